From an optimization exercise on the open Yosys and OpenROAD flow, aimed at small area; shortcuts taken in it are not production practice. Where RTL was checked, it was by simulation tests only, not by an equivalence proof against the original. The runs stand in the order in which they began. Some may have run side by side, so a run need not build on the results above it, and the first need not be the original design. The series may have gaps, and a smaller design here may also do less where the tests do not look. For runs 5 and 6, only the layout was checked, not whether the RTL still works. Power is estimated from default activity; no workload was simulated.

File: design/flow/config.mk
export PLATFORM = sky130hd
export DESIGN_NAME = PCC_4op
export DESIGN_NICKNAME = PCC_4op
export VERILOG_FILES = /design/flow/design.v
export SDC_FILE = /design/flow/constraint.sdc
export NUM_CORES = 4
export LEC_CHECK = 0
export CAP_MARGIN = 20
export CORE_MARGIN = 2
export CORE_UTILIZATION = 40
export SLEW_MARGIN = 20
File: design/flow/constraint.sdc
create_clock -name core_clock -period 4.0 [get_ports {clk}]
set_input_delay 0.8000 -clock core_clock [delete_from_list [all_inputs] [get_ports {clk}]]
set_output_delay 0.8000 -clock core_clock [all_outputs]
set_load 0.01 [all_outputs]
File: design/flow/design.v
`timescale 1ns / 10ps
module InputFSM
#(
parameter	LOCAL_Y		=	4'b0010,
parameter	LOCAL_X		=	4'b0010,
parameter	DATAW		=	66,
parameter	ADDRYX		=	8,
parameter	BWCTRLW		=	3
)
(
input		clk,
input		reset,
input					input_stb_i,
input					input_fwd_i,
input					input_grant_i, 
input	[BWCTRLW-1:0]	input_bwctrl_i, 
input					input_deny_i, 
input	[DATAW-1:0]		input_data_i,
output					input_fwd_o,
output					input_stb_o,
output	[DATAW-1:0]		input_data_o,
output					input_request_o,
output					input_cancel_o,
output					input_suspend_o,
output					input_pack_o,
output					input_fail_o,
output	[ADDRYX-1:0]	input_address_o
);
parameter	PACKPOS		=	0;
parameter	SUSPENDPOS	=	1;
parameter	CANCELPOS	=	2;
parameter	F_IDLE		=	3'b000;
parameter	F_REQ1		=	3'b001;
parameter	F_REQ2		=	3'b010;
parameter	F_PRELOCK	=	3'b011;
parameter	F_LOCK		=	3'b100;
parameter	F_FALL		=	3'b101;
wire	  	 check_pot;
wire[1:0]    multicast;
wire[1:0]	 channel;
reg		     skip_pack_r;
reg	[ADDRYX-1:0]	address_r;
reg					fail_r;
reg					request_r;
reg					pack_r;
reg					suspend_r;
reg					cancel_r;
reg	[2:0]		input_cs;
reg	[2:0]		input_ns;
assign  multicast=(reset)?2'd0:((input_data_i[DATAW-3]==1'b0)?2'd1:(input_data_i[DATAW-3]==1'b1)?2'd2:2'd0);
always@(posedge clk)	begin
	if(reset)
		input_cs<=F_IDLE;
	else
		input_cs<=input_ns;
end	
always@(input_stb_i,input_data_i,input_grant_i,input_bwctrl_i,input_deny_i,input_cs)	begin
	input_ns=input_cs;
	case(input_cs)
		F_IDLE	:	begin
						if(input_stb_i && input_data_i[DATAW-1])
							input_ns=F_REQ1;
						else
							input_ns=F_IDLE;		
					end
		F_REQ1	:	begin
						if(!input_stb_i)
							input_ns=F_IDLE;
						else if(input_deny_i)
							input_ns=F_FALL;
						else if(input_grant_i)
							input_ns=F_PRELOCK;
						else
							input_ns=F_REQ1;
					end
		F_REQ2	:	begin
						if(!input_stb_i)
							input_ns=F_IDLE;
						else if(input_deny_i)
							input_ns=F_FALL;
						else if(input_grant_i)
							input_ns=F_PRELOCK;
						else
							input_ns=F_REQ2;
					end
		F_PRELOCK:	begin
						if(!input_stb_i)
							input_ns=F_IDLE;
						else if(input_deny_i)
							input_ns=F_FALL;
						else if(input_bwctrl_i[PACKPOS] && (!check_pot || skip_pack_r))
							input_ns=F_LOCK;
						else if(input_bwctrl_i[PACKPOS] && check_pot)
							input_ns=F_REQ2;
						else
							input_ns=F_PRELOCK;
					end
		F_LOCK	:	begin
						if(!input_stb_i)
							input_ns=F_IDLE;
 						else if(input_deny_i)
							input_ns=F_FALL;
						else if(input_bwctrl_i[CANCELPOS])
							input_ns=F_IDLE;
						else
							input_ns=F_LOCK;
					end
		F_FALL	:	begin
						if(!input_stb_i)
							input_ns=F_IDLE;
						else
							input_ns=F_FALL;
					end
		default	:	input_ns=F_IDLE;			
	endcase
end
always@(posedge clk)	begin
	if(reset)
		address_r<=8'd0;
	else if(multicast==2'd1)
	  begin
		if(input_ns==F_REQ1 && input_stb_i)
			address_r<=input_data_i[2*ADDRYX-1:ADDRYX];
		else if(input_ns==F_REQ2 && input_stb_i)
			address_r<=input_data_i[3*ADDRYX-1:ADDRYX*2];
		else
			address_r<=8'd0;
	  end
	else if(multicast==2'd2)
	  begin
		if(input_ns==F_REQ1 && input_stb_i)
			address_r[7:4]<=input_data_i[ADDRYX+3:ADDRYX];
		else if(input_ns==F_REQ2 && input_stb_i)
			address_r[7:4]<=input_data_i[2*ADDRYX-1:ADDRYX+4];
		else
			address_r<=8'd0;
	  end  
end
always@(posedge clk)	begin
	if(reset)
		skip_pack_r<=1'd0;
	else if(!input_stb_i)
		skip_pack_r<=1'd0;
	else if(input_ns==F_REQ2 && input_stb_i)
		skip_pack_r<=1'd1;
	else
		skip_pack_r<=skip_pack_r;
end
assign	check_pot	=	input_data_i[DATAW-1:DATAW-2]==2'b10 && ( (multicast==2'd2 && input_data_i[ADDRYX+3:ADDRYX]==LOCAL_Y && |input_data_i[2*ADDRYX-1:ADDRYX+4]) || (multicast==2'd1 && input_data_i[ADDRYX+3:ADDRYX]==LOCAL_X && input_data_i[2*ADDRYX-1:ADDRYX+4]==LOCAL_Y && |input_data_i[3*ADDRYX-1:ADDRYX*2]));
always@(posedge clk)	begin
	if(reset)
		fail_r<=1'b0;
	else if(input_cs!=F_FALL &&	input_ns==F_FALL && input_stb_i)
		fail_r<=1'b1;
	else
		fail_r<=1'b0;
end
always@(posedge clk)	begin
	if(reset)
		request_r<=1'b0;
	else if((input_ns==F_REQ1 || input_ns==F_REQ2)&& input_stb_i)
		request_r<=1'b1;
	else
		request_r<=1'b0;
end
always@(posedge clk)	begin
	if(reset)
		pack_r<=1'b0;
	else
		pack_r<=input_bwctrl_i[PACKPOS];
end
always@(posedge clk)	begin
	if(reset)
		suspend_r<=1'b0;
	else
		suspend_r<=input_bwctrl_i[SUSPENDPOS];
end
always@(posedge clk)	begin
	if(reset)
		cancel_r<=1'b0;
	else
		cancel_r<=input_bwctrl_i[CANCELPOS];
end
assign	input_data_o	=	input_data_i;
assign	input_stb_o		=	input_stb_i;
assign	input_fwd_o		=	input_fwd_i;
assign	input_request_o	=	request_r;
assign	input_address_o	=	address_r;
assign	input_fail_o    = 	fail_r;                              
assign	input_pack_o    = 	pack_r;                              
assign	input_suspend_o = 	suspend_r;                           
assign	input_cancel_o  = 	cancel_r;
endmodule
`timescale 1ns / 10ps
module Priority
#(parameter	PORTS=4)
(
input	[PORTS-1:0]	priority_request_i, 
output	[PORTS-1:0]	priority_request_o
);
wire	[PORTS-1:0]	priority_select;
assign	priority_select	=	priority_request_i[0]?	4'b0001:				 
							priority_request_i[3]?	4'b1000:				 
							priority_request_i[1]?	4'b0010:				 
							priority_request_i[2]?	4'b0100:4'b0000;		 
assign	priority_request_o=priority_select;
endmodule
`timescale 1ns / 10ps
module Decoder
#(
parameter	LOCAL_Y		=	4'b0010,
parameter	LOCAL_X		=	4'b0010,
parameter	PORTS		=	4,
parameter	ADDRYX		=	8,
parameter	ADDRX		=	4,
parameter	ADDRY		=	4,
parameter	IPCOREPOS	=	0,
parameter	BRIDGEPOS	=	3,
parameter	CLKWPOS		=	2,
parameter	ATCLKWPOS	=	1
)
(
input						clk,
input						reset,
input	[PORTS-1:0]			decoder_select_i,   
input	[PORTS*ADDRYX-1:0]	decoder_address_i,	
output	[PORTS-1:0]			decoder_src_o, 
output	[PORTS-1:0]			decoder_dest_o 
);
reg		[PORTS-1:0]		src_r;
reg		[PORTS-1:0]		dest_r;
wire	[ADDRX-1:0]		addr_x_num;
wire	[ADDRY-1:0]		addr_y_num;
wire	[PORTS-1:0]		dest_num;
wire	[ADDRYX-1:0]    address_num;
assign	address_num	=	decoder_select_i[0]?	decoder_address_i[ADDRYX-1:0]: 
						decoder_select_i[1]?	decoder_address_i[2*ADDRYX-1:ADDRYX]:
						decoder_select_i[2]?	decoder_address_i[3*ADDRYX-1:2*ADDRYX]:
						decoder_select_i[3]?	decoder_address_i[4*ADDRYX-1:3*ADDRYX]:{ADDRYX{1'b0}};
assign	addr_y_num	=	address_num[ADDRX+ADDRY-1:ADDRX];				
assign	addr_x_num	=	address_num[ADDRX-1:0];	
reg  CLKW;
reg  ATCLKW;
reg  BRIDGE;
reg [3:0] addr_y_bridge;
wire [3:0] abs;
reg [3:0] abs2;
assign abs=addr_y_num - LOCAL_Y ; 
always@(posedge clk )begin
	if(reset)begin
		CLKW <= 1'b0;
		ATCLKW <= 1'b0;
		BRIDGE <= 1'b0;
		addr_y_bridge <= 4'd0;
	end
	else if(addr_x_num==LOCAL_X && (decoder_select_i[0]==1'b1||decoder_select_i[3]==1'b1))begin	
		if((addr_x_num == 4'd1 && abs <= 8 && abs!=0) || (addr_x_num == 4'd2 && abs <= 4 && abs!=0))begin
				CLKW <= 1'b1;
				ATCLKW <= 1'b0;
				BRIDGE <= 1'b0;
				end
		else begin
				ATCLKW <= 1'b1;
				CLKW <= 1'b0;
				BRIDGE <= 1'b0;
				end
	end
	else if(addr_x_num==LOCAL_X && decoder_select_i[1]==1'b1)begin
			CLKW <= 1'b1;
			ATCLKW <= 1'b0;
			BRIDGE <= 1'b0;
			end
	else if(addr_x_num==LOCAL_X && decoder_select_i[2]==1'b1)begin
			CLKW   <= 1'b0;
			ATCLKW <= 1'b1;
			BRIDGE <= 1'b0;
			end	
	else if(addr_x_num!=LOCAL_X && addr_x_num != 4'd0)begin
		if(LOCAL_X == 4'd2)begin
			case(addr_y_num)
			4'd0: addr_y_bridge <= 4'd1;
			4'd1: addr_y_bridge <= 4'd1;
			4'd2: addr_y_bridge <= 4'd1;
			4'd3: addr_y_bridge <= 4'd1;
			4'd4: addr_y_bridge <= 4'd3;
			4'd5: addr_y_bridge <= 4'd3;
			4'd6: addr_y_bridge <= 4'd3;
			4'd7: addr_y_bridge <= 4'd3;
			4'd8: addr_y_bridge <= 4'd5;
			4'd9: addr_y_bridge <= 4'd5;
			4'd10: addr_y_bridge <= 4'd5;
			4'd11: addr_y_bridge <= 4'd5;
			4'd12: addr_y_bridge <= 4'd7;
			4'd13: addr_y_bridge <= 4'd7;
			4'd14: addr_y_bridge <= 4'd7;
			4'd15: addr_y_bridge <= 4'd7;
			default:;
			endcase
			abs2=addr_y_bridge - LOCAL_Y ;
			if(addr_y_bridge == LOCAL_Y)begin
				BRIDGE <= 1'b1;
				ATCLKW <= 1'b0;
				CLKW <= 1'b0;
			end
			else if(abs2 <= 4 && abs2!=0)begin
				CLKW   <= 1'b1;
				BRIDGE <= 1'b0;
				ATCLKW <= 1'b0;
			end
			else
				begin
				ATCLKW <=1'b1;
				CLKW   <= 1'b0;
				BRIDGE <= 1'b0;
			end
		end
		else if(LOCAL_X == 4'd1)begin
			case(LOCAL_Y)
			4'd0: addr_y_bridge <= 4'd2;
			4'd1: addr_y_bridge <= 4'd2;
			4'd2: addr_y_bridge <= 4'd2;
			4'd3: addr_y_bridge <= 4'd2;
			4'd4: addr_y_bridge <= 4'd6;
			4'd5: addr_y_bridge <= 4'd6;
			4'd6: addr_y_bridge <= 4'd6;
			4'd7: addr_y_bridge <= 4'd6;
			4'd8: addr_y_bridge <= 4'd10;
			4'd9: addr_y_bridge <= 4'd10;
			4'd10: addr_y_bridge <= 4'd10;
			4'd11: addr_y_bridge <= 4'd10;
			4'd12: addr_y_bridge <= 4'd14;
			4'd13: addr_y_bridge <= 4'd14;
			4'd14: addr_y_bridge <= 4'd14;
			4'd15: addr_y_bridge <= 4'd14;
			default:;
			endcase		
			if(addr_y_bridge == LOCAL_Y)begin
				BRIDGE <= 1'b1;
				ATCLKW <= 1'b0;
				CLKW <= 1'b0;
			end
			else if(addr_y_bridge > LOCAL_Y)begin
				CLKW   <= 1'b1;
				BRIDGE <= 1'b0;
				ATCLKW <= 1'b0;
			end
			else if(addr_y_bridge < LOCAL_Y)begin
				ATCLKW <=1'b1;
				CLKW   <= 1'b0;
				BRIDGE <= 1'b0;
			end
		end
	end
end
assign	dest_num[IPCOREPOS]		=	(|decoder_select_i && addr_x_num==LOCAL_X  &&  addr_y_num==LOCAL_Y)?	1'b1:1'b0;
assign	dest_num[BRIDGEPOS]		=	(|decoder_select_i && BRIDGE == 1'b1)?	1'b1:1'b0;
assign	dest_num[CLKWPOS]		=	(|decoder_select_i && CLKW	 == 1'b1)?	1'b1:1'b0;
assign	dest_num[ATCLKWPOS]		=	(|decoder_select_i && ATCLKW == 1'b1)?	1'b1:1'b0;
always@(posedge clk)
	if(reset)
		dest_r<={PORTS{1'b0}};
	else
		dest_r<=dest_num;
reg		[PORTS-1:0]		src_r_delay;
always@(posedge clk)
	if(reset)
		src_r_delay<={PORTS{1'b0}};
	else
		src_r_delay<=decoder_select_i;
always@(posedge clk)
	if(reset)
		src_r<={PORTS{1'b0}};
	else
		src_r<=src_r_delay;	          	
assign	decoder_src_o	=	src_r;
assign	decoder_dest_o	=	dest_r;
endmodule
`timescale 1ns / 10ps
module Arbiter
#(parameter	CONNECTIONW=16,PORTS=4)
(
input						clk,
input						reset,
input	[PORTS-1:0]			arbiter_stb_i,
input	[PORTS-1:0]			arbiter_src_i,
input	[PORTS-1:0]			arbiter_dest_i,
input	[PORTS-1:0]			arbiter_fail_i,
input	[PORTS-1:0]			arbiter_cancel_i,
output	[PORTS-1:0]			arbiter_grant_o, 
output	[PORTS-1:0]			arbiter_deny_o, 
output	[CONNECTIONW-1:0]	arbiter_connections_o,  
output	[PORTS-1:0]			arbiter_occupied_o 
);
reg		[PORTS-1:0]			src_r;
reg		[CONNECTIONW-1:0]	connections_r;
wire	[PORTS-1:0]			grant_int;
wire	[PORTS-1:0]			deny_src_int;
wire	[PORTS-1:0]			deny_int;
wire	[PORTS-1:0]			occupied_int;
wire						src_change_int;
always@(posedge clk)
	if(reset)
		src_r<={PORTS{1'b0}};
	else
		src_r<=arbiter_src_i;
always@(posedge clk)
	if(reset)
		connections_r<={CONNECTIONW{1'b0}};
	else
		begin
			if((|arbiter_cancel_i)||(|arbiter_fail_i))
				begin
					if(arbiter_cancel_i[0]||arbiter_fail_i[0]) 
						connections_r[3:0]<=4'b0;
					if(arbiter_cancel_i[1]||arbiter_fail_i[1])
						connections_r[7:4]<=4'b0;
					if(arbiter_cancel_i[2]||arbiter_fail_i[2])
						connections_r[11:8]<=4'b0;
					if(arbiter_cancel_i[3]||arbiter_fail_i[3])
						connections_r[15:12]<=4'b0;
				end 
			if(src_change_int)
				begin
					if(arbiter_src_i[0]) 
						begin
							if(arbiter_dest_i[0]&&!occupied_int[0]) 
								connections_r[0]<=1'b1;
							else if(arbiter_dest_i[1]&&!occupied_int[1]) 
								connections_r[4]<=1'b1;
							else if(arbiter_dest_i[2]&&!occupied_int[2])
								connections_r[8]<=1'b1;
							else if(arbiter_dest_i[3]&&!occupied_int[3])
								connections_r[12]<=1'b1;						
						end
					if(arbiter_src_i[1])
						begin
							if(arbiter_dest_i[0]&&!occupied_int[0])
								connections_r[1]<=1'b1;
							else if(arbiter_dest_i[1]&&!occupied_int[1])
								connections_r[5]<=1'b1;
							else if(arbiter_dest_i[2]&&!occupied_int[2])
								connections_r[9]<=1'b1;
							else if(arbiter_dest_i[3]&&!occupied_int[3])
								connections_r[13]<=1'b1;							
						end
					if(arbiter_src_i[2])
						begin
							if(arbiter_dest_i[0]&&!occupied_int[0])
								connections_r[2]<=1'b1;
							else if(arbiter_dest_i[1]&&!occupied_int[1])
								connections_r[6]<=1'b1;
							else if(arbiter_dest_i[2]&&!occupied_int[2])
								connections_r[10]<=1'b1;
							else if(arbiter_dest_i[3]&&!occupied_int[3])
								connections_r[14]<=1'b1;
						end
					if(arbiter_src_i[3])
						begin
							if(arbiter_dest_i[0]&&!occupied_int[0])
								connections_r[3]<=1'b1;
							else if(arbiter_dest_i[1]&&!occupied_int[1])
								connections_r[7]<=1'b1;
							else if(arbiter_dest_i[2]&&!occupied_int[2])
								connections_r[11]<=1'b1;
							else if(arbiter_dest_i[3]&&!occupied_int[3])
								connections_r[15]<=1'b1;						
						end
				end
			if(!arbiter_stb_i[0])
				begin
					connections_r[0]<=1'b0;
					connections_r[4]<=1'b0;
					connections_r[8]<=1'b0;
					connections_r[12]<=1'b0;				
				end
			if(!arbiter_stb_i[1])
				begin
					connections_r[1]<=1'b0;
					connections_r[5]<=1'b0;
					connections_r[9]<=1'b0;
					connections_r[13]<=1'b0;
				end
			if(!arbiter_stb_i[2])
				begin
					connections_r[2]<=1'b0;
					connections_r[6]<=1'b0;
					connections_r[10]<=1'b0;
					connections_r[14]<=1'b0;
				end
			if(!arbiter_stb_i[3])
				begin
					connections_r[3]<=1'b0;
					connections_r[7]<=1'b0;
					connections_r[11]<=1'b0;
					connections_r[15]<=1'b0;
				end							
		end
assign	src_change_int	=	(src_r != arbiter_src_i)?	1'b1:1'b0;
assign	occupied_int	=	{	|{connections_r[15:12]},
								|{connections_r[11:8]},
								|{connections_r[7:4]},
								|{connections_r[3:0]} 
							};
assign	grant_int	=	(src_change_int && |((~occupied_int) & arbiter_dest_i))?	arbiter_src_i:{PORTS{1'b0}};
assign	deny_src_int	=	(src_change_int && !(|((~occupied_int) & arbiter_dest_i)))?	arbiter_src_i:{PORTS{1'b0}};
assign	deny_int	=	deny_src_int	|(arbiter_fail_i[0]?	connections_r[3:0]		:4'd0)
										|(arbiter_fail_i[1]?	connections_r[7:4]		:4'd0)
										|(arbiter_fail_i[2]?	connections_r[11:8]		:4'd0)
										|(arbiter_fail_i[3]?	connections_r[15:12]	:4'd0);
assign	arbiter_grant_o			=	grant_int;
assign	arbiter_deny_o			=	deny_int;
assign	arbiter_connections_o	=	connections_r;
assign	arbiter_occupied_o		=	occupied_int;
endmodule
`timescale 1ns / 10ps
module Crossbar
#(
parameter	DATAW			=	66,
parameter	PORTS			=	4,
parameter	CONNECTIONW		=	16,
parameter	FWCTRLW			=	1,
parameter	BWCTRLW			=	3
)
(
input	[CONNECTIONW-1:0]		crossbar_connections_i, 
input	[PORTS*FWCTRLW-1:0]		crossbar_fw_ctrl_i, 
input	[PORTS*BWCTRLW-1:0]		crossbar_bw_ctrl_i, 
input	[PORTS*DATAW-1:0]		crossbar_data_i,
output	[PORTS*FWCTRLW-1:0]		crossbar_fw_ctrl_o, 
output	[PORTS*BWCTRLW-1:0]		crossbar_bw_ctrl_o, 
output	[PORTS*DATAW-1:0]		crossbar_data_o 
);
assign	crossbar_data_o[DATAW-1:0]			=	crossbar_connections_i[0]?crossbar_data_i[DATAW-1:0]			: 
												crossbar_connections_i[1]?crossbar_data_i[DATAW*2-1:DATAW]	    : 
												crossbar_connections_i[2]?crossbar_data_i[DATAW*3-1:DATAW*2]	:
												crossbar_connections_i[3]?crossbar_data_i[DATAW*4-1:DATAW*3]	:	{DATAW{1'b0}};													
assign	crossbar_data_o[DATAW*2-1:DATAW]	=	crossbar_connections_i[4]?crossbar_data_i[DATAW-1:0]			:
												crossbar_connections_i[5]?crossbar_data_i[DATAW*2-1:DATAW]	    :
												crossbar_connections_i[6]?crossbar_data_i[DATAW*3-1:DATAW*2]	:
												crossbar_connections_i[7]?crossbar_data_i[DATAW*4-1:DATAW*3]	:	{DATAW{1'b0}};													
assign	crossbar_data_o[DATAW*3-1:DATAW*2]	=	crossbar_connections_i[8]?crossbar_data_i[DATAW-1:0]			:
												crossbar_connections_i[9]?crossbar_data_i[DATAW*2-1:DATAW]		:
												crossbar_connections_i[10]?crossbar_data_i[DATAW*3-1:DATAW*2]	:
												crossbar_connections_i[11]?crossbar_data_i[DATAW*4-1:DATAW*3]	:	{DATAW{1'b0}};	
assign	crossbar_data_o[DATAW*4-1:DATAW*3]	=	crossbar_connections_i[12]?crossbar_data_i[DATAW-1:0]			:
												crossbar_connections_i[13]?crossbar_data_i[DATAW*2-1:DATAW]		:
												crossbar_connections_i[14]?crossbar_data_i[DATAW*3-1:DATAW*2]	:
												crossbar_connections_i[15]?crossbar_data_i[DATAW*4-1:DATAW*3]	:	{DATAW{1'b0}};												
assign	crossbar_fw_ctrl_o[0]	=	crossbar_connections_i[0]	?	crossbar_fw_ctrl_i[0]	: 
									crossbar_connections_i[1]	?	crossbar_fw_ctrl_i[1]	:
									crossbar_connections_i[2]	?	crossbar_fw_ctrl_i[2]	:	
									crossbar_connections_i[3]	?	crossbar_fw_ctrl_i[3]	:	1'b0;									
assign	crossbar_fw_ctrl_o[1]	=	crossbar_connections_i[4]	?	crossbar_fw_ctrl_i[0]	:
									crossbar_connections_i[5]	?	crossbar_fw_ctrl_i[1]	:
									crossbar_connections_i[6]	?	crossbar_fw_ctrl_i[2]	:	
									crossbar_connections_i[7]	?	crossbar_fw_ctrl_i[3]	:	1'b0;										
assign	crossbar_fw_ctrl_o[2]	=	crossbar_connections_i[8]	?	crossbar_fw_ctrl_i[0]	:
									crossbar_connections_i[9]	?	crossbar_fw_ctrl_i[1]	:
									crossbar_connections_i[10]	?	crossbar_fw_ctrl_i[2]	:	
									crossbar_connections_i[11]	?	crossbar_fw_ctrl_i[3]	:	1'b0;									
assign	crossbar_fw_ctrl_o[3]	=	crossbar_connections_i[12]	?	crossbar_fw_ctrl_i[0]	:
									crossbar_connections_i[13]	?	crossbar_fw_ctrl_i[1]	:
									crossbar_connections_i[14]	?	crossbar_fw_ctrl_i[2]	:
									crossbar_connections_i[15]	?	crossbar_fw_ctrl_i[3]	:	1'b0;
assign	crossbar_bw_ctrl_o[BWCTRLW-1:0]				=	 (crossbar_connections_i[0]		?   crossbar_bw_ctrl_i[BWCTRLW-1:0]				:{BWCTRLW{1'b0}})
														|(crossbar_connections_i[4]		?   crossbar_bw_ctrl_i[BWCTRLW*2-1:BWCTRLW]		:{BWCTRLW{1'b0}})
														|(crossbar_connections_i[8]		?   crossbar_bw_ctrl_i[BWCTRLW*3-1:BWCTRLW*2]	:{BWCTRLW{1'b0}})
														|(crossbar_connections_i[12]	?   crossbar_bw_ctrl_i[BWCTRLW*4-1:BWCTRLW*3]	:{BWCTRLW{1'b0}});
assign	crossbar_bw_ctrl_o[BWCTRLW*2-1:BWCTRLW]		=	 (crossbar_connections_i[1]	 	?	crossbar_bw_ctrl_i[BWCTRLW-1:0]				:{BWCTRLW{1'b0}})
														|(crossbar_connections_i[5]		?	crossbar_bw_ctrl_i[BWCTRLW*2-1:BWCTRLW]		:{BWCTRLW{1'b0}})
														|(crossbar_connections_i[9]		?	crossbar_bw_ctrl_i[BWCTRLW*3-1:BWCTRLW*2]	:{BWCTRLW{1'b0}})
														|(crossbar_connections_i[13]	?   crossbar_bw_ctrl_i[BWCTRLW*4-1:BWCTRLW*3]	:{BWCTRLW{1'b0}});
assign	crossbar_bw_ctrl_o[BWCTRLW*3-1:BWCTRLW*2]	=	 (crossbar_connections_i[2]		?	crossbar_bw_ctrl_i[BWCTRLW-1:0]				:{BWCTRLW{1'b0}})
														|(crossbar_connections_i[6]		?	crossbar_bw_ctrl_i[BWCTRLW*2-1:BWCTRLW]		:{BWCTRLW{1'b0}})
														|(crossbar_connections_i[10]	?	crossbar_bw_ctrl_i[BWCTRLW*3-1:BWCTRLW*2]	:{BWCTRLW{1'b0}})
														|(crossbar_connections_i[14]	?   crossbar_bw_ctrl_i[BWCTRLW*4-1:BWCTRLW*3]	:{BWCTRLW{1'b0}});
assign	crossbar_bw_ctrl_o[BWCTRLW*4-1:BWCTRLW*3]	=	 (crossbar_connections_i[3]		?	crossbar_bw_ctrl_i[BWCTRLW-1:0]				:{BWCTRLW{1'b0}})
														|(crossbar_connections_i[7]		?	crossbar_bw_ctrl_i[BWCTRLW*2-1:BWCTRLW]		:{BWCTRLW{1'b0}})
														|(crossbar_connections_i[11]	?	crossbar_bw_ctrl_i[BWCTRLW*3-1:BWCTRLW*2]	:{BWCTRLW{1'b0}})
														|(crossbar_connections_i[15]	?	crossbar_bw_ctrl_i[BWCTRLW*4-1:BWCTRLW*3]	:{BWCTRLW{1'b0}});
endmodule
`timescale 1ns / 10ps
module OutputFSM
#(
parameter	LOCAL_Y		=	4'b0010,
parameter	LOCAL_X		=	4'b0100,
parameter	DATAW		=	66,
parameter	OFSMNUM		=	0,
parameter	ADDRYX		=	8,
parameter	BWCTRLW		=	3
)
(
input		clk,
input		reset,
input					output_fwd_i, 
input					output_occupied_i, 
input					output_cancel_i,
input					output_suspend_i,
input					output_pack_i,
input					output_fail_i, 
input	[DATAW-1:0]		output_data_i,
output	[BWCTRLW-1:0]	output_bwctrl_o,
output					output_fail_o,
output					output_cancel_o,
output					output_fwd_o,       
output					output_stb_o,       
output	[DATAW-1:0]		output_data_o
);
parameter	F_IDLE		=	2'b01;
parameter	F_LOCK		=	2'b10;
reg	[1:0]	output_cs;
reg	[1:0]	output_ns;
always@(posedge clk)	begin
	if(reset)
		output_cs<=F_IDLE;
	else
		output_cs<=output_ns;
end
always@(output_cs,output_occupied_i) begin
	case(output_cs)
	F_IDLE	:	begin
					if(output_occupied_i)
						output_ns=F_LOCK;
					else
						output_ns=F_IDLE;
				end
	F_LOCK	:	begin
					if(!output_occupied_i)
						output_ns=F_IDLE;
					else
						output_ns=F_LOCK;
				end
	default	:	output_ns=F_IDLE;
	endcase
end
reg				stb_r;
reg				fwd_r;
reg	[DATAW-1:0]	data_r;
reg				fail_r;
reg				cancel_r;
reg				suspend_r;
reg				pack_r;
always@(posedge clk)	begin
	if(reset)
		stb_r<=1'b0;
	else if(output_ns==F_LOCK)
		stb_r<=1'b1;
	else
		stb_r<=1'b0;
end
always@(posedge clk)	begin
	if(reset)
		fwd_r<=1'b0;
	else
		fwd_r<=output_fwd_i;
end
always@(posedge clk)	begin
	if(reset)
		data_r<={DATAW{1'b0}};
	else
		data_r<=output_data_i;
end
always@(posedge clk)	begin
	if(reset)
		fail_r<=1'b0;
	else
		fail_r<=output_fail_i;
end
always@(posedge clk)	begin
	if(reset)
		cancel_r<=1'b0;
	else if(output_data_i[DATAW-1:DATAW-2]==2'b01)
		cancel_r<=output_cancel_i;
	else
		cancel_r<=1'b0;
end
always@(posedge clk)	begin
	if(reset)
		suspend_r<=1'b0;
	else
		suspend_r<=output_suspend_i;
end
always@(posedge clk)	begin
	if(reset)
		pack_r<=1'b0;
	else
		pack_r<=output_pack_i;
end
assign	output_data_o		=	data_r;
assign	output_fwd_o		=	fwd_r;
assign	output_stb_o		=	stb_r;
assign	output_bwctrl_o		=	{cancel_r,suspend_r,pack_r};
assign	output_cancel_o		=	cancel_r;
assign	output_fail_o		=	fail_r;
endmodule
`timescale 1ns / 10ps
module PCC_4op
#(
parameter	LOCAL_Y	=	4'b0010,
parameter	LOCAL_X	=	4'b0001,
parameter	DATAW		=	66,
parameter	PORTS		=	4,
parameter   OUT_PORTS	=	4,
parameter	CONNECTIONW	=	16,
parameter	ADDRYX		=	8,
parameter	FWCTRLW		=	1,
parameter	BWCTRLW		=	3
)
(
input				clk,
input				reset,
input	[DATAW-1:0]	PCC_ip_data_i0,		PCC_ip_data_i1,		PCC_ip_data_i2,		PCC_ip_data_i3,	 
input				PCC_ip_stb_i0,		PCC_ip_stb_i1,		PCC_ip_stb_i2,		PCC_ip_stb_i3,	
input				PCC_ip_fwd_i0,		PCC_ip_fwd_i1,		PCC_ip_fwd_i2,		PCC_ip_fwd_i3,	    	
input				PCC_op_fail_i0,		PCC_op_fail_i1,		PCC_op_fail_i2,		PCC_op_fail_i3,	
input				PCC_op_pack_i0,		PCC_op_pack_i1,		PCC_op_pack_i2,		PCC_op_pack_i3,	
input				PCC_op_suspend_i0,	PCC_op_suspend_i1,	PCC_op_suspend_i2,	PCC_op_suspend_i3,	
input				PCC_op_cancel_i0,	PCC_op_cancel_i1,	PCC_op_cancel_i2,	PCC_op_cancel_i3,	
output	[DATAW-1:0]	PCC_op_data_o0,		PCC_op_data_o1,		PCC_op_data_o2,		PCC_op_data_o3,	
output				PCC_op_stb_o0,		PCC_op_stb_o1,		PCC_op_stb_o2,		PCC_op_stb_o3,	
output				PCC_op_fwd_o0,		PCC_op_fwd_o1,		PCC_op_fwd_o2,		PCC_op_fwd_o3,	
output				PCC_ip_fail_o0,		PCC_ip_fail_o1,		PCC_ip_fail_o2,		PCC_ip_fail_o3,	 
output				PCC_ip_pack_o0,		PCC_ip_pack_o1,		PCC_ip_pack_o2,		PCC_ip_pack_o3,	
output				PCC_ip_suspend_o0,	PCC_ip_suspend_o1,	PCC_ip_suspend_o2,	PCC_ip_suspend_o3,	
output				PCC_ip_cancel_o0,	PCC_ip_cancel_o1,	PCC_ip_cancel_o2,	PCC_ip_cancel_o3
);
wire	[PORTS-1:0]			if_pe_request;
wire	[DATAW*PORTS-1:0]	if_cb_data;
wire	[PORTS-1:0]			if_arb_stb;
wire	[PORTS-1:0]			if_cb_fwd;
wire	[ADDRYX*PORTS-1:0]	if_de_address;
wire	[PORTS-1:0]			pe_de_sel;
wire	[PORTS-1:0]			de_arb_src;
wire	[OUT_PORTS-1:0]		de_arb_dest;
wire	[PORTS-1:0]			arb_if_grant;
wire	[PORTS-1:0]			arb_if_deny;
wire	[CONNECTIONW-1:0]	arb_cb_connections;
wire	[OUT_PORTS-1:0]		arb_of_occupied;
wire	[BWCTRLW*PORTS-1:0]		cb_if_bw;
wire	[DATAW*OUT_PORTS-1:0]	cb_of_data;
wire	[FWCTRLW*OUT_PORTS-1:0]	cb_of_fwd;
wire	[OUT_PORTS-1:0]			of_arb_fail;
wire	[OUT_PORTS-1:0]			of_arb_cancel;
wire	[BWCTRLW*OUT_PORTS-1:0]	of_cb_bw;
InputFSM #(LOCAL_Y,LOCAL_X,DATAW)	InputFSM_IPCORE (
    .clk(clk), 
    .reset(reset), 
    .input_stb_i(PCC_ip_stb_i0), 
    .input_fwd_i(PCC_ip_fwd_i0), 
    .input_grant_i(arb_if_grant[0]), 
    .input_bwctrl_i(cb_if_bw[BWCTRLW-1:0]), 
    .input_deny_i(arb_if_deny[0]), 
    .input_data_i(PCC_ip_data_i0), 
    .input_fwd_o(if_cb_fwd[0]), 
    .input_stb_o(if_arb_stb[0]), 
    .input_data_o(if_cb_data[DATAW-1:0]), 
    .input_request_o(if_pe_request[0]), 
    .input_cancel_o(PCC_ip_cancel_o0), 
    .input_suspend_o(PCC_ip_suspend_o0), 
    .input_pack_o(PCC_ip_pack_o0), 
    .input_fail_o(PCC_ip_fail_o0), 
    .input_address_o(if_de_address[ADDRYX-1:0])
    );
InputFSM #(LOCAL_Y,LOCAL_X,DATAW)	InputFSM_1 (
    .clk(clk), 
    .reset(reset), 
    .input_stb_i(PCC_ip_stb_i1), 
    .input_fwd_i(PCC_ip_fwd_i1), 
    .input_grant_i(arb_if_grant[1]), 
    .input_bwctrl_i(cb_if_bw[BWCTRLW*2-1:BWCTRLW]), 
    .input_deny_i(arb_if_deny[1]), 
    .input_data_i(PCC_ip_data_i1), 
    .input_fwd_o(if_cb_fwd[1]), 
    .input_stb_o(if_arb_stb[1]), 
    .input_data_o(if_cb_data[DATAW*2-1:DATAW]), 
    .input_request_o(if_pe_request[1]), 
    .input_cancel_o(PCC_ip_cancel_o1), 
    .input_suspend_o(PCC_ip_suspend_o1), 
    .input_pack_o(PCC_ip_pack_o1), 
    .input_fail_o(PCC_ip_fail_o1), 
    .input_address_o(if_de_address[ADDRYX*2-1:ADDRYX])
    );
InputFSM #(LOCAL_Y,LOCAL_X,DATAW)	InputFSM_2 (
    .clk(clk), 
    .reset(reset), 
    .input_stb_i(PCC_ip_stb_i2), 
    .input_fwd_i(PCC_ip_fwd_i2), 
    .input_grant_i(arb_if_grant[2]), 
    .input_bwctrl_i(cb_if_bw[BWCTRLW*3-1:BWCTRLW*2]), 
    .input_deny_i(arb_if_deny[2]), 
    .input_data_i(PCC_ip_data_i2), 
    .input_fwd_o(if_cb_fwd[2]), 
    .input_stb_o(if_arb_stb[2]), 
    .input_data_o(if_cb_data[DATAW*3-1:DATAW*2]), 
    .input_request_o(if_pe_request[2]), 
    .input_cancel_o(PCC_ip_cancel_o2), 
    .input_suspend_o(PCC_ip_suspend_o2), 
    .input_pack_o(PCC_ip_pack_o2), 
    .input_fail_o(PCC_ip_fail_o2), 
    .input_address_o(if_de_address[ADDRYX*3-1:ADDRYX*2])
    );
InputFSM #(LOCAL_Y,LOCAL_X,DATAW)	InputFSM_BRIDGE (
    .clk(clk), 
    .reset(reset), 
    .input_stb_i(PCC_ip_stb_i3), 
    .input_fwd_i(PCC_ip_fwd_i3), 
    .input_grant_i(arb_if_grant[3]), 
    .input_bwctrl_i(cb_if_bw[BWCTRLW*4-1:BWCTRLW*3]), 
    .input_deny_i(arb_if_deny[3]), 
    .input_data_i(PCC_ip_data_i3), 
    .input_fwd_o(if_cb_fwd[3]), 
    .input_stb_o(if_arb_stb[3]), 
    .input_data_o(if_cb_data[DATAW*4-1:DATAW*3]), 
    .input_request_o(if_pe_request[3]), 
    .input_cancel_o(PCC_ip_cancel_o3), 
    .input_suspend_o(PCC_ip_suspend_o3), 
    .input_pack_o(PCC_ip_pack_o3), 
    .input_fail_o(PCC_ip_fail_o3), 
    .input_address_o(if_de_address[ADDRYX*4-1:ADDRYX*3])
    );
Priority Priority (
    .priority_request_i(if_pe_request), 
    .priority_request_o(pe_de_sel)
    );
Decoder #(LOCAL_Y,LOCAL_X,PORTS)	Decoder (
    .clk(clk), 
    .reset(reset), 
    .decoder_select_i(pe_de_sel), 
    .decoder_address_i(if_de_address),
    .decoder_src_o(de_arb_src), 
    .decoder_dest_o(de_arb_dest)
    );	
Arbiter Arbiter (
    .clk(clk), 
    .reset(reset), 
    .arbiter_stb_i(if_arb_stb), 
    .arbiter_src_i(de_arb_src), 
    .arbiter_dest_i(de_arb_dest), 
    .arbiter_fail_i(of_arb_fail), 
    .arbiter_cancel_i(of_arb_cancel),
    .arbiter_grant_o(arb_if_grant), 
    .arbiter_deny_o(arb_if_deny), 
    .arbiter_connections_o(arb_cb_connections), 
    .arbiter_occupied_o(arb_of_occupied)
    );
Crossbar #(DATAW)	Crossbar (
    .crossbar_connections_i(arb_cb_connections), 
    .crossbar_fw_ctrl_i(if_cb_fwd), 
    .crossbar_bw_ctrl_i(of_cb_bw), 
    .crossbar_data_i(if_cb_data), 
    .crossbar_fw_ctrl_o(cb_of_fwd), 
    .crossbar_bw_ctrl_o(cb_if_bw), 
    .crossbar_data_o(cb_of_data)
    );
OutputFSM #(LOCAL_Y,LOCAL_X,DATAW,3'd0)	OutputFSM_IPCORE (
    .clk(clk), 
    .reset(reset), 
    .output_fwd_i(cb_of_fwd[0]), 
    .output_occupied_i(arb_of_occupied[0]), 
    .output_cancel_i(PCC_op_cancel_i0), 
    .output_suspend_i(PCC_op_suspend_i0), 
    .output_pack_i(PCC_op_pack_i0), 
    .output_fail_i(PCC_op_fail_i0), 
    .output_data_i(cb_of_data[DATAW-1:0]), 
    .output_bwctrl_o(of_cb_bw[BWCTRLW-1:0]), 
    .output_fail_o(of_arb_fail[0]), 
    .output_cancel_o(of_arb_cancel[0]), 
    .output_fwd_o(PCC_op_fwd_o0), 
    .output_stb_o(PCC_op_stb_o0), 
    .output_data_o(PCC_op_data_o0)
    );
OutputFSM #(LOCAL_Y,LOCAL_X,DATAW,3'd1)	OutputFSM_1 (
    .clk(clk), 
    .reset(reset), 
    .output_fwd_i(cb_of_fwd[1]), 
    .output_occupied_i(arb_of_occupied[1]), 
    .output_cancel_i(PCC_op_cancel_i1), 
    .output_suspend_i(PCC_op_suspend_i1), 
    .output_pack_i(PCC_op_pack_i1), 
    .output_fail_i(PCC_op_fail_i1), 
    .output_data_i(cb_of_data[DATAW*2-1:DATAW]), 
    .output_bwctrl_o(of_cb_bw[BWCTRLW*2-1:BWCTRLW]), 
    .output_fail_o(of_arb_fail[1]), 
    .output_cancel_o(of_arb_cancel[1]), 
    .output_fwd_o(PCC_op_fwd_o1), 
    .output_stb_o(PCC_op_stb_o1), 
    .output_data_o(PCC_op_data_o1)
    );
OutputFSM #(LOCAL_Y,LOCAL_X,DATAW,3'd2)	OutputFSM_2 (
    .clk(clk), 
    .reset(reset), 
    .output_fwd_i(cb_of_fwd[2]), 
    .output_occupied_i(arb_of_occupied[2]), 
    .output_cancel_i(PCC_op_cancel_i2), 
    .output_suspend_i(PCC_op_suspend_i2), 
    .output_pack_i(PCC_op_pack_i2), 
    .output_fail_i(PCC_op_fail_i2), 
    .output_data_i(cb_of_data[DATAW*3-1:DATAW*2]), 
    .output_bwctrl_o(of_cb_bw[BWCTRLW*3-1:BWCTRLW*2]), 
    .output_fail_o(of_arb_fail[2]), 
    .output_cancel_o(of_arb_cancel[2]), 
    .output_fwd_o(PCC_op_fwd_o2), 
    .output_stb_o(PCC_op_stb_o2), 
    .output_data_o(PCC_op_data_o2)
    );
OutputFSM #(LOCAL_Y,LOCAL_X,DATAW,3'd3)	OutputFSM_BRIDGE (
    .clk(clk), 
    .reset(reset), 
    .output_fwd_i(cb_of_fwd[3]), 
    .output_occupied_i(arb_of_occupied[3]), 
    .output_cancel_i(PCC_op_cancel_i3), 
    .output_suspend_i(PCC_op_suspend_i3), 
    .output_pack_i(PCC_op_pack_i3), 
    .output_fail_i(PCC_op_fail_i3), 
    .output_data_i(cb_of_data[DATAW*4-1:DATAW*3]),
    .output_bwctrl_o(of_cb_bw[BWCTRLW*4-1:BWCTRLW*3]), 
    .output_fail_o(of_arb_fail[3]), 
    .output_cancel_o(of_arb_cancel[3]), 
    .output_fwd_o(PCC_op_fwd_o3), 
    .output_stb_o(PCC_op_stb_o3), 
    .output_data_o(PCC_op_data_o3)
    );
endmodule
File: design/flow/run.sh
#!/bin/bash
# synth_recipe.tcl (not shown) runs the flow's synth.tcl, then flattens the netlist and writes it again
# the make line also repeats each setting of config.mk as NAME=value (left out here)
make -C /OpenROAD-flow-scripts/flow DESIGN_CONFIG=/design/flow/config.mk WORK_HOME=/design/flow/orfs CLKGATE_MAP_FILE= SYNTH_SCRIPT=/design/flow/synth_recipe.tcl finish
==> flow_summary_export.csv, run 1 <==
group,metric,value,unit
status,outcome,"complete, no violations",
clock_network,max-clock-path-buffers,3,
synthesis,synth_most_common_cell,"sky130_fd_sc_hd__nor2_1",
power_and_ir_drop,power-per-cell-area,320,nW/um^2
synthesis,synth_area_leaders,"sky130_fd_sc_hd__dfxtp_1 (38%), sky130_fd_sc_hd__nor2_1 (18%), sky130_fd_sc_hd__a21oi_1 (17%)",
synthesis,instance_count_of_the_mapped_netlist,3141,
timing,final.period_utilization,0.874,
timing,max_freq,286,MHz
worst_setup_path,crit_path_max_fanout,6,
worst_setup_path,cp_endpoint_kind,"flop",
global_route,antenna_found_initial,21,
floorplanning,die_width,233,um
timing,tns_setup,0,ns
global_route,grt_pass1_vias,23060,
global_route,grt_overflow,0,
routing,via_per_inst,5.78,
timing,timing.final.crit_period,3.49,ns
place,routabilityCongestion,1.02,
worst_setup_path,critical_r2r_launch,"Arbiter.connections_r[4]",
routing,drt-wirelength-per-cell,23.7,um
power_and_ir_drop,p_leak,11.8,nW
routing,drt_pass1_iterations,8,
floorplanning,die_height,233,um
cells_and_area,final_area,29200,um^2
min_path,worst_hold_path.num_cells,1,
timing,finalClockSkew,0.0303,ns
timing,slew_violations,0,
clock_network,clk_latency,0.61,ns
timing,finalSetupViolCount,0,
routing,postRouteAntennaNets,0,
global_route,grt_first_pass_wirelength,149000,um
place,placement.io_buffers,577,
cells_and_area,nNetsFinal,3901,
min_path,worst_hold_path_type,"reg -> reg",
clock_network,tritoncts.num_buffers,46,
clock_network,hold_buffers,0,
routing,remaining_drc_errors,0,
place,hpwl,72300,um
timing,slew_at_the_pin_closest_to_its_max_slew_limit,1.12,ns
synthesis,synth_top_area_cell,"sky130_fd_sc_hd__dfxtp_1",
routing,route.vias.total,25140,
routing,drtIter0Drc,2808,
global_route,maximum_number_of_pins_on_one_net_before_global_route_repair,92,
cells_and_area,post_route_cells_drive_above_1_share,0.0645,
synthesis,synth_enable_flop_cells,0,
power_and_ir_drop,power.share.switching,0.236,
clock_network,cts.repair.resized,0,
run,cap_violations,0,
cells_and_area,synthesis_to_layout_area_growth,38.8,%
worst_setup_path,r2r.worst_path.cells,9,
place,place_area,27500,um^2
synthesis,ys.warnings.count,7,
synthesis,synth_area,21100,um^2
synthesis,synth_cell_type_count,92,
floorplanning,num_io_pins,578,
worst_setup_path,setup.worst_path.start_class,"input pin",
power_and_ir_drop,net-switching-power,2.21,mW
synthesis,synth_commonest_cells,"sky130_fd_sc_hd__nor2_1 (1,025), sky130_fd_sc_hd__a21oi_1 (723), sky130_fd_sc_hd__dfxtp_1 (396)",
synthesis,avgSynthCellArea,6.70,um^2
worst_setup_path,worstSetupPathType,"in -> reg",
worst_setup_path,endpoint,"InputFSM_1.address_r[1]",
timing,timing.final.hold_violations,0,
floorplanning,core_area,52300,um^2
clock_network,path_clk_slew,0.06,ns
floorplanning,dieArea,54500,um^2
floorplanning,row_count,84,
cells_and_area,multi_input_area,12000,um^2
power_and_ir_drop,worst_ir_drop_vdd,292,uV
clock_network,cts_tree,"built",
cells_and_area,final-seq-area,7980,um^2
synthesis,synth_top_flop_cell,"sky130_fd_sc_hd__dfxtp_1",
worst_setup_path,worst-endpoint-required,4.49,ns
synthesis,synth_top_cell_area_share,0.376,
worst_setup_path,startpoint,"PCC_ip_data_i1[21]",
worst_setup_path,reg2reg_slack,0.62,ns
synthesis,postSynthRegisterBits,396,
global_route,grt_use_total,0.363,
power_and_ir_drop,clkPwrFrac,0.496,
power_and_ir_drop,seq_power_share,0.425,
floorplanning,floorplan.initialDensity,0.402,
synthesis,synthArstFlopShare,0,
worst_setup_path,worstPathArrival,3.99,ns
clock_network,h-tree-depth,2,
clock_network,cts.sinks,396,
synthesis,syn-num-nets,3433,
clock_network,post-cts-setup-buffers,0,
power_and_ir_drop,power_report.internal_total,7.15,mW
worst_setup_path,r2r-end,"InputFSM_IPCORE.address_r[5]",
timing,max_slew_margin,0.256,
routing,finalWirelength,103000,um
cells_and_area,layout.filler_cells,5086,
power_and_ir_drop,p_comb_frac,0.078,
clock_network,cts_root_buf,"sky130_fd_sc_hd__clkbuf_16",
synthesis,seq_area_frac_synth,0.376,
timing,setup_repair_after_global_routing_missed_its_margin,"no",
flip-flops by register name, summed over array words and instances, names as in the netlist, 8 cells and up:
register and count:
Arbiter.connections_r 16, InputFSM_1.address_r 8, InputFSM_2.address_r 8, InputFSM_BRIDGE.address_r 8, InputFSM_IPCORE.address_r 8, OutputFSM_1.data_r 66, OutputFSM_2.data_r 66, OutputFSM_BRIDGE.data_r 66
OutputFSM_IPCORE.data_r 66
cell usage in the layout (no fill, tap or decap), drive strengths merged, types with 30 or more instances in the layout:
cell type / instances
nand2: 230
a22oi: 105
dfxtp: 396
clkbuf: 59
buf: 103
o21ai: 30
clkdlybuf4s50: 576
nor2: 1025
nor2b: 50
inv: 30
nor3: 32
a21oi: 725
layout make-up:
| cell class | instances | area share |
|---|---|---|
| inverter | 29 | 0.00372 |
| antenna | 19 | 0.00163 |
| sequential | 396 | 0.273 |
| clock buffer | 59 | 0.0442 |
| multi-input combinational | 2457 | 0.412 |
| timing repair buffer | 679 | 0.224 |
| clock inverter | 23 | 0.0119 |
| tap | 688 | 0.0295 |
how the worst min path moves through the flow:
stage                                      start               end  slack, ns
after floorplan           Decoder.src_r_delay[0]  Decoder.src_r[0]       0.41
after global placement    Decoder.src_r_delay[2]  Decoder.src_r[2]       0.42
after detailed placement  Decoder.src_r_delay[2]  Decoder.src_r[2]       0.43
after CTS                 Decoder.src_r_delay[2]  Decoder.src_r[2]       0.43
after global routing      Decoder.src_r_delay[2]  Decoder.src_r[2]       0.45
final                     Decoder.src_r_delay[2]  Decoder.src_r[2]       0.42
stage by stage:
stage	setup slack (ns)	std cells	power [mW]	util	hold WS (ns)
6_report	0.505	4350	9.36	0.558	0.425
5_1_grt	0.376	4344	9.59	0.558	0.449
4_1_cts	0.646	4330	9.39	0.557	0.434
3_5_place_dp	0.0194	4248	4.78	0.526	0.428
3_3_place_gp	0.0823	4248	4.77	0.526	0.416
2_1_floorplan	1.07	3141	4.22	-	0.414
logic make-up after synthesis:
| logic type | Yosys count | synth area share |
|---|---|---|
| AOI/OAI and AO/OA | 1000 | 0.278 |
| xor gates and xnor gates | 10 | 0.00416 |
| adders and majority gates | 2 | 0.00119 |
| buffers and inverters | 288 | 0.0526 |
| DFF | 396 | 0.376 |
| muxes | 4 | 0.00190 |
| and+or+nand+nor | 1441 | 0.286 |
layer usage:
metal | global-route usage | up-vias | part of all wire
met5 | 0 | - | 0.00089
li1 | - | 11655 | -
met2 | 0.567 | 1467 | 0.44
met1 | 0.469 | 11749 | 0.40
met3 | 0.0938 | 255 | 0.11
met4 | 0.163 | 14 | 0.045
worst max-delay path, cell delays in order:
cell and delay [ns]:
sky130_fd_sc_hd__clkdlybuf4s50_1 0.50, sky130_fd_sc_hd__nor4_1 0.84, sky130_fd_sc_hd__a211oi_1 0.21, sky130_fd_sc_hd__a311o_1 0.41, sky130_fd_sc_hd__o21a_1 0.18, sky130_fd_sc_hd__o2111ai_1 0.19, sky130_fd_sc_hd__buf_4 0.17, sky130_fd_sc_hd__or2_1 0.20
sky130_fd_sc_hd__a21oi_2 0.11, sky130_fd_sc_hd__a221o_1 0.36
power by group through the flow:
stage | clock [mW] | combinational, mW | sequential (mW)
detailed placement | 0 | 0.711 | 4.07
CTS | 4.69 | 0.715 | 3.98
global placement | 0 | 0.703 | 4.07
global route | 4.85 | 0.763 | 3.98
floorplan | 0 | 0.158 | 4.07
finish | 4.64 | 0.733 | 3.98
==> inputs of run 2 (changes only) <==
==> design/flow/design.v (replaced) <==
`timescale 1ns / 10ps
module PCC_4op
#(
parameter	LOCAL_Y	=	4'b0010,
parameter	LOCAL_X	=	4'b0001,
parameter	DATAW		=	66,
parameter	PORTS		=	4,
parameter   OUT_PORTS	=	4,
parameter	CONNECTIONW	=	16,
parameter	ADDRYX		=	8,
parameter	FWCTRLW		=	1,
parameter	BWCTRLW		=	3
)
(
input				clk,
input				reset,
input	[DATAW-1:0]	PCC_ip_data_i0,		PCC_ip_data_i1,		PCC_ip_data_i2,		PCC_ip_data_i3,	 
input				PCC_ip_stb_i0,		PCC_ip_stb_i1,		PCC_ip_stb_i2,		PCC_ip_stb_i3,	
input				PCC_ip_fwd_i0,		PCC_ip_fwd_i1,		PCC_ip_fwd_i2,		PCC_ip_fwd_i3,	    	
input				PCC_op_fail_i0,		PCC_op_fail_i1,		PCC_op_fail_i2,		PCC_op_fail_i3,	
input				PCC_op_pack_i0,		PCC_op_pack_i1,		PCC_op_pack_i2,		PCC_op_pack_i3,	
input				PCC_op_suspend_i0,	PCC_op_suspend_i1,	PCC_op_suspend_i2,	PCC_op_suspend_i3,	
input				PCC_op_cancel_i0,	PCC_op_cancel_i1,	PCC_op_cancel_i2,	PCC_op_cancel_i3,	
output	[DATAW-1:0]	PCC_op_data_o0,		PCC_op_data_o1,		PCC_op_data_o2,		PCC_op_data_o3,	
output				PCC_op_stb_o0,		PCC_op_stb_o1,		PCC_op_stb_o2,		PCC_op_stb_o3,	
output				PCC_op_fwd_o0,		PCC_op_fwd_o1,		PCC_op_fwd_o2,		PCC_op_fwd_o3,	
output				PCC_ip_fail_o0,		PCC_ip_fail_o1,		PCC_ip_fail_o2,		PCC_ip_fail_o3,	 
output				PCC_ip_pack_o0,		PCC_ip_pack_o1,		PCC_ip_pack_o2,		PCC_ip_pack_o3,	
output				PCC_ip_suspend_o0,	PCC_ip_suspend_o1,	PCC_ip_suspend_o2,	PCC_ip_suspend_o3,	
output				PCC_ip_cancel_o0,	PCC_ip_cancel_o1,	PCC_ip_cancel_o2,	PCC_ip_cancel_o3
);
localparam [2:0] S_IDLE = 3'd0, S_REQ1 = 3'd1, S_REQ2 = 3'd2,
                 S_PRE  = 3'd3, S_LOCK = 3'd4, S_FALL = 3'd5;
wire nr = ~reset;
wire [DATAW-1:0] din [0:3];
assign din[0] = PCC_ip_data_i0;
assign din[1] = PCC_ip_data_i1;
assign din[2] = PCC_ip_data_i2;
assign din[3] = PCC_ip_data_i3;
wire [3:0] stb_i   = {PCC_ip_stb_i3, PCC_ip_stb_i2, PCC_ip_stb_i1, PCC_ip_stb_i0};
wire [3:0] fwd_i   = {PCC_ip_fwd_i3, PCC_ip_fwd_i2, PCC_ip_fwd_i1, PCC_ip_fwd_i0};
wire [3:0] ofail_i = {PCC_op_fail_i3, PCC_op_fail_i2, PCC_op_fail_i1, PCC_op_fail_i0};
wire [3:0] opack_i = {PCC_op_pack_i3, PCC_op_pack_i2, PCC_op_pack_i1, PCC_op_pack_i0};
wire [3:0] osusp_i = {PCC_op_suspend_i3, PCC_op_suspend_i2, PCC_op_suspend_i1, PCC_op_suspend_i0};
wire [3:0] ocanc_i = {PCC_op_cancel_i3, PCC_op_cancel_i2, PCC_op_cancel_i1, PCC_op_cancel_i0};
reg  [15:0] conn;
reg  [4*DATAW-1:0] odata;
reg  [3:0]  ostb, ofwd, ofail, ocanc, osusp, opack;
reg  [3:0]  ipack, isusp, icanc, ifail, ireq, iskip;
reg  [11:0] ics;
reg  [3:0]  ax_eq, ax_off;           
reg  [3:0]  ay_loc, ay_cw;           
reg  [3:0]  sel_d1, sel_d2;          
reg         chg;                     
reg  [3:0]  dest_r;
reg         dir_a, dir_b, dir_c, ybr;
wire [3:0] occ = {|conn[15:12], |conn[11:8], |conn[7:4], |conn[3:0]};
wire [15:0] csel = conn & {16{nr}};
wire [DATAW-1:0] xd [0:3];
wire [3:0] xfwd;
wire [3:0] bw_pack, bw_susp, bw_canc;
genvar j, k;
generate
for (j = 0; j < 4; j = j + 1) begin : g_out
    assign xd[j] = ({DATAW{conn[4*j  ]}} & din[0]) | ({DATAW{conn[4*j+1]}} & din[1])
                 | ({DATAW{conn[4*j+2]}} & din[2]) | ({DATAW{conn[4*j+3]}} & din[3]);
    assign xfwd[j] = |(conn[4*j+:4] & fwd_i);
    always @(posedge clk) begin
        odata[DATAW*j+:DATAW] <= ({DATAW{csel[4*j  ]}} & din[0]) | ({DATAW{csel[4*j+1]}} & din[1])
                  | ({DATAW{csel[4*j+2]}} & din[2]) | ({DATAW{csel[4*j+3]}} & din[3]);
        ofwd[j]  <= nr & xfwd[j];
        ostb[j]  <= nr & occ[j];
        ofail[j] <= nr & ofail_i[j];
        opack[j] <= nr & opack_i[j];
        osusp[j] <= nr & osusp_i[j];
        ocanc[j] <= nr & ocanc_i[j] & ~xd[j][DATAW-1] & xd[j][DATAW-2];
    end
end
for (k = 0; k < 4; k = k + 1) begin : g_bw
    wire [3:0] col = {conn[12+k], conn[8+k], conn[4+k], conn[k]};
    assign bw_pack[k] = |(col & opack);
    assign bw_susp[k] = |(col & osusp);
    assign bw_canc[k] = |(col & ocanc);
end
endgenerate
wire [3:0] sel = ireq[0] ? 4'b0001 : ireq[3] ? 4'b1000 :
                 ireq[1] ? 4'b0010 : ireq[2] ? 4'b0100 : 4'b0000;
wire any_sel = |ireq;
wire s_xeq  = |(sel & ax_eq);
wire s_xoff = |(sel & ax_off);
wire s_yloc = |(sel & ay_loc);
wire s_ycw  = |(sel & ay_cw);
always @(posedge clk) begin
    sel_d1 <= sel & {4{nr}};
    sel_d2 <= sel_d1 & {4{nr}};
    chg    <= nr & (sel_d1 != sel_d2);
    dest_r <= {4{nr}} & {any_sel & dir_b, any_sel & dir_c, any_sel & dir_a, s_xeq & s_yloc};
    if (reset) begin
        dir_a <= 1'b0; dir_b <= 1'b0; dir_c <= 1'b0; ybr <= 1'b0;
    end else if (s_xeq) begin
        if (sel[1] || ((sel[0] || sel[3]) && s_ycw)) begin
            dir_c <= 1'b1; dir_a <= 1'b0; dir_b <= 1'b0;
        end else begin
            dir_c <= 1'b0; dir_a <= 1'b1; dir_b <= 1'b0;
        end
    end else if (s_xoff) begin
        dir_b <= ybr; dir_a <= ~ybr; dir_c <= 1'b0; ybr <= 1'b1;
    end
end
wire [3:0] src = sel_d2;
wire [3:0] freed = dest_r & ~occ;
wire anyfree = |freed;
wire [3:0] first = {freed[3] & ~|freed[2:0], freed[2] & ~|freed[1:0], freed[1] & ~freed[0], freed[0]};
wire [3:0] grant = (chg & anyfree) ? src : 4'b0;
wire [3:0] deny  = ((chg & ~anyfree) ? src : 4'b0)
                 | (ofail[0] ? conn[3:0]   : 4'b0) | (ofail[1] ? conn[7:4]   : 4'b0)
                 | (ofail[2] ? conn[11:8]  : 4'b0) | (ofail[3] ? conn[15:12] : 4'b0);
generate
for (j = 0; j < 4; j = j + 1) begin : g_conn_j
    for (k = 0; k < 4; k = k + 1) begin : g_conn_k
        always @(posedge clk)
            conn[4*j+k] <= nr & stb_i[k] &
                ((conn[4*j+k] & ~(ocanc[j] | ofail[j])) | (chg & src[k] & first[j]));
    end
end
endgenerate
function [1:0] xcls;    
    input [3:0] x;
    xcls = {x != LOCAL_X && x != 4'd0, x == LOCAL_X};
endfunction
function [1:0] ycls;    
    input [3:0] y;
    reg [3:0] d;
    begin
        d = y - LOCAL_Y;
        ycls = {(LOCAL_X == 4'd1 && d <= 4'd8 && d != 4'd0) || (LOCAL_X == 4'd2 && d <= 4'd4 && d != 4'd0),
                y == LOCAL_Y};
    end
endfunction
generate
for (k = 0; k < 4; k = k + 1) begin : g_in
    wire [DATAW-1:0] d = din[k];
    wire stb = stb_i[k];
    wire [2:0] cs = ics[3*k+:3];
    wire mc2 = d[DATAW-3];
    wire check_pot = d[DATAW-1:DATAW-2] == 2'b10 &&
        ((mc2 && d[11:8] == LOCAL_Y && |d[15:12]) ||
         (!mc2 && d[11:8] == LOCAL_X && d[15:12] == LOCAL_Y && |d[23:16]));
    reg [2:0] ns;
    always @(*) begin
        case (cs)
        S_IDLE: ns = (stb && d[DATAW-1]) ? S_REQ1 : S_IDLE;
        S_REQ1: ns = !stb ? S_IDLE : deny[k] ? S_FALL : grant[k] ? S_PRE : S_REQ1;
        S_REQ2: ns = !stb ? S_IDLE : deny[k] ? S_FALL : grant[k] ? S_PRE : S_REQ2;
        S_PRE:  ns = !stb ? S_IDLE : deny[k] ? S_FALL :
                     !bw_pack[k] ? S_PRE : (!check_pot || iskip[k]) ? S_LOCK : S_REQ2;
        S_LOCK: ns = !stb ? S_IDLE : deny[k] ? S_FALL : bw_canc[k] ? S_IDLE : S_LOCK;
        S_FALL: ns = !stb ? S_IDLE : S_FALL;
        default: ns = S_IDLE;
        endcase
    end
    wire ld1 = ns == S_REQ1;
    wire ld2 = ns == S_REQ2;
    wire [1:0] xc = ld1 ? xcls(d[11:8]) : xcls(d[19:16]);
    wire [1:0] yc = !mc2 ? (ld2 ? ycls(d[23:20]) : ycls(d[15:12]))
                         : (ld2 ? ycls(d[15:12]) : ycls(d[11:8]));
    always @(posedge clk) begin
        ics[3*k+:3] <= reset ? S_IDLE : ns;
        ifail[k] <= nr & (cs != S_FALL) & (ns == S_FALL);
        ireq[k]  <= nr & (ld1 | ld2);
        iskip[k] <= nr & stb & (ld2 | iskip[k]);
        ipack[k] <= nr & bw_pack[k];
        isusp[k] <= nr & bw_susp[k];
        icanc[k] <= nr & bw_canc[k];
        if (!nr || !(ld1 || ld2)) begin
            ax_eq[k] <= 1'b0; ax_off[k] <= 1'b0;
        end else if (!mc2) begin
            ax_eq[k] <= xc[0]; ax_off[k] <= xc[1];
        end
        ay_loc[k] <= yc[0];
        ay_cw[k]  <= yc[1];
    end
end
endgenerate
assign PCC_op_data_o0 = odata[DATAW*0+:DATAW];
assign PCC_op_data_o1 = odata[DATAW*1+:DATAW];
assign PCC_op_data_o2 = odata[DATAW*2+:DATAW];
assign PCC_op_data_o3 = odata[DATAW*3+:DATAW];
assign {PCC_op_stb_o3, PCC_op_stb_o2, PCC_op_stb_o1, PCC_op_stb_o0} = ostb;
assign {PCC_op_fwd_o3, PCC_op_fwd_o2, PCC_op_fwd_o1, PCC_op_fwd_o0} = ofwd;
assign {PCC_ip_fail_o3, PCC_ip_fail_o2, PCC_ip_fail_o1, PCC_ip_fail_o0} = ifail;
assign {PCC_ip_pack_o3, PCC_ip_pack_o2, PCC_ip_pack_o1, PCC_ip_pack_o0} = ipack;
assign {PCC_ip_suspend_o3, PCC_ip_suspend_o2, PCC_ip_suspend_o1, PCC_ip_suspend_o0} = isusp;
assign {PCC_ip_cancel_o3, PCC_ip_cancel_o2, PCC_ip_cancel_o1, PCC_ip_cancel_o0} = icanc;
endmodule
==> flow_summary_export.csv, run 2 <==
group,metric,value,unit
status,outcome,"complete, no violations",
floorplanning,row_count,74,
routing,finalWirelength,84300,um
cells_and_area,post_route_cells_drive_above_1_share,0.0719,
power_and_ir_drop,p_leak,9.52,nW
worst_setup_path,critical_r2r_launch,"conn[14]",
worst_setup_path,worst-endpoint-required,4.47,ns
clock_network,clk_latency,0.57,ns
cells_and_area,layout.filler_cells,3598,
timing,setup_repair_after_global_routing_missed_its_margin,"no",
timing,max_freq,288,MHz
worst_setup_path,reg2reg_slack,0.52,ns
clock_network,cts.repair.resized,0,
clock_network,cts_root_buf,"sky130_fd_sc_hd__clkbuf_16",
global_route,grt_pass1_vias,17802,
routing,drtIter0Drc,2465,
clock_network,cts_tree,"built",
worst_setup_path,cp_endpoint_kind,"flop",
floorplanning,die_height,208,um
power_and_ir_drop,power-per-cell-area,334,nW/um^2
place,placed_cells,2867,
floorplanning,die_width,208,um
clock_network,tritoncts.num_buffers,42,
global_route,grt_use_total,0.374,
synthesis,synth_top_flop_cell,"sky130_fd_sc_hd__dfxtp_1",
timing,timing.final.crit_period,3.48,ns
synthesis,instance_count_of_the_mapped_netlist,1867,
synthesis,ys.warnings.count,1,
place,hpwl,58100,um
synthesis,synth_commonest_cells,"sky130_fd_sc_hd__a22oi_1 (564), sky130_fd_sc_hd__dfxtp_1 (371), sky130_fd_sc_hd__nand2_1 (293)",
worst_setup_path,endpoint,"ax_eq[2]",
worst_setup_path,worstSetupPathType,"reg -> reg",
synthesis,seq_area_frac_synth,0.447,
min_path,worst_hold_path_type,"reg -> reg",
timing,tns_setup,0,ns
floorplanning,floorplan.initialDensity,0.406,
worst_setup_path,r2r-end,"ax_eq[2]",
global_route,grt_first_pass_wirelength,123000,um
cells_and_area,final_common_cell,"sky130_fd_sc_hd__clkdlybuf4s50_1",
place,placement.io_buffers,577,
global_route,antenna_found_initial,7,
cells_and_area,largest_register_ffs,264,
synthesis,synth_top_cell_area_share,0.447,
place,worst_slack_after_detailed_placement,0.148,ns
routing,drt-wirelength-per-cell,28.6,um
timing,finalClockSkew,0.0156,ns
cells_and_area,final_cell_count_no_fill,2943,
routing,route.vias.total,18576,
global_route,grt_overflow,0,
timing,slew_violations,0,
synthesis,avgSynthCellArea,8.90,um^2
clock_network,hold_buffers,0,
cells_and_area,multi_input_area,8480,um^2
worst_setup_path,crit_path_max_fanout,11,
timing,final.period_utilization,0.869,
routing,remaining_drc_errors,0,
floorplanning,dieArea,43200,um^2
worst_setup_path,setup.worst_path.start_class,"flop",
clock_network,post-cts-setup-buffers,0,
cells_and_area,largest_register,"odata",
cells_and_area,final-seq-area,7430,um^2
cells_and_area,nNetsFinal,2687,
cells_and_area,synthesis_to_layout_area_growth,46.8,%
clock_network,path_clk_slew,0.06,ns
routing,via_per_inst,6.31,
timing,max_slew_margin,0.414,
synthesis,synth_most_common_cell,"sky130_fd_sc_hd__a22oi_1",
cells_and_area,final_area,24400,um^2
synthesis,synthArstFlopShare,0,
floorplanning,core_area,40900,um^2
synthesis,synth_cell_type_count,84,
synthesis,synth_enable_flop_cells,0,
clock_network,max-clock-path-buffers,3,
worst_setup_path,r2r.worst_path.cells,8,
clock_network,h-tree-depth,2,
synthesis,synth_area,16600,um^2
global_route,maximum_number_of_pins_on_one_net_before_global_route_repair,65,
worst_setup_path,worstPathArrival,3.94,ns
timing,slew_at_the_pin_closest_to_its_max_slew_limit,0.867,ns
routing,drt_pass1_iterations,8,
synthesis,synth_top_area_cell,"sky130_fd_sc_hd__dfxtp_1",
timing,finalSetupViolCount,0,
floorplanning,num_io_pins,578,
synthesis,synth_area_leaders,"sky130_fd_sc_hd__dfxtp_1 (45%), sky130_fd_sc_hd__a22oi_1 (25%), sky130_fd_sc_hd__nand2_1 (6.6%)",
cells_and_area,mostFrequentLayoutCells,"sky130_fd_sc_hd__clkdlybuf4s50_1 (576), sky130_fd_sc_hd__a22oi_1 (564), sky130_fd_sc_hd__dfxtp_1 (371), sky130_fd_sc_hd__nand2_1 (293), sky130_fd_sc_hd__nor2_1 (94)",
place,place_area,23100,um^2
synthesis,postSynthRegisterBits,371,
cells_and_area,layout_top_registers,"odata (264), conn (16), ics (12)",
power_and_ir_drop,finalPower,8.14,mW
clock_network,cts.sinks,371,
worst_setup_path,startpoint,"conn[14]",
timing,timing.final.hold_violations,0,
run,cap_violations,0,
routing,postRouteAntennaNets,0,
power_and_ir_drop,worst_ir_drop_vdd,247,uV
synthesis,syn-num-nets,2175,
timing,fin_ws,0.524,ns
place,routabilityCongestion,0.992,
## run 2: worst max-delay path: stages (launching register included)
cell and delay, ns:
sky130_fd_sc_hd__dfxtp_1 0.67, sky130_fd_sc_hd__nor4_4 0.15, sky130_fd_sc_hd__a22oi_2 0.63, sky130_fd_sc_hd__nand2_1 0.34, sky130_fd_sc_hd__and3_1 0.28, sky130_fd_sc_hd__o2111ai_1 0.34
sky130_fd_sc_hd__and4_4 0.33, sky130_fd_sc_hd__mux2_4 0.32, sky130_fd_sc_hd__a2111oi_4 0.33
## run 2: worst min-delay path by stage
stage               cells past startpoint         to      start
finish                                  2   ax_eq[3]   ax_eq[3]
global route                            1  sel_d2[2]  sel_d1[2]
CTS                                     2   ax_eq[3]   ax_eq[3]
detailed placement                      1  dest_r[2]      dir_c
global placement                        1  dest_r[2]      dir_c
floorplan                               1  dest_r[3]      dir_b
## run 2: layer usage
layer / up-vias / share of wire / global-route usage
met3: 232 / 0.12 / 0.112
li1: 8016 / - / -
met4: 6 / 0.045 / 0.161
met5: - / 0.00052 / 0
met2: 1435 / 0.45 / 0.592
met1: 8887 / 0.38 / 0.471
## run 2: final cells by class
| type | count | area share |
|---|---|---|
| Multi-Input combinational cell | 1291 | 0.348 |
| Inverter | 35 | 0.00538 |
| Antenna cell | 6 | 0.000615 |
| Sequential cell | 371 | 0.304 |
| Clock buffer | 55 | 0.0484 |
| Clock inverter | 15 | 0.00436 |
| Timing Repair Buffer | 638 | 0.262 |
| Tap cell | 532 | 0.0273 |
## run 2: power breakdown
part / switching, mW / total [mW] / leakage (nW) / internal, mW
Combinational: 0.326 / 0.657 / 5.88 / 0.331
Clock: 1.61 / 3.74 / 0.646 / 2.13
Sequential: 0.0275 / 3.75 / 2.99 / 3.72
Total: 1.96 / 8.14 / 9.52 / 6.18
## run 2: kinds of logic after synthesis
kind of cell             after synthesis  synth area share
buffers and inverters                205            0.0501
AO/OA/AOI/OAI                        710             0.321
multiplexers                          13           0.00851
adder cells (fa/ha/maj)               18            0.0136
AND/OR/NAND/NOR                      534             0.152
XOR/XNOR                              16           0.00843
flip-flops                           371             0.447
## run 2: per-stage QoR
stage / utilization / hold slack, ns
after global placement: 0.564 / 0.453
after global routing: 0.596 / 0.497
after detailed placement: 0.564 / 0.466
after CTS: 0.596 / 0.478
final: 0.596 / 0.475
after floorplan: - / 0.429
==> inputs of run 3 (changes only) <==
--- a/design/flow/config.mk
+++ b/design/flow/config.mk
@@ -5,6 +5,7 @@
 export SDC_FILE = /design/flow/constraint.sdc
 export NUM_CORES = 4
 export LEC_CHECK = 0
+export ABC_AREA = 1
 export CAP_MARGIN = 20
 export CORE_MARGIN = 2
 export CORE_UTILIZATION = 40
==> flow_summary_export.csv, run 3 <==
group,metric,value,unit
synthesis,seq_area_frac_synth,0.440,
timing,timing.final.hold_violations,0,
cells_and_area,largest_register_ffs,264,
cells_and_area,synthesis_to_layout_area_growth,47.2,%
routing,drtIter0Drc,3046,
floorplanning,core_area,41900,um^2
worst_setup_path,crit_path_max_fanout,6,
floorplanning,row_count,75,
timing,max_freq,369,MHz
routing,drt_pass1_iterations,8,
cells_and_area,final_common_cell,"sky130_fd_sc_hd__clkdlybuf4s50_1",
global_route,grt_use_total,0.404,
synthesis,synth_top_area_cell,"sky130_fd_sc_hd__dfxtp_1",
synthesis,synth_enable_flop_cells,0,
synthesis,ys.warnings.count,1,
timing,slew_at_the_pin_closest_to_its_max_slew_limit,0.928,ns
timing,final.period_utilization,0.677,
clock_network,tritoncts.num_buffers,43,
cells_and_area,post_route_cells_drive_above_1_share,0.0605,
cells_and_area,mostFrequentLayoutCells,"sky130_fd_sc_hd__clkdlybuf4s50_1 (576), sky130_fd_sc_hd__nand2_1 (391), sky130_fd_sc_hd__dfxtp_1 (371), sky130_fd_sc_hd__inv_1 (305), sky130_fd_sc_hd__o21ai_0 (260)",
worst_setup_path,setup.worst_path.start_class,"input pin",
synthesis,synth_most_common_cell,"sky130_fd_sc_hd__nand2_1",
worst_setup_path,worst-endpoint-required,4.52,ns
place,hpwl,68100,um
timing,setup_repair_after_global_routing_missed_its_margin,"no",
synthesis,synth_top_cell_area_share,0.440,
worst_setup_path,worstPathArrival,3.23,ns
run,cap_violations,0,
clock_network,hold_buffers,0,
timing,slew_violations,0,
cells_and_area,nNetsFinal,3185,
clock_network,max-clock-path-buffers,3,
synthesis,synthArstFlopShare,0,
synthesis,synth_commonest_cells,"sky130_fd_sc_hd__nand2_1 (391), sky130_fd_sc_hd__dfxtp_1 (371), sky130_fd_sc_hd__inv_1 (308)",
routing,route.vias.total,20365,
clock_network,path_clk_slew,0.06,ns
cells_and_area,layout_top_registers,"odata (264), conn (16), ics (12)",
floorplanning,num_io_pins,578,
synthesis,synth_area,16900,um^2
synthesis,syn-num-nets,2626,
global_route,grt_first_pass_wirelength,131000,um
synthesis,synth_top_flop_cell,"sky130_fd_sc_hd__dfxtp_1",
clock_network,post-cts-setup-buffers,0,
synthesis,synth_area_leaders,"sky130_fd_sc_hd__dfxtp_1 (44%), sky130_fd_sc_hd__nand2_1 (8.7%), sky130_fd_sc_hd__o21ai_0 (7.7%)",
routing,via_per_inst,5.89,
global_route,maximum_number_of_pins_on_one_net_before_global_route_repair,51,
power_and_ir_drop,power-per-cell-area,343,nW/um^2
routing,drt-wirelength-per-cell,26.8,um
timing,tns_setup,0,ns
place,worst_slack_after_detailed_placement,0.773,ns
floorplanning,die_width,209,um
power_and_ir_drop,worst_ir_drop_vdd,274,uV
clock_network,cts_root_buf,"sky130_fd_sc_hd__clkbuf_16",
synthesis,postSynthRegisterBits,371,
clock_network,cts_tree,"built",
place,placement.io_buffers,577,
clock_network,cts.repair.resized,0,
timing,finalSetupViolCount,0,
floorplanning,dieArea,43900,um^2
floorplanning,die_height,209,um
worst_setup_path,cp_endpoint_kind,"flop",
timing,max_slew_margin,0.381,
timing,finalClockSkew,0.0275,ns
cells_and_area,largest_register,"odata",
clock_network,clk_latency,0.59,ns
routing,postRouteAntennaNets,0,
synthesis,instance_count_of_the_mapped_netlist,2318,
power_and_ir_drop,p_leak,9.94,nW
worst_setup_path,worstSetupPathType,"in -> reg",
timing,timing.final.crit_period,2.71,ns
power_and_ir_drop,finalPower,8.52,mW
synthesis,avgSynthCellArea,7.28,um^2
place,routabilityCongestion,0.993,
timing,fin_ws,1.29,ns
clock_network,h-tree-depth,2,
global_route,grt_overflow,0,
clock_network,cts.sinks,371,
min_path,worst_hold_path_type,"reg -> reg",
global_route,antenna_found_initial,9,
global_route,grt_pass1_vias,19379,
routing,remaining_drc_errors,0,
synthesis,synth_cell_type_count,46,
floorplanning,floorplan.initialDensity,0.403,
status,outcome,"complete, no violations",
routing,finalWirelength,92600,um
[run 3: changes by cell type after synthesis, sizes merged, moves of 32 or more]
cell / change
inv: +282
nand3: +50
buf: -34
a21oi: +205
o21ai: +246
a22oi: -567
nand4: +32
o22ai: +198
nor2: +66
nand2: +109
nor2b: -42
[run 3: final cells by class]
cell class,instances,area (um^2)
antenna,6,15.0
sequential,371,7430
tap,539,674
inverter,321,1200
timing repair buffer,626,6230
clock inverter,17,198
multi-input combinational,1514,7880
fill,3830,17000
clock buffer,61,1220
[run 3: where the power goes]
part / switching (mW) / leakage [nW] / total [mW] / internal [mW]
logic: 0.384 / 6.25 / 0.717 / 0.333
clock network: 1.67 / 0.700 / 4.06 / 2.39
registers: 0.0201 / 2.99 / 3.74 / 3.72
[run 3: final timing paths]
kind,from,to,slack [ns],cells past startpoint
min reg2reg,sel_d1[2],sel_d2[2],0.44,2
min,sel_d1[2],sel_d2[2],0.44,2
max reg2reg,conn[12],ax_eq[0],1.48,13
max,PCC_ip_data_i2[14],ax_off[2],1.29,18
[run 3: layer usage]
layer | global-route usage | part of all wire | wire length [um] | vias up
li1 | - | - | - | 9011
met1 | 0.510 | 0.38 | 35100 | 9558
met2 | 0.638 | 0.45 | 41600 | 1486
met3 | 0.0977 | 0.11 | 10400 | 302
met4 | 0.220 | 0.058 | 5410 | 8
met5 | 0 | 0.00057 | 53 | -
[run 3: critical path, cell delays in order]
cell	delay, ns
sky130_fd_sc_hd__clkdlybuf4s50_1	0.40
sky130_fd_sc_hd__inv_1	0.21
sky130_fd_sc_hd__ha_1	0.20
sky130_fd_sc_hd__nor3b_1	0.33
sky130_fd_sc_hd__nand2_1	0.12
sky130_fd_sc_hd__nor2_1	0.11
sky130_fd_sc_hd__nand2_1	0.06
sky130_fd_sc_hd__nand2_1	0.07
sky130_fd_sc_hd__nand2_1	0.05
sky130_fd_sc_hd__nand2_1	0.09
sky130_fd_sc_hd__nand2_1	0.06
sky130_fd_sc_hd__nand2_1	0.12
sky130_fd_sc_hd__nand2_1	0.10
sky130_fd_sc_hd__nor2_2	0.14
sky130_fd_sc_hd__inv_2	0.06
sky130_fd_sc_hd__nand2_1	0.09
sky130_fd_sc_hd__nand3_1	0.07
sky130_fd_sc_hd__nor2_1	0.14
[run 3: metrics by stage]
stage,std cells,util,instance area (um^2),hold WS (ns)
6_report,3455,0.594,24900,0.436
2_1_floorplan,2318,-,16900,0.416
4_1_cts,3449,0.593,24800,0.441
3_5_place_dp,3371,0.559,23400,0.426
5_1_grt,3452,0.594,24800,0.464
3_3_place_gp,3371,0.559,23400,0.424
[run 3: logic make-up after synthesis]
logic type	share of synthesized area
adder cells (fa/ha/maj)	0.0133
AND/OR/NAND/NOR	0.174
flip-flops	0.440
XOR/XNOR	0.00830
buffers and inverters	0.0977
AO/OA/AOI/OAI	0.266
==> inputs of run 4 (changes only) <==
==> design/flow/flow/run.sh (new file) <==
#!/bin/bash
# Standard ORFS layout, with the smallest buffer for the port buffers and
# smaller clock-tree buffers without dummy loads.
set -euo pipefail
bash standard.sh \
  "BUFFER_PORTS_ARGS=-buffer_cell sky130_fd_sc_hd__buf_1" \
  "CTS_ARGS=-sink_clustering_enable -repair_clock_nets -dont_use_dummy_load -buf_list {sky130_fd_sc_hd__clkbuf_4 sky130_fd_sc_hd__clkbuf_8}" \
  finish > flow_make.log 2>&1
==> design/flow/standard.sh (new file) <==
#!/bin/bash
# synth_recipe.tcl (not shown) runs the flow's synth.tcl, then flattens the netlist and writes it again
# the make line also repeats each setting of config.mk as NAME=value (left out here)
make -C /OpenROAD-flow-scripts/flow DESIGN_CONFIG=/design/flow/config.mk WORK_HOME=/design/flow/orfs CLKGATE_MAP_FILE= SYNTH_SCRIPT=/design/flow/synth_recipe.tcl "${@:-finish}"
--- a/design/flow/config.mk
+++ b/design/flow/config.mk
@@ -5,7 +5,6 @@
 export SDC_FILE = /design/flow/constraint.sdc
 export NUM_CORES = 4
 export LEC_CHECK = 0
-export ABC_AREA = 1
 export CAP_MARGIN = 20
 export CORE_MARGIN = 2
 export CORE_UTILIZATION = 40
removed: design/flow/run.sh
==> flow_summary_export.csv, run 4 <==
group,metric,value,unit
status,outcome,"complete, no violations",
global_route,grt_overflow,0,
cells_and_area,largest_register_ffs,264,
synthesis,synth_top_flop_cell,"sky130_fd_sc_hd__dfxtp_1",
synthesis,post_synth_xor_area_fraction,0.00843,
worst_setup_path,r2r.worst_path.cells,8,
clock_network,post-cts-setup-buffers,0,
clock_network,tritoncts.num_buffers,69,
timing,tns_setup,0,ns
run,cap_violations,0,
worst_setup_path,r2r-end,"ax_eq[2]",
timing,max_slew_margin,0.390,
synthesis,synth_enable_flop_cells,0,
cells_and_area,largest_register,"odata",
worst_setup_path,setup.worst_path.start_class,"flop",
routing,via_per_inst,6.31,
synthesis,postSynthRegisterBits,371,
timing,slew_at_the_pin_closest_to_its_max_slew_limit,0.914,ns
routing,postRouteAntennaNets,0,
worst_setup_path,worstSetupPathType,"reg -> reg",
worst_setup_path,crit_path_max_fanout,10,
global_route,antenna_found_initial,7,
cells_and_area,final_common_cell,"sky130_fd_sc_hd__buf_1",
clock_network,max-clock-path-buffers,3,
synthesis,synth_area,16600,um^2
clock_network,path_clk_slew,0.06,ns
synthesis,synth_commonest_cells,"sky130_fd_sc_hd__a22oi_1 (564), sky130_fd_sc_hd__dfxtp_1 (371), sky130_fd_sc_hd__nand2_1 (293)",
floorplanning,core_area,40900,um^2
cells_and_area,synthesis_to_layout_area_growth,21.9,%
synthesis,instance_count_of_the_mapped_netlist,1867,
routing,drt-wirelength-per-cell,27.0,um
synthesis,synth_most_common_cell,"sky130_fd_sc_hd__a22oi_1",
worst_setup_path,startpoint,"conn[2]",
clock_network,cts_root_buf,"sky130_fd_sc_hd__clkbuf_8",
power_and_ir_drop,worst_ir_drop_vdd,258,uV
place,placement.io_buffers,577,
synthesis,synth_simple_gate_area_frac,0.152,
synthesis,synth_compound_area_frac,0.321,
routing,drt_pass1_iterations,8,
synthesis,synth_area_leaders,"sky130_fd_sc_hd__dfxtp_1 (45%), sky130_fd_sc_hd__a22oi_1 (25%), sky130_fd_sc_hd__nand2_1 (6.6%)",
timing,finalClockSkew,0.0584,ns
timing,worst_hold_slack,0.402,ns
clock_network,h-tree-depth,3,
floorplanning,floorplan.initialDensity,0.406,
floorplanning,num_io_pins,578,
timing,slew_violations,0,
clock_network,hold_buffers,0,
routing,finalWirelength,78800,um
synthesis,synth_cell_type_count,84,
synthesis,synthArstFlopShare,0,
clock_network,cts.repair.resized,0,
cells_and_area,layout_top_registers,"odata (264), conn (16), ics (12)",
timing,setup_repair_after_global_routing_missed_its_margin,"no",
cells_and_area,nNetsFinal,2692,
timing,timing.final.hold_violations,0,
clock_network,cts.sinks,371,
worst_setup_path,reg2reg_slack,0.95,ns
synthesis,synth_top_area_cell,"sky130_fd_sc_hd__dfxtp_1",
worst_setup_path,worst-endpoint-required,4.50,ns
synthesis,largest_family_of_logic_cells_by_synthesized_area,"compound AO/OA/AOI/OAI gates",
worst_setup_path,endpoint,"ax_eq[2]",
global_route,grt_use_total,0.348,
synthesis,syn-num-nets,2175,
floorplanning,die_width,208,um
global_route,grt_first_pass_wirelength,116000,um
min_path,worst_hold_path_type,"in -> reg",
floorplanning,dieArea,43200,um^2
power_and_ir_drop,p_leak,7.82,nW
clock_network,clk_latency,0.62,ns
synthesis,ys.warnings.count,1,
worst_setup_path,critical_r2r_launch,"conn[2]",
synthesis,avgSynthCellArea,8.90,um^2
power_and_ir_drop,power-per-cell-area,356,nW/um^2
worst_setup_path,worstPathArrival,3.55,ns
timing,max_freq,328,MHz
synthesis,synth_fa_ha_area_frac,0.0136,
cells_and_area,layout.filler_cells,4056,
cells_and_area,post_route_cells_drive_above_1_share,0.0655,
timing,timing.final.crit_period,3.05,ns
floorplanning,row_count,74,
floorplanning,die_height,208,um
cells_and_area,mostFrequentLayoutCells,"sky130_fd_sc_hd__buf_1 (576), sky130_fd_sc_hd__a22oi_1 (564), sky130_fd_sc_hd__dfxtp_1 (371), sky130_fd_sc_hd__nand2_1 (293), sky130_fd_sc_hd__nor2_1 (94)",
worst_setup_path,cp_endpoint_kind,"flop",
clock_network,cts_tree,"built",
global_route,maximum_number_of_pins_on_one_net_before_global_route_repair,65,
synthesis,synthMuxAreaShare,0.00851,
routing,remaining_drc_errors,0,
place,routabilityCongestion,0.970,
routing,route.vias.total,18408,
timing,finalSetupViolCount,0,
synthesis,seq_area_frac_synth,0.447,
timing,final.period_utilization,0.763,
synthesis,synth_top_cell_area_share,0.447,
place,hpwl,53400,um
routing,drtIter0Drc,2511,
global_route,grt_pass1_vias,17826,
-- run 4: kinds of logic after synthesis --
family          after synthesis
compound gates              710
buf+inv                     205
xor+xnor                     16
simple gates                534
flops                       371
fa+ha+maj                    18
mux                          13
-- run 4: layout make-up --
cell class / instances / area (um^2) / area share
diodes: 5 / 12.5 / 0.000617
clock buffers: 69 / 950 / 0.0469
inverters: 35 / 131 / 0.00648
multi-input cells: 1291 / 8480 / 0.418
flip-flops and latches: 371 / 7430 / 0.366
well taps: 532 / 666 / 0.0328
repair buffers: 616 / 2600 / 0.128
-- run 4: worst min path at each step --
stage / depth (start not counted) / startpoint / end / slack [ns]
finish: 2 / PCC_op_fail_i0 / ofail[0] / 0.40
global route: 2 / PCC_op_fail_i1 / ofail[1] / 0.40
CTS: 2 / PCC_op_fail_i0 / ofail[0] / 0.36
detailed placement: 1 / dir_c / dest_r[2] / 0.46
global placement: 1 / dir_c / dest_r[2] / 0.45
floorplan: 1 / dir_b / dest_r[3] / 0.43
-- run 4: worst max-delay path, stage by stage (launching register included) --
cell and delay, ns:
sky130_fd_sc_hd__dfxtp_1 0.66, sky130_fd_sc_hd__a22o_1 0.27, sky130_fd_sc_hd__o21ai_0 0.23, sky130_fd_sc_hd__a211oi_1 0.39, sky130_fd_sc_hd__nor2_1 0.09, sky130_fd_sc_hd__o2111ai_1 0.35
sky130_fd_sc_hd__and4_4 0.33, sky130_fd_sc_hd__mux2_4 0.32, sky130_fd_sc_hd__a2111oi_4 0.32
-- run 4: layer usage --
metal / GRT usage / vias up / wire [um]
met5: 0 / - / 25
met4: 0.166 / 4 / 3380
met3: 0.0882 / 218 / 9190
met2: 0.542 / 1436 / 35500
met1: 0.450 / 8762 / 30700
li1: - / 7988 / -
-- run 4: metrics by stage --
step                      area [um^2]  setup slack (ns)   util  power [mW]  cells
after global placement          19300             0.601  0.472        4.25   2845
after CTS                       20300              1.00  0.495        7.24   2914
after detailed placement        19300             0.522  0.472        4.26   2845
after global routing            20300             0.764  0.495        7.45   2917
final                           20300             0.947  0.495        7.21   2919
after floorplan                 16600              1.07      -        3.96   1867
-- run 4: power breakdown --
part	internal [mW]	switching, mW
combinational	0.135	0.321
sequential	3.72	0.0268
clock	1.52	1.48
total	5.38	1.83
==> inputs of run 5 (changes only) <==
--- a/design/flow/design.v
+++ b/design/flow/design.v
@@ -29,8 +29,8 @@
 output				PCC_ip_suspend_o0,	PCC_ip_suspend_o1,	PCC_ip_suspend_o2,	PCC_ip_suspend_o3,	
 output				PCC_ip_cancel_o0,	PCC_ip_cancel_o1,	PCC_ip_cancel_o2,	PCC_ip_cancel_o3
 );
-localparam [2:0] S_IDLE = 3'd0, S_REQ1 = 3'd1, S_REQ2 = 3'd2,
-                 S_PRE  = 3'd3, S_LOCK = 3'd4, S_FALL = 3'd5;
+localparam [2:0] S_IDLE = 3'b000, S_PRE  = 3'b001, S_LOCK = 3'b010,
+                 S_FALL = 3'b011, S_REQ1 = 3'b100, S_REQ2 = 3'b101;
 wire nr = ~reset;
 wire [DATAW-1:0] din [0:3];
 assign din[0] = PCC_ip_data_i0;
@@ -46,7 +46,7 @@
 reg  [15:0] conn;
 reg  [4*DATAW-1:0] odata;
 reg  [3:0]  ostb, ofwd, ofail, ocanc, osusp, opack;
-reg  [3:0]  ipack, isusp, icanc, ifail, ireq, iskip;
+reg  [3:0]  ipack, isusp, icanc, ifail, iskip;
 reg  [11:0] ics;
 reg  [3:0]  ax_eq, ax_off;           
 reg  [3:0]  ay_loc, ay_cw;           
@@ -54,35 +54,32 @@
 reg         chg;                     
 reg  [3:0]  dest_r;
 reg         dir_a, dir_b, dir_c, ybr;
-wire [3:0] occ = {|conn[15:12], |conn[11:8], |conn[7:4], |conn[3:0]};
-wire [15:0] csel = conn & {16{nr}};
-wire [DATAW-1:0] xd [0:3];
-wire [3:0] xfwd;
+wire [15:0] cs_ = conn & {16{nr}};
+wire [3:0] occ = {|cs_[15:12], |cs_[11:8], |cs_[7:4], |cs_[3:0]};
 wire [3:0] bw_pack, bw_susp, bw_canc;
 genvar j, k;
 generate
 for (j = 0; j < 4; j = j + 1) begin : g_out
-    assign xd[j] = ({DATAW{conn[4*j  ]}} & din[0]) | ({DATAW{conn[4*j+1]}} & din[1])
-                 | ({DATAW{conn[4*j+2]}} & din[2]) | ({DATAW{conn[4*j+3]}} & din[3]);
-    assign xfwd[j] = |(conn[4*j+:4] & fwd_i);
+    wire [DATAW-1:0] xd = ({DATAW{cs_[4*j  ]}} & din[0]) | ({DATAW{cs_[4*j+1]}} & din[1])
+                        | ({DATAW{cs_[4*j+2]}} & din[2]) | ({DATAW{cs_[4*j+3]}} & din[3]);
     always @(posedge clk) begin
-        odata[DATAW*j+:DATAW] <= ({DATAW{csel[4*j  ]}} & din[0]) | ({DATAW{csel[4*j+1]}} & din[1])
-                  | ({DATAW{csel[4*j+2]}} & din[2]) | ({DATAW{csel[4*j+3]}} & din[3]);
-        ofwd[j]  <= nr & xfwd[j];
-        ostb[j]  <= nr & occ[j];
-        ofail[j] <= nr & ofail_i[j];
-        opack[j] <= nr & opack_i[j];
-        osusp[j] <= nr & osusp_i[j];
-        ocanc[j] <= nr & ocanc_i[j] & ~xd[j][DATAW-1] & xd[j][DATAW-2];
+        odata[DATAW*j+:DATAW] <= xd;
+        ofwd[j]  <= |(cs_[4*j+:4] & fwd_i);
+        ostb[j]  <= occ[j];
+        ofail[j] <= ofail_i[j];
+        opack[j] <= opack_i[j];
+        osusp[j] <= osusp_i[j];
+        ocanc[j] <= ocanc_i[j] & ~xd[DATAW-1] & xd[DATAW-2];
     end
 end
 for (k = 0; k < 4; k = k + 1) begin : g_bw
-    wire [3:0] col = {conn[12+k], conn[8+k], conn[4+k], conn[k]};
+    wire [3:0] col = {cs_[12+k], cs_[8+k], cs_[4+k], cs_[k]};
     assign bw_pack[k] = |(col & opack);
     assign bw_susp[k] = |(col & osusp);
     assign bw_canc[k] = |(col & ocanc);
 end
 endgenerate
+wire [3:0] ireq = {ics[11], ics[8], ics[5], ics[2]};
 wire [3:0] sel = ireq[0] ? 4'b0001 : ireq[3] ? 4'b1000 :
                  ireq[1] ? 4'b0010 : ireq[2] ? 4'b0100 : 4'b0000;
 wire any_sel = |ireq;
@@ -94,7 +91,7 @@
     sel_d1 <= sel & {4{nr}};
     sel_d2 <= sel_d1 & {4{nr}};
     chg    <= nr & (sel_d1 != sel_d2);
-    dest_r <= {4{nr}} & {any_sel & dir_b, any_sel & dir_c, any_sel & dir_a, s_xeq & s_yloc};
+    dest_r <= {any_sel & dir_b, any_sel & dir_c, any_sel & dir_a, s_xeq & s_yloc};
     if (reset) begin
         dir_a <= 1'b0; dir_b <= 1'b0; dir_c <= 1'b0; ybr <= 1'b0;
     end else if (s_xeq) begin
@@ -113,8 +110,8 @@
 wire [3:0] first = {freed[3] & ~|freed[2:0], freed[2] & ~|freed[1:0], freed[1] & ~freed[0], freed[0]};
 wire [3:0] grant = (chg & anyfree) ? src : 4'b0;
 wire [3:0] deny  = ((chg & ~anyfree) ? src : 4'b0)
-                 | (ofail[0] ? conn[3:0]   : 4'b0) | (ofail[1] ? conn[7:4]   : 4'b0)
-                 | (ofail[2] ? conn[11:8]  : 4'b0) | (ofail[3] ? conn[15:12] : 4'b0);
+                 | (ofail[0] ? cs_[3:0]   : 4'b0) | (ofail[1] ? cs_[7:4]   : 4'b0)
+                 | (ofail[2] ? cs_[11:8]  : 4'b0) | (ofail[3] ? cs_[15:12] : 4'b0);
 generate
 for (j = 0; j < 4; j = j + 1) begin : g_conn_j
     for (k = 0; k < 4; k = k + 1) begin : g_conn_k
@@ -128,14 +125,22 @@
     input [3:0] x;
     xcls = {x != LOCAL_X && x != 4'd0, x == LOCAL_X};
 endfunction
+function [15:0] cw_table;
+    input dummy;
+    integer i;
+    reg [3:0] d;
+    begin
+        for (i = 0; i < 16; i = i + 1) begin
+            d = i - LOCAL_Y;
+            cw_table[i] = (LOCAL_X == 4'd1 && d <= 4'd8 && d != 4'd0) ||
+                          (LOCAL_X == 4'd2 && d <= 4'd4 && d != 4'd0);
+        end
+    end
+endfunction
+localparam [15:0] CW_TAB = cw_table(1'b0);
 function [1:0] ycls;    
     input [3:0] y;
-    reg [3:0] d;
-    begin
-        d = y - LOCAL_Y;
-        ycls = {(LOCAL_X == 4'd1 && d <= 4'd8 && d != 4'd0) || (LOCAL_X == 4'd2 && d <= 4'd4 && d != 4'd0),
-                y == LOCAL_Y};
-    end
+    ycls = {CW_TAB[y], y == LOCAL_Y};
 endfunction
 generate
 for (k = 0; k < 4; k = k + 1) begin : g_in
@@ -167,11 +172,10 @@
     always @(posedge clk) begin
         ics[3*k+:3] <= reset ? S_IDLE : ns;
         ifail[k] <= nr & (cs != S_FALL) & (ns == S_FALL);
-        ireq[k]  <= nr & (ld1 | ld2);
         iskip[k] <= nr & stb & (ld2 | iskip[k]);
-        ipack[k] <= nr & bw_pack[k];
-        isusp[k] <= nr & bw_susp[k];
-        icanc[k] <= nr & bw_canc[k];
+        ipack[k] <= bw_pack[k];
+        isusp[k] <= bw_susp[k];
+        icanc[k] <= bw_canc[k];
         if (!nr || !(ld1 || ld2)) begin
             ax_eq[k] <= 1'b0; ax_off[k] <= 1'b0;
         end else if (!mc2) begin
==> design/flow/flow/run.sh (replaced) <==
#!/bin/bash
# Standard ORFS layout, with the smallest buffer for the port buffers and
# a coarser clock tree without dummy loads.
set -euo pipefail
bash standard.sh \
  "BUFFER_PORTS_ARGS=-buffer_cell sky130_fd_sc_hd__buf_1" \
  "CTS_ARGS=-sink_clustering_enable -repair_clock_nets -dont_use_dummy_load -sink_clustering_size 26 -sink_clustering_max_diameter 80 -buf_list {sky130_fd_sc_hd__clkbuf_16}" \
  finish > flow_make.log 2>&1
--- a/design/flow/config.mk
+++ b/design/flow/config.mk
@@ -5,7 +5,7 @@
 export SDC_FILE = /design/flow/constraint.sdc
 export NUM_CORES = 4
 export LEC_CHECK = 0
-export CAP_MARGIN = 20
+export CAP_MARGIN = 0
 export CORE_MARGIN = 2
 export CORE_UTILIZATION = 40
-export SLEW_MARGIN = 20
+export SLEW_MARGIN = 0
==> flow_summary_export.csv, run 5 <==
group,metric,value,unit
cells_and_area,synthesis_to_layout_area_growth,21.1,%
power_and_ir_drop,power-per-cell-area,339,nW/um^2
routing,finalWirelength,77700,um
synthesis,synth_top_flop_cell,"sky130_fd_sc_hd__dfxtp_1",
place,place_area,18600,um^2
synthesis,synth_most_common_cell,"sky130_fd_sc_hd__a22oi_1",
timing,max_freq,332,MHz
cells_and_area,final_common_cell,"sky130_fd_sc_hd__buf_1",
power_and_ir_drop,worst_ir_drop_vdd,284,uV
worst_setup_path,crit_path_max_fanout,6,
worst_setup_path,reg2reg_slack,0.99,ns
clock_network,hold_buffers,0,
timing,final.period_utilization,0.753,
synthesis,synth_area,15900,um^2
floorplanning,floorplan.initialDensity,0.403,
synthesis,seq_area_frac_synth,0.462,
clock_network,path_clk_slew,0.09,ns
clock_network,cts.repair.resized,0,
clock_network,cts.sinks,367,
place,routabilityCongestion,0.978,
global_route,grt_first_pass_wirelength,111000,um
worst_setup_path,r2r-end,"ay_loc[2]",
routing,postRouteAntennaNets,0,
synthesis,synth_enable_flop_cells,0,
synthesis,instance_count_of_the_mapped_netlist,1813,
cells_and_area,final_area,19300,um^2
floorplanning,num_io_pins,578,
global_route,maximum_number_of_pins_on_one_net_before_global_route_repair,69,
routing,route.vias.total,17658,
global_route,grt_overflow,0,
place,hpwl,53300,um
synthesis,synth_cell_type_count,72,
place,worst_slack_after_detailed_placement,0.548,ns
synthesis,synth_area_leaders,"sky130_fd_sc_hd__dfxtp_1 (46%), sky130_fd_sc_hd__a22oi_1 (27%), sky130_fd_sc_hd__nand2_1 (7.4%)",
worst_setup_path,worst-endpoint-required,4.52,ns
synthesis,synth_top_cell_area_share,0.462,
global_route,grt_pass1_vias,16258,
cells_and_area,largest_register,"odata",
timing,fin_ws,0.988,ns
clock_network,h-tree-depth,1,
timing,timing.final.hold_violations,0,
clock_network,cts_tree,"built",
routing,remaining_drc_errors,0,
synthesis,postSynthRegisterBits,367,
timing,slew_violations,0,
clock_network,clk_latency,0.61,ns
synthesis,synth_top_area_cell,"sky130_fd_sc_hd__dfxtp_1",
synthesis,synth_commonest_cells,"sky130_fd_sc_hd__a22oi_1 (571), sky130_fd_sc_hd__dfxtp_1 (367), sky130_fd_sc_hd__nand2_1 (314)",
cells_and_area,layout.filler_cells,3986,
synthesis,avgSynthCellArea,8.78,um^2
routing,via_per_inst,6.21,
cells_and_area,largest_register_ffs,264,
worst_setup_path,setup.worst_path.start_class,"flop",
min_path,worst_hold_path_type,"in -> reg",
min_path,worst_hold_path.num_cells,1,
global_route,grt_use_total,0.355,
routing,drtIter0Drc,2288,
place,placed_cells,2802,
min_path,hold_start,"PCC_op_pack_i3",
cells_and_area,post_route_cells_drive_above_1_share,0.0482,
floorplanning,core_area,39500,um^2
cells_and_area,mostFrequentLayoutCells,"sky130_fd_sc_hd__buf_1 (576), sky130_fd_sc_hd__a22oi_1 (571), sky130_fd_sc_hd__dfxtp_1 (367), sky130_fd_sc_hd__nand2_1 (314), sky130_fd_sc_hd__nor2_1 (92)",
timing,timing.final.crit_period,3.01,ns
cells_and_area,core_occupancy_in_the_finished_layout,0.488,
place,placement.io_buffers,577,
status,outcome,"complete, no violations",
floorplanning,dieArea,41400,um^2
cells_and_area,nNetsFinal,2594,
run,cap_violations,0,
clock_network,tritoncts.num_buffers,25,
cells_and_area,final_cell_count_no_fill,2842,
worst_setup_path,cp_endpoint_kind,"flop",
worst_setup_path,worstSetupPathType,"reg -> reg",
routing,drt-wirelength-per-cell,27.3,um
timing,tns_setup,0,ns
floorplanning,die_height,203,um
timing,max_slew_margin,0.225,
clock_network,post-cts-setup-buffers,0,
timing,slew_at_the_pin_closest_to_its_max_slew_limit,1.16,ns
timing,finalClockSkew,0.0575,ns
min_path,worst_hold_path.endpoint,"opack[3]",
global_route,antenna_found_initial,11,
synthesis,synthArstFlopShare,0,
worst_setup_path,r2r.worst_path.cells,8,
synthesis,syn-num-nets,2103,
cells_and_area,layout_top_registers,"odata (264), conn (16), ics (12)",
routing,drt_pass1_iterations,7,
clock_network,cts_root_buf,"sky130_fd_sc_hd__clkbuf_16",
timing,finalSetupViolCount,0,
worst_setup_path,worstPathArrival,3.53,ns
timing,setup_repair_after_global_routing_missed_its_margin,"no",
floorplanning,row_count,73,
floorplanning,die_width,203,um
clock_network,max-clock-path-buffers,3,
worst_setup_path,critical_r2r_launch,"conn[8]",
synthesis,ys.warnings.count,1,
power_and_ir_drop,p_leak,7.40,nW
==> run 5: kinds of logic after synthesis <==
| logic type | Yosys count | synth area share |
|---|---|---|
| buffers and inverters | 181 | 0.0444 |
| flip-flops | 367 | 0.462 |
| AND/OR/NAND/NOR | 544 | 0.155 |
| multiplexers | 17 | 0.0109 |
| XOR/XNOR | 10 | 0.00550 |
| AO/OA/AOI/OAI | 694 | 0.322 |
==> run 5: stage by stage <==
| step | hold slack [ns] | total power, mW |
|---|---|---|
| 5_1_grt | 0.294 | 6.71 |
| 4_1_cts | 0.296 | 6.53 |
| 2_1_floorplan | 0.426 | 3.88 |
| 3_3_place_gp | 0.444 | 4.18 |
| 6_report | 0.311 | 6.52 |
| 3_5_place_dp | 0.460 | 4.19 |
==> run 5: power breakdown <==
part           internal (mW)  leakage (nW)  total (mW)  switching [mW]
clock                   1.10         0.308        2.40            1.30
sequential              3.67          2.96        3.69          0.0228
combinational          0.125          4.13       0.431           0.306
==> run 5: final cells by class <==
type                            count  area [um^2]  share of cell area
Antenna cell                       15         37.5             0.00195
Clock buffer                       25          626              0.0325
Inverter                           23         86.3             0.00448
Multi-Input combinational cell   1265         7980               0.414
Sequential cell                   367         7350               0.381
Tap cell                          525          657              0.0341
Timing Repair Buffer              622         2530               0.131
==> run 5: critical path, stage by stage (launching register included) <==
cell and delay, ns:
sky130_fd_sc_hd__dfxtp_1 0.36, sky130_fd_sc_hd__nor4_1 0.52, sky130_fd_sc_hd__o21ai_0 0.28, sky130_fd_sc_hd__and4_1 0.39, sky130_fd_sc_hd__a21oi_1 0.34, sky130_fd_sc_hd__a41oi_1 0.29
sky130_fd_sc_hd__nor3b_4 0.30, sky130_fd_sc_hd__mux2_2 0.36, sky130_fd_sc_hd__o21ai_1 0.11
==> run 5: per-layer routing <==
metal | share of wire | GRT usage
met4 | 0.049 | 0.166
met2 | 0.45 | 0.554
met3 | 0.12 | 0.0940
met5 | 0 | 0
met1 | 0.38 | 0.457
==> run 5: worst max path at each step <==
stage	start	end	slack [ns]
global placement	PCC_ip_data_i3[8]	ay_cw[3]	0.56
floorplan	PCC_ip_data_i3[11]	ay_cw[3]	0.88
detailed placement	PCC_ip_data_i3[8]	ay_cw[3]	0.55
CTS	conn[0]	ay_loc[2]	1.05
finish	conn[8]	ay_loc[2]	0.99
global route	conn[0]	ay_loc[2]	0.73
==> inputs of run 6 (changes only) <==
==> design/flow/flow/run.sh (replaced) <==
#!/bin/bash
# Standard ORFS layout, with the smallest buffer for the port buffers and
# a coarser clock tree without dummy loads.
set -euo pipefail
bash standard.sh \
  "BUFFER_PORTS_ARGS=-buffer_cell sky130_fd_sc_hd__buf_1" \
  "CTS_ARGS=-sink_clustering_enable -repair_clock_nets -dont_use_dummy_load -sink_clustering_size 14 -sink_clustering_max_diameter 60 -buf_list {sky130_fd_sc_hd__clkbuf_8}" \
  finish > flow_make.log 2>&1
==> flow_summary_export.csv, run 6 <==
group,metric,value,unit
synthesis,seq_area_frac_synth,0.462,
clock_network,hold_buffers,0,
routing,drt_pass1_iterations,7,
clock_network,cts_root_buf,"sky130_fd_sc_hd__clkbuf_8",
worst_setup_path,setup.worst_path.start_class,"flop",
timing,slew_at_the_pin_closest_to_its_max_slew_limit,1.16,ns
clock_network,clk_latency,0.64,ns
clock_network,post-cts-setup-buffers,0,
cells_and_area,layout.filler_cells,4004,
worst_setup_path,r2r-end,"ay_loc[2]",
cells_and_area,multi_input_area,7980,um^2
routing,finalWirelength,78000,um
floorplanning,die_height,203,um
cells_and_area,mostFrequentLayoutCells,"sky130_fd_sc_hd__buf_1 (576), sky130_fd_sc_hd__a22oi_1 (571), sky130_fd_sc_hd__dfxtp_1 (367), sky130_fd_sc_hd__nand2_1 (314), sky130_fd_sc_hd__nor2_1 (92)",
timing,final.period_utilization,0.761,
floorplanning,num_io_pins,578,
place,hpwl,53300,um
synthesis,synth_top_cell_area_share,0.462,
routing,remaining_drc_errors,0,
routing,drt-wirelength-per-cell,27.4,um
power_and_ir_drop,worst_ir_drop_vdd,237,uV
clock_network,cts.repair.resized,0,
clock_network,max-clock-path-buffers,3,
routing,route.vias.total,17772,
worst_setup_path,critical_r2r_launch,"conn[1]",
routing,postRouteAntennaNets,0,
floorplanning,floorplan.initialDensity,0.403,
power_and_ir_drop,p_leak,7.35,nW
floorplanning,dieArea,41400,um^2
synthesis,synthArstFlopShare,0,
routing,via_per_inst,6.24,
synthesis,synth_area,15900,um^2
floorplanning,die_width,203,um
routing,drtIter0Drc,2333,
synthesis,synth_enable_flop_cells,0,
synthesis,avgSynthCellArea,8.78,um^2
synthesis,synth_area_leaders,"sky130_fd_sc_hd__dfxtp_1 (46%), sky130_fd_sc_hd__a22oi_1 (27%), sky130_fd_sc_hd__nand2_1 (7.4%)",
clock_network,cts.sinks,367,
cells_and_area,post_route_cells_drive_above_1_share,0.0527,
worst_setup_path,worstPathArrival,3.60,ns
cells_and_area,final_common_cell,"sky130_fd_sc_hd__buf_1",
cells_and_area,layout_top_registers,"odata (264), conn (16), ics (12)",
worst_setup_path,reg2reg_slack,0.96,ns
run,cap_violations,0,
cells_and_area,final_cell_count_no_fill,2849,
clock_network,tritoncts.num_buffers,36,
synthesis,synth_most_common_cell,"sky130_fd_sc_hd__a22oi_1",
floorplanning,core_area,39500,um^2
global_route,maximum_number_of_pins_on_one_net_before_global_route_repair,69,
worst_setup_path,r2r.worst_path.cells,8,
synthesis,synth_top_area_cell,"sky130_fd_sc_hd__dfxtp_1",
min_path,hold_start,"PCC_op_pack_i3",
cells_and_area,largest_register,"odata",
synthesis,syn-num-nets,2103,
worst_setup_path,worst-endpoint-required,4.56,ns
synthesis,instance_count_of_the_mapped_netlist,1813,
global_route,grt_use_total,0.357,
timing,setup_repair_after_global_routing_missed_its_margin,"no",
timing,max_freq,329,MHz
place,placement.io_buffers,577,
worst_setup_path,crit_path_max_fanout,6,
min_path,worst_hold_path_type,"in -> reg",
timing,slew_violations,0,
clock_network,h-tree-depth,2,
min_path,worst_hold_path.num_cells,1,
synthesis,synth_cell_type_count,72,
timing,timing.final.crit_period,3.04,ns
place,placed_cells,2802,
timing,finalSetupViolCount,0,
cells_and_area,synthesis_to_layout_area_growth,20.2,%
worst_setup_path,worstSetupPathType,"reg -> reg",
synthesis,postSynthRegisterBits,367,
timing,finalClockSkew,0.0657,ns
power_and_ir_drop,power-per-cell-area,325,nW/um^2
synthesis,synth_commonest_cells,"sky130_fd_sc_hd__a22oi_1 (571), sky130_fd_sc_hd__dfxtp_1 (367), sky130_fd_sc_hd__nand2_1 (314)",
synthesis,synth_top_flop_cell,"sky130_fd_sc_hd__dfxtp_1",
place,routabilityCongestion,0.978,
timing,tns_setup,0,ns
cells_and_area,nNetsFinal,2605,
timing,max_slew_margin,0.225,
timing,timing.final.hold_violations,0,
synthesis,ys.warnings.count,1,
global_route,grt_first_pass_wirelength,111000,um
cells_and_area,final-seq-area,7350,um^2
global_route,grt_pass1_vias,16368,
cells_and_area,largest_register_ffs,264,
clock_network,path_clk_slew,0.08,ns
clock_network,cts_tree,"built",
min_path,worst_hold_path.endpoint,"opack[3]",
global_route,grt_overflow,0,
worst_setup_path,cp_endpoint_kind,"flop",
floorplanning,row_count,73,
global_route,antenna_found_initial,10,
status,outcome,"complete, no violations",
-- run 6: per-stage QoR --
step / setup slack [ns] / power [mW] / hold slack, ns / util / cell area [um^2]
detailed placement: 0.548 / 4.19 / 0.460 / 0.471 / 18600
floorplan: 0.881 / 3.88 / 0.426 / - / 15900
global placement: 0.564 / 4.18 / 0.444 / 0.471 / 18600
CTS: 1.02 / 6.23 / 0.225 / 0.484 / 19100
global route: 0.709 / 6.40 / 0.229 / 0.484 / 19100
finish: 0.956 / 6.21 / 0.253 / 0.485 / 19100
-- run 6: final cells by class --
cell class / instances / share of cell area
inverter: 23 / 0.00452
sequential: 367 / 0.384
timing repair buffer: 622 / 0.132
clock buffer: 36 / 0.0259
tap: 525 / 0.0344
antenna: 11 / 0.00144
multi-input combinational: 1265 / 0.417
-- run 6: critical path, cell delays in order, from the launching register on --
cell and delay (ns):
sky130_fd_sc_hd__dfxtp_1 0.38, sky130_fd_sc_hd__nor4_1 0.47, sky130_fd_sc_hd__o21ai_0 0.32, sky130_fd_sc_hd__and4_1 0.38
sky130_fd_sc_hd__a21oi_1 0.34, sky130_fd_sc_hd__a41oi_1 0.29, sky130_fd_sc_hd__nor3b_4 0.31, sky130_fd_sc_hd__mux2_2 0.36
sky130_fd_sc_hd__o21ai_1 0.10
-- run 6: worst max-delay path by stage --
stage / from / to / slack [ns] / cells past startpoint
2_1_floorplan: PCC_ip_data_i3[11] / ay_cw[3] / 0.88 / 9
3_3_place_gp: PCC_ip_data_i3[8] / ay_cw[3] / 0.56 / 9
3_5_place_dp: PCC_ip_data_i3[8] / ay_cw[3] / 0.55 / 9
4_1_cts: conn[1] / ay_loc[2] / 1.02 / 8
5_1_grt: conn[0] / ay_loc[2] / 0.71 / 8
6_report: conn[1] / ay_loc[2] / 0.96 / 8
-- run 6: report_power, final --
| group | leakage, nW | internal [mW] | switching, mW |
|---|---|---|---|
| clock | 0.259 | 0.807 | 1.28 |
| sequential | 2.96 | 3.67 | 0.0227 |
| combinational | 4.13 | 0.125 | 0.306 |
| total | 7.35 | 4.60 | 1.61 |
-- run 6: cells by family after synthesis --
logic type | after synthesis | synth area share
compound gates | 694 | 0.322
flops | 367 | 0.462
xor+xnor | 10 | 0.00550
simple gates | 544 | 0.155
mux | 17 | 0.0109
buf+inv | 181 | 0.0444
-- run 6: metal layers --
metal	share of wire	vias to the layer above	GRT usage
met5	0.00023	-	0
met4	0.051	2	0.168
met3	0.12	235	0.0978
met2	0.45	1328	0.559
met1	0.38	8432	0.456
li1	-	7775	-
==> inputs of run 7 (changes only) <==
--- a/design/flow/design.v
+++ b/design/flow/design.v
@@ -48,12 +48,13 @@
 reg  [3:0]  ostb, ofwd, ofail, ocanc, osusp, opack;
 reg  [3:0]  ipack, isusp, icanc, ifail, iskip;
 reg  [11:0] ics;
-reg  [3:0]  ax_eq, ax_off;           
-reg  [3:0]  ay_loc, ay_cw;           
+reg  [7:0]  act;
+reg  [3:0]  loc;
 reg  [3:0]  sel_d1, sel_d2;          
 reg         chg;                     
 reg  [3:0]  dest_r;
-reg         dir_a, dir_b, dir_c, ybr;
+reg  [1:0]  dir;                     
+reg         ybr;                     
 wire [15:0] cs_ = conn & {16{nr}};
 wire [3:0] occ = {|cs_[15:12], |cs_[11:8], |cs_[7:4], |cs_[3:0]};
 wire [3:0] bw_pack, bw_susp, bw_canc;
@@ -83,25 +84,20 @@
 wire [3:0] sel = ireq[0] ? 4'b0001 : ireq[3] ? 4'b1000 :
                  ireq[1] ? 4'b0010 : ireq[2] ? 4'b0100 : 4'b0000;
 wire any_sel = |ireq;
-wire s_xeq  = |(sel & ax_eq);
-wire s_xoff = |(sel & ax_off);
-wire s_yloc = |(sel & ay_loc);
-wire s_ycw  = |(sel & ay_cw);
+wire [1:0] s_act = ({2{sel[0]}} & act[1:0]) | ({2{sel[1]}} & act[3:2])
+                 | ({2{sel[2]}} & act[5:4]) | ({2{sel[3]}} & act[7:6]);
+wire s_loc = |(sel & loc);
 always @(posedge clk) begin
     sel_d1 <= sel & {4{nr}};
     sel_d2 <= sel_d1 & {4{nr}};
     chg    <= nr & (sel_d1 != sel_d2);
-    dest_r <= {any_sel & dir_b, any_sel & dir_c, any_sel & dir_a, s_xeq & s_yloc};
+    dest_r <= {any_sel & (dir == 2'b11), any_sel & (dir == 2'b10), any_sel & (dir == 2'b01), s_loc};
     if (reset) begin
-        dir_a <= 1'b0; dir_b <= 1'b0; dir_c <= 1'b0; ybr <= 1'b0;
-    end else if (s_xeq) begin
-        if (sel[1] || ((sel[0] || sel[3]) && s_ycw)) begin
-            dir_c <= 1'b1; dir_a <= 1'b0; dir_b <= 1'b0;
-        end else begin
-            dir_c <= 1'b0; dir_a <= 1'b1; dir_b <= 1'b0;
-        end
-    end else if (s_xoff) begin
-        dir_b <= ybr; dir_a <= ~ybr; dir_c <= 1'b0; ybr <= 1'b1;
+        dir <= 2'b00; ybr <= 1'b0;
+    end else if (s_act == 2'b11) begin
+        dir <= {ybr, 1'b1}; ybr <= 1'b1;
+    end else if (s_act != 2'b00) begin
+        dir <= s_act;
     end
 end
 wire [3:0] src = sel_d2;
@@ -166,7 +162,9 @@
     end
     wire ld1 = ns == S_REQ1;
     wire ld2 = ns == S_REQ2;
-    wire [1:0] xc = ld1 ? xcls(d[11:8]) : xcls(d[19:16]);
+    wire [1:0] xn = ld1 ? xcls(d[11:8]) : xcls(d[19:16]);
+    wire [1:0] xo = {act[2*k+1] & act[2*k], act[2*k+1] ^ act[2*k]};
+    wire [1:0] xc = mc2 ? xo : xn;
     wire [1:0] yc = !mc2 ? (ld2 ? ycls(d[23:20]) : ycls(d[15:12]))
                          : (ld2 ? ycls(d[15:12]) : ycls(d[11:8]));
     always @(posedge clk) begin
@@ -176,13 +174,15 @@
         ipack[k] <= bw_pack[k];
         isusp[k] <= bw_susp[k];
         icanc[k] <= bw_canc[k];
-        if (!nr || !(ld1 || ld2)) begin
-            ax_eq[k] <= 1'b0; ax_off[k] <= 1'b0;
-        end else if (!mc2) begin
-            ax_eq[k] <= xc[0]; ax_off[k] <= xc[1];
-        end
-        ay_loc[k] <= yc[0];
-        ay_cw[k]  <= yc[1];
+        if (!nr || !(ld1 || ld2))
+            act[2*k+:2] <= 2'b00;
+        else if (xc[1])
+            act[2*k+:2] <= 2'b11;
+        else if (xc[0])
+            act[2*k+:2] <= (k == 1 || ((k == 0 || k == 3) && yc[1])) ? 2'b10 : 2'b01;
+        else
+            act[2*k+:2] <= 2'b00;
+        loc[k] <= xc[0] & yc[0];
     end
 end
 endgenerate
==> flow_summary_export.csv, run 7 <==
group,metric,value,unit
status,outcome,"complete, no violations",
timing,finalSetupViolCount,0,
place,placement.io_buffers,577,
routing,drt_pass1_iterations,6,
clock_network,cts.repair.resized,0,
synthesis,synth_cell_type_count,83,
global_route,antenna_found_initial,2,
synthesis,synth_commonest_cells,"sky130_fd_sc_hd__a22oi_1 (571), sky130_fd_sc_hd__dfxtp_1 (364), sky130_fd_sc_hd__nand2_1 (323)",
synthesis,synth_top_flop_cell,"sky130_fd_sc_hd__dfxtp_1",
global_route,grt_first_pass_wirelength,109000,um
power_and_ir_drop,p_leak,7.26,nW
routing,postRouteAntennaNets,0,
cells_and_area,largest_register_ffs,264,
cells_and_area,final_area,19000,um^2
cells_and_area,layout_top_registers,"odata (264), conn (16), ics (12)",
routing,remaining_drc_errors,0,
clock_network,clk_latency,0.61,ns
cells_and_area,synthesis_to_layout_area_growth,19.3,%
timing,slew_violations,0,
timing,max_slew_margin,0.103,
cells_and_area,nNetsFinal,2580,
synthesis,synth_enable_flop_cells,0,
synthesis,seq_area_frac_synth,0.459,
place,place_area,18400,um^2
clock_network,h-tree-depth,2,
place,hpwl,51800,um
worst_setup_path,worst-endpoint-required,4.49,ns
floorplanning,dieArea,41300,um^2
clock_network,cts.sinks,364,
cells_and_area,final_common_cell,"sky130_fd_sc_hd__buf_1",
synthesis,postSynthRegisterBits,364,
synthesis,avgSynthCellArea,8.86,um^2
cells_and_area,mostFrequentLayoutCells,"sky130_fd_sc_hd__buf_1 (576), sky130_fd_sc_hd__a22oi_1 (571), sky130_fd_sc_hd__dfxtp_1 (364), sky130_fd_sc_hd__nand2_1 (323), sky130_fd_sc_hd__nor2_1 (87)",
timing,tns_setup,0,ns
timing,timing.final.crit_period,2.70,ns
min_path,worst_hold_path_type,"in -> reg",
clock_network,hold_buffers,0,
timing,timing.final.hold_violations,0,
floorplanning,die_width,203,um
place,routabilityCongestion,0.954,
worst_setup_path,cp_endpoint_kind,"flop",
routing,finalWirelength,75800,um
synthesis,instance_count_of_the_mapped_netlist,1793,
cells_and_area,largest_register,"odata",
floorplanning,die_height,203,um
power_and_ir_drop,power-per-cell-area,327,nW/um^2
cells_and_area,multi_input_area,8010,um^2
global_route,maximum_number_of_pins_on_one_net_before_global_route_repair,69,
timing,final.period_utilization,0.676,
clock_network,post-cts-setup-buffers,0,
clock_network,max-clock-path-buffers,3,
clock_network,path_clk_slew,0.10,ns
clock_network,cts_root_buf,"sky130_fd_sc_hd__clkbuf_8",
timing,finalClockSkew,0.0489,ns
cells_and_area,final-seq-area,7290,um^2
synthesis,synth_most_common_cell,"sky130_fd_sc_hd__a22oi_1",
global_route,grt_pass1_vias,17086,
global_route,grt_use_total,0.350,
synthesis,ys.warnings.count,1,
synthesis,synth_top_cell_area_share,0.459,
synthesis,synth_area,15900,um^2
worst_setup_path,crit_path_max_fanout,5,
cells_and_area,post_route_cells_drive_above_1_share,0.0525,
worst_setup_path,setup.worst_path.start_class,"flop",
floorplanning,row_count,73,
synthesis,syn-num-nets,2087,
timing,slew_at_the_pin_closest_to_its_max_slew_limit,1.34,ns
timing,max_freq,370,MHz
run,cap_violations,0,
global_route,grt_overflow,0,
floorplanning,core_area,39500,um^2
power_and_ir_drop,worst_ir_drop_vdd,203,uV
floorplanning,floorplan.initialDensity,0.403,
cells_and_area,layout.filler_cells,4018,
routing,drtIter0Drc,2076,
worst_setup_path,worstSetupPathType,"reg -> reg",
clock_network,tritoncts.num_buffers,37,
routing,route.vias.total,17527,
routing,via_per_inst,6.24,
timing,setup_repair_after_global_routing_missed_its_margin,"no",
routing,drt-wirelength-per-cell,27.0,um
synthesis,synth_top_area_cell,"sky130_fd_sc_hd__dfxtp_1",
clock_network,cts_tree,"built",
worst_setup_path,worstPathArrival,3.19,ns
floorplanning,num_io_pins,578,
synthesis,synth_area_leaders,"sky130_fd_sc_hd__dfxtp_1 (46%), sky130_fd_sc_hd__a22oi_1 (27%), sky130_fd_sc_hd__nand2_1 (7.6%)",
synthesis,synthArstFlopShare,0,
[run 7: final timing paths]
| kind | from | to | slack (ns) | cells after the start |
|---|---|---|---|---|
| setup / recovery | conn[8] | act[1] | 1.30 | 8 |
| hold / removal | PCC_op_suspend_i2 | osusp[2] | 0.30 | 1 |
| setup reg to reg | conn[8] | act[1] | 1.30 | 8 |
| hold reg to reg | dir[0] | dest_r[1] | 0.46 | 2 |
[run 7: area by class of cell]
class	count	share of cell area
Inverter	14	0.00277
Timing Repair Buffer	610	0.129
Antenna cell	2	0.000264
Clock buffer	37	0.0269
Tap cell	525	0.0347
Sequential cell	364	0.384
Multi-Input combinational cell	1259	0.422
[run 7: cells by family after synthesis]
family                   count (synthesis)  share of synthesized area
AO/OA/AOI/OAI                          693                      0.326
XOR/XNOR                                10                    0.00551
adder cells (fa/ha/maj)                  4                    0.00315
buffers and inverters                  170                     0.0448
flip-flops                             364                      0.459
multiplexers                            13                    0.00890
AND/OR/NAND/NOR                        539                      0.153
[run 7: worst max-delay path, stage by stage, from the launching register on]
cell	delay, ns
sky130_fd_sc_hd__dfxtp_1	0.38
sky130_fd_sc_hd__nor4_2	0.47
sky130_fd_sc_hd__o21ai_1	0.19
sky130_fd_sc_hd__nand4_1	0.36
sky130_fd_sc_hd__o211ai_2	0.15
sky130_fd_sc_hd__a211oi_4	0.45
sky130_fd_sc_hd__mux2i_1	0.23
sky130_fd_sc_hd__mux2i_1	0.12
sky130_fd_sc_hd__a31o_1	0.25
[run 7: power breakdown]
part / switching [mW] / total, mW / leakage, nW / internal [mW]
Combinational: 0.302 / 0.421 / 4.06 / 0.119
Clock: 1.28 / 2.11 / 0.266 / 0.828
Sequential: 0.0247 / 3.66 / 2.94 / 3.64
Total: 1.61 / 6.19 / 7.26 / 4.58
[run 7: layer usage]
| layer | global-route usage | vias up | part of all wire |
|---|---|---|---|
| met1 | 0.437 | 8429 | 0.38 |
| met4 | 0.184 | 2 | 0.049 |
| li1 | - | 7682 | - |
| met5 | 0 | - | 0.00017 |
| met2 | 0.556 | 1185 | 0.46 |
| met3 | 0.0920 | 229 | 0.11 |
[run 7: per-stage QoR]
| step | total power [mW] | hold slack [ns] | std cells | setup slack [ns] | utilization |
|---|---|---|---|---|---|
| 6_report | 6.19 | 0.296 | 2811 | 1.30 | 0.480 |
| 5_1_grt | 6.39 | 0.272 | 2810 | 1.07 | 0.480 |
| 4_1_cts | 6.21 | 0.257 | 2809 | 1.34 | 0.480 |
| 3_5_place_dp | 4.15 | 0.444 | 2772 | 0.761 | 0.467 |
| 3_3_place_gp | 4.14 | 0.443 | 2772 | 0.808 | 0.467 |
| 2_1_floorplan | 3.85 | 0.417 | 1793 | 1.28 | - |
==> inputs of run 8 (changes only) <==
--- a/design/flow/design.v
+++ b/design/flow/design.v
@@ -29,8 +29,9 @@
 output				PCC_ip_suspend_o0,	PCC_ip_suspend_o1,	PCC_ip_suspend_o2,	PCC_ip_suspend_o3,	
 output				PCC_ip_cancel_o0,	PCC_ip_cancel_o1,	PCC_ip_cancel_o2,	PCC_ip_cancel_o3
 );
-localparam [2:0] S_IDLE = 3'b000, S_PRE  = 3'b001, S_LOCK = 3'b010,
-                 S_FALL = 3'b011, S_REQ1 = 3'b100, S_REQ2 = 3'b101;
+localparam [2:0] S_IDLE  = 3'd1, S_PRE  = 3'd2, S_LOCK  = 3'd0,
+                 S_FAIL2 = 3'd5, S_REQ1 = 3'd4, S_REQ2 = 3'd6,
+                 S_FAIL1 = 3'd3;
 wire nr = ~reset;
 wire [DATAW-1:0] din [0:3];
 assign din[0] = PCC_ip_data_i0;
@@ -46,7 +47,8 @@
 reg  [15:0] conn;
 reg  [4*DATAW-1:0] odata;
 reg  [3:0]  ostb, ofwd, ofail, ocanc, osusp, opack;
-reg  [3:0]  ipack, isusp, icanc, ifail, iskip;
+reg  [3:0]  ipack, isusp, icanc, iskip;
+wire [3:0]  ifail;
 reg  [11:0] ics;
 reg  [7:0]  act;
 reg  [3:0]  loc;
@@ -61,8 +63,11 @@
 genvar j, k;
 generate
 for (j = 0; j < 4; j = j + 1) begin : g_out
-    wire [DATAW-1:0] xd = ({DATAW{cs_[4*j  ]}} & din[0]) | ({DATAW{cs_[4*j+1]}} & din[1])
-                        | ({DATAW{cs_[4*j+2]}} & din[2]) | ({DATAW{cs_[4*j+3]}} & din[3]);
+    wire [DATAW-1:0] xd, xn, tn;
+    PCC_xb3 u_xb3 (.a(din[0]), .b(din[1]), .c(din[2]),
+                   .sa(cs_[4*j]), .sb(cs_[4*j+1]), .sc(cs_[4*j+2]), .yn(xn));
+    PCC_xn2 u_xn2 (.a(din[3]), .s(cs_[4*j+3]), .yn(tn));
+    PCC_xb1 u_xb1 (.an(xn), .bn(tn), .y(xd));
     always @(posedge clk) begin
         odata[DATAW*j+:DATAW] <= xd;
         ofwd[j]  <= |(cs_[4*j+:4] & fwd_i);
@@ -80,7 +85,12 @@
     assign bw_canc[k] = |(col & ocanc);
 end
 endgenerate
-wire [3:0] ireq = {ics[11], ics[8], ics[5], ics[2]};
+wire [3:0] ireq;
+generate
+for (k = 0; k < 4; k = k + 1) begin : g_req
+    assign ireq[k] = ics[3*k+:3] == S_REQ1 || ics[3*k+:3] == S_REQ2;
+end
+endgenerate
 wire [3:0] sel = ireq[0] ? 4'b0001 : ireq[3] ? 4'b1000 :
                  ireq[1] ? 4'b0010 : ireq[2] ? 4'b0100 : 4'b0000;
 wire any_sel = |ireq;
@@ -151,15 +161,16 @@
     always @(*) begin
         case (cs)
         S_IDLE: ns = (stb && d[DATAW-1]) ? S_REQ1 : S_IDLE;
-        S_REQ1: ns = !stb ? S_IDLE : deny[k] ? S_FALL : grant[k] ? S_PRE : S_REQ1;
-        S_REQ2: ns = !stb ? S_IDLE : deny[k] ? S_FALL : grant[k] ? S_PRE : S_REQ2;
-        S_PRE:  ns = !stb ? S_IDLE : deny[k] ? S_FALL :
+        S_REQ1: ns = !stb ? S_IDLE : deny[k] ? S_FAIL1 : grant[k] ? S_PRE : S_REQ1;
+        S_REQ2: ns = !stb ? S_IDLE : deny[k] ? S_FAIL1 : grant[k] ? S_PRE : S_REQ2;
+        S_PRE:  ns = !stb ? S_IDLE : deny[k] ? S_FAIL1 :
                      !bw_pack[k] ? S_PRE : (!check_pot || iskip[k]) ? S_LOCK : S_REQ2;
-        S_LOCK: ns = !stb ? S_IDLE : deny[k] ? S_FALL : bw_canc[k] ? S_IDLE : S_LOCK;
-        S_FALL: ns = !stb ? S_IDLE : S_FALL;
+        S_LOCK: ns = !stb ? S_IDLE : deny[k] ? S_FAIL1 : bw_canc[k] ? S_IDLE : S_LOCK;
+        S_FAIL1, S_FAIL2: ns = !stb ? S_IDLE : S_FAIL2;
         default: ns = S_IDLE;
         endcase
     end
+    assign ifail[k] = cs == S_FAIL1;
     wire ld1 = ns == S_REQ1;
     wire ld2 = ns == S_REQ2;
     wire [1:0] xn = ld1 ? xcls(d[11:8]) : xcls(d[19:16]);
@@ -169,7 +180,6 @@
                          : (ld2 ? ycls(d[15:12]) : ycls(d[11:8]));
     always @(posedge clk) begin
         ics[3*k+:3] <= reset ? S_IDLE : ns;
-        ifail[k] <= nr & (cs != S_FALL) & (ns == S_FALL);
         iskip[k] <= nr & stb & (ld2 | iskip[k]);
         ipack[k] <= bw_pack[k];
         isusp[k] <= bw_susp[k];
@@ -197,3 +207,12 @@
 assign {PCC_ip_suspend_o3, PCC_ip_suspend_o2, PCC_ip_suspend_o1, PCC_ip_suspend_o0} = isusp;
 assign {PCC_ip_cancel_o3, PCC_ip_cancel_o2, PCC_ip_cancel_o1, PCC_ip_cancel_o0} = icanc;
 endmodule
+module PCC_xb3 (input [65:0] a, b, c, input sa, sb, sc, output [65:0] yn);
+assign yn = ~(({66{sa}} & a) | ({66{sb}} & b) | ({66{sc}} & c));
+endmodule
+module PCC_xn2 (input [65:0] a, input s, output [65:0] yn);
+assign yn = ~({66{s}} & a);
+endmodule
+module PCC_xb1 (input [65:0] an, bn, output [65:0] y);
+assign y = ~(an & bn);
+endmodule
--- a/design/flow/config.mk
+++ b/design/flow/config.mk
@@ -9,3 +9,4 @@
 export CORE_MARGIN = 2
 export CORE_UTILIZATION = 40
 export SLEW_MARGIN = 0
+export SYNTH_HIERARCHICAL = 1
==> flow_summary_export.csv, run 8 <==
group,metric,value,unit
routing,drt_pass1_iterations,17,
global_route,grt_first_pass_wirelength,107000,um
synthesis,avgSynthCellArea,8.88,um^2
timing,slew_violations,0,
worst_setup_path,worstSetupPathType,"reg -> reg",
timing,timing.final.hold_violations,0,
place,placed_cells,2744,
clock_network,cts_tree,"built",
timing,finalClockSkew,0.0471,ns
timing,finalSetupViolCount,0,
floorplanning,row_count,72,
timing,setup_repair_after_global_routing_missed_its_margin,"no",
cells_and_area,nNetsFinal,2560,
floorplanning,die_height,201,um
floorplanning,floorplan.initialDensity,0.403,
routing,finalWirelength,72700,um
cells_and_area,largest_register,"odata",
synthesis,synth_top_cell_area_share,0.466,
clock_network,cts.repair.resized,0,
clock_network,h-tree-depth,2,
timing,slew_at_the_pin_closest_to_its_max_slew_limit,1.21,ns
timing,tns_setup,0,ns
synthesis,postSynthRegisterBits,360,
timing,max_freq,325,MHz
status,outcome,"complete, no violations",
synthesis,synth_area,15500,um^2
synthesis,seq_area_frac_synth,0.466,
global_route,maximum_number_of_pins_on_one_net_before_global_route_repair,69,
global_route,grt_overflow,0,
synthesis,synth_top_area_cell,"sky130_fd_sc_hd__dfxtp_1",
timing,max_slew_margin,0.193,
cells_and_area,core_occupancy_in_the_finished_layout,0.482,
floorplanning,core_area,38400,um^2
synthesis,synth_area_leaders,"sky130_fd_sc_hd__dfxtp_1 (47%), sky130_fd_sc_hd__a222oi_1 (17%), sky130_fd_sc_hd__nand2_1 (14%)",
clock_network,clk_latency,0.62,ns
timing,timing.final.crit_period,3.07,ns
min_path,worst_hold_path_type,"in -> reg",
routing,remaining_drc_errors,0,
synthesis,synth_top_flop_cell,"sky130_fd_sc_hd__dfxtp_1",
timing,final.period_utilization,0.768,
floorplanning,dieArea,40300,um^2
cells_and_area,mostFrequentLayoutCells,"sky130_fd_sc_hd__buf_1 (576), sky130_fd_sc_hd__nand2_1 (574), sky130_fd_sc_hd__dfxtp_1 (360), sky130_fd_sc_hd__a222oi_1 (264), sky130_fd_sc_hd__nor2_1 (85)",
cells_and_area,layout.filler_cells,3896,
place,placement.io_buffers,577,
power_and_ir_drop,worst_ir_drop_vdd,192,uV
routing,postRouteAntennaNets,0,
synthesis,synthArstFlopShare,0,
cells_and_area,final_common_cell,"sky130_fd_sc_hd__buf_1",
cells_and_area,layout_top_registers,"odata (264), conn (16), ics (12)",
routing,via_per_inst,6.30,
power_and_ir_drop,finalPower,6.14,mW
worst_setup_path,cp_endpoint_kind,"flop",
floorplanning,die_width,201,um
power_and_ir_drop,p_leak,7.42,nW
worst_setup_path,setup.worst_path.start_class,"flop",
routing,drt-wirelength-per-cell,26.1,um
timing,fin_ws,0.927,ns
global_route,grt_pass1_vias,16562,
cells_and_area,largest_register_ffs,264,
global_route,antenna_found_initial,6,
synthesis,synth_cell_type_count,71,
cells_and_area,final_cell_count_no_fill,2789,
cells_and_area,synthesis_to_layout_area_growth,19.5,%
run,cap_violations,0,
place,hpwl,49300,um
synthesis,synth_commonest_cells,"sky130_fd_sc_hd__nand2_1 (574), sky130_fd_sc_hd__dfxtp_1 (360), sky130_fd_sc_hd__a222oi_1 (264)",
synthesis,syn-num-nets,2037,
synthesis,instance_count_of_the_mapped_netlist,1743,
routing,drtIter0Drc,3507,
synthesis,synth_most_common_cell,"sky130_fd_sc_hd__nand2_1",
floorplanning,num_io_pins,578,
clock_network,post-cts-setup-buffers,0,
clock_network,max-clock-path-buffers,3,
worst_setup_path,worstPathArrival,3.55,ns
clock_network,hold_buffers,0,
global_route,grt_use_total,0.345,
cells_and_area,post_route_cells_drive_above_1_share,0.0499,
worst_setup_path,worst-endpoint-required,4.47,ns
place,routabilityCongestion,1.00,
place,worst_slack_after_detailed_placement,0.534,ns
clock_network,path_clk_slew,0.08,ns
clock_network,cts_root_buf,"sky130_fd_sc_hd__clkbuf_8",
clock_network,tritoncts.num_buffers,38,
worst_setup_path,crit_path_max_fanout,6,
power_and_ir_drop,power-per-cell-area,332,nW/um^2
clock_network,cts.sinks,360,
synthesis,ys.warnings.count,7,
routing,route.vias.total,17573,
synthesis,synth_enable_flop_cells,0,
-- run 8: cell types whose count changed after synthesis, sizes merged, moves of 7 or more --
| cell | change |
|---|---|
| buf | +65 |
| nand3 | +7 |
| o21ai | -9 |
| clkbuf | -89 |
| nor3b | -8 |
| nor3 | +10 |
| a222oi | +264 |
| and2 | -7 |
| nand2 | +251 |
| a22oi | -519 |
| a221oi | -7 |
-- run 8: worst max-delay path: stages (launching register included) --
cell	delay, ns
sky130_fd_sc_hd__dfxtp_1	0.38
sky130_fd_sc_hd__nor4_1	0.57
sky130_fd_sc_hd__o21ai_1	0.25
sky130_fd_sc_hd__and4_1	0.32
sky130_fd_sc_hd__buf_4	0.18
sky130_fd_sc_hd__a21oi_1	0.17
sky130_fd_sc_hd__o2111ai_2	0.17
sky130_fd_sc_hd__a211oi_4	0.46
sky130_fd_sc_hd__mux2i_1	0.24
sky130_fd_sc_hd__mux2i_1	0.11
sky130_fd_sc_hd__o2bb2ai_1	0.13
-- run 8: logic make-up after synthesis --
| kind of cell | Yosys count | share of synthesized area |
|---|---|---|
| and+or+nand+nor | 792 | 0.216 |
| AOI/OAI and AO/OA | 422 | 0.244 |
| DFF | 360 | 0.466 |
| buffers and inverters | 141 | 0.0565 |
| muxes | 13 | 0.00857 |
| xor gates and xnor gates | 11 | 0.00623 |
| adders and majority gates | 4 | 0.00323 |
-- run 8: path summary, 6_finish.rpt --
kind	end	start	depth (start not counted)	slack [ns]
worst max-delay path	act[7]	conn[4]	10	0.93
worst min-delay path	opack[1]	PCC_op_pack_i1	1	0.29
worst max register to register	act[7]	conn[4]	10	0.93
worst min register to register	dest_r[2]	dir[1]	2	0.46
-- run 8: layer usage --
| metal | vias to the layer above | part of all wire | global-route usage |
|---|---|---|---|
| met3 | 246 | 0.12 | 0.0818 |
| met4 | 0 | 0.056 | 0.174 |
| li1 | 7646 | - | - |
| met5 | - | 0 | 0 |
| met2 | 1447 | 0.46 | 0.560 |
| met1 | 8234 | 0.36 | 0.428 |
-- run 8: where the power goes --
group	leakage (nW)	switching (mW)	internal (mW)	total (mW)
combinational	4.24	0.293	0.116	0.409
sequential	2.90	0.0202	3.59	3.61
clock	0.273	1.26	0.849	2.11
-- run 8: final cells by class --
cell class                      count  area [um^2]  area share
Sequential cell                   360         7210       0.390
Inverter                            9         33.8     0.00183
Multi-Input combinational cell   1242         7510       0.406
Timing Repair Buffer              615         2550       0.138
Clock buffer                       38          523      0.0283
Tap cell                          518          648      0.0350
Antenna cell                        7         17.5    0.000947
-- run 8: Yosys stat by module (local to each module, per instance) --
module / flops+latches / cell area (um^2)
PCC_4op: 360 / 10100
PCC_xb3: 0 / 801
PCC_xn2: 0 / 295
PCC_xb1: 0 / 248
-- run 8: through the flow --
step	cell area (um^2)	hold WS, ns
floorplan	15500	0.416
global placement	18000	0.429
detailed placement	18000	0.450
CTS	18500	0.261
global route	18500	0.268
finish	18500	0.295
==> inputs of run 9 (changes only) <==
==> design/flow/flow/run.sh (replaced) <==
#!/bin/bash
# Standard ORFS layout, with the smallest buffer for the port buffers and
# a coarser clock tree without dummy loads.
set -euo pipefail
bash standard.sh \
  "BUFFER_PORTS_ARGS=-buffer_cell sky130_fd_sc_hd__buf_1" \
  "CTS_ARGS=-sink_clustering_enable -repair_clock_nets -dont_use_dummy_load -sink_clustering_size 18 -sink_clustering_max_diameter 70 -buf_list {sky130_fd_sc_hd__clkbuf_8}" \
  RECOVER_POWER=100 \
  finish > flow_make.log 2>&1
==> flow_summary_export.csv, run 9 <==
group,metric,value,unit
status,outcome,"complete, but fails checks",
status,failed_checks,"max-capacitance violations, max-slew violations",
synthesis,synth_enable_flop_cells,0,
cells_and_area,layout_top_registers,"odata (264), conn (16), ics (12)",
worst_setup_path,worst_path_max_delay_cell,"sky130_fd_sc_hd__clkbuf_1",
clock_network,post-cts-setup-buffers,0,
global_route,grt_pass1_vias,16562,
global_route,grt_use_total,0.342,
clock_network,hold_buffers,0,
cells_and_area,core_occupancy_in_the_finished_layout,0.477,
synthesis,synthArstFlopShare,0,
worst_setup_path,worstSetupPathType,"in -> reg",
place,place_area,18000,um^2
cells_and_area,largest_register,"odata",
timing,max_freq,288,MHz
worst_setup_path,worst-endpoint-required,4.54,ns
timing,slew_at_the_pin_closest_to_its_max_slew_limit,2.15,ns
place,placement.io_buffers,577,
routing,remaining_drc_errors,0,
timing,slew_violations,203,
power_and_ir_drop,power-per-cell-area,323,nW/um^2
synthesis,synth_top_flop_cell,"sky130_fd_sc_hd__dfxtp_1",
synthesis,syn-num-nets,2037,
clock_network,path_clk_slew,0.11,ns
timing,max_slew_margin,-0.436,
worst_setup_path,cpPeakStageDelay,1.12,ns
synthesis,postSynthRegisterBits,360,
floorplanning,num_io_pins,578,
floorplanning,die_height,201,um
clock_network,max-clock-path-buffers,3,
clock_network,clk_latency,0.67,ns
min_path,worst_hold_path_type,"in -> reg",
clock_network,cts_root_buf,"sky130_fd_sc_hd__clkbuf_8",
cells_and_area,largest_register_ffs,264,
synthesis,synth_top_cell_area_share,0.466,
power_and_ir_drop,worst_ir_drop_vdd,225,uV
clock_network,cts.sinks,360,
worst_setup_path,crit_path_max_fanout,27,
floorplanning,floorplan.initialDensity,0.403,
global_route,grt_overflow,0,
timing,timing.final.hold_violations,0,
worst_setup_path,setup.worst_path.start_class,"input pin",
cells_and_area,mostFrequentLayoutCells,"sky130_fd_sc_hd__nand2_1 (574), sky130_fd_sc_hd__buf_1 (569), sky130_fd_sc_hd__dfxtp_1 (360), sky130_fd_sc_hd__a222oi_1 (264), sky130_fd_sc_hd__nor2_1 (85)",
routing,via_per_inst,6.32,
synthesis,instance_count_of_the_mapped_netlist,1743,
power_and_ir_drop,p_leak,7.34,nW
timing,timing.final.crit_period,3.47,ns
worst_setup_path,worstPathArrival,4.01,ns
clock_network,h-tree-depth,1,
floorplanning,die_width,201,um
routing,postRouteAntennaNets,0,
routing,drtIter0Drc,3546,
worst_setup_path,cp_endpoint_kind,"flop",
place,routabilityCongestion,1.00,
routing,route.vias.total,17576,
global_route,maximum_number_of_pins_on_one_net_before_global_route_repair,69,
synthesis,synth_area_leaders,"sky130_fd_sc_hd__dfxtp_1 (47%), sky130_fd_sc_hd__a222oi_1 (17%), sky130_fd_sc_hd__nand2_1 (14%)",
global_route,grt_first_pass_wirelength,107000,um
cells_and_area,layout.filler_cells,3927,
worst_setup_path,crit_path_frequent_cell,"sky130_fd_sc_hd__clkbuf_1",
timing,setup_repair_after_global_routing_missed_its_margin,"no",
routing,drt_pass1_iterations,17,
synthesis,synth_commonest_cells,"sky130_fd_sc_hd__nand2_1 (574), sky130_fd_sc_hd__dfxtp_1 (360), sky130_fd_sc_hd__a222oi_1 (264)",
cells_and_area,final_common_cell,"sky130_fd_sc_hd__nand2_1",
clock_network,tritoncts.num_buffers,31,
synthesis,avgSynthCellArea,8.88,um^2
synthesis,synth_area,15500,um^2
synthesis,ys.warnings.count,7,
global_route,antenna_found_initial,6,
clock_network,cts_tree,"built",
floorplanning,core_area,38400,um^2
synthesis,synth_top_area_cell,"sky130_fd_sc_hd__dfxtp_1",
run,cap_violations,4,
cells_and_area,post_route_cells_drive_above_1_share,0.0416,
worst_setup_path,worstPathBufferInverterCount,3,
timing,tns_setup,0,ns
cells_and_area,nNetsFinal,2553,
timing,final.period_utilization,0.867,
worst_setup_path,critical-path-top-delay-family,"buffers and inverters",
place,hpwl,49300,um
cells_and_area,synthesis_to_layout_area_growth,18.3,%
cells_and_area,final_cell_count_no_fill,2780,
synthesis,seq_area_frac_synth,0.466,
cells_and_area,final_area,18300,um^2
clock_network,cts.repair.resized,0,
floorplanning,row_count,72,
floorplanning,dieArea,40300,um^2
timing,finalSetupViolCount,0,
synthesis,synth_most_common_cell,"sky130_fd_sc_hd__nand2_1",
synthesis,synth_cell_type_count,71,
worst_setup_path,crit_path_cell_trace,"clkbuf_1, buf_4, nor2b_1, clkbuf_1, a222oi_1, nand2_1",
routing,finalWirelength,72800,um
routing,drt-wirelength-per-cell,26.2,um
place,placed_cells,2744,
timing,finalClockSkew,0.0538,ns
-- run 9: final timing paths --
kind	slack [ns]	to	from	cells past startpoint
worst max-delay path	0.53	odata[198]	reset	6
worst min-delay path	0.25	opack[1]	PCC_op_pack_i1	1
worst max register to register	0.75	odata[218]	conn[12]	4
worst min register to register	0.44	sel_d2[0]	sel_d1[0]	1
-- run 9: cell type report --
type,count,area [um^2],area share
diodes,5,12.5,0.000684
clock buffers,31,427,0.0233
inverters,9,33.8,0.00185
multi-input cells,1242,7450,0.407
flip-flops and latches,360,7210,0.394
well taps,518,648,0.0354
repair buffers,615,2530,0.138
-- run 9: power breakdown --
| group | internal, mW | total, mW | switching [mW] | leakage (nW) |
|---|---|---|---|---|
| registers | 3.59 | 3.61 | 0.0201 | 2.90 |
| logic | 0.115 | 0.407 | 0.292 | 4.22 |
| clock network | 0.687 | 1.90 | 1.21 | 0.223 |
| total | 4.40 | 5.92 | 1.53 | 7.34 |
-- run 9: Yosys stat by module, one instance, submodules excluded --
| module | cell area (um^2) | cells | flops+latches |
|---|---|---|---|
| PCC_xb3 | 801 | 87 | 0 |
| PCC_xn2 | 295 | 73 | 0 |
| PCC_xb1 | 248 | 66 | 0 |
| PCC_4op | 10100 | 839 | 360 |
-- run 9: per-stage QoR --
stage | power [mW] | hold WS [ns] | worst slack (ns)
after floorplan | 3.79 | 0.416 | 1.07
after global routing | 6.11 | 0.218 | 0.526
final | 5.92 | 0.249 | 0.532
after global placement | 4.08 | 0.429 | 0.619
after detailed placement | 4.09 | 0.450 | 0.534
after CTS | 5.94 | 0.199 | 0.901
-- run 9: per-layer routing --
metal | GRT usage | up-vias | part of all wire
li1 | - | 7631 | -
met1 | 0.431 | 8232 | 0.36
met2 | 0.562 | 1461 | 0.46
met3 | 0.0635 | 252 | 0.12
met4 | 0.173 | 0 | 0.057
met5 | 0 | - | 0
-- run 9: worst register-to-register path, cell delays in order, from the launching register on --
cell and delay, ns:
sky130_fd_sc_hd__dfxtp_1 0.48, sky130_fd_sc_hd__nor2b_2 1.63, sky130_fd_sc_hd__clkbuf_2 0.73, sky130_fd_sc_hd__a222oi_1 0.23, sky130_fd_sc_hd__nand2_1 0.12
-- run 9: kinds of logic after synthesis --
family	after synthesis	share of synthesized area
flip-flops	360	0.466
AO/OA/AOI/OAI	422	0.244
XOR/XNOR	11	0.00623
AND/OR/NAND/NOR	792	0.216
adder cells (fa/ha/maj)	4	0.00323
multiplexers	13	0.00857
buffers and inverters	141	0.0565
==> inputs of run 10 (changes only) <==
--- a/design/flow/design.v
+++ b/design/flow/design.v
@@ -101,12 +101,12 @@
     sel_d1 <= sel & {4{nr}};
     sel_d2 <= sel_d1 & {4{nr}};
     chg    <= nr & (sel_d1 != sel_d2);
-    dest_r <= {any_sel & (dir == 2'b11), any_sel & (dir == 2'b10), any_sel & (dir == 2'b01), s_loc};
+    dest_r <= {any_sel & (dir == 2'b01), any_sel & (dir == 2'b11), any_sel & (dir == 2'b10), s_loc};
     if (reset) begin
         dir <= 2'b00; ybr <= 1'b0;
-    end else if (s_act == 2'b11) begin
-        dir <= {ybr, 1'b1}; ybr <= 1'b1;
-    end else if (s_act != 2'b00) begin
+    end else if (s_act == 2'b01) begin
+        dir <= {~ybr, ybr}; ybr <= 1'b1;
+    end else if (s_act[1]) begin
         dir <= s_act;
     end
 end
@@ -174,7 +174,7 @@
     wire ld1 = ns == S_REQ1;
     wire ld2 = ns == S_REQ2;
     wire [1:0] xn = ld1 ? xcls(d[11:8]) : xcls(d[19:16]);
-    wire [1:0] xo = {act[2*k+1] & act[2*k], act[2*k+1] ^ act[2*k]};
+    wire [1:0] xo = {~act[2*k+1] & act[2*k], act[2*k+1]};
     wire [1:0] xc = mc2 ? xo : xn;
     wire [1:0] yc = !mc2 ? (ld2 ? ycls(d[23:20]) : ycls(d[15:12]))
                          : (ld2 ? ycls(d[15:12]) : ycls(d[11:8]));
@@ -187,9 +187,9 @@
         if (!nr || !(ld1 || ld2))
             act[2*k+:2] <= 2'b00;
         else if (xc[1])
-            act[2*k+:2] <= 2'b11;
+            act[2*k+:2] <= 2'b01;
         else if (xc[0])
-            act[2*k+:2] <= (k == 1 || ((k == 0 || k == 3) && yc[1])) ? 2'b10 : 2'b01;
+            act[2*k+:2] <= (k == 1 || ((k == 0 || k == 3) && yc[1])) ? 2'b11 : 2'b10;
         else
             act[2*k+:2] <= 2'b00;
         loc[k] <= xc[0] & yc[0];
==> design/flow/flow/run.sh (replaced) <==
#!/bin/bash
# Standard ORFS layout, with the smallest buffer for the port buffers and
# a coarser clock tree without dummy loads.
set -euo pipefail
bash standard.sh \
  "BUFFER_PORTS_ARGS=-buffer_cell sky130_fd_sc_hd__buf_1" \
  "CTS_ARGS=-sink_clustering_enable -repair_clock_nets -dont_use_dummy_load -sink_clustering_size 14 -sink_clustering_max_diameter 60 -buf_list {sky130_fd_sc_hd__clkbuf_8}" \
  finish > flow_make.log 2>&1
==> flow_summary_export.csv, run 10 <==
group,metric,value,unit
status,outcome,"complete, no violations",
timing,max_slew_margin,0.125,
clock_network,max-clock-path-buffers,3,
timing,finalClockSkew,0.0410,ns
synthesis,instance_count_of_the_mapped_netlist,1734,
global_route,antenna_found_initial,6,
synthesis,synth_commonest_cells,"sky130_fd_sc_hd__nand2_1 (574), sky130_fd_sc_hd__dfxtp_1 (360), sky130_fd_sc_hd__a222oi_1 (264)",
clock_network,cts_tree,"built",
routing,postRouteAntennaNets,0,
clock_network,clk_latency,0.61,ns
clock_network,cts_root_buf,"sky130_fd_sc_hd__clkbuf_8",
global_route,grt_use_total,0.352,
timing,tns_setup,0,ns
clock_network,tritoncts.num_buffers,36,
synthesis,ys.warnings.count,7,
synthesis,syn-num-nets,2024,
global_route,maximum_number_of_pins_on_one_net_before_global_route_repair,69,
synthesis,synthArstFlopShare,0,
worst_setup_path,worstSetupPathType,"reg -> reg",
synthesis,synth_top_flop_cell,"sky130_fd_sc_hd__dfxtp_1",
synthesis,synth_cell_type_count,68,
cells_and_area,largest_register,"odata",
worst_setup_path,worstPathArrival,3.83,ns
clock_network,hold_buffers,0,
cells_and_area,layout_top_registers,"odata (264), conn (16), ics (12)",
worst_setup_path,cp_endpoint_kind,"flop",
synthesis,avgSynthCellArea,8.85,um^2
min_path,worst_hold_path.num_cells,1,
floorplanning,row_count,71,
cells_and_area,nNetsFinal,2550,
timing,slew_at_the_pin_closest_to_its_max_slew_limit,1.31,ns
timing,timing.final.crit_period,3.34,ns
timing,finalSetupViolCount,0,
worst_setup_path,worst-endpoint-required,4.49,ns
synthesis,seq_area_frac_synth,0.469,
clock_network,cts.sinks,360,
place,routabilityCongestion,1.01,
synthesis,synth_enable_flop_cells,0,
clock_network,h-tree-depth,2,
routing,drtIter0Drc,3491,
power_and_ir_drop,p_leak,7.35,nW
synthesis,synth_top_area_cell,"sky130_fd_sc_hd__dfxtp_1",
worst_setup_path,setup.worst_path.start_class,"flop",
cells_and_area,mostFrequentLayoutCells,"sky130_fd_sc_hd__buf_1 (576), sky130_fd_sc_hd__nand2_1 (574), sky130_fd_sc_hd__dfxtp_1 (360), sky130_fd_sc_hd__a222oi_1 (264), sky130_fd_sc_hd__nor2_1 (72)",
worst_setup_path,r2r.worst_path.cells,9,
routing,drt-wirelength-per-cell,26.7,um
cells_and_area,synthesis_to_layout_area_growth,19.2,%
routing,via_per_inst,6.35,
clock_network,cts.repair.resized,0,
worst_setup_path,crit_path_max_fanout,10,
cells_and_area,largest_register_ffs,264,
routing,finalWirelength,74000,um
floorplanning,die_width,200,um
synthesis,postSynthRegisterBits,360,
cells_and_area,final_common_cell,"sky130_fd_sc_hd__buf_1",
cells_and_area,post_route_cells_drive_above_1_share,0.0469,
cells_and_area,final_cell_count_no_fill,2772,
timing,max_freq,299,MHz
routing,drt_pass1_iterations,12,
synthesis,synth_most_common_cell,"sky130_fd_sc_hd__nand2_1",
timing,final.period_utilization,0.835,
timing,setup_repair_after_global_routing_missed_its_margin,"no",
routing,remaining_drc_errors,0,
place,placed_cells,2733,
place,hpwl,51000,um
floorplanning,num_io_pins,578,
routing,route.vias.total,17592,
power_and_ir_drop,worst_ir_drop_vdd,248,uV
global_route,grt_overflow,0,
timing,timing.final.hold_violations,0,
timing,slew_violations,0,
run,cap_violations,0,
min_path,worst_hold_path_type,"in -> reg",
clock_network,path_clk_slew,0.08,ns
floorplanning,dieArea,40000,um^2
global_route,grt_pass1_vias,16550,
floorplanning,core_area,37800,um^2
synthesis,synth_top_cell_area_share,0.469,
floorplanning,die_height,200,um
global_route,grt_first_pass_wirelength,106000,um
synthesis,synth_area_leaders,"sky130_fd_sc_hd__dfxtp_1 (47%), sky130_fd_sc_hd__a222oi_1 (17%), sky130_fd_sc_hd__nand2_1 (14%)",
synthesis,synth_area,15400,um^2
floorplanning,floorplan.initialDensity,0.407,
clock_network,post-cts-setup-buffers,0,
place,placement.io_buffers,577,
power_and_ir_drop,power-per-cell-area,333,nW/um^2
## run 10: changes by cell type in the layout (fill, tap and decap cells not counted), moves of 9 or more
cell / previous run / this run
sky130_fd_sc_hd__o21ai_0: 10 / 20
sky130_fd_sc_hd__buf_4: 22 / 33
sky130_fd_sc_hd__a22oi_1: 52 / 43
sky130_fd_sc_hd__clkbuf_1: 12 / 0
sky130_fd_sc_hd__nor2_1: 85 / 72
## run 10: cell type report
class                           count  area [um^2]
Antenna cell                        3         7.51
Clock buffer                       36          495
Fill cell                        3855        19400
Inverter                           16         60.1
Multi-Input combinational cell   1231         7380
Sequential cell                   360         7210
Tap cell                          511          639
Timing Repair Buffer              615         2510
## run 10: layer usage
layer  track usage  share of wire
met1         0.435           0.36
met4         0.195          0.059
met3        0.0914           0.13
met2         0.560           0.46
met5             0        0.00049
## run 10: Yosys stat by module (local to each module, per instance)
module   times used  flip-flops and latches
PCC_xb1           4                       0
PCC_4op           1                     360
PCC_xb3           4                       0
PCC_xn2           4                       0
## run 10: worst max-delay path: stages, from the launching register on
cell,delay (ns)
sky130_fd_sc_hd__dfxtp_1,0.39
sky130_fd_sc_hd__nor4_1,0.78
sky130_fd_sc_hd__o21ai_0,0.34
sky130_fd_sc_hd__nand4_2,0.32
sky130_fd_sc_hd__o21ai_0,0.11
sky130_fd_sc_hd__a21boi_0,0.37
sky130_fd_sc_hd__nor3b_4,0.41
sky130_fd_sc_hd__mux2i_1,0.22
sky130_fd_sc_hd__mux2i_1,0.09
sky130_fd_sc_hd__a22o_1,0.20
## run 10: worst paths after layout
kind	start	endpoint	slack, ns
setup / recovery	conn[8]	act[0]	0.66
hold / removal	PCC_op_pack_i3	opack[3]	0.28
setup reg to reg	conn[8]	act[0]	0.66
hold reg to reg	dir[1]	dest_r[1]	0.45
## run 10: metrics by stage
| stage | worst slack, ns | hold slack, ns | power [mW] | utilization | instance area (um^2) |
|---|---|---|---|---|---|
| 3_5_place_dp | 0.657 | 0.440 | 4.09 | 0.472 | 17800 |
| 6_report | 0.659 | 0.276 | 6.09 | 0.485 | 18300 |
| 4_1_cts | 0.675 | 0.242 | 6.12 | 0.485 | 18300 |
| 5_1_grt | 0.505 | 0.252 | 6.29 | 0.485 | 18300 |
| 3_3_place_gp | 0.767 | 0.429 | 4.08 | 0.472 | 17800 |
| 2_1_floorplan | 1.14 | 0.416 | 3.78 | - | 15400 |
## run 10: logic make-up (layout without fill, tap and decap cells)
group           after synthesis  in the layout  share of synthesized area
simple gates                782            782                      0.216
compound gates              423            423                      0.241
flops                       360            360                      0.469
buf+inv                     143            667                     0.0575
mux                          16             16                     0.0106
xor+xnor                     10             10                    0.00570
other cells                   0              3                          0
## run 10: report_power, final
part | switching, mW | internal, mW | leakage, nW
Clock | 1.26 | 0.807 | 0.259
Combinational | 0.298 | 0.112 | 4.19
Sequential | 0.0207 | 3.59 | 2.90
Total | 1.58 | 4.51 | 7.35
==> inputs of run 11 (changes only) <==
--- a/design/flow/config.mk
+++ b/design/flow/config.mk
@@ -6,6 +6,7 @@
 export NUM_CORES = 4
 export LEC_CHECK = 0
 export CAP_MARGIN = 0
+export CELL_PAD_IN_SITES_DETAIL_PLACEMENT = 1
 export CORE_MARGIN = 2
 export CORE_UTILIZATION = 40
 export SLEW_MARGIN = 0
==> flow_summary_export.csv, run 11 <==
group,metric,value,unit
status,outcome,"complete, no violations",
cells_and_area,final_area,18300,um^2
power_and_ir_drop,worst_ir_drop_vdd,251,uV
worst_setup_path,crit_path_max_fanout,10,
worst_setup_path,crit_path_cell_trace,"nor4_1, o21ai_0, nand4_2, o21ai_0, a21boi_0, nor3b_4, mux2i_1, mux2i_1, a22o_1",
synthesis,synth_most_common_cell,"sky130_fd_sc_hd__nand2_1",
global_route,grt_use_total,0.374,
cells_and_area,layout_top_registers,"odata (264), conn (16), ics (12)",
worst_setup_path,worstPathArrival,3.68,ns
worst_setup_path,worst_path_max_delay_cell,"sky130_fd_sc_hd__nor4_1",
synthesis,ys.warnings.count,7,
worst_setup_path,cp_endpoint_kind,"flop",
cells_and_area,largest_register,"odata",
synthesis,postSynthRegisterBits,360,
synthesis,synth_cell_type_count,68,
clock_network,h-tree-depth,2,
synthesis,synth_top_flop_cell,"sky130_fd_sc_hd__dfxtp_1",
timing,tns_setup,0,ns
global_route,grt_pass1_vias,18098,
routing,via_per_inst,6.40,
synthesis,synth_area_leaders,"sky130_fd_sc_hd__dfxtp_1 (47%), sky130_fd_sc_hd__a222oi_1 (17%), sky130_fd_sc_hd__nand2_1 (14%)",
cells_and_area,nNetsFinal,2550,
synthesis,avgSynthCellArea,8.85,um^2
global_route,grt_overflow,0,
clock_network,max-clock-path-buffers,3,
clock_network,path_clk_slew,0.09,ns
floorplanning,die_height,200,um
cells_and_area,mostFrequentLayoutCells,"sky130_fd_sc_hd__buf_1 (576), sky130_fd_sc_hd__nand2_1 (574), sky130_fd_sc_hd__dfxtp_1 (360), sky130_fd_sc_hd__a222oi_1 (264), sky130_fd_sc_hd__nor2_1 (72)",
worst_setup_path,critical-path-top-delay-family,"simple AND/OR/NAND/NOR gates",
timing,slew_at_the_pin_closest_to_its_max_slew_limit,1.32,ns
power_and_ir_drop,power-per-cell-area,334,nW/um^2
clock_network,cts_root_buf,"sky130_fd_sc_hd__clkbuf_8",
floorplanning,dieArea,40000,um^2
cells_and_area,post_route_cells_drive_above_1_share,0.0469,
clock_network,cts.sinks,360,
floorplanning,num_io_pins,578,
place,hpwl,54600,um
routing,drt-wirelength-per-cell,28.0,um
cells_and_area,largest_register_ffs,264,
timing,max_slew_margin,0.120,
floorplanning,die_width,200,um
timing,slew_violations,0,
timing,timing.final.hold_violations,0,
clock_network,cts_tree,"built",
worst_setup_path,cpPeakStageDelay,0.67,ns
place,placed_cells,2733,
routing,remaining_drc_errors,0,
synthesis,syn-num-nets,2024,
synthesis,synth_top_area_cell,"sky130_fd_sc_hd__dfxtp_1",
power_and_ir_drop,p_leak,7.35,nW
cells_and_area,layout.filler_cells,4746,
place,worst_slack_after_detailed_placement,0.650,ns
clock_network,hold_buffers,0,
place,routabilityCongestion,1.01,
clock_network,clk_latency,0.63,ns
synthesis,synth_area,15400,um^2
cells_and_area,final_common_cell,"sky130_fd_sc_hd__buf_1",
clock_network,cts.repair.resized,0,
clock_network,post-cts-setup-buffers,0,
synthesis,synth_commonest_cells,"sky130_fd_sc_hd__nand2_1 (574), sky130_fd_sc_hd__dfxtp_1 (360), sky130_fd_sc_hd__a222oi_1 (264)",
routing,finalWirelength,77700,um
global_route,maximum_number_of_pins_on_one_net_before_global_route_repair,69,
place,placement.io_buffers,577,
routing,drtIter0Drc,3014,
floorplanning,core_area,37800,um^2
synthesis,synth_enable_flop_cells,0,
floorplanning,row_count,71,
timing,finalClockSkew,0.0425,ns
run,cap_violations,0,
routing,postRouteAntennaNets,0,
synthesis,seq_area_frac_synth,0.469,
timing,finalSetupViolCount,0,
worst_setup_path,worstPathBufferInverterCount,0,
synthesis,synth_top_cell_area_share,0.469,
worst_setup_path,worstSetupPathType,"reg -> reg",
global_route,antenna_found_initial,3,
timing,final.period_utilization,0.796,
timing,max_freq,314,MHz
cells_and_area,final_cell_count_no_fill,2771,
cells_and_area,core_occupancy_in_the_finished_layout,0.485,
worst_setup_path,worst-endpoint-required,4.49,ns
timing,fin_ws,0.814,ns
min_path,worst_hold_path_type,"in -> reg",
synthesis,synthArstFlopShare,0,
worst_setup_path,setup.worst_path.start_class,"flop",
cells_and_area,synthesis_to_layout_area_growth,19.2,%
routing,drt_pass1_iterations,14,
floorplanning,floorplan.initialDensity,0.407,
timing,setup_repair_after_global_routing_missed_its_margin,"no",
place,place_area,17800,um^2
routing,route.vias.total,17736,
global_route,grt_first_pass_wirelength,112000,um
timing,timing.final.crit_period,3.19,ns
synthesis,instance_count_of_the_mapped_netlist,1734,
clock_network,tritoncts.num_buffers,36,
-- run 11: cell counts after synthesis --
No cell type changed its count.
-- run 11: final cells by class --
| cell class | count | area (um^2) | area share |
|---|---|---|---|
| Sequential cell | 360 | 7210 | 0.394 |
| Clock buffer | 36 | 495 | 0.0271 |
| Antenna cell | 2 | 5.00 | 0.000273 |
| Inverter | 16 | 60.1 | 0.00328 |
| Multi-Input combinational cell | 1231 | 7380 | 0.403 |
| Timing Repair Buffer | 615 | 2510 | 0.137 |
| Tap cell | 511 | 639 | 0.0349 |
-- run 11: metrics by stage --
step | hold slack [ns] | power, mW
after floorplan | 0.416 | 3.78
after global placement | 0.429 | 4.08
after detailed placement | 0.435 | 4.09
after CTS | 0.239 | 6.12
after global routing | 0.260 | 6.29
final | 0.276 | 6.12
-- run 11: where the power goes --
part | switching, mW | total [mW] | internal (mW)
Combinational | 0.306 | 0.418 | 0.112
Clock | 1.28 | 2.08 | 0.807
Sequential | 0.0209 | 3.61 | 3.59
-- run 11: logic make-up (layout without fill, tap and decap cells) --
kind of cell	after synthesis	after routing	share of synthesized area
AOI/OAI and AO/OA	423	423	0.241
xor gates and xnor gates	10	10	0.00570
buffers and inverters	143	667	0.0575
DFF	360	360	0.469
muxes	16	16	0.0106
other	0	2	0
and+or+nand+nor	782	782	0.216
-- run 11: worst paths after layout --
path / startpoint / end / slack, ns / cells after the start
max: conn[8] / act[0] / 0.81 / 9
min: PCC_op_suspend_i1 / osusp[1] / 0.28 / 1
max reg2reg: conn[8] / act[0] / 0.81 / 9
min reg2reg: dir[1] / dest_r[1] / 0.43 / 2
-- run 11: per-module statistics from Yosys, one instance, submodules excluded --
module	cells	area, um^2	times used
PCC_xb3	87	801	4
PCC_xb1	66	248	4
PCC_xn2	73	295	4
PCC_4op	830	9980	1
-- run 11: metal layers --
metal | share of wire | track usage | vias up | routed length (um)
met5 | 0.00017 | 0 | - | 13
met3 | 0.11 | 0.0894 | 310 | 8460
met1 | 0.36 | 0.447 | 8535 | 28300
met2 | 0.46 | 0.593 | 1301 | 35400
met4 | 0.071 | 0.260 | 2 | 5530
li1 | - | - | 7588 | -
==> inputs of run 12 (changes only) <==
--- a/design/flow/config.mk
+++ b/design/flow/config.mk
@@ -8,6 +8,6 @@
 export CAP_MARGIN = 0
 export CELL_PAD_IN_SITES_DETAIL_PLACEMENT = 1
 export CORE_MARGIN = 2
-export CORE_UTILIZATION = 40
+export CORE_UTILIZATION = 60
 export SLEW_MARGIN = 0
 export SYNTH_HIERARCHICAL = 1
==> flow_summary_export.csv, run 12 <==
group,metric,value,unit
floorplanning,num_io_pins,578,
floorplanning,row_count,58,
place,placement.io_buffers,577,
place,routabilityCongestion,1.06,
synthesis,synth_top_flop_cell,"sky130_fd_sc_hd__dfxtp_1",
synthesis,syn-num-nets,2024,
synthesis,ys.warnings.count,7,
status,outcome,"stopped before the end",
synthesis,seq_area_frac_synth,0.469,
synthesis,synth_cell_type_count,68,
synthesis,postSynthRegisterBits,360,
floorplanning,die_height,164,um
synthesis,synthMuxAreaShare,0.0106,
synthesis,avgSynthCellArea,8.85,um^2
synthesis,synth_commonest_cells,"sky130_fd_sc_hd__nand2_1 (574), sky130_fd_sc_hd__dfxtp_1 (360), sky130_fd_sc_hd__a222oi_1 (264)",
status,error_message,"[ERROR DPL-0033] detailed placement checks failed during check placement.",
synthesis,synth_simple_gate_area_frac,0.216,
synthesis,synth_most_common_cell,"sky130_fd_sc_hd__nand2_1",
status,last-stage-reached,"detailed placement",
synthesis,synth_enable_flop_cells,0,
synthesis,synthArstFlopShare,0,
floorplanning,floorplan.initialDensity,0.610,
synthesis,post_synth_xor_area_fraction,0.00570,
synthesis,synth_top_area_cell,"sky130_fd_sc_hd__dfxtp_1",
synthesis,synth_area_leaders,"sky130_fd_sc_hd__dfxtp_1 (47%), sky130_fd_sc_hd__a222oi_1 (17%), sky130_fd_sc_hd__nand2_1 (14%)",
synthesis,synth_compound_area_frac,0.241,
place,hpwl,71100,um
synthesis,synth_top_cell_area_share,0.469,
synthesis,instance_count_of_the_mapped_netlist,1734,
synthesis,synth_area,15400,um^2
synthesis,largest_family_of_logic_cells_by_synthesized_area,"compound AO/OA/AOI/OAI gates",
synthesis,synth_fa_ha_area_frac,0,
floorplanning,die_width,164,um
-- run 12: metrics by stage --
| stage | cells | power [mW] | hold WS (ns) | cell area, um^2 |
|---|---|---|---|---|
| floorplan | 1734 | 3.78 | 0.416 | 15400 |
| global placement | 2554 | 4.07 | 0.436 | 17600 |
-- run 12: how the worst max path moves through the flow --
stage,start,endpoint,slack (ns),depth (start not counted)
3_3_place_gp,PCC_ip_data_i0[65],act[0],0.77,10
2_1_floorplan,PCC_ip_data_i3[63],act[6],1.14,10
-- run 12: power groups by stage --
stage | Combinational, mW | Sequential [mW] | Clock [mW]
after floorplan | 0.0921 | 3.69 | 0
after global placement | 0.369 | 3.70 | 0
-- run 12: logic make-up after synthesis --
| family | after synthesis |
|---|---|
| AOI/OAI and AO/OA | 423 |
| buffers and inverters | 143 |
| muxes | 16 |
| xor gates and xnor gates | 10 |
| DFF | 360 |
| and+or+nand+nor | 782 |
-- run 12: modules after synthesis (local to each module, per instance) --
module	cells	area (um^2)	flip-flops and latches	times used
PCC_xb1	66	248	0	4
PCC_xn2	73	295	0	4
PCC_4op	830	9980	360	1
PCC_xb3	87	801	0	4
==> inputs of run 13 (changes only) <==
==> design/flow/flow/run.sh (replaced) <==
#!/bin/bash
# Standard ORFS layout, with the smallest buffer for the port buffers and
# a coarser clock tree without dummy loads.
set -euo pipefail
bash standard.sh \
  "BUFFER_PORTS_ARGS=-buffer_cell sky130_fd_sc_hd__buf_1" \
  "CTS_ARGS=-sink_clustering_enable -repair_clock_nets -dont_use_dummy_load -sink_clustering_size 8 -sink_clustering_max_diameter 40 -buf_list {sky130_fd_sc_hd__clkbuf_4 sky130_fd_sc_hd__clkbuf_8} -sink_clustering_buffer sky130_fd_sc_hd__clkbuf_4" \
  finish > flow_make.log 2>&1
--- a/design/flow/config.mk
+++ b/design/flow/config.mk
@@ -8,6 +8,6 @@
 export CAP_MARGIN = 0
 export CELL_PAD_IN_SITES_DETAIL_PLACEMENT = 1
 export CORE_MARGIN = 2
-export CORE_UTILIZATION = 60
+export CORE_UTILIZATION = 40
 export SLEW_MARGIN = 0
 export SYNTH_HIERARCHICAL = 1
==> flow_summary_export.csv, run 13 <==
group,metric,value,unit
synthesis,synth_cell_type_count,68,
synthesis,synth_top_cell_area_share,0.469,
clock_network,max-clock-path-buffers,3,
min_path,worst_hold_path.num_cells,1,
global_route,grt_overflow,0,
worst_setup_path,critical_r2r_launch,"conn[8]",
worst_setup_path,crit_path_cell_trace,"nor4_1, o21ai_0, nand4_2, o21ai_0, a21boi_0, nor3b_4, mux2i_1, mux2i_1, a22o_1",
synthesis,instance_count_of_the_mapped_netlist,1734,
cells_and_area,final-seq-area,7210,um^2
clock_network,clk_latency,0.61,ns
routing,drt_pass1_iterations,15,
worst_setup_path,cp_endpoint_kind,"flop",
cells_and_area,synthesis_to_layout_area_growth,19.6,%
timing,finalClockSkew,0.0556,ns
min_path,worst_hold_path_type,"in -> reg",
routing,drt-wirelength-per-cell,28.0,um
synthesis,synth_area_leaders,"sky130_fd_sc_hd__dfxtp_1 (47%), sky130_fd_sc_hd__a222oi_1 (17%), sky130_fd_sc_hd__nand2_1 (14%)",
synthesis,ys.warnings.count,7,
timing,worst_hold_slack,0.280,ns
synthesis,synth_top_flop_cell,"sky130_fd_sc_hd__dfxtp_1",
synthesis,post_synth_xor_area_fraction,0.00570,
global_route,grt_first_pass_wirelength,113000,um
worst_setup_path,critical-path-top-delay-family,"simple AND/OR/NAND/NOR gates",
cells_and_area,final_cell_count_no_fill,2803,
clock_network,cts_tree,"built",
clock_network,path_clk_slew,0.09,ns
timing,setup_repair_after_global_routing_missed_its_margin,"no",
synthesis,postSynthRegisterBits,360,
worst_setup_path,r2r-end,"act[0]",
timing,timing.final.hold_violations,0,
run,cap_violations,0,
floorplanning,die_width,200,um
worst_setup_path,worst_path_max_delay_cell,"sky130_fd_sc_hd__nor4_1",
synthesis,synthArstFlopShare,0,
floorplanning,core_area,37800,um^2
global_route,grt_pass1_vias,18386,
clock_network,post-cts-setup-buffers,0,
cells_and_area,post_route_cells_drive_above_1_share,0.0594,
timing,slew_at_the_pin_closest_to_its_max_slew_limit,1.29,ns
cells_and_area,mostFrequentLayoutCells,"sky130_fd_sc_hd__buf_1 (576), sky130_fd_sc_hd__nand2_1 (574), sky130_fd_sc_hd__dfxtp_1 (360), sky130_fd_sc_hd__a222oi_1 (264), sky130_fd_sc_hd__nor2_1 (72)",
global_route,maximum_number_of_pins_on_one_net_before_global_route_repair,69,
power_and_ir_drop,power-per-cell-area,339,nW/um^2
clock_network,tritoncts.num_buffers,66,
routing,via_per_inst,6.40,
place,worst_slack_after_detailed_placement,0.650,ns
min_path,hold_start,"PCC_op_suspend_i1",
timing,max_freq,319,MHz
synthesis,syn-num-nets,2024,
floorplanning,dieArea,40000,um^2
timing,finalSetupViolCount,0,
synthesis,synth_most_common_cell,"sky130_fd_sc_hd__nand2_1",
synthesis,seq_area_frac_synth,0.469,
synthesis,synth_enable_flop_cells,0,
floorplanning,floorplan.initialDensity,0.407,
clock_network,cts.repair.resized,0,
synthesis,synthMuxAreaShare,0.0106,
power_and_ir_drop,worst_ir_drop_vdd,205,uV
cells_and_area,nNetsFinal,2580,
global_route,antenna_found_initial,4,
clock_network,h-tree-depth,3,
worst_setup_path,startpoint,"conn[8]",
floorplanning,num_io_pins,578,
timing,max_slew_margin,0.138,
status,outcome,"complete, no violations",
cells_and_area,largest_register_ffs,264,
worst_setup_path,worstSetupPathType,"reg -> reg",
worst_setup_path,setup.worst_path.start_class,"flop",
worst_setup_path,r2r.worst_path.cells,9,
synthesis,synth_compound_area_frac,0.241,
timing,slew_violations,0,
cells_and_area,layout_top_registers,"odata (264), conn (16), ics (12)",
floorplanning,row_count,71,
synthesis,largest_family_of_logic_cells_by_synthesized_area,"compound AO/OA/AOI/OAI gates",
synthesis,synth_commonest_cells,"sky130_fd_sc_hd__nand2_1 (574), sky130_fd_sc_hd__dfxtp_1 (360), sky130_fd_sc_hd__a222oi_1 (264)",
synthesis,synth_fa_ha_area_frac,0,
worst_setup_path,crit_path_max_fanout,10,
floorplanning,die_height,200,um
synthesis,synth_top_area_cell,"sky130_fd_sc_hd__dfxtp_1",
clock_network,hold_buffers,0,
routing,remaining_drc_errors,0,
place,hpwl,54600,um
routing,finalWirelength,78400,um
synthesis,synth_area,15400,um^2
worst_setup_path,worstPathArrival,3.63,ns
place,placement.io_buffers,577,
global_route,grt_use_total,0.377,
timing,final.period_utilization,0.783,
synthesis,synth_simple_gate_area_frac,0.216,
cells_and_area,layout.filler_cells,4749,
clock_network,cts_root_buf,"sky130_fd_sc_hd__clkbuf_8",
routing,route.vias.total,17946,
cells_and_area,largest_register,"odata",
routing,postRouteAntennaNets,0,
power_and_ir_drop,p_leak,7.42,nW
worst_setup_path,worst-endpoint-required,4.50,ns
synthesis,avgSynthCellArea,8.85,um^2
timing,tns_setup,0,ns
min_path,worst_hold_path.endpoint,"osusp[1]",
routing,drtIter0Drc,3159,
worst_setup_path,worstPathBufferInverterCount,0,
cells_and_area,final_common_cell,"sky130_fd_sc_hd__buf_1",
timing,fin_ws,0.866,ns
place,placed_cells,2733,
worst_setup_path,reg2reg_slack,0.87,ns
timing,timing.final.crit_period,3.13,ns
cells_and_area,multi_input_area,7380,um^2
cells_and_area,core_occupancy_in_the_finished_layout,0.486,
worst_setup_path,cpPeakStageDelay,0.66,ns
place,routabilityCongestion,1.01,
clock_network,cts.sinks,360,
## run 13: per-module statistics from Yosys, one instance, submodules excluded
module	cell area, um^2	cells	flip-flops and latches
PCC_xn2	295	73	0
PCC_xb3	801	87	0
PCC_4op	9980	830	360
PCC_xb1	248	66	0
## run 13: power breakdown
part | switching [mW] | internal, mW | total (mW)
clock | 1.34 | 0.862 | 2.20
combinational | 0.306 | 0.112 | 0.417
sequential | 0.0210 | 3.59 | 3.61
## run 13: area by class of cell
cell class,instances,area share
multi-input cells,1231,0.402
flip-flops and latches,360,0.392
repair buffers,615,0.137
well taps,511,0.0348
clock buffers,66,0.0300
inverters,16,0.00327
diodes,4,0.000545
## run 13: per-stage QoR
stage	area (um^2)	total power [mW]
final	18400	6.24
after global routing	18400	6.44
after CTS	18400	6.25
after detailed placement	17800	4.09
after global placement	17800	4.08
after floorplan	15400	3.78
## run 13: worst max-delay path by stage
| stage | to | slack (ns) | cells past startpoint |
|---|---|---|---|
| 3_3_place_gp | act[6] | 0.77 | 9 |
| 4_1_cts | act[0] | 0.86 | 9 |
| 6_report | act[0] | 0.87 | 9 |
| 2_1_floorplan | act[6] | 1.14 | 10 |
| 3_5_place_dp | act[6] | 0.65 | 9 |
| 5_1_grt | act[0] | 0.66 | 9 |
## run 13: metal layers
layer,track usage,vias to the layer above,wire length [um]
met4,0.254,6,5170
met2,0.599,1438,35800
met1,0.449,8534,28000
li1,-,7674,-
met5,0.00741,-,60
met3,0.0951,294,9270
## run 13: logic make-up (layout without fill, tap and decap cells)
family / count (synthesis) / count (layout)
compound gates: 423 / 423
buf+inv: 143 / 697
mux: 16 / 16
xor+xnor: 10 / 10
simple gates: 782 / 782
flops: 360 / 360
other cells: 0 / 4
==> inputs of run 14 (changes only) <==
--- a/design/flow/design.v
+++ b/design/flow/design.v
@@ -52,7 +52,7 @@
 reg  [11:0] ics;
 reg  [7:0]  act;
 reg  [3:0]  loc;
-reg  [3:0]  sel_d1, sel_d2;          
+reg  [2:0]  sel_d1, sel_d2;          
 reg         chg;                     
 reg  [3:0]  dest_r;
 reg  [1:0]  dir;                     
@@ -98,9 +98,9 @@
                  | ({2{sel[2]}} & act[5:4]) | ({2{sel[3]}} & act[7:6]);
 wire s_loc = |(sel & loc);
 always @(posedge clk) begin
-    sel_d1 <= sel & {4{nr}};
-    sel_d2 <= sel_d1 & {4{nr}};
-    chg    <= nr & (sel_d1 != sel_d2);
+    sel_d1 <= {nr & any_sel, ~ireq[0] & (ireq[3] | ~ireq[1]), ~ireq[0] & (ireq[3] | ireq[1])};
+    sel_d2 <= {nr & sel_d1[2], sel_d1[1:0]};
+    chg    <= nr & (sel_d1[2] != sel_d2[2] || (sel_d1[2] && sel_d1[1:0] != sel_d2[1:0]));
     dest_r <= {any_sel & (dir == 2'b01), any_sel & (dir == 2'b11), any_sel & (dir == 2'b10), s_loc};
     if (reset) begin
         dir <= 2'b00; ybr <= 1'b0;
@@ -110,7 +110,7 @@
         dir <= s_act;
     end
 end
-wire [3:0] src = sel_d2;
+wire [3:0] src = {4{sel_d2[2]}} & (4'b0001 << sel_d2[1:0]);
 wire [3:0] freed = dest_r & ~occ;
 wire anyfree = |freed;
 wire [3:0] first = {freed[3] & ~|freed[2:0], freed[2] & ~|freed[1:0], freed[1] & ~freed[0], freed[0]};
==> flow_summary_export.csv, run 14 <==
group,metric,value,unit
synthesis,instance_count_of_the_mapped_netlist,1733,
floorplanning,num_io_pins,578,
min_path,worst_hold_path_type,"in -> reg",
worst_setup_path,crit_path_max_fanout,8,
synthesis,postSynthRegisterBits,358,
cells_and_area,synthesis_to_layout_area_growth,18.5,%
power_and_ir_drop,power_report.internal_total,4.41,mW
place,routabilityCongestion,0.963,
routing,postRouteAntennaNets,0,
clock_network,cts_tree,"built",
floorplanning,die_width,200,um
synthesis,synth_commonest_cells,"sky130_fd_sc_hd__nand2_1 (577), sky130_fd_sc_hd__dfxtp_1 (358), sky130_fd_sc_hd__a222oi_1 (264)",
worst_setup_path,crit_path_cell_trace,"buf_1, or4bb_1, a2111oi_1, a41oi_1, a211oi_2, nor3_1, a211oi_1",
cells_and_area,final_area,18200,um^2
place,hpwl,52500,um
clock_network,h-tree-depth,2,
floorplanning,core_area,37800,um^2
global_route,grt_first_pass_wirelength,113000,um
power_and_ir_drop,clkPwrFrac,0.334,
synthesis,seq_area_frac_synth,0.466,
timing,timing.final.crit_period,2.71,ns
synthesis,synth_enable_flop_cells,0,
cells_and_area,final_common_cell,"sky130_fd_sc_hd__nand2_1",
routing,drt_pass1_iterations,13,
cells_and_area,layout_top_registers,"odata (264), conn (16), ics (12)",
routing,via_per_inst,6.47,
clock_network,post-cts-setup-buffers,0,
cells_and_area,post_route_cells_drive_above_1_share,0.0555,
power_and_ir_drop,p_comb_frac,0.069,
routing,remaining_drc_errors,0,
global_route,antenna_found_initial,8,
synthesis,synthArstFlopShare,0,
global_route,grt_use_total,0.365,
clock_network,clk_latency,0.66,ns
worst_setup_path,cpPeakStageDelay,0.56,ns
synthesis,synth_top_area_cell,"sky130_fd_sc_hd__dfxtp_1",
global_route,maximum_number_of_pins_on_one_net_before_global_route_repair,69,
clock_network,cts.sinks,358,
synthesis,synth_most_common_cell,"sky130_fd_sc_hd__nand2_1",
cells_and_area,layout.filler_cells,4775,
synthesis,synth_area,15400,um^2
cells_and_area,mostFrequentLayoutCells,"sky130_fd_sc_hd__nand2_1 (577), sky130_fd_sc_hd__buf_1 (576), sky130_fd_sc_hd__dfxtp_1 (358), sky130_fd_sc_hd__a222oi_1 (264), sky130_fd_sc_hd__nor2_1 (76)",
run,cap_violations,0,
power_and_ir_drop,power.share.switching,0.267,
cells_and_area,nNetsFinal,2561,
place,placed_cells,2722,
clock_network,path_clk_slew,0.09,ns
timing,final.period_utilization,0.679,
place,worst_slack_after_detailed_placement,0.643,ns
synthesis,ys.warnings.count,7,
synthesis,avgSynthCellArea,8.88,um^2
routing,route.vias.total,18029,
cells_and_area,multi_input_area,7470,um^2
place,place_area,17700,um^2
global_route,grt_pass1_vias,18228,
timing,finalSetupViolCount,0,
power_and_ir_drop,power-per-cell-area,330,nW/um^2
clock_network,tritoncts.num_buffers,58,
timing,finalClockSkew,0.0850,ns
timing,slew_violations,0,
worst_setup_path,worst_path_max_delay_cell,"sky130_fd_sc_hd__a2111oi_1",
cells_and_area,largest_register_ffs,264,
synthesis,synth_area_leaders,"sky130_fd_sc_hd__dfxtp_1 (47%), sky130_fd_sc_hd__a222oi_1 (17%), sky130_fd_sc_hd__nand2_1 (14%)",
synthesis,synth_cell_type_count,69,
global_route,grt_overflow,0,
place,placement.io_buffers,577,
timing,slew_at_the_pin_closest_to_its_max_slew_limit,1.16,ns
synthesis,syn-num-nets,2023,
timing,timing.final.hold_violations,0,
routing,drtIter0Drc,3213,
timing,fin_ws,1.29,ns
timing,max_freq,368,MHz
worst_setup_path,cp_endpoint_kind,"flop",
routing,finalWirelength,76500,um
timing,max_slew_margin,0.227,
worst_setup_path,setup.worst_path.start_class,"input pin",
clock_network,max-clock-path-buffers,3,
clock_network,hold_buffers,0,
cells_and_area,final_cell_count_no_fill,2787,
synthesis,synth_top_cell_area_share,0.466,
timing,worst_hold_slack,0.266,ns
synthesis,synth_top_flop_cell,"sky130_fd_sc_hd__dfxtp_1",
worst_setup_path,worst-endpoint-required,4.55,ns
status,outcome,"complete, no violations",
floorplanning,die_height,200,um
clock_network,cts_root_buf,"sky130_fd_sc_hd__clkbuf_8",
cells_and_area,final-seq-area,7170,um^2
clock_network,cts.repair.resized,0,
power_and_ir_drop,seq_power_share,0.597,
timing,tns_setup,0,ns
worst_setup_path,reg2reg_slack,1.32,ns
power_and_ir_drop,p_leak,7.34,nW
routing,drt-wirelength-per-cell,27.5,um
timing,setup_repair_after_global_routing_missed_its_margin,"no",
worst_setup_path,worstPathArrival,3.26,ns
cells_and_area,largest_register,"odata",
floorplanning,floorplan.initialDensity,0.407,
floorplanning,row_count,71,
power_and_ir_drop,net-switching-power,1.60,mW
worst_setup_path,worstSetupPathType,"in -> reg",
floorplanning,dieArea,40000,um^2
power_and_ir_drop,worst_ir_drop_vdd,188,uV
[run 14: cell count changes after synthesis, moves of 5 or more]
cell and delta:
sky130_fd_sc_hd__nor4_1 -6, sky130_fd_sc_hd__nor2b_1 +8, sky130_fd_sc_hd__mux2i_1 -9, sky130_fd_sc_hd__a31oi_1 +8, sky130_fd_sc_hd__a21oi_1 -18, sky130_fd_sc_hd__o21ai_1 +5
sky130_fd_sc_hd__o21ai_0 -9, sky130_fd_sc_hd__a221oi_1 +5, sky130_fd_sc_hd__nor3_1 +10, sky130_fd_sc_hd__a22oi_1 +5, sky130_fd_sc_hd__nand2b_1 -5, sky130_fd_sc_hd__inv_1 -6
[run 14: power groups by stage]
| stage | clock [mW] | combinational (mW) | sequential [mW] |
|---|---|---|---|
| 6_report | 2.01 | 0.415 | 3.60 |
| 5_1_grt | 2.20 | 0.440 | 3.60 |
| 4_1_cts | 2.04 | 0.399 | 3.59 |
| 3_5_place_dp | 0 | 0.396 | 3.68 |
| 3_3_place_gp | 0 | 0.384 | 3.68 |
| 2_1_floorplan | 0 | 0.0963 | 3.67 |
[run 14: layout make-up]
cell class / instances / share of cell area
multi-input combinational: 1236 / 0.410
sequential: 358 / 0.393
inverter: 10 / 0.00206
antenna: 7 / 0.000961
tap: 511 / 0.0351
clock buffer: 58 / 0.0256
timing repair buffer: 607 / 0.133
[run 14: logic make-up after synthesis]
| logic type | share of synthesized area |
|---|---|
| xor+xnor | 0.00455 |
| compound gates | 0.249 |
| simple gates | 0.219 |
| mux | 0.00472 |
| flops | 0.466 |
| buf+inv | 0.0562 |
[run 14: per-stage QoR]
step	power, mW	utilization
3_5_place_dp	4.07	0.470
6_report	6.02	0.483
2_1_floorplan	3.76	-
4_1_cts	6.04	0.482
3_3_place_gp	4.06	0.470
5_1_grt	6.23	0.483
[run 14: modules after synthesis, one instance, submodules excluded]
module | area (um^2) | cells | flops+latches | times used
PCC_xb3 | 801 | 87 | 0 | 4
PCC_xb1 | 248 | 66 | 0 | 4
PCC_xn2 | 295 | 73 | 0 | 4
PCC_4op | 10000 | 829 | 358 | 1
[run 14: worst paths after layout]
kind | cells after the start | endpoint | from
hold / removal | 1 | ofail[0] | PCC_op_fail_i0
hold reg to reg | 0 | sel_d2[0] | sel_d1[0]
setup / recovery | 7 | loc[1] | PCC_ip_data_i1[65]
setup reg to reg | 8 | act[6] | conn[0]
[run 14: worst max-delay path, delay by kind of cell]
kind	cells	cell delay, ns
AOI/OAI and AO/OA	4	1.44
buffers and inverters	1	0.39
and+or+nand+nor	2	0.63
[run 14: routing by layer]
layer / GRT usage / part of all wire
met3: 0.0846 / 0.11
met4: 0.233 / 0.063
met5: 0 / 0.00039
met2: 0.588 / 0.47
met1: 0.441 / 0.36
==> inputs of run 15 (changes only) <==
==> design/flow/flow/run.sh (replaced) <==
#!/bin/bash
# Standard ORFS layout, with the smallest buffer for the port buffers and
# a coarser clock tree without dummy loads.
set -euo pipefail
bash standard.sh \
  "BUFFER_PORTS_ARGS=-buffer_cell sky130_fd_sc_hd__buf_1" \
  "CTS_ARGS=-sink_clustering_enable -repair_clock_nets -dont_use_dummy_load -sink_clustering_size 14 -sink_clustering_max_diameter 60 -buf_list {sky130_fd_sc_hd__clkbuf_8}" \
  finish > flow_make.log 2>&1
==> flow_summary_export.csv, run 15 <==
group,metric,value,unit
clock_network,h-tree-depth,2,
cells_and_area,core_occupancy_in_the_finished_layout,0.484,
synthesis,synth_commonest_cells,"sky130_fd_sc_hd__nand2_1 (577), sky130_fd_sc_hd__dfxtp_1 (358), sky130_fd_sc_hd__a222oi_1 (264)",
timing,tns_setup,0,ns
global_route,grt_pass1_vias,17906,
synthesis,avgSynthCellArea,8.88,um^2
synthesis,seq_area_frac_synth,0.466,
cells_and_area,synthesis_to_layout_area_growth,18.8,%
clock_network,path_clk_slew,0.08,ns
worst_setup_path,worst-endpoint-required,4.55,ns
global_route,grt_first_pass_wirelength,113000,um
cells_and_area,final-seq-area,7170,um^2
synthesis,synth_top_area_cell,"sky130_fd_sc_hd__dfxtp_1",
clock_network,post-cts-setup-buffers,0,
floorplanning,dieArea,40000,um^2
power_and_ir_drop,power-per-cell-area,334,nW/um^2
worst_setup_path,setup.worst_path.start_class,"input pin",
routing,drt-wirelength-per-cell,27.7,um
place,hpwl,52500,um
floorplanning,die_height,200,um
synthesis,synthArstFlopShare,0,
timing,finalClockSkew,0.0694,ns
synthesis,synth_top_cell_area_share,0.466,
place,placement.io_buffers,577,
clock_network,tritoncts.num_buffers,37,
cells_and_area,nNetsFinal,2540,
cells_and_area,largest_register,"odata",
routing,route.vias.total,17832,
cells_and_area,layout_top_registers,"odata (264), conn (16), ics (12)",
power_and_ir_drop,p_leak,7.33,nW
clock_network,cts_root_buf,"sky130_fd_sc_hd__clkbuf_8",
synthesis,ys.warnings.count,7,
synthesis,postSynthRegisterBits,358,
floorplanning,core_area,37800,um^2
clock_network,cts_tree,"built",
timing,finalSetupViolCount,0,
worst_setup_path,crit_path_max_fanout,19,
min_path,worst_hold_path_type,"in -> reg",
clock_network,max-clock-path-buffers,3,
timing,setup_repair_after_global_routing_missed_its_margin,"no",
timing,slew_at_the_pin_closest_to_its_max_slew_limit,1.12,ns
routing,postRouteAntennaNets,0,
global_route,antenna_found_initial,7,
synthesis,synth_area_leaders,"sky130_fd_sc_hd__dfxtp_1 (47%), sky130_fd_sc_hd__a222oi_1 (17%), sky130_fd_sc_hd__nand2_1 (14%)",
cells_and_area,mostFrequentLayoutCells,"sky130_fd_sc_hd__nand2_1 (577), sky130_fd_sc_hd__buf_1 (576), sky130_fd_sc_hd__dfxtp_1 (358), sky130_fd_sc_hd__a222oi_1 (264), sky130_fd_sc_hd__nor2_1 (76)",
run,cap_violations,0,
cells_and_area,multi_input_area,7470,um^2
worst_setup_path,worstPathArrival,3.32,ns
global_route,maximum_number_of_pins_on_one_net_before_global_route_repair,69,
status,outcome,"complete, no violations",
clock_network,hold_buffers,0,
routing,remaining_drc_errors,0,
cells_and_area,final_common_cell,"sky130_fd_sc_hd__nand2_1",
routing,finalWirelength,76500,um
synthesis,synth_cell_type_count,69,
timing,max_freq,360,MHz
clock_network,cts.repair.resized,0,
routing,via_per_inst,6.44,
synthesis,synth_most_common_cell,"sky130_fd_sc_hd__nand2_1",
synthesis,synth_area,15400,um^2
routing,drt_pass1_iterations,12,
timing,final.period_utilization,0.694,
worst_setup_path,cp_endpoint_kind,"flop",
worst_setup_path,worstSetupPathType,"in -> reg",
floorplanning,die_width,200,um
floorplanning,num_io_pins,578,
cells_and_area,largest_register_ffs,264,
place,routabilityCongestion,0.963,
routing,drtIter0Drc,3086,
synthesis,synth_top_flop_cell,"sky130_fd_sc_hd__dfxtp_1",
global_route,grt_overflow,0,
synthesis,instance_count_of_the_mapped_netlist,1733,
timing,slew_violations,0,
floorplanning,floorplan.initialDensity,0.407,
floorplanning,row_count,71,
timing,max_slew_margin,0.250,
timing,timing.final.hold_violations,0,
power_and_ir_drop,worst_ir_drop_vdd,229,uV
clock_network,cts.sinks,358,
cells_and_area,layout.filler_cells,4751,
cells_and_area,post_route_cells_drive_above_1_share,0.0467,
synthesis,syn-num-nets,2023,
global_route,grt_use_total,0.365,
clock_network,clk_latency,0.63,ns
timing,timing.final.crit_period,2.77,ns
synthesis,synth_enable_flop_cells,0,
==> run 15: cell counts after synthesis <==
Identical to the previous run, type by type.
==> run 15: worst paths after layout <==
| check | from | endpoint | slack [ns] | depth (start not counted) |
|---|---|---|---|---|
| min | PCC_op_pack_i2 | opack[2] | 0.30 | 1 |
| min reg2reg | sel_d1[1] | sel_d2[1] | 0.38 | 0 |
| max | reset | act[6] | 1.23 | 8 |
| max reg2reg | conn[1] | act[6] | 1.28 | 8 |
==> run 15: final cells by class <==
class / instances / share of cell area
multi-input cells: 1236 / 0.409
flip-flops and latches: 358 / 0.392
repair buffers: 607 / 0.133
well taps: 511 / 0.0350
clock buffers: 37 / 0.0279
inverters: 10 / 0.00205
diodes: 8 / 0.00110
==> run 15: worst max-delay path: stages <==
cell                        delay [ns]
sky130_fd_sc_hd__clkbuf_2         0.37
sky130_fd_sc_hd__o21ai_1          0.36
sky130_fd_sc_hd__and4_1           0.56
sky130_fd_sc_hd__a21oi_1          0.20
sky130_fd_sc_hd__a41oi_2          0.36
sky130_fd_sc_hd__o21ai_1          0.12
sky130_fd_sc_hd__a2111oi_1        0.38
sky130_fd_sc_hd__a211o_1          0.15
==> run 15: cells by family (layout without fill, tap and decap cells) <==
logic type             count (synthesis)  in the layout  share of synthesized area
AND/OR/NAND/NOR                      793            793                      0.219
flip-flops                           358            358                      0.466
XOR/XNOR                               8              8                    0.00455
multiplexers                           7              7                    0.00472
other                                  0              8                          0
buffers and inverters                139            654                     0.0562
AO/OA/AOI/OAI                        428            428                      0.249
==> run 15: stage by stage <==
step | setup WS (ns) | instances | hold slack (ns) | instance area, um^2 | power (mW)
after floorplan | 1.44 | 1733 | 0.350 | 15400 | 3.76
after CTS | 1.30 | 2759 | 0.267 | 18300 | 6.11
final | 1.23 | 2767 | 0.301 | 18300 | 6.10
after global placement | 0.690 | 2722 | 0.356 | 17700 | 4.06
after global routing | 1.01 | 2762 | 0.266 | 18300 | 6.29
after detailed placement | 0.643 | 2722 | 0.359 | 17700 | 4.07
==> run 15: routing by layer <==
| metal | wire length [um] | share of wire | vias to the layer above | track usage |
|---|---|---|---|---|
| met5 | 0 | 0 | - | 0 |
| met4 | 4560 | 0.060 | 0 | 0.214 |
| met3 | 8160 | 0.11 | 255 | 0.0831 |
| met2 | 35700 | 0.47 | 1316 | 0.590 |
| met1 | 28200 | 0.37 | 8672 | 0.445 |
| li1 | - | - | 7589 | - |
==> run 15: where the power goes <==
part	internal (mW)	total (mW)	leakage, nW	switching (mW)
sequential	3.58	3.60	2.89	0.0203
clock	0.827	2.09	0.266	1.26
combinational	0.114	0.416	4.18	0.302
total	4.52	6.10	7.33	1.59
==> run 15: per-module statistics from Yosys, one instance, submodules excluded <==
module	cells	area [um^2]
PCC_xn2	73	295
PCC_xb1	66	248
PCC_4op	829	10000
PCC_xb3	87	801
==> inputs of run 16 (changes only) <==
==> design/flow/flow/run.sh (replaced) <==
#!/bin/bash
# Standard ORFS layout, with the smallest buffer for the port buffers and
# a coarser clock tree without dummy loads.
set -euo pipefail
bash standard.sh \
  "BUFFER_PORTS_ARGS=-buffer_cell sky130_fd_sc_hd__buf_1" \
  "CTS_ARGS=-sink_clustering_enable -repair_clock_nets -dont_use_dummy_load -sink_clustering_size 16 -sink_clustering_max_diameter 60 -buf_list {sky130_fd_sc_hd__clkbuf_8}" \
  finish > flow_make.log 2>&1
==> flow_summary_export.csv, run 16 <==
group,metric,value,unit
cells_and_area,post_route_cells_drive_above_1_share,0.0463,
floorplanning,row_count,71,
clock_network,max-clock-path-buffers,3,
routing,route.vias.total,17855,
global_route,grt_pass1_vias,17950,
timing,tns_setup,0,ns
clock_network,cts.sinks,358,
clock_network,path_clk_slew,0.09,ns
synthesis,synth_top_cell_area_share,0.466,
min_path,hold_start,"PCC_op_pack_i2",
min_path,worst_hold_path.num_cells,1,
synthesis,synth_most_common_cell,"sky130_fd_sc_hd__nand2_1",
clock_network,cts.repair.resized,0,
timing,max_freq,352,MHz
global_route,grt_use_total,0.362,
routing,via_per_inst,6.46,
timing,slew_violations,0,
cells_and_area,nNetsFinal,2539,
worst_setup_path,r2r-end,"act[6]",
status,outcome,"complete, no violations",
timing,worst_hold_slack,0.305,ns
routing,drt_pass1_iterations,12,
synthesis,synth_enable_flop_cells,0,
cells_and_area,layout.filler_cells,4747,
timing,setup_repair_after_global_routing_missed_its_margin,"no",
clock_network,clk_latency,0.59,ns
synthesis,synth_commonest_cells,"sky130_fd_sc_hd__nand2_1 (577), sky130_fd_sc_hd__dfxtp_1 (358), sky130_fd_sc_hd__a222oi_1 (264)",
timing,finalSetupViolCount,0,
synthesis,seq_area_frac_synth,0.466,
clock_network,cts_root_buf,"sky130_fd_sc_hd__clkbuf_8",
global_route,maximum_number_of_pins_on_one_net_before_global_route_repair,69,
worst_setup_path,worst-endpoint-required,4.50,ns
synthesis,syn-num-nets,2023,
power_and_ir_drop,p_leak,7.32,nW
worst_setup_path,critical_r2r_launch,"conn[1]",
cells_and_area,synthesis_to_layout_area_growth,18.7,%
worst_setup_path,crit_path_cell_trace,"clkbuf_2, o21ai_1, and4_1, a21oi_1, a41oi_2, o21ai_1, a2111oi_1, a211o_1",
routing,drtIter0Drc,3366,
timing,max_slew_margin,0.260,
cells_and_area,layout_top_registers,"odata (264), conn (16), ics (12)",
clock_network,hold_buffers,0,
place,hpwl,52500,um
worst_setup_path,crit_path_frequent_cell,"sky130_fd_sc_hd__o21ai_1",
floorplanning,core_area,37800,um^2
clock_network,post-cts-setup-buffers,0,
synthesis,synthArstFlopShare,0,
timing,final.period_utilization,0.709,
synthesis,synth_cell_type_count,69,
worst_setup_path,reg2reg_slack,1.24,ns
cells_and_area,final_common_cell,"sky130_fd_sc_hd__nand2_1",
floorplanning,die_height,200,um
clock_network,tritoncts.num_buffers,36,
global_route,grt_first_pass_wirelength,113000,um
worst_setup_path,cpPeakStageDelay,0.56,ns
floorplanning,floorplan.initialDensity,0.407,
worst_setup_path,crit_path_max_fanout,19,
timing,timing.final.crit_period,2.84,ns
synthesis,ys.warnings.count,7,
clock_network,cts_tree,"built",
synthesis,synth_top_area_cell,"sky130_fd_sc_hd__dfxtp_1",
worst_setup_path,r2r.worst_path.cells,8,
clock_network,h-tree-depth,2,
cells_and_area,core_occupancy_in_the_finished_layout,0.484,
routing,finalWirelength,76000,um
synthesis,synth_top_flop_cell,"sky130_fd_sc_hd__dfxtp_1",
floorplanning,dieArea,40000,um^2
floorplanning,die_width,200,um
synthesis,avgSynthCellArea,8.88,um^2
place,placement.io_buffers,577,
run,cap_violations,0,
min_path,worst_hold_path_type,"in -> reg",
routing,drt-wirelength-per-cell,27.5,um
routing,remaining_drc_errors,0,
worst_setup_path,setup.worst_path.start_class,"input pin",
synthesis,synth_area_leaders,"sky130_fd_sc_hd__dfxtp_1 (47%), sky130_fd_sc_hd__a222oi_1 (17%), sky130_fd_sc_hd__nand2_1 (14%)",
synthesis,synth_area,15400,um^2
cells_and_area,largest_register,"odata",
global_route,antenna_found_initial,7,
routing,postRouteAntennaNets,0,
min_path,worst_hold_path.endpoint,"opack[2]",
cells_and_area,mostFrequentLayoutCells,"sky130_fd_sc_hd__nand2_1 (577), sky130_fd_sc_hd__buf_1 (576), sky130_fd_sc_hd__dfxtp_1 (358), sky130_fd_sc_hd__a222oi_1 (264), sky130_fd_sc_hd__nor2_1 (76)",
power_and_ir_drop,power-per-cell-area,332,nW/um^2
global_route,grt_overflow,0,
cells_and_area,largest_register_ffs,264,
timing,timing.final.hold_violations,0,
floorplanning,num_io_pins,578,
worst_setup_path,worst_path_max_delay_cell,"sky130_fd_sc_hd__and4_1",
place,routabilityCongestion,0.963,
timing,slew_at_the_pin_closest_to_its_max_slew_limit,1.11,ns
worst_setup_path,worstSetupPathType,"in -> reg",
timing,finalClockSkew,0.0525,ns
synthesis,postSynthRegisterBits,358,
worst_setup_path,cp_endpoint_kind,"flop",
power_and_ir_drop,worst_ir_drop_vdd,218,uV
synthesis,instance_count_of_the_mapped_netlist,1733,
worst_setup_path,worstPathArrival,3.34,ns
-- run 16: cell counts after synthesis --
Identical to the previous run, type by type.
-- run 16: metrics by stage --
stage | instance area, um^2 | power [mW] | setup WS (ns) | cells
final | 18300 | 6.06 | 1.16 | 2765
after global routing | 18200 | 6.25 | 0.964 | 2761
after CTS | 18200 | 6.06 | 1.26 | 2758
after detailed placement | 17700 | 4.07 | 0.643 | 2722
after global placement | 17700 | 4.06 | 0.690 | 2722
after floorplan | 15400 | 3.76 | 1.44 | 1733
-- run 16: how the worst max path moves through the flow --
stage                     cells past startpoint  slack (ns)          startpoint     end
after floorplan                               8        1.44  PCC_ip_data_i3[12]  act[6]
after global placement                        7        0.69  PCC_ip_data_i1[65]  loc[1]
after detailed placement                      7        0.64  PCC_ip_data_i1[65]  loc[1]
after CTS                                     7        1.26  PCC_ip_data_i1[65]  loc[1]
after global routing                          8        0.96               reset  act[6]
final                                         8        1.16               reset  act[6]
-- run 16: logic make-up after synthesis --
kind of cell,Yosys count,synth area share
flip-flops,358,0.466
multiplexers,7,0.00472
AO/OA/AOI/OAI,428,0.249
buffers and inverters,139,0.0562
AND/OR/NAND/NOR,793,0.219
XOR/XNOR,8,0.00455
-- run 16: per-layer routing --
layer / global-route usage / share of wire / vias up
met1: 0.442 / 0.36 / 8617
met3: 0.0781 / 0.11 / 248
met2: 0.588 / 0.47 / 1395
met4: 0.215 / 0.059 / 2
met5: 0 / 0.00017 / -
li1: - / - / 7593
-- run 16: worst max-delay path: cells and delay by family --
family / cells / cell delay, ns
compound gates: 6 / 1.57
buf+inv: 1 / 0.37
simple gates: 1 / 0.56
-- run 16: layout make-up --
type	count	area (um^2)	area share
repair buffers	607	2430	0.133
diodes	7	17.5	0.000959
flip-flops and latches	358	7170	0.393
well taps	511	639	0.0350
multi-input cells	1236	7470	0.409
inverters	10	37.5	0.00206
clock buffers	36	495	0.0271
-- run 16: report_power, final --
part / internal, mW / switching [mW] / total (mW) / leakage [nW]
combinational: 0.114 / 0.301 / 0.415 / 4.18
clock: 0.806 / 1.24 / 2.05 / 0.259
sequential: 3.58 / 0.0204 / 3.60 / 2.89
-- run 16: Yosys stat by module (local to each module, per instance) --
module | times used | flops+latches | cells inside
PCC_xb3 | 4 | 0 | 87
PCC_4op | 1 | 358 | 829
PCC_xb1 | 4 | 0 | 66
PCC_xn2 | 4 | 0 | 73
==> inputs of run 17 (changes only) <==
--- a/design/flow/design.v
+++ b/design/flow/design.v
@@ -173,14 +173,15 @@
     assign ifail[k] = cs == S_FAIL1;
     wire ld1 = ns == S_REQ1;
     wire ld2 = ns == S_REQ2;
-    wire [1:0] xn = ld1 ? xcls(d[11:8]) : xcls(d[19:16]);
+    wire two = cs == S_PRE || cs == S_REQ2;
+    wire [1:0] xn = !two ? xcls(d[11:8]) : xcls(d[19:16]);
     wire [1:0] xo = {~act[2*k+1] & act[2*k], act[2*k+1]};
     wire [1:0] xc = mc2 ? xo : xn;
-    wire [1:0] yc = !mc2 ? (ld2 ? ycls(d[23:20]) : ycls(d[15:12]))
-                         : (ld2 ? ycls(d[15:12]) : ycls(d[11:8]));
+    wire [1:0] yc = !mc2 ? (two ? ycls(d[23:20]) : ycls(d[15:12]))
+                         : (two ? ycls(d[15:12]) : ycls(d[11:8]));
     always @(posedge clk) begin
         ics[3*k+:3] <= reset ? S_IDLE : ns;
-        iskip[k] <= nr & stb & (ld2 | iskip[k]);
+        iskip[k] <= nr & stb & (iskip[k] | (cs == S_PRE && !deny[k] && bw_pack[k] && check_pot));
         ipack[k] <= bw_pack[k];
         isusp[k] <= bw_susp[k];
         icanc[k] <= bw_canc[k];
==> design/flow/flow/run.sh (replaced) <==
#!/bin/bash
# Standard ORFS layout, with the smallest buffer for the port buffers and
# a coarser clock tree without dummy loads.
set -euo pipefail
bash standard.sh \
  "BUFFER_PORTS_ARGS=-buffer_cell sky130_fd_sc_hd__buf_1" \
  "CTS_ARGS=-sink_clustering_enable -repair_clock_nets -dont_use_dummy_load -sink_clustering_size 8 -sink_clustering_max_diameter 40 -buf_list {sky130_fd_sc_hd__clkbuf_4 sky130_fd_sc_hd__clkbuf_8} -sink_clustering_buffer sky130_fd_sc_hd__clkbuf_4" \
  finish > flow_make.log 2>&1
==> flow_summary_export.csv, run 17 <==
group,metric,value,unit
synthesis,synth_top_area_cell,"sky130_fd_sc_hd__dfxtp_1",
worst_setup_path,setup.worst_path.start_class,"input pin",
worst_setup_path,worst_path_max_delay_cell,"sky130_fd_sc_hd__nor2b_4",
global_route,antenna_found_initial,4,
timing,timing.final.crit_period,2.55,ns
routing,drt_pass1_iterations,14,
clock_network,path_clk_slew,0.10,ns
min_path,worst_hold_path.num_cells,1,
synthesis,synthArstFlopShare,0,
clock_network,max-clock-path-buffers,3,
power_and_ir_drop,finalPower,6.06,mW
timing,finalSetupViolCount,0,
cells_and_area,final_cell_count_no_fill,2786,
run,cap_violations,0,
power_and_ir_drop,net-switching-power,1.64,mW
place,routabilityCongestion,0.927,
timing,final.period_utilization,0.637,
clock_network,cts.repair.resized,0,
timing,worst_hold_slack,0.263,ns
cells_and_area,post_route_cells_drive_above_1_share,0.0561,
clock_network,cts_tree,"built",
floorplanning,die_height,199,um
floorplanning,die_width,199,um
synthesis,syn-num-nets,2016,
routing,route.vias.total,18008,
worst_setup_path,crit_path_max_fanout,40,
synthesis,postSynthRegisterBits,358,
place,worst_slack_after_detailed_placement,0.911,ns
worst_setup_path,crit_path_cell_trace,"clkbuf_2, nor2b_4, buf_4, a222oi_1, nand2_1",
worst_setup_path,worst-endpoint-required,4.59,ns
clock_network,h-tree-depth,2,
global_route,grtUsageMet1,0.437,
clock_network,post-cts-setup-buffers,0,
power_and_ir_drop,worst_ir_drop_vdd,191,uV
worst_setup_path,worstPathBufferInverterCount,2,
power_and_ir_drop,power_report.internal_total,4.43,mW
cells_and_area,synthesis_to_layout_area_growth,19.1,%
place,hpwl,53700,um
cells_and_area,layout_top_registers,"odata (264), conn (16), ics (12)",
worst_setup_path,critical-path-top-delay-family,"simple AND/OR/NAND/NOR gates",
worst_setup_path,reg2reg_slack,1.46,ns
synthesis,instance_count_of_the_mapped_netlist,1726,
timing,max_slew_margin,0.160,
global_route,grt_overflow,0,
timing,slew_at_the_pin_closest_to_its_max_slew_limit,1.26,ns
min_path,hold_start,"PCC_op_fail_i3",
floorplanning,row_count,71,
place,place_area,17700,um^2
cells_and_area,final-seq-area,7170,um^2
cells_and_area,nNetsFinal,2557,
routing,drt-wirelength-per-cell,27.6,um
cells_and_area,final_common_cell,"sky130_fd_sc_hd__nand2_1",
cells_and_area,largest_register,"odata",
floorplanning,dieArea,39700,um^2
power_and_ir_drop,seq_power_share,0.594,
global_route,maximum_number_of_pins_on_one_net_before_global_route_repair,41,
min_path,worst_hold_path_type,"in -> reg",
clock_network,cts_root_buf,"sky130_fd_sc_hd__clkbuf_8",
place,placement.io_buffers,577,
synthesis,synth_enable_flop_cells,0,
power_and_ir_drop,clkPwrFrac,0.340,
cells_and_area,core_occupancy_in_the_finished_layout,0.483,
routing,finalWirelength,76900,um
cells_and_area,mostFrequentLayoutCells,"sky130_fd_sc_hd__nand2_1 (582), sky130_fd_sc_hd__buf_1 (576), sky130_fd_sc_hd__dfxtp_1 (358), sky130_fd_sc_hd__a222oi_1 (264), sky130_fd_sc_hd__nor2_1 (75)",
synthesis,synth_area_leaders,"sky130_fd_sc_hd__dfxtp_1 (47%), sky130_fd_sc_hd__a222oi_1 (17%), sky130_fd_sc_hd__nand2_1 (14%)",
synthesis,synth_top_cell_area_share,0.470,
synthesis,synth_cell_type_count,68,
floorplanning,core_area,37600,um^2
routing,postRouteAntennaNets,0,
status,outcome,"complete, no violations",
timing,tns_setup,0,ns
min_path,worst_hold_path.endpoint,"ofail[3]",
timing,timing.final.hold_violations,0,
power_and_ir_drop,p_comb_frac,0.067,
global_route,grt_first_pass_wirelength,111000,um
timing,setup_repair_after_global_routing_missed_its_margin,"no",
synthesis,synth_top_flop_cell,"sky130_fd_sc_hd__dfxtp_1",
clock_network,cts.sinks,358,
global_route,grt_pass1_vias,17961,
power_and_ir_drop,p_leak,7.25,nW
floorplanning,num_io_pins,578,
global_route,grtUsageMet3,0.107,
power_and_ir_drop,power-per-cell-area,334,nW/um^2
synthesis,ys.warnings.count,7,
global_route,grt-busiest-layer,"met2",
synthesis,synth_area,15300,um^2
worst_setup_path,cp_endpoint_kind,"flop",
synthesis,synth_commonest_cells,"sky130_fd_sc_hd__nand2_1 (582), sky130_fd_sc_hd__dfxtp_1 (358), sky130_fd_sc_hd__a222oi_1 (264)",
routing,via_per_inst,6.46,
cells_and_area,final_area,18200,um^2
timing,fin_ws,1.45,ns
synthesis,avgSynthCellArea,8.84,um^2
cells_and_area,layout.filler_cells,4754,
synthesis,synth_most_common_cell,"sky130_fd_sc_hd__nand2_1",
timing,max_freq,393,MHz
timing,slew_violations,0,
global_route,use_met2,0.593,
place,placed_cells,2716,
clock_network,hold_buffers,0,
worst_setup_path,cpPeakStageDelay,1.05,ns
synthesis,seq_area_frac_synth,0.470,
floorplanning,floorplan.initialDensity,0.406,
cells_and_area,multi_input_area,7350,um^2
worst_setup_path,worstSetupPathType,"in -> reg",
timing,finalClockSkew,0.0682,ns
global_route,grt_use_total,0.370,
clock_network,clk_latency,0.65,ns
power_and_ir_drop,power.share.switching,0.270,
worst_setup_path,r2r.worst_path.cells,4,
clock_network,tritoncts.num_buffers,60,
cells_and_area,largest_register_ffs,264,
worst_setup_path,critical_r2r_launch,"conn[9]",
routing,drtIter0Drc,3058,
routing,remaining_drc_errors,0,
worst_setup_path,r2r-end,"odata[195]",
worst_setup_path,worstPathArrival,3.14,ns
run 17: cell types whose count changed after synthesis, sizes merged, moves of 5 or more:
cell,delta
nor3,-10
nor4,+9
a21oi,+17
nand2,+6
nor2b,-5
a311oi,+7
o31ai,-5
run 17: worst max path at each step:
| stage | start | endpoint | slack [ns] | cells after the start |
|---|---|---|---|---|
| floorplan | reset | ocanc[1] | 1.51 | 10 |
| global placement | reset | odata[195] | 0.95 | 5 |
| detailed placement | reset | odata[70] | 0.91 | 5 |
| CTS | ics[1] | PCC_ip_fail_o0 | 1.57 | 3 |
| global route | conn[8] | ics[2] | 1.40 | 6 |
| finish | reset | odata[70] | 1.45 | 5 |
run 17: cells by family (layout without fill, tap and decap cells):
kind of cell	after synthesis	after routing	synth area share
and+or+nand+nor	792	792	0.219
AOI/OAI and AO/OA	428	428	0.249
DFF	358	358	0.470
other	0	10	0
xor gates and xnor gates	8	8	0.00459
buffers and inverters	139	678	0.0567
muxes	1	1	0.000656
run 17: cell type report:
type | instances | area share
Sequential cell | 358 | 0.395
Clock buffer | 60 | 0.0265
Timing Repair Buffer | 610 | 0.136
Tap cell | 511 | 0.0352
Antenna cell | 10 | 0.00138
Inverter | 8 | 0.00165
Multi-Input combinational cell | 1229 | 0.404
run 17: per-layer routing:
layer / wire length (um) / up-vias
met1: 27600 / 8713
met3: 9200 / 270
li1: - / 7650
met5: 0 / -
met2: 35900 / 1375
met4: 4270 / 0
run 17: power by group through the flow:
stage          clock (mW)  combinational [mW]  sequential [mW]
5_1_grt              2.23               0.424             3.60
3_3_place_gp            0               0.374             3.68
3_5_place_dp            0               0.385             3.68
4_1_cts              2.09               0.387             3.60
2_1_floorplan           0              0.0854             3.67
6_report             2.06               0.403             3.60
run 17: Yosys stat by module (local to each module, per instance):
| module | flops+latches | area, um^2 | cells inside |
|---|---|---|---|
| PCC_xb1 | 0 | 248 | 66 |
| PCC_xb3 | 0 | 801 | 87 |
| PCC_4op | 358 | 9880 | 822 |
| PCC_xn2 | 0 | 295 | 73 |
run 17: worst register-to-register path: stages, from the launching register on:
cell,delay [ns]
sky130_fd_sc_hd__dfxtp_1,0.51
sky130_fd_sc_hd__nor2b_4,1.01
sky130_fd_sc_hd__buf_4,0.63
sky130_fd_sc_hd__a222oi_1,0.18
sky130_fd_sc_hd__nand2_1,0.13
==> inputs of run 18 (changes only) <==
==> design/flow/flow/run.sh (replaced) <==
#!/bin/bash
# Standard ORFS layout, with the smallest buffer for the port buffers and
# a coarser clock tree without dummy loads.
set -euo pipefail
bash standard.sh \
  "BUFFER_PORTS_ARGS=-buffer_cell sky130_fd_sc_hd__buf_1" \
  "CTS_ARGS=-sink_clustering_enable -repair_clock_nets -dont_use_dummy_load -sink_clustering_size 16 -sink_clustering_max_diameter 60 -buf_list {sky130_fd_sc_hd__clkbuf_8}" \
  finish > flow_make.log 2>&1
==> flow_summary_export.csv, run 18 <==
group,metric,value,unit
status,outcome,"complete, no violations",
synthesis,synth_area,15300,um^2
synthesis,avgSynthCellArea,8.84,um^2
timing,timing.final.hold_violations,0,
global_route,antenna_found_initial,5,
floorplanning,die_width,199,um
global_route,grt_first_pass_wirelength,110000,um
timing,max_slew_margin,0.141,
cells_and_area,mostFrequentLayoutCells,"sky130_fd_sc_hd__nand2_1 (582), sky130_fd_sc_hd__buf_1 (576), sky130_fd_sc_hd__dfxtp_1 (358), sky130_fd_sc_hd__a222oi_1 (264), sky130_fd_sc_hd__nor2_1 (75)",
synthesis,syn-num-nets,2016,
timing,slew_at_the_pin_closest_to_its_max_slew_limit,1.29,ns
clock_network,cts.repair.resized,0,
timing,finalClockSkew,0.0509,ns
timing,fin_ws,1.39,ns
clock_network,tritoncts.num_buffers,34,
synthesis,postSynthRegisterBits,358,
clock_network,hold_buffers,0,
synthesis,synth_enable_flop_cells,0,
place,placement.io_buffers,577,
routing,routed-wl-met3,9050,um
timing,setup_repair_after_global_routing_missed_its_margin,"no",
synthesis,synth_top_flop_cell,"sky130_fd_sc_hd__dfxtp_1",
clock_network,cts_root_buf,"sky130_fd_sc_hd__clkbuf_8",
floorplanning,dieArea,39700,um^2
cells_and_area,largest_register_ffs,264,
synthesis,synth_most_common_cell,"sky130_fd_sc_hd__nand2_1",
worst_setup_path,worstPathArrival,3.17,ns
timing,worst_hold_slack,0.270,ns
global_route,maximum_number_of_pins_on_one_net_before_global_route_repair,41,
routing,drt_pass1_iterations,13,
clock_network,clk_latency,0.61,ns
clock_network,post-cts-setup-buffers,0,
cells_and_area,post_route_cells_drive_above_1_share,0.0451,
cells_and_area,nNetsFinal,2531,
power_and_ir_drop,p_leak,7.20,nW
floorplanning,core_area,37600,um^2
clock_network,cts_tree,"built",
worst_setup_path,setup.worst_path.start_class,"input pin",
floorplanning,num_io_pins,578,
synthesis,instance_count_of_the_mapped_netlist,1726,
cells_and_area,largest_register,"odata",
power_and_ir_drop,power-per-cell-area,332,nW/um^2
run,cap_violations,0,
routing,drt-wirelength-per-cell,27.7,um
routing,drt-met1-wl,27700,um
clock_network,max-clock-path-buffers,3,
place,place_area,17700,um^2
place,hpwl,53700,um
floorplanning,die_height,199,um
routing,finalWirelength,76500,um
synthesis,synth_cell_type_count,68,
synthesis,seq_area_frac_synth,0.470,
clock_network,path_clk_slew,0.10,ns
timing,timing.final.crit_period,2.61,ns
global_route,grt_pass1_vias,17741,
synthesis,ys.warnings.count,7,
global_route,grt_overflow,0,
place,routabilityCongestion,0.927,
synthesis,synthArstFlopShare,0,
power_and_ir_drop,worst_ir_drop_vdd,232,uV
routing,routed.top_layer,"met4",
routing,drtIter0Drc,3091,
routing,routed-wl-met2,35300,um
timing,max_freq,383,MHz
global_route,grt_use_total,0.367,
worst_setup_path,reg2reg_slack,1.46,ns
clock_network,cts.sinks,358,
routing,route.vias.total,17754,
synthesis,synth_top_cell_area_share,0.470,
cells_and_area,layout_top_registers,"odata (264), conn (16), ics (12)",
place,worst_slack_after_detailed_placement,0.911,ns
worst_setup_path,crit_path_max_fanout,40,
cells_and_area,synthesis_to_layout_area_growth,19.0,%
worst_setup_path,worst-endpoint-required,4.56,ns
timing,finalSetupViolCount,0,
timing,slew_violations,0,
floorplanning,floorplan.initialDensity,0.406,
clock_network,h-tree-depth,2,
cells_and_area,core_occupancy_in_the_finished_layout,0.483,
synthesis,synth_commonest_cells,"sky130_fd_sc_hd__nand2_1 (582), sky130_fd_sc_hd__dfxtp_1 (358), sky130_fd_sc_hd__a222oi_1 (264)",
timing,final.period_utilization,0.653,
timing,tns_setup,0,ns
routing,via_per_inst,6.43,
routing,postRouteAntennaNets,0,
min_path,worst_hold_path_type,"in -> reg",
worst_setup_path,cp_endpoint_kind,"flop",
floorplanning,row_count,71,
cells_and_area,final_area,18100,um^2
cells_and_area,final_common_cell,"sky130_fd_sc_hd__nand2_1",
worst_setup_path,worstSetupPathType,"in -> reg",
synthesis,synth_area_leaders,"sky130_fd_sc_hd__dfxtp_1 (47%), sky130_fd_sc_hd__a222oi_1 (17%), sky130_fd_sc_hd__nand2_1 (14%)",
routing,remaining_drc_errors,0,
synthesis,synth_top_area_cell,"sky130_fd_sc_hd__dfxtp_1",
run 18: area by class of cell:
class | instances | area, um^2
Tap cell | 511 | 639
Timing Repair Buffer | 610 | 2480
Clock buffer | 34 | 468
Fill cell | 4721 | 19400
Multi-Input combinational cell | 1229 | 7350
Sequential cell | 358 | 7170
Antenna cell | 9 | 22.5
Inverter | 8 | 30.0
run 18: power breakdown:
part / switching [mW] / internal [mW] / leakage [nW] / total, mW
Clock: 1.26 / 0.763 / 0.245 / 2.02
Combinational: 0.299 / 0.104 / 4.07 / 0.404
Sequential: 0.0231 / 3.58 / 2.89 / 3.60
Total: 1.58 / 4.44 / 7.20 / 6.02
run 18: metal layers:
metal	vias up	track usage
li1	7576	-
met1	8559	0.439
met5	-	0
met4	0	0.232
met3	270	0.0991
met2	1349	0.584
run 18: metrics by stage:
step                      std cells  power (mW)
after floorplan                1726        3.75
after global placement         2716        4.05
after detailed placement       2716        4.07
after CTS                      2750        6.02
after global routing           2753        6.19
final                          2759        6.02
run 18: worst paths after layout:
check / depth (start not counted) / start / to
worst min register to register: 0 / sel_d1[1] / sel_d2[1]
worst max-delay path: 5 / reset / odata[98]
worst max register to register: 4 / conn[4] / odata[98]
worst min-delay path: 1 / PCC_op_fail_i3 / ofail[3]
run 18: logic make-up (layout without fill, tap and decap cells):
logic type,Yosys count,after routing,synth area share
AO/OA/AOI/OAI,428,428,0.249
XOR/XNOR,8,8,0.00459
buffers and inverters,139,652,0.0567
flip-flops,358,358,0.470
multiplexers,1,1,0.000656
other,0,9,0
AND/OR/NAND/NOR,792,792,0.219
run 18: per-module statistics from Yosys, one instance, submodules excluded:
| module | area, um^2 | flip-flops and latches | times used |
|---|---|---|---|
| PCC_4op | 9880 | 358 | 1 |
| PCC_xb3 | 801 | 0 | 4 |
| PCC_xn2 | 295 | 0 | 4 |
| PCC_xb1 | 248 | 0 | 4 |
run 18: critical path, stage by stage:
cell	delay, ns
sky130_fd_sc_hd__clkbuf_2	0.33
sky130_fd_sc_hd__nor2b_4	1.04
sky130_fd_sc_hd__buf_4	0.56
sky130_fd_sc_hd__a222oi_1	0.21
sky130_fd_sc_hd__nand2_1	0.12

-- port drivers added, routing unchanged --
No port has a modelled driver above. Below, the same layouts with a new extraction and two added sets of constraints.
Step 1 (the two cells are an assumption about what drives the block):
set clk [get_ports {clk}]
set_driving_cell -lib_cell sky130_fd_sc_hd__clkbuf_16 $clk
set_driving_cell -lib_cell sky130_fd_sc_hd__buf_2 [delete_from_list [all_inputs] $clk]
Step 2 times the ports against the registers' clock, not the clock port: input delays grow and output delays shrink by t, the midpoint of the rising clock arrivals with the driver on.
a / b / c = ideal / step 1 / step 2; a / b = the first two.
run	shift t [ns]	setup slack, ns	worst setup path after step 2	latest minus earliest clock arrival (ns)	cell pins on the clock port's net
run 1	0.655	0.505 / 0.544 / -0.110	input to register	0.031 / 0.031	1
run 2	0.617	0.524 / 0.524 / 0.058	input to register	0.016 / 0.017	1
run 3	0.633	1.293 / 1.333 / 0.700	input to register	0.031 / 0.032	1
run 4	0.642	0.947 / 0.947 / 0.447	input to register	0.068 / 0.068	1
run 5	0.631	0.988 / 0.988 / 0.510	input to register	0.074 / 0.073	1
run 6	0.659	0.956 / 0.956 / 0.466	input to register	0.066 / 0.066	1
run 7	0.639	1.298 / 1.298 / 0.687	input to register	0.049 / 0.049	1
run 8	0.647	0.927 / 0.927 / 0.416	input to register	0.053 / 0.053	1
run 9	0.692	0.532 / 0.565 / -0.127	input to register	0.073 / 0.072	1
run 10	0.642	0.659 / 0.659 / 0.584	input to register	0.052 / 0.052	1
run 11	0.658	0.814 / 0.814 / 0.613	input to register	0.052 / 0.052	1
run 13	0.637	0.866 / 0.866 / 0.606	input to register	0.065 / 0.065	1
run 14	0.669	1.286 / 1.310 / 0.641	input to register	0.086 / 0.085	1
run 15	0.647	1.226 / 1.247 / 0.600	input to register	0.070 / 0.071	1
run 16	0.614	1.162 / 1.185 / 0.571	input to register	0.056 / 0.056	1
run 17	0.664	1.453 / 1.461 / 0.818	input to register	0.069 / 0.068	1
run 18	0.646	1.387 / 1.417 / 0.771	input to register	0.061 / 0.060	1
For run 9, which loses most, drivers alone change the setup slack by +0.033 ns; drivers and shift together by -0.659 ns.
